Context: an optimization exercise on an open-source flow, tuned for small area. The choices shown serve that exercise and are no tape-out recipe. At most, simulation tests tie the RTL to the original design; equivalence was not proved. The runs stand in the order in which they began. Some may have run side by side, so a run need not build on the results above it, and the first need not be the original design. Not every run is shown, and edits may drop behaviour that the tests do not exercise. For runs 3 and 4, only the layout was checked, not whether the RTL still works. Power figures rest on the tool's default switching activity, not on a simulated workload.

--- flow/config.mk ---
export PLATFORM = sky130hd
export DESIGN_NAME = my_chip
export DESIGN_NICKNAME = my_chip
export VERILOG_FILES = /design/flow/design.v
export SDC_FILE = /design/flow/constraint.sdc
export NUM_CORES = 4
export LEC_CHECK = 0
export CAP_MARGIN = 20
export CORE_MARGIN = 2
export CORE_UTILIZATION = 40
export SLEW_MARGIN = 20
--- flow/constraint.sdc ---
create_clock -name core_clock -period 20.0 [get_ports {clock}]
set_input_delay 4.0000 -clock core_clock [delete_from_list [all_inputs] [get_ports {clock}]]
set_output_delay 4.0000 -clock core_clock [all_outputs]
set_load 0.01 [all_outputs]
--- flow/design.v ---
`default_nettype none
module Board (
	row,
	col,
	is_board
);
	input wire [8:0] row;
	input wire [9:0] col;
	output wire is_board;
	wire level_0_H_Between;
	wire level_1_H_Between;
	wire level_2_H_Between;
	wire level_3_H_Between;
	wire level_4_H_Between;
	wire level_5_H_Between;
	wire level_6_H_Between;
	wire is_board_H;
	assign is_board_H = (((((level_0_H_Between | level_1_H_Between) | level_2_H_Between) | level_3_H_Between) | level_4_H_Between) | level_5_H_Between) | level_6_H_Between;
	RangeCheck #(.w(9)) level_0_H(
		.val(row),
		.high(9'd29),
		.low(9'd0),
		.is_between(level_0_H_Between)
	);
	RangeCheck #(.w(9)) level_1_H(
		.val(row),
		.high(9'd104),
		.low(9'd75),
		.is_between(level_1_H_Between)
	);
	RangeCheck #(.w(9)) level_2_H(
		.val(row),
		.high(9'd179),
		.low(9'd150),
		.is_between(level_2_H_Between)
	);
	RangeCheck #(.w(9)) level_3_H(
		.val(row),
		.high(9'd254),
		.low(9'd225),
		.is_between(level_3_H_Between)
	);
	RangeCheck #(.w(9)) level_4_H(
		.val(row),
		.high(9'd329),
		.low(9'd300),
		.is_between(level_4_H_Between)
	);
	RangeCheck #(.w(9)) level_5_H(
		.val(row),
		.high(9'd404),
		.low(9'd375),
		.is_between(level_5_H_Between)
	);
	RangeCheck #(.w(9)) level_6_H(
		.val(row),
		.high(9'd479),
		.low(9'd450),
		.is_between(level_6_H_Between)
	);
	wire level_0_V_Between;
	wire level_1_V_Between;
	wire level_2_V_Between;
	wire level_3_V_Between;
	wire level_4_V_Between;
	wire level_5_V_Between;
	wire level_6_V_Between;
	wire level_7_V_Between;
	wire is_board_V;
	assign is_board_V = ((((((level_0_V_Between | level_1_V_Between) | level_2_V_Between) | level_3_V_Between) | level_4_V_Between) | level_5_V_Between) | level_6_V_Between) | level_7_V_Between;
	RangeCheck #(.w(10)) level_0_V(
		.val(col),
		.high(10'd44),
		.low(10'd0),
		.is_between(level_0_V_Between)
	);
	RangeCheck #(.w(10)) level_1_V(
		.val(col),
		.high(10'd129),
		.low(10'd85),
		.is_between(level_1_V_Between)
	);
	RangeCheck #(.w(10)) level_2_V(
		.val(col),
		.high(10'd214),
		.low(10'd170),
		.is_between(level_2_V_Between)
	);
	RangeCheck #(.w(10)) level_3_V(
		.val(col),
		.high(10'd299),
		.low(10'd255),
		.is_between(level_3_V_Between)
	);
	RangeCheck #(.w(10)) level_4_V(
		.val(col),
		.high(10'd384),
		.low(10'd340),
		.is_between(level_4_V_Between)
	);
	RangeCheck #(.w(10)) level_5_V(
		.val(col),
		.high(10'd469),
		.low(10'd425),
		.is_between(level_5_V_Between)
	);
	RangeCheck #(.w(10)) level_6_V(
		.val(col),
		.high(10'd554),
		.low(10'd510),
		.is_between(level_6_V_Between)
	);
	RangeCheck #(.w(10)) level_7_V(
		.val(col),
		.high(10'd639),
		.low(10'd595),
		.is_between(level_7_V_Between)
	);
	assign is_board = is_board_H | is_board_V;
endmodule
`default_nettype none
module Ownership (
	player_1_input,
	player_2_input,
	player_1_confirm,
	player_2_confirm,
	switchTurn,
	clock,
	reset,
	tokens,
	newGame
);
	input wire [6:0] player_1_input;
	input wire [6:0] player_2_input;
	input wire player_1_confirm;
	input wire player_2_confirm;
	input wire switchTurn;
	input wire clock;
	input wire reset;
	output reg [83:0] tokens;
	input wire newGame;
	reg [6:0] move;
	reg confirm;
	wire [1:0] set;
	wire currentPlayer;
	wire [1:0] tokensIn [0:5][0:6];
	currentPlayerFSM fsm(
		.switchTurn(switchTurn),
		.currentPlayer(currentPlayer),
		.clock(clock),
		.reset(reset)
	);
	assign set = (~currentPlayer & confirm ? 2'b01 : (currentPlayer & confirm ? 2'b10 : 2'b00));
	always @(posedge clock)
		if (reset)
			tokens <= 84'd0;
		else if (newGame)
			tokens <= 84'd0;
		else if (~confirm || (move > 7'd6))
			tokens <= tokens;
		else if (tokens[(0 + (6 - move)) * 2+:2] == 2'b00)
			tokens[(0 + (6 - move)) * 2+:2] <= set;
		else if (tokens[(7 + (6 - move)) * 2+:2] == 2'b00)
			tokens[(7 + (6 - move)) * 2+:2] <= set;
		else if (tokens[(14 + (6 - move)) * 2+:2] == 2'b00)
			tokens[(14 + (6 - move)) * 2+:2] <= set;
		else if (tokens[(21 + (6 - move)) * 2+:2] == 2'b00)
			tokens[(21 + (6 - move)) * 2+:2] <= set;
		else if (tokens[(28 + (6 - move)) * 2+:2] == 2'b00)
			tokens[(28 + (6 - move)) * 2+:2] <= set;
		else if (tokens[(35 + (6 - move)) * 2+:2] == 2'b00)
			tokens[(35 + (6 - move)) * 2+:2] <= set;
	always @(*)
		if (~currentPlayer) begin
			case (player_1_input)
				7'd1: move = 7'd0;
				7'd2: move = 7'd1;
				7'd4: move = 7'd2;
				7'd8: move = 7'd3;
				7'd16: move = 7'd4;
				7'd32: move = 7'd5;
				7'd64: move = 7'd6;
				default: move = 7'd9;
			endcase
			confirm = player_1_confirm;
		end
		else begin
			case (player_2_input)
				7'd1: move = 7'd0;
				7'd2: move = 7'd1;
				7'd4: move = 7'd2;
				7'd8: move = 7'd3;
				7'd16: move = 7'd4;
				7'd32: move = 7'd5;
				7'd64: move = 7'd6;
				default: move = 7'd9;
			endcase
			confirm = player_2_confirm;
		end
endmodule
module currentPlayerFSM (
	switchTurn,
	currentPlayer,
	clock,
	reset
);
	input wire switchTurn;
	output reg currentPlayer;
	input wire clock;
	input wire reset;
	reg currState;
	reg nextState;
	always @(posedge clock)
		if (reset)
			currState <= 1'd0;
		else
			currState <= nextState;
	always @(*)
		case (currState)
			1'd0:
				if (switchTurn)
					nextState = 1'd1;
				else
					nextState = 1'd0;
			1'd1:
				if (~switchTurn)
					nextState = 1'd0;
				else
					nextState = 1'd1;
		endcase
	always @(*)
		case (currState)
			1'd0: currentPlayer = 0;
			1'd1: currentPlayer = 1;
		endcase
endmodule
`default_nettype none
module PvE (
	clock,
	reset,
	tokens,
	bot_turn,
	bot_move,
	bot_confirm
);
	input wire clock;
	input wire reset;
	input wire [83:0] tokens;
	input wire bot_turn;
	output wire [6:0] bot_move;
	output wire bot_confirm;
	wire [6:0] random;
	reg col0Full;
	reg col1Full;
	reg col2Full;
	reg col3Full;
	reg col4Full;
	reg col5Full;
	reg col6Full;
	reg [6:0] wantToMove;
	wire bot_confirm_FSM;
	LSFR0 rand0(
		.reset(reset),
		.clock(clock),
		.randomOut(random[0])
	);
	LSFR1 rand1(
		.reset(reset),
		.clock(clock),
		.randomOut(random[1])
	);
	LSFR2 rand2(
		.reset(reset),
		.clock(clock),
		.randomOut(random[2])
	);
	LSFR3 rand3(
		.reset(reset),
		.clock(clock),
		.randomOut(random[3])
	);
	LSFR4 rand4(
		.reset(reset),
		.clock(clock),
		.randomOut(random[4])
	);
	LSFR5 rand5(
		.reset(reset),
		.clock(clock),
		.randomOut(random[5])
	);
	LSFR6 rand6(
		.reset(reset),
		.clock(clock),
		.randomOut(random[6])
	);
	always @(*) begin
		col6Full = (tokens[70+:2] == 2'b00 ? 0 : 1);
		col5Full = (tokens[72+:2] == 2'b00 ? 0 : 1);
		col4Full = (tokens[74+:2] == 2'b00 ? 0 : 1);
		col3Full = (tokens[76+:2] == 2'b00 ? 0 : 1);
		col2Full = (tokens[78+:2] == 2'b00 ? 0 : 1);
		col1Full = (tokens[80+:2] == 2'b00 ? 0 : 1);
		col0Full = (tokens[82+:2] == 2'b00 ? 0 : 1);
	end
	always @(*) begin
		wantToMove[0] = (random[0] & ~col0Full) & bot_turn;
		wantToMove[1] = (random[1] & ~col1Full) & bot_turn;
		wantToMove[2] = (random[2] & ~col2Full) & bot_turn;
		wantToMove[3] = (random[3] & ~col3Full) & bot_turn;
		wantToMove[4] = (random[4] & ~col4Full) & bot_turn;
		wantToMove[5] = (random[5] & ~col5Full) & bot_turn;
		wantToMove[6] = (random[6] & ~col6Full) & bot_turn;
	end
	PvEFSM fsm(
		.clock(clock),
		.reset(reset),
		.wantToMove(wantToMove),
		.bot_move(bot_move),
		.bot_confirm(bot_confirm),
		.bot_turn(bot_turn)
	);
endmodule
module PvEFSM (
	clock,
	reset,
	wantToMove,
	bot_turn,
	bot_move,
	bot_confirm
);
	input wire clock;
	input wire reset;
	input wire [6:0] wantToMove;
	input wire bot_turn;
	output reg [6:0] bot_move;
	output reg bot_confirm;
	reg [6:0] selectedMove;
	reg [12:0] timeOut;
	reg timeOutEn;
	reg timeOutClear;
	wire [12:0] timeOutDelay = 13'd6250;
	reg [4:0] currState;
	reg [4:0] nextState;
	always @(posedge clock)
		if (reset) begin
			currState <= 5'd0;
			timeOut <= 13'd0;
		end
		else begin
			currState <= nextState;
			if (timeOutClear)
				timeOut <= 13'd0;
			else if (timeOutEn)
				timeOut <= timeOut + 13'd1;
		end
	always @(*)
		if (wantToMove[3])
			selectedMove = 7'd3;
		else if (wantToMove[4])
			selectedMove = 7'd4;
		else if (wantToMove[2])
			selectedMove = 7'd2;
		else if (wantToMove[5])
			selectedMove = 7'd5;
		else if (wantToMove[1])
			selectedMove = 7'd1;
		else if (wantToMove[6])
			selectedMove = 7'd6;
		else if (wantToMove[0])
			selectedMove = 7'd0;
		else
			selectedMove = 7'd10;
	always @(*) begin
		bot_move = 7'd0;
		bot_confirm = 0;
		timeOutClear = 1;
		timeOutEn = 0;
		case (currState)
			5'd0: begin
				bot_confirm = 0;
				bot_move = 7'd9;
				timeOutClear = 1;
				timeOutEn = 0;
				if (~bot_turn)
					nextState = 5'd0;
				else if (selectedMove < 7'd7)
					nextState = 5'd1;
				else
					nextState = 5'd0;
			end
			5'd1: begin
				if (selectedMove < 7'd7)
					bot_move[selectedMove] = 1;
				bot_confirm = 1;
				timeOutClear = 1;
				timeOutEn = 0;
				nextState = 5'd2;
			end
			5'd2: begin
				bot_move = 7'd9;
				bot_confirm = 0;
				timeOutEn = 1;
				timeOutClear = 0;
				if (~bot_turn && (timeOut >= timeOutDelay))
					nextState = 5'd0;
				else
					nextState = 5'd2;
			end
			default: begin
				bot_move = 7'd9;
				bot_confirm = 0;
				nextState = 5'd0;
			end
		endcase
	end
endmodule
module LSFR0 (
	reset,
	clock,
	randomOut
);
	input wire reset;
	input wire clock;
	output wire randomOut;
	reg [3:0] inputFF;
	reg [3:0] outputFF;
	assign randomOut = outputFF[3];
	always @(posedge clock)
		if (reset)
			outputFF <= 4'b1111;
		else
			outputFF <= inputFF;
	always @(*) begin
		inputFF[0] = outputFF[3] ^ outputFF[2];
		inputFF[1] = outputFF[0];
		inputFF[2] = outputFF[1];
		inputFF[3] = outputFF[2];
	end
endmodule
module LSFR1 (
	reset,
	clock,
	randomOut
);
	input wire reset;
	input wire clock;
	output wire randomOut;
	reg [3:0] inputFF;
	reg [3:0] outputFF;
	assign randomOut = outputFF[3];
	always @(posedge clock)
		if (reset)
			outputFF <= 4'b0011;
		else
			outputFF <= inputFF;
	always @(*) begin
		inputFF[0] = outputFF[3] ^ outputFF[2];
		inputFF[1] = outputFF[0];
		inputFF[2] = outputFF[1];
		inputFF[3] = outputFF[2];
	end
endmodule
module LSFR2 (
	reset,
	clock,
	randomOut
);
	input wire reset;
	input wire clock;
	output wire randomOut;
	reg [3:0] inputFF;
	reg [3:0] outputFF;
	assign randomOut = outputFF[3];
	always @(posedge clock)
		if (reset)
			outputFF <= 4'b1101;
		else
			outputFF <= inputFF;
	always @(*) begin
		inputFF[0] = outputFF[3] ^ outputFF[2];
		inputFF[1] = outputFF[0];
		inputFF[2] = outputFF[1];
		inputFF[3] = outputFF[2];
	end
endmodule
module LSFR3 (
	reset,
	clock,
	randomOut
);
	input wire reset;
	input wire clock;
	output wire randomOut;
	reg [3:0] inputFF;
	reg [3:0] outputFF;
	assign randomOut = outputFF[3];
	always @(posedge clock)
		if (reset)
			outputFF <= 4'b1100;
		else
			outputFF <= inputFF;
	always @(*) begin
		inputFF[0] = outputFF[3] ^ outputFF[2];
		inputFF[1] = outputFF[0];
		inputFF[2] = outputFF[1];
		inputFF[3] = outputFF[2];
	end
endmodule
module LSFR4 (
	reset,
	clock,
	randomOut
);
	input wire reset;
	input wire clock;
	output wire randomOut;
	reg [3:0] inputFF;
	reg [3:0] outputFF;
	assign randomOut = outputFF[3];
	always @(posedge clock)
		if (reset)
			outputFF <= 4'b1001;
		else
			outputFF <= inputFF;
	always @(*) begin
		inputFF[0] = outputFF[3] ^ outputFF[2];
		inputFF[1] = outputFF[0];
		inputFF[2] = outputFF[1];
		inputFF[3] = outputFF[2];
	end
endmodule
module LSFR5 (
	reset,
	clock,
	randomOut
);
	input wire reset;
	input wire clock;
	output wire randomOut;
	reg [3:0] inputFF;
	reg [3:0] outputFF;
	assign randomOut = outputFF[3];
	always @(posedge clock)
		if (reset)
			outputFF <= 4'b0011;
		else
			outputFF <= inputFF;
	always @(*) begin
		inputFF[0] = outputFF[3] ^ outputFF[2];
		inputFF[1] = outputFF[0];
		inputFF[2] = outputFF[1];
		inputFF[3] = outputFF[2];
	end
endmodule
module LSFR6 (
	reset,
	clock,
	randomOut
);
	input wire reset;
	input wire clock;
	output wire randomOut;
	reg [3:0] inputFF;
	reg [3:0] outputFF;
	assign randomOut = outputFF[3];
	always @(posedge clock)
		if (reset)
			outputFF <= 4'b0101;
		else
			outputFF <= inputFF;
	always @(*) begin
		inputFF[0] = outputFF[3] ^ outputFF[2];
		inputFF[1] = outputFF[0];
		inputFF[2] = outputFF[1];
		inputFF[3] = outputFF[2];
	end
endmodule
`default_nettype none
module Token (
	row,
	col,
	is_token,
	tokenRow,
	tokenCol
);
	input wire [8:0] row;
	input wire [9:0] col;
	output wire is_token;
	output wire [5:0] tokenRow;
	output wire [6:0] tokenCol;
	wire is_token_0;
	wire is_token_1;
	wire is_token_2;
	wire is_token_3;
	wire is_token_4;
	wire is_token_5;
	wire is_token_6;
	wire is_token_0_row;
	wire is_token_1_row;
	wire is_token_2_row;
	wire is_token_3_row;
	wire is_token_4_row;
	wire is_token_5_row;
	wire is_token_6_row;
	wire is_token_0_col;
	wire is_token_1_col;
	wire is_token_2_col;
	wire is_token_3_col;
	wire is_token_4_col;
	wire is_token_5_col;
	wire is_token_6_col;
	wire is_token_row_0;
	assign is_token_row_0 = (((((is_token_0 | is_token_1) | is_token_2) | is_token_3) | is_token_4) | is_token_5) | is_token_6;
	wire is_token_7;
	wire is_token_8;
	wire is_token_9;
	wire is_token_10;
	wire is_token_11;
	wire is_token_12;
	wire is_token_13;
	wire is_token_7_row;
	wire is_token_8_row;
	wire is_token_9_row;
	wire is_token_10_row;
	wire is_token_11_row;
	wire is_token_12_row;
	wire is_token_13_row;
	wire is_token_7_col;
	wire is_token_8_col;
	wire is_token_9_col;
	wire is_token_10_col;
	wire is_token_11_col;
	wire is_token_12_col;
	wire is_token_13_col;
	wire is_token_row_1;
	assign is_token_row_1 = (((((is_token_7 | is_token_8) | is_token_9) | is_token_10) | is_token_11) | is_token_12) | is_token_13;
	wire is_token_14;
	wire is_token_15;
	wire is_token_16;
	wire is_token_17;
	wire is_token_18;
	wire is_token_19;
	wire is_token_20;
	wire is_token_14_row;
	wire is_token_15_row;
	wire is_token_16_row;
	wire is_token_17_row;
	wire is_token_18_row;
	wire is_token_19_row;
	wire is_token_20_row;
	wire is_token_14_col;
	wire is_token_15_col;
	wire is_token_16_col;
	wire is_token_17_col;
	wire is_token_18_col;
	wire is_token_19_col;
	wire is_token_20_col;
	wire is_token_row_2;
	assign is_token_row_2 = (((((is_token_14 | is_token_15) | is_token_16) | is_token_17) | is_token_18) | is_token_19) | is_token_20;
	wire is_token_21;
	wire is_token_22;
	wire is_token_23;
	wire is_token_24;
	wire is_token_25;
	wire is_token_26;
	wire is_token_27;
	wire is_token_21_row;
	wire is_token_22_row;
	wire is_token_23_row;
	wire is_token_24_row;
	wire is_token_25_row;
	wire is_token_26_row;
	wire is_token_27_row;
	wire is_token_21_col;
	wire is_token_22_col;
	wire is_token_23_col;
	wire is_token_24_col;
	wire is_token_25_col;
	wire is_token_26_col;
	wire is_token_27_col;
	wire is_token_row_3;
	assign is_token_row_3 = (((((is_token_21 | is_token_22) | is_token_23) | is_token_24) | is_token_25) | is_token_26) | is_token_27;
	wire is_token_28;
	wire is_token_29;
	wire is_token_30;
	wire is_token_31;
	wire is_token_32;
	wire is_token_33;
	wire is_token_34;
	wire is_token_28_row;
	wire is_token_29_row;
	wire is_token_30_row;
	wire is_token_31_row;
	wire is_token_32_row;
	wire is_token_33_row;
	wire is_token_34_row;
	wire is_token_28_col;
	wire is_token_29_col;
	wire is_token_30_col;
	wire is_token_31_col;
	wire is_token_32_col;
	wire is_token_33_col;
	wire is_token_34_col;
	wire is_token_row_4;
	assign is_token_row_4 = (((((is_token_28 | is_token_29) | is_token_30) | is_token_31) | is_token_32) | is_token_33) | is_token_34;
	wire is_token_35;
	wire is_token_36;
	wire is_token_37;
	wire is_token_38;
	wire is_token_39;
	wire is_token_40;
	wire is_token_41;
	wire is_token_35_row;
	wire is_token_36_row;
	wire is_token_37_row;
	wire is_token_38_row;
	wire is_token_39_row;
	wire is_token_40_row;
	wire is_token_41_row;
	wire is_token_35_col;
	wire is_token_36_col;
	wire is_token_37_col;
	wire is_token_38_col;
	wire is_token_39_col;
	wire is_token_40_col;
	wire is_token_41_col;
	wire is_token_row_5;
	assign is_token_row_5 = (((((is_token_35 | is_token_36) | is_token_37) | is_token_38) | is_token_39) | is_token_40) | is_token_41;
	assign is_token = ((((is_token_row_0 | is_token_row_1) | is_token_row_2) | is_token_row_3) | is_token_row_4) | is_token_row_5;
	assign tokenRow = {is_token_row_0, is_token_row_1, is_token_row_2, is_token_row_3, is_token_row_4, is_token_row_5};
	wire is_token_col_0;
	wire is_token_col_1;
	wire is_token_col_2;
	wire is_token_col_3;
	wire is_token_col_4;
	wire is_token_col_5;
	wire is_token_col_6;
	assign is_token_col_0 = ((((is_token_0 | is_token_7) | is_token_14) | is_token_21) | is_token_28) | is_token_35;
	assign is_token_col_1 = ((((is_token_1 | is_token_8) | is_token_15) | is_token_22) | is_token_29) | is_token_36;
	assign is_token_col_2 = ((((is_token_2 | is_token_9) | is_token_16) | is_token_23) | is_token_30) | is_token_37;
	assign is_token_col_3 = ((((is_token_3 | is_token_10) | is_token_17) | is_token_24) | is_token_31) | is_token_38;
	assign is_token_col_4 = ((((is_token_4 | is_token_11) | is_token_18) | is_token_25) | is_token_32) | is_token_39;
	assign is_token_col_5 = ((((is_token_5 | is_token_12) | is_token_19) | is_token_26) | is_token_33) | is_token_40;
	assign is_token_col_6 = ((((is_token_6 | is_token_13) | is_token_20) | is_token_27) | is_token_34) | is_token_41;
	assign tokenCol = {is_token_col_0, is_token_col_1, is_token_col_2, is_token_col_3, is_token_col_4, is_token_col_5, is_token_col_6};
	RangeCheck #(.w(9)) level_0_V_0(
		.val(row),
		.high(9'd74),
		.low(9'd30),
		.is_between(is_token_0_row)
	);
	RangeCheck #(.w(10)) level_0_H_0(
		.val(col),
		.high(10'd84),
		.low(10'd45),
		.is_between(is_token_0_col)
	);
	assign is_token_0 = is_token_0_col & is_token_0_row;
	RangeCheck #(.w(9)) level_0_V_1(
		.val(row),
		.high(9'd74),
		.low(9'd30),
		.is_between(is_token_1_row)
	);
	RangeCheck #(.w(10)) level_1_H_1(
		.val(col),
		.high(10'd169),
		.low(10'd130),
		.is_between(is_token_1_col)
	);
	assign is_token_1 = is_token_1_col & is_token_1_row;
	RangeCheck #(.w(9)) level_0_V_2(
		.val(row),
		.high(9'd74),
		.low(9'd30),
		.is_between(is_token_2_row)
	);
	RangeCheck #(.w(10)) level_2_H_2(
		.val(col),
		.high(10'd254),
		.low(10'd215),
		.is_between(is_token_2_col)
	);
	assign is_token_2 = is_token_2_col & is_token_2_row;
	RangeCheck #(.w(9)) level_0_V_3(
		.val(row),
		.high(9'd74),
		.low(9'd30),
		.is_between(is_token_3_row)
	);
	RangeCheck #(.w(10)) level_3_H_3(
		.val(col),
		.high(10'd339),
		.low(10'd300),
		.is_between(is_token_3_col)
	);
	assign is_token_3 = is_token_3_col & is_token_3_row;
	RangeCheck #(.w(9)) level_0_V_4(
		.val(row),
		.high(9'd74),
		.low(9'd30),
		.is_between(is_token_4_row)
	);
	RangeCheck #(.w(10)) level_4_H_4(
		.val(col),
		.high(10'd424),
		.low(10'd385),
		.is_between(is_token_4_col)
	);
	assign is_token_4 = is_token_4_col & is_token_4_row;
	RangeCheck #(.w(9)) level_0_V_5(
		.val(row),
		.high(9'd74),
		.low(9'd30),
		.is_between(is_token_5_row)
	);
	RangeCheck #(.w(10)) level_5_H_5(
		.val(col),
		.high(10'd509),
		.low(10'd470),
		.is_between(is_token_5_col)
	);
	assign is_token_5 = is_token_5_col & is_token_5_row;
	RangeCheck #(.w(9)) level_0_V_6(
		.val(row),
		.high(9'd74),
		.low(9'd30),
		.is_between(is_token_6_row)
	);
	RangeCheck #(.w(10)) level_6_H_6(
		.val(col),
		.high(10'd594),
		.low(10'd555),
		.is_between(is_token_6_col)
	);
	assign is_token_6 = is_token_6_col & is_token_6_row;
	RangeCheck #(.w(9)) level_1_V_7(
		.val(row),
		.high(9'd149),
		.low(9'd105),
		.is_between(is_token_7_row)
	);
	RangeCheck #(.w(10)) level_0_H_7(
		.val(col),
		.high(10'd84),
		.low(10'd45),
		.is_between(is_token_7_col)
	);
	assign is_token_7 = is_token_7_col & is_token_7_row;
	RangeCheck #(.w(9)) level_1_V_8(
		.val(row),
		.high(9'd149),
		.low(9'd105),
		.is_between(is_token_8_row)
	);
	RangeCheck #(.w(10)) level_1_H_8(
		.val(col),
		.high(10'd169),
		.low(10'd130),
		.is_between(is_token_8_col)
	);
	assign is_token_8 = is_token_8_col & is_token_8_row;
	RangeCheck #(.w(9)) level_1_V_9(
		.val(row),
		.high(9'd149),
		.low(9'd105),
		.is_between(is_token_9_row)
	);
	RangeCheck #(.w(10)) level_2_H_9(
		.val(col),
		.high(10'd254),
		.low(10'd215),
		.is_between(is_token_9_col)
	);
	assign is_token_9 = is_token_9_col & is_token_9_row;
	RangeCheck #(.w(9)) level_1_V_10(
		.val(row),
		.high(9'd149),
		.low(9'd105),
		.is_between(is_token_10_row)
	);
	RangeCheck #(.w(10)) level_3_H_10(
		.val(col),
		.high(10'd339),
		.low(10'd300),
		.is_between(is_token_10_col)
	);
	assign is_token_10 = is_token_10_col & is_token_10_row;
	RangeCheck #(.w(9)) level_1_V_11(
		.val(row),
		.high(9'd149),
		.low(9'd105),
		.is_between(is_token_11_row)
	);
	RangeCheck #(.w(10)) level_4_H_11(
		.val(col),
		.high(10'd424),
		.low(10'd385),
		.is_between(is_token_11_col)
	);
	assign is_token_11 = is_token_11_col & is_token_11_row;
	RangeCheck #(.w(9)) level_1_V_12(
		.val(row),
		.high(9'd149),
		.low(9'd105),
		.is_between(is_token_12_row)
	);
	RangeCheck #(.w(10)) level_5_H_12(
		.val(col),
		.high(10'd509),
		.low(10'd470),
		.is_between(is_token_12_col)
	);
	assign is_token_12 = is_token_12_col & is_token_12_row;
	RangeCheck #(.w(9)) level_1_V_13(
		.val(row),
		.high(9'd149),
		.low(9'd105),
		.is_between(is_token_13_row)
	);
	RangeCheck #(.w(10)) level_6_H_13(
		.val(col),
		.high(10'd594),
		.low(10'd555),
		.is_between(is_token_13_col)
	);
	assign is_token_13 = is_token_13_col & is_token_13_row;
	RangeCheck #(.w(9)) level_2_V_14(
		.val(row),
		.high(9'd224),
		.low(9'd180),
		.is_between(is_token_14_row)
	);
	RangeCheck #(.w(10)) level_0_H_14(
		.val(col),
		.high(10'd84),
		.low(10'd45),
		.is_between(is_token_14_col)
	);
	assign is_token_14 = is_token_14_col & is_token_14_row;
	RangeCheck #(.w(9)) level_2_V_15(
		.val(row),
		.high(9'd224),
		.low(9'd180),
		.is_between(is_token_15_row)
	);
	RangeCheck #(.w(10)) level_1_H_15(
		.val(col),
		.high(10'd169),
		.low(10'd130),
		.is_between(is_token_15_col)
	);
	assign is_token_15 = is_token_15_col & is_token_15_row;
	RangeCheck #(.w(9)) level_2_V_16(
		.val(row),
		.high(9'd224),
		.low(9'd180),
		.is_between(is_token_16_row)
	);
	RangeCheck #(.w(10)) level_2_H_16(
		.val(col),
		.high(10'd254),
		.low(10'd215),
		.is_between(is_token_16_col)
	);
	assign is_token_16 = is_token_16_col & is_token_16_row;
	RangeCheck #(.w(9)) level_2_V_17(
		.val(row),
		.high(9'd224),
		.low(9'd180),
		.is_between(is_token_17_row)
	);
	RangeCheck #(.w(10)) level_3_H_17(
		.val(col),
		.high(10'd339),
		.low(10'd300),
		.is_between(is_token_17_col)
	);
	assign is_token_17 = is_token_17_col & is_token_17_row;
	RangeCheck #(.w(9)) level_2_V_18(
		.val(row),
		.high(9'd224),
		.low(9'd180),
		.is_between(is_token_18_row)
	);
	RangeCheck #(.w(10)) level_4_H_18(
		.val(col),
		.high(10'd424),
		.low(10'd385),
		.is_between(is_token_18_col)
	);
	assign is_token_18 = is_token_18_col & is_token_18_row;
	RangeCheck #(.w(9)) level_2_V_19(
		.val(row),
		.high(9'd224),
		.low(9'd180),
		.is_between(is_token_19_row)
	);
	RangeCheck #(.w(10)) level_5_H_19(
		.val(col),
		.high(10'd509),
		.low(10'd470),
		.is_between(is_token_19_col)
	);
	assign is_token_19 = is_token_19_col & is_token_19_row;
	RangeCheck #(.w(9)) level_2_V_20(
		.val(row),
		.high(9'd224),
		.low(9'd180),
		.is_between(is_token_20_row)
	);
	RangeCheck #(.w(10)) level_6_H_20(
		.val(col),
		.high(10'd594),
		.low(10'd555),
		.is_between(is_token_20_col)
	);
	assign is_token_20 = is_token_20_col & is_token_20_row;
	RangeCheck #(.w(9)) level_3_V_21(
		.val(row),
		.high(9'd299),
		.low(9'd255),
		.is_between(is_token_21_row)
	);
	RangeCheck #(.w(10)) level_0_H_21(
		.val(col),
		.high(10'd84),
		.low(10'd45),
		.is_between(is_token_21_col)
	);
	assign is_token_21 = is_token_21_col & is_token_21_row;
	RangeCheck #(.w(9)) level_3_V_22(
		.val(row),
		.high(9'd299),
		.low(9'd255),
		.is_between(is_token_22_row)
	);
	RangeCheck #(.w(10)) level_1_H_22(
		.val(col),
		.high(10'd169),
		.low(10'd130),
		.is_between(is_token_22_col)
	);
	assign is_token_22 = is_token_22_col & is_token_22_row;
	RangeCheck #(.w(9)) level_3_V_23(
		.val(row),
		.high(9'd299),
		.low(9'd255),
		.is_between(is_token_23_row)
	);
	RangeCheck #(.w(10)) level_2_H_23(
		.val(col),
		.high(10'd254),
		.low(10'd215),
		.is_between(is_token_23_col)
	);
	assign is_token_23 = is_token_23_col & is_token_23_row;
	RangeCheck #(.w(9)) level_3_V_24(
		.val(row),
		.high(9'd299),
		.low(9'd255),
		.is_between(is_token_24_row)
	);
	RangeCheck #(.w(10)) level_3_H_24(
		.val(col),
		.high(10'd339),
		.low(10'd300),
		.is_between(is_token_24_col)
	);
	assign is_token_24 = is_token_24_col & is_token_24_row;
	RangeCheck #(.w(9)) level_3_V_25(
		.val(row),
		.high(9'd299),
		.low(9'd255),
		.is_between(is_token_25_row)
	);
	RangeCheck #(.w(10)) level_4_H_25(
		.val(col),
		.high(10'd424),
		.low(10'd385),
		.is_between(is_token_25_col)
	);
	assign is_token_25 = is_token_25_col & is_token_25_row;
	RangeCheck #(.w(9)) level_3_V_26(
		.val(row),
		.high(9'd299),
		.low(9'd255),
		.is_between(is_token_26_row)
	);
	RangeCheck #(.w(10)) level_5_H_26(
		.val(col),
		.high(10'd509),
		.low(10'd470),
		.is_between(is_token_26_col)
	);
	assign is_token_26 = is_token_26_col & is_token_26_row;
	RangeCheck #(.w(9)) level_3_V_27(
		.val(row),
		.high(9'd299),
		.low(9'd255),
		.is_between(is_token_27_row)
	);
	RangeCheck #(.w(10)) level_6_H_27(
		.val(col),
		.high(10'd594),
		.low(10'd555),
		.is_between(is_token_27_col)
	);
	assign is_token_27 = is_token_27_col & is_token_27_row;
	RangeCheck #(.w(9)) level_4_V_28(
		.val(row),
		.high(9'd374),
		.low(9'd330),
		.is_between(is_token_28_row)
	);
	RangeCheck #(.w(10)) level_0_H_28(
		.val(col),
		.high(10'd84),
		.low(10'd45),
		.is_between(is_token_28_col)
	);
	assign is_token_28 = is_token_28_col & is_token_28_row;
	RangeCheck #(.w(9)) level_4_V_29(
		.val(row),
		.high(9'd374),
		.low(9'd330),
		.is_between(is_token_29_row)
	);
	RangeCheck #(.w(10)) level_1_H_29(
		.val(col),
		.high(10'd169),
		.low(10'd130),
		.is_between(is_token_29_col)
	);
	assign is_token_29 = is_token_29_col & is_token_29_row;
	RangeCheck #(.w(9)) level_4_V_30(
		.val(row),
		.high(9'd374),
		.low(9'd330),
		.is_between(is_token_30_row)
	);
	RangeCheck #(.w(10)) level_2_H_30(
		.val(col),
		.high(10'd254),
		.low(10'd215),
		.is_between(is_token_30_col)
	);
	assign is_token_30 = is_token_30_col & is_token_30_row;
	RangeCheck #(.w(9)) level_4_V_31(
		.val(row),
		.high(9'd374),
		.low(9'd330),
		.is_between(is_token_31_row)
	);
	RangeCheck #(.w(10)) level_3_H_31(
		.val(col),
		.high(10'd339),
		.low(10'd300),
		.is_between(is_token_31_col)
	);
	assign is_token_31 = is_token_31_col & is_token_31_row;
	RangeCheck #(.w(9)) level_4_V_32(
		.val(row),
		.high(9'd374),
		.low(9'd330),
		.is_between(is_token_32_row)
	);
	RangeCheck #(.w(10)) level_4_H_32(
		.val(col),
		.high(10'd424),
		.low(10'd385),
		.is_between(is_token_32_col)
	);
	assign is_token_32 = is_token_32_col & is_token_32_row;
	RangeCheck #(.w(9)) level_4_V_33(
		.val(row),
		.high(9'd374),
		.low(9'd330),
		.is_between(is_token_33_row)
	);
	RangeCheck #(.w(10)) level_5_H_33(
		.val(col),
		.high(10'd509),
		.low(10'd470),
		.is_between(is_token_33_col)
	);
	assign is_token_33 = is_token_33_col & is_token_33_row;
	RangeCheck #(.w(9)) level_4_V_34(
		.val(row),
		.high(9'd374),
		.low(9'd330),
		.is_between(is_token_34_row)
	);
	RangeCheck #(.w(10)) level_6_H_34(
		.val(col),
		.high(10'd594),
		.low(10'd555),
		.is_between(is_token_34_col)
	);
	assign is_token_34 = is_token_34_col & is_token_34_row;
	RangeCheck #(.w(9)) level_5_V_35(
		.val(row),
		.high(9'd449),
		.low(9'd405),
		.is_between(is_token_35_row)
	);
	RangeCheck #(.w(10)) level_0_H_35(
		.val(col),
		.high(10'd84),
		.low(10'd45),
		.is_between(is_token_35_col)
	);
	assign is_token_35 = is_token_35_col & is_token_35_row;
	RangeCheck #(.w(9)) level_5_V_36(
		.val(row),
		.high(9'd449),
		.low(9'd405),
		.is_between(is_token_36_row)
	);
	RangeCheck #(.w(10)) level_1_H_36(
		.val(col),
		.high(10'd169),
		.low(10'd130),
		.is_between(is_token_36_col)
	);
	assign is_token_36 = is_token_36_col & is_token_36_row;
	RangeCheck #(.w(9)) level_5_V_37(
		.val(row),
		.high(9'd449),
		.low(9'd405),
		.is_between(is_token_37_row)
	);
	RangeCheck #(.w(10)) level_2_H_37(
		.val(col),
		.high(10'd254),
		.low(10'd215),
		.is_between(is_token_37_col)
	);
	assign is_token_37 = is_token_37_col & is_token_37_row;
	RangeCheck #(.w(9)) level_5_V_38(
		.val(row),
		.high(9'd449),
		.low(9'd405),
		.is_between(is_token_38_row)
	);
	RangeCheck #(.w(10)) level_3_H_38(
		.val(col),
		.high(10'd339),
		.low(10'd300),
		.is_between(is_token_38_col)
	);
	assign is_token_38 = is_token_38_col & is_token_38_row;
	RangeCheck #(.w(9)) level_5_V_39(
		.val(row),
		.high(9'd449),
		.low(9'd405),
		.is_between(is_token_39_row)
	);
	RangeCheck #(.w(10)) level_4_H_39(
		.val(col),
		.high(10'd424),
		.low(10'd385),
		.is_between(is_token_39_col)
	);
	assign is_token_39 = is_token_39_col & is_token_39_row;
	RangeCheck #(.w(9)) level_5_V_40(
		.val(row),
		.high(9'd449),
		.low(9'd405),
		.is_between(is_token_40_row)
	);
	RangeCheck #(.w(10)) level_5_H_40(
		.val(col),
		.high(10'd509),
		.low(10'd470),
		.is_between(is_token_40_col)
	);
	assign is_token_40 = is_token_40_col & is_token_40_row;
	RangeCheck #(.w(9)) level_5_V_41(
		.val(row),
		.high(9'd449),
		.low(9'd405),
		.is_between(is_token_41_row)
	);
	RangeCheck #(.w(10)) level_6_H_41(
		.val(col),
		.high(10'd594),
		.low(10'd555),
		.is_between(is_token_41_col)
	);
	assign is_token_41 = is_token_41_col & is_token_41_row;
endmodule
`default_nettype none
module RangeCheck (
	val,
	high,
	low,
	is_between
);
	parameter w = 8;
	input wire [w - 1:0] val;
	input wire [w - 1:0] high;
	input wire [w - 1:0] low;
	output reg is_between;
	always @(*) is_between = ((low <= val) && (high >= val) ? 1 : 0);
endmodule
`default_nettype none
module TopChip (
	inputMoves,
	inputConfirm,
	inputSwitchPlayer,
	inputSwitchPVP,
	inputNewGame,
	inputChangeDebug,
	outputs,
	clock,
	reset
);
	input wire [6:0] inputMoves;
	input wire inputConfirm;
	input wire inputSwitchPlayer;
	input wire inputSwitchPVP;
	input wire inputNewGame;
	input wire inputChangeDebug;
	output wire [11:0] outputs;
	input wire clock;
	input wire reset;
	reg [6:0] inputMovesHalf;
	reg [6:0] inputMovesSync;
	reg inputConfirmHalf;
	reg inputConfirmSync;
	reg inputSwitchPlayerHalf;
	reg inputSwitchPlayerSync;
	reg inputSwitchPVPHalf;
	reg inputSwitchPVPSync;
	reg inputNewGameHalf;
	reg inputNewGameSync;
	reg [1:0] inputChangeDebugHalf;
	reg [1:0] inputChangeDebugSync;
	wire HS;
	wire VS;
	wire blank;
	wire [8:0] rowFromVGA;
	wire [9:0] colFromVGA;
	wire [8:0] rowToModule;
	wire [9:0] colToModule;
	wire is_board;
	wire is_token;
	wire [1:0] VGA_Red;
	wire [1:0] VGA_Green;
	wire [1:0] VGA_Blue;
	wire [83:0] tokens;
	wire [6:0] bot_input;
	wire bot_confirm;
	wire [6:0] player_2_input;
	wire player_2_confirm;
	wire [5:0] tokenRow;
	wire [6:0] tokenCol;
	reg debounceCountEn;
	reg debounceClear;
	reg [12:0] debounceCount;
	wire [12:0] debounceLimit = 13'd6250;
	assign rowToModule = rowFromVGA;
	assign colToModule = colFromVGA;
	always @(posedge clock) begin
		inputMovesSync <= inputMovesHalf;
		inputMovesHalf <= inputMoves;
		inputConfirmSync <= inputConfirmHalf;
		inputConfirmHalf <= inputConfirm;
		inputSwitchPlayerSync <= inputSwitchPlayerHalf;
		inputSwitchPlayerHalf <= inputSwitchPlayer;
		inputSwitchPVPSync <= inputSwitchPVPHalf;
		inputSwitchPVPHalf <= inputSwitchPVP;
		inputNewGameSync <= inputNewGameHalf;
		inputNewGameHalf <= inputNewGame;
		inputChangeDebugSync <= inputChangeDebugHalf;
		inputChangeDebugHalf <= inputChangeDebug;
	end
	reg inputConfirmLimited;
	reg [1:0] currStateConfirm;
	reg [1:0] nextStateConfirm;
	always @(posedge clock)
		if (reset) begin
			currStateConfirm <= 2'd2;
			debounceCount <= 0;
		end
		else begin
			currStateConfirm <= nextStateConfirm;
			if (debounceCountEn)
				debounceCount <= debounceCount + 13'd1;
			else if (debounceClear)
				debounceCount <= 13'd0;
		end
	always @(*) begin
		inputConfirmLimited = 0;
		debounceCountEn = 0;
		case (currStateConfirm)
			2'd0: begin
				inputConfirmLimited = 1;
				nextStateConfirm = 2'd1;
				debounceCountEn = 0;
				debounceClear = 1;
			end
			2'd2: begin
				inputConfirmLimited = 0;
				debounceCountEn = 0;
				debounceClear = 1;
				if (inputConfirmSync)
					nextStateConfirm = 2'd0;
				else
					nextStateConfirm = 2'd2;
			end
			2'd1: begin
				inputConfirmLimited = 0;
				debounceCountEn = 1;
				debounceClear = 0;
				if (~inputConfirmSync && (debounceCount >= debounceLimit))
					nextStateConfirm = 2'd2;
				else
					nextStateConfirm = 2'd1;
			end
			default: begin
				inputConfirmLimited = 0;
				debounceCountEn = 0;
				debounceClear = 1;
				nextStateConfirm = 2'd2;
			end
		endcase
	end
	assign player_2_input = (inputSwitchPVPSync ? inputMovesSync : bot_input);
	assign player_2_confirm = (inputSwitchPVPSync ? inputConfirmLimited : bot_confirm);
	assign outputs[0] = VS;
	assign outputs[1] = HS;
	assign outputs[2] = blank;
	assign outputs[4] = VGA_Red[1];
	assign outputs[5] = VGA_Red[0];
	assign outputs[6] = VGA_Green[1];
	assign outputs[7] = VGA_Green[0];
	assign outputs[8] = VGA_Blue[1];
	assign outputs[9] = VGA_Blue[0];
	assign outputs[3] = 1'b0;
	assign outputs[11:10] = 2'b00;
	vga vga(
		.clk(clock),
		.rst(reset),
		.hsync(HS),
		.vsync(VS),
		.valid(blank),
		.v_idx(rowFromVGA),
		.h_idx(colFromVGA)
	);
	Board board(
		.row(rowToModule),
		.col(colToModule),
		.is_board(is_board)
	);
	Token token(
		.row(rowToModule),
		.col(colToModule),
		.is_token(is_token),
		.tokenRow(tokenRow),
		.tokenCol(tokenCol)
	);
	Colors colors(
		.is_board(is_board),
		.is_token(is_token),
		.tokens(tokens),
		.red(VGA_Red),
		.blue(VGA_Blue),
		.green(VGA_Green),
		.clock(clock),
		.reset(reset),
		.tokenRow(tokenRow),
		.tokenCol(tokenCol)
	);
	Ownership owner(
		.player_1_input(inputMovesSync),
		.player_1_confirm(inputConfirmLimited),
		.player_2_input(player_2_input),
		.player_2_confirm(player_2_confirm),
		.switchTurn(inputSwitchPlayerSync),
		.clock(clock),
		.reset(reset),
		.tokens(tokens),
		.newGame(inputNewGameSync)
	);
	PvE pve(
		.clock(clock),
		.reset(reset),
		.tokens(tokens),
		.bot_turn(inputSwitchPlayerSync),
		.bot_move(bot_input),
		.bot_confirm(bot_confirm)
	);
endmodule
module Colors (
	is_board,
	is_token,
	clock,
	reset,
	tokens,
	red,
	blue,
	green,
	tokenRow,
	tokenCol
);
	input wire is_board;
	input wire is_token;
	input wire clock;
	input wire reset;
	input wire [83:0] tokens;
	output reg [1:0] red;
	output reg [1:0] blue;
	output reg [1:0] green;
	input wire [5:0] tokenRow;
	input wire [6:0] tokenCol;
	wire is_player_1;
	wire is_player_2;
	reg [5:0] currentTokenRow;
	reg [6:0] currentTokenCol;
	always @(*)
		case (tokenRow)
			6'b100000: currentTokenRow = 6'd0;
			6'b010000: currentTokenRow = 6'd1;
			6'b001000: currentTokenRow = 6'd2;
			6'b000100: currentTokenRow = 6'd3;
			6'b000010: currentTokenRow = 6'd4;
			6'b000001: currentTokenRow = 6'd5;
			default: currentTokenRow = 6'd0;
		endcase
	always @(*)
		case (tokenCol)
			7'b1000000: currentTokenCol = 7'd0;
			7'b0100000: currentTokenCol = 7'd1;
			7'b0010000: currentTokenCol = 7'd2;
			7'b0001000: currentTokenCol = 7'd3;
			7'b0000100: currentTokenCol = 7'd4;
			7'b0000010: currentTokenCol = 7'd5;
			7'b0000001: currentTokenCol = 7'd6;
			default: currentTokenCol = 7'd0;
		endcase
	assign is_player_1 = (tokens[(((5 - currentTokenRow) * 7) + (6 - currentTokenCol)) * 2+:2] == 2'b01 ? 1 : 0);
	assign is_player_2 = (tokens[(((5 - currentTokenRow) * 7) + (6 - currentTokenCol)) * 2+:2] == 2'b10 ? 1 : 0);
	always @(*) begin
		red = 2'b00;
		green = 2'b00;
		blue = 2'b00;
		if (is_board) begin
			red = 2'b00;
			green = 2'b00;
			blue = 2'b11;
		end
		else if (is_token && is_player_1) begin
			red = 2'b11;
			green = 2'b00;
			blue = 2'b00;
		end
		else if (is_token && is_player_2) begin
			red = 2'b11;
			green = 2'b11;
			blue = 2'b00;
		end
		else if (is_token) begin
			red = 2'b00;
			green = 2'b00;
			blue = 2'b00;
		end
	end
endmodule
module vga (
	v_idx,
	h_idx,
	valid,
	vsync,
	hsync,
	rst,
	clk
);
	output reg [9:0] v_idx;
	output reg [9:0] h_idx;
	output wire valid;
	output reg vsync;
	output reg hsync;
	input wire rst;
	input wire clk;
	assign valid = (v_idx < 480) && (h_idx < 640);
	always @(posedge clk)
		if (rst) begin
			v_idx <= 0;
			h_idx <= 0;
			vsync <= 1;
			hsync <= 1;
		end
		else begin
			hsync <= 1;
			h_idx <= h_idx + 1;
			if ((h_idx >= 656) && (h_idx < 752))
				hsync <= 1'b0;
			if (h_idx >= 800) begin
				h_idx <= 0;
				v_idx <= v_idx + 1;
				if ((v_idx >= 490) && (v_idx < 492))
					vsync <= 0;
				else
					vsync <= 1;
				if (v_idx >= 525)
					v_idx <= 0;
			end
		end
endmodule
`default_nettype none
module my_chip (
    input logic [11:0] io_in,  
    output logic [11:0] io_out,  
    input logic clock,
    input logic reset  
);
    TopChip top_i (.clock(clock), .reset(reset), .inputMoves(io_in[6:0]), .inputConfirm(io_in[7]),
                .inputSwitchPlayer(io_in[8]), .inputSwitchPVP(io_in[9]), .inputNewGame(io_in[10]),
                .inputChangeDebug(io_in[11]),
                .outputs(io_out));
endmodule
--- flow/run.sh ---
#!/bin/bash
# synth_recipe.tcl (not shown) runs the flow's synth.tcl, then flattens the netlist and writes it again
# the make line also repeats each setting of config.mk as NAME=value (left out here)
make -C /OpenROAD-flow-scripts/flow DESIGN_CONFIG=/design/flow/config.mk WORK_HOME=/design/flow/orfs CLKGATE_MAP_FILE= SYNTH_SCRIPT=/design/flow/synth_recipe.tcl finish
==> results of run 1 <==
## area by class of cell
type	instances	area, um2	share of cell area
multi-input combinational	2917	19800	0.745
sequential	187	3740	0.141
tap	837	1050	0.0394
timing repair buffer	131	1040	0.0390
clock buffer	17	425	0.0160
inverter	73	277	0.0104
clock inverter	15	233	0.00876
antenna	6	15.0	0.000565
## report_power, final
group / total [mW] / internal (mW) / switching, mW
Sequential: 0.389 / 0.380 / 0.00883
Clock: 0.397 / 0.185 / 0.212
Combinational: 0.730 / 0.185 / 0.545
## logic make-up after synthesis
| logic type | count (synthesis) |
|---|---|
| flops | 187 |
| other cells | 2 |
| mux | 157 |
| compound gates | 1239 |
| fa+ha+maj | 77 |
| xor+xnor | 80 |
| buf+inv | 443 |
| simple gates | 1357 |
## state kept, by name, indices dropped and copies added, names as in the netlist, 2 cells and up
name                      cells
top_i.owner.tokens           84
top_i.debounceCount          13
top_i.pve.fsm.timeOut        13
top_i.vga.h_idx              10
top_i.vga.v_idx              10
top_i.inputMovesHalf          7
top_i.inputMovesSync          7
top_i.pve.rand0.outputFF      4
top_i.pve.rand1.outputFF      4
top_i.pve.rand2.outputFF      4
top_i.pve.rand3.outputFF      4
top_i.pve.rand4.outputFF      4
top_i.pve.rand5.outputFF      4
top_i.pve.rand6.outputFF      4
top_i.currStateConfirm        2
top_i.pve.fsm.currState       2
## metal layers
metal | track usage | vias to the layer above | part of all wire
met4 | 0.307 | 10 | 0.099
met1 | 0.486 | 14300 | 0.36
met5 | 0.00376 | - | 0.00061
met3 | 0.187 | 823 | 0.16
li1 | - | 13100 | -
met2 | 0.557 | 2798 | 0.38
## metrics by stage
stage          instance area (um2)  cells
3_3_place_gp                 25900   4145
2_1_floorplan                25200   3547
5_1_grt                      26500   4177
3_5_place_dp                 25900   4145
4_1_cts                      26500   4177
6_report                     26600   4183
## cell usage after synthesis, types with 16 or more instances
library cell               count
sky130_fd_sc_hd__mux4_2       37
sky130_fd_sc_hd__or3_1        28
sky130_fd_sc_hd__o21ai_0     207
sky130_fd_sc_hd__a21oi_1     227
sky130_fd_sc_hd__o22ai_1      16
sky130_fd_sc_hd__a31oi_1      59
sky130_fd_sc_hd__a31o_2       16
sky130_fd_sc_hd__nand2_1     381
sky130_fd_sc_hd__o31ai_1      27
sky130_fd_sc_hd__a22o_1       27
sky130_fd_sc_hd__mux2i_1      84
sky130_fd_sc_hd__o221ai_1     28
sky130_fd_sc_hd__o21a_1       18
sky130_fd_sc_hd__a32o_1       23
sky130_fd_sc_hd__nor2b_1      36
sky130_fd_sc_hd__buf_1        44
sky130_fd_sc_hd__nand2b_1     30
sky130_fd_sc_hd__a211oi_1     75
sky130_fd_sc_hd__nand3_1     148
sky130_fd_sc_hd__mux2_2       33
sky130_fd_sc_hd__a22oi_1      98
sky130_fd_sc_hd__and2_1       45
sky130_fd_sc_hd__o211ai_1     50
sky130_fd_sc_hd__a21o_1       28
sky130_fd_sc_hd__nor2_1      311
sky130_fd_sc_hd__clkbuf_1    254
sky130_fd_sc_hd__nand4_1      49
sky130_fd_sc_hd__a221oi_1     88
sky130_fd_sc_hd__xor2_1       35
sky130_fd_sc_hd__a221o_1      20
sky130_fd_sc_hd__and3_1       39
sky130_fd_sc_hd__nor4_1       45
sky130_fd_sc_hd__dfxtp_1     187
sky130_fd_sc_hd__nor3_1      107
sky130_fd_sc_hd__xnor2_1      41
sky130_fd_sc_hd__ha_1         72
sky130_fd_sc_hd__a32oi_1      24
sky130_fd_sc_hd__buf_2        51
sky130_fd_sc_hd__inv_1        67
sky130_fd_sc_hd__or2_2        26
## worst max-delay path by stage
stage               cells past startpoint                                  end
floorplan                              24                            io_out[7]
global placement                       40  top_i.owner.tokens[60]$_SDFFE_PP0P_
detailed placement                     39  top_i.owner.tokens[11]$_SDFFE_PP0P_
CTS                                    39  top_i.owner.tokens[11]$_SDFFE_PP0P_
global route                           40  top_i.owner.tokens[60]$_SDFFE_PP0P_
finish                                 38  top_i.owner.tokens[75]$_SDFFE_PP0P_
## worst max-delay path: cells and delay by family (launching register included)
kind | cells | cell delay [ps]
flops | 1 | 610
simple gates | 12 | 3860
buf+inv | 9 | 2390
fa+ha+maj | 4 | 2000
compound gates | 13 | 3460
==> run summary, run 1 <==
Worst setup path
The critical path class is reg2reg. The maximum fanout encountered on the critical timing path is 43. In this run the critical register-to-register path is launched from top_i.inputSwitchPlayerSync$_DFF_P_. The critical path's most frequent cell is sky130_fd_sc_hd__buf_4. The end of the worst register-to-register path is top_i.owner.tokens[75]$_SDFFE_PP0P_. The first element of the critical path is top_i.inputSwitchPlayerSync$_DFF_P_. The critical path data arrival time is 13,010 ps. The critical path startpoint category is a flop. For this design, the slowest cell found on the critical path is sky130_fd_sc_hd__nor2_1. The reg-to-reg setup timing slack is 7480 ps.

On the worst path, the slowest cell contributes a delay of 840 ps. The critical path capture point type is a flop. The required arrival time at the worst endpoint is 20,490 ps. The count of cells along the worst register-to-register path is 38.

Power and ir drop
Power spread over the standard cell area amounts to 57.1 nW/um2. VDD sags by at most 0.0737 mV. The total chip power is 1.52 mW. The reported leakage power is 8.64 nW.

Yosys
The average instance in the mapped netlist occupies 7.10 um2. The mux cell area share after synthesis is 0.0829. The basic-gate share of the synthesized area counting and, or, nand and nor cells is 0.275.

The post-synthesis cell type count is ~140. The number of synthesized register bits is 187. After technology mapping, the gate count stands at 3,542. Of the total synthesized cell area, the portion taken by full adders, half adders and majority gates is 0.0398. The share of the Yosys chip area taken by registers is 0.149. Yosys printed 17 warnings. Yosys attributes the largest share of cell area to sky130_fd_sc_hd__dfxtp_1, sky130_fd_sc_hd__nand2_1, sky130_fd_sc_hd__nor2_1.

The complex-gate fraction of the synthesized area is 0.351. The netlist area before placement is ~25,000 um2. The dominant synthesized flop cell is sky130_fd_sc_hd__dfxtp_1. Of the post-synthesis cell area, the dominant cell type holds 0.149. The cell type contributing the most total cell area after synthesis is sky130_fd_sc_hd__dfxtp_1. The share of the synthesized netlist area taken by xor and xnor gates is 0.0296.

Yosys mapped a number of flops with a built-in enable equal to 0. After synthesis, the largest family of logic cells by area is compound AO/OA/AOI/OAI gates. Of all flip-flops after synthesis, the portion carrying an async set or reset was 0.

CTS
The CTS tree is done. The later pin in the worst-skew pair is clocked with a latency of 550 ps. The H-tree generated during clock tree synthesis spans 4 levels. Clock tree synthesis inserted a total of 17 buffers. Once the clock tree was built, the setup fixing pass inserted 0 buffers. The number of hold buffers added after cts is 0. The TritonCTS sink count is 187. Post-CTS repair changed the size of 0 cells.

The buffer type at the clock tree root is sky130_fd_sc_hd__clkbuf_16. Clock-pin slew was measured on the worst setup and hold paths at about 100 ps. The longest clock path from root to sink contains 2 buffers.

Floorplanning
The area of the core region is 61,900 um2. The die covers roughly 65,000 um2. The initialized floorplan defines 91 standard-cell rows. The total I/O pin count is 26. In this run the vertical extent of the chip is 255 um. For this configuration, the core starts out at a cell density of 0.406. The width of the die is roughly 250 um.

STA
The final count of negative-setup-slack endpoints is 0. The final hold violation count is 0. The final sum of negative setup slack is 0 ps. The tightest hold path in the finished design has a slack of 329 ps. The final period utilization is 0.626. The headroom to the max-slew limit is 0.103. For this run, the top clock speed supported by timing is 0.0799 GHz. The worst-case setup margin in the final layout is 7480 ps. Setup repair after global routing left no endpoint under its margin. The max-slew violation total from the final report is 0. The worst path needs about 13,000 ps of the cycle, external delays included.

Across the routed clock network, the largest skew measured is 29.2 ps. The transition time at the pin with the least slew margin is 1330 ps.

Route
The total iterations of the first detailed-routing run is 12. Dividing the detail-routed wire length by the instance count gives 32.1 um. The first routing iteration left 5,535 violations. The residual DRC count is 0. The via total after detailed routing is about 31,000.

The via density per instance is 7.43. Once detail routing completed, the nets flagged for antenna violations numbered 0. The wire length reported by the detailed router is between 100,000 and 150,000 um.

Hold path
The path class of the tightest hold or removal check is reg2reg. The cell depth of the worst min-delay path is 0. The worst hold endpoint is top_i.inputMovesSync[0]$_DFF_P_. In this run the most critical hold path is launched from top_i.inputMovesHalf[0]$_DFF_P_.

Placed design
The number of port buffers is 21. Detailed placement finished with a half-perimeter wire length of roughly 93,000 um. The worst slack at placement is between 7000 and 8000 ps. The weighted congestion at the end of routability-driven global placement is 1.10.

GRT
Global routing finished with a remaining overflow of 0. The total routing usage reported by global routing is 0.405. The pin count of the biggest net entering global routing is 77. The first-pass GRT wire length is 193,000 um. The via count of the first global-routing pass was 28,100. The number of antenna violations at the first check in global routing is 9.

Cells and area
For this run, the share of the core covered by cells in the final layout is 0.429. The count of nets after finishing is 3,418. The layout filler cell count is ~6,500. From synthesis to final layout, the design area changed by 5.62%.

The commonest non-fill, non-tap cell in the layout is sky130_fd_sc_hd__nand2_1. The layout cell share with drive strength beyond 1 is 0.110. In the layout the commonest cells are sky130_fd_sc_hd__nand2_1, sky130_fd_sc_hd__nor2_1, sky130_fd_sc_hd__a21oi_1.

Status
The flow ran to the end and the layout has no timing, DRC or antenna violations.

Run
Max-cap violations in this run came to 0.
==> run 2: changes to the inputs <==
==> flow/design.v (replaced) <==
`default_nettype none
module TopChip (
	input wire clock,
	input wire reset,
	input wire [11:0] io_in,
	output wire [11:0] io_out
);
	reg [6:0] mv_h, mv_s;
	reg cf_h, cf_s, sp_h, sp_s, pvp_h, pvp_s, ng_h, ng_s;
	always @(posedge clock) begin
		mv_h <= io_in[6:0];
		mv_s <= mv_h;
		cf_h <= io_in[7];
		cf_s <= cf_h;
		sp_h <= io_in[8];
		sp_s <= sp_h;
		pvp_h <= io_in[9];
		pvp_s <= pvp_h;
		ng_h <= io_in[10];
		ng_s <= ng_h;
	end
	reg cp;
	always @(posedge clock)
		if (reset)
			cp <= 1'b0;
		else
			cp <= sp_s;
	reg c_pulse, c_lock;
	reg [12:0] dcnt;
	wire d_done = ~cf_s & (dcnt >= 13'd6250);
	always @(posedge clock) begin
		if (reset) begin
			c_pulse <= 1'b0;
			c_lock <= 1'b0;
		end
		else begin
			c_pulse <= ~c_pulse & ~c_lock & cf_s;
			c_lock <= c_pulse | (c_lock & ~d_done);
		end
		dcnt <= c_lock ? dcnt + 13'd1 : 13'd0;
	end
	reg [48:0] bd;
	wire [6:0] full;
	genvar gc;
	generate
		for (gc = 0; gc < 7; gc = gc + 1) begin : g_full
			assign full[gc] = bd[7 * gc + 6];
		end
	endgenerate
	reg [3:0] lf;
	always @(posedge clock)
		if (reset)
			lf <= 4'b1001;
		else
			lf <= {lf[2:0], lf[3] ^ lf[2]};
	wire x21 = lf[2] ^ lf[1];
	wire [6:0] rnd = {x21, lf[2], lf[3], lf[3] ^ x21, lf[0], lf[2], lf[3] ^ lf[1]};
	wire [6:0] want = rnd & ~full & {7{sp_s}};
	wire [6:0] bsel;
	assign bsel[3] = want[3];
	assign bsel[4] = want[4] & ~want[3];
	assign bsel[2] = want[2] & ~(want[3] | want[4]);
	assign bsel[5] = want[5] & ~(want[3] | want[4] | want[2]);
	assign bsel[1] = want[1] & ~(want[3] | want[4] | want[2] | want[5]);
	assign bsel[6] = want[6] & ~(want[3] | want[4] | want[2] | want[5] | want[1]);
	assign bsel[0] = want[0] & ~(want[3] | want[4] | want[2] | want[5] | want[1] | want[6]);
	reg b1, b2;
	reg [12:0] tcnt;
	wire t_done = ~sp_s & (tcnt >= 13'd6250);
	always @(posedge clock) begin
		if (reset) begin
			b1 <= 1'b0;
			b2 <= 1'b0;
		end
		else begin
			b1 <= ~b1 & ~b2 & (|want);
			b2 <= b1 | (b2 & ~t_done);
		end
		tcnt <= b2 ? tcnt + 13'd1 : 13'd0;
	end
	wire human = ~cp | pvp_s;
	wire [6:0] mvec = human ? mv_s : bsel;
	wire conf = human ? c_pulse : b1;
	reg m_any, m_multi;
	integer i;
	always @(*) begin
		m_any = 1'b0;
		m_multi = 1'b0;
		for (i = 0; i < 7; i = i + 1) begin
			m_multi = m_multi | (m_any & mvec[i]);
			m_any = m_any | mvec[i];
		end
	end
	wire do_move = conf & m_any & ~m_multi;
	reg [48:0] bd_push;
	integer c, b;
	reg above;
	always @(*) begin
		bd_push = bd;
		for (c = 0; c < 7; c = c + 1) begin
			above = 1'b0;
			for (b = 6; b >= 0; b = b - 1) begin
				if (mvec[c] & ~bd[7 * c + 6] & ~above) begin
					if (bd[7 * c + b])
						bd_push[7 * c + b] = cp;
					else if (b > 0)
						bd_push[7 * c + b] = bd[7 * c + ((b > 0) ? b - 1 : 0)];
				end
				above = above | bd[7 * c + b];
			end
		end
	end
	always @(posedge clock)
		if (reset | ng_s)
			bd <= {7{7'b0000001}};
		else if (do_move)
			bd <= bd_push;
	reg [6:0] hm;
	reg [3:0] hk;
	reg [6:0] vn;
	reg [2:0] vj;
	wire eol = (hk == 4'd9) & (hm == 7'd35);
	always @(posedge clock)
		if (reset) begin
			hm <= 7'd0;
			hk <= 4'd0;
			vn <= 7'd0;
			vj <= 3'd0;
		end
		else begin
			if (eol) begin
				hm <= 7'd0;
				hk <= 4'd0;
			end
			else if (hm == 7'd84) begin
				hm <= 7'd0;
				hk <= hk + 4'd1;
			end
			else
				hm <= hm + 7'd1;
			if (eol) begin
				if (vj == 3'd7) begin
					vn <= 7'd0;
					vj <= 3'd0;
				end
				else if (vn == 7'd74) begin
					vn <= 7'd0;
					vj <= vj + 3'd1;
				end
				else
					vn <= vn + 7'd1;
			end
		end
	wire hsync = ~(((hk == 4'd7) & (hm >= 7'd62)) | ((hk == 4'd8) & (hm <= 7'd72)));
	wire vsync = ~((vj == 3'd6) & ((vn == 7'd41) | (vn == 7'd42)));
	wire valid = ((hk < 4'd7) | ((hk == 4'd7) & (hm < 7'd45))) &
	             ((vj < 3'd6) | ((vj == 3'd6) & (vn < 7'd30)));
	wire is_board = (hm < 7'd45) | (vn < 7'd30);
	reg [6:0] w;
	always @(*)
		case (hk[2:0])
			3'd0: w = bd[6:0];
			3'd1: w = bd[13:7];
			3'd2: w = bd[20:14];
			3'd3: w = bd[27:21];
			3'd4: w = bd[34:28];
			3'd5: w = bd[41:35];
			default: w = bd[48:42];
		endcase
	reg occ, p2;
	always @(*)
		case (vj)
			3'd0: begin occ = w[6]; p2 = w[5]; end
			3'd1: begin occ = |w[6:5]; p2 = w[4]; end
			3'd2: begin occ = |w[6:4]; p2 = w[3]; end
			3'd3: begin occ = |w[6:3]; p2 = w[2]; end
			3'd4: begin occ = |w[6:2]; p2 = w[1]; end
			default: begin occ = |w[6:1]; p2 = w[0]; end
		endcase
	wire red = ~is_board & occ;
	wire green = red & p2;
	assign io_out[0] = vsync;
	assign io_out[1] = hsync;
	assign io_out[2] = valid;
	assign io_out[3] = 1'b0;
	assign io_out[5:4] = {2{red}};
	assign io_out[7:6] = {2{green}};
	assign io_out[9:8] = {2{is_board}};
	assign io_out[11:10] = 2'b00;
endmodule
`default_nettype none
module my_chip (
    input logic [11:0] io_in,  
    output logic [11:0] io_out,  
    input logic clock,
    input logic reset  
);
    TopChip top_i (.clock(clock), .reset(reset), .io_in(io_in), .io_out(io_out));
endmodule
==> run summary, run 2 <==
GRT
The via count of the first global-routing pass was 4,821. Entering global routing, the biggest net connects 34 pins. For this run the aggregate overflow at the end of global routing stands at 0. The number of antenna violations at the first check in global routing is 0.

The first-pass GRT wire length is roughly 24,000 um. The total routing usage reported by global routing is 0.180.

Floorplanning
The floorplan die area is 16,800 um2. The initial standard-cell utilization of the core is 0.413. In this run the count of I/O pins placed on the die edge is 26. The width of the die is 130 um. The number of placement rows is 45.

The area of the core region is about 15,000 um2. The floorplan step set the die height to 130 um.

Worst setup path
For flop-to-flop paths, the worst setup slack is roughly 16,000 ps. The maximum fanout encountered on the critical timing path is 21. At the worst endpoint, the required time is 16,000 ps. The critical path capture point type is an output pin. The worst setup path is launched from a flop. Traced cell by cell, the critical path runs through inv_1 -> ha_1 -> a32o_1 -> a221oi_1 -> a31oi_1 -> a222oi_1 -> nor2_1 -> a2111oi_0 -> a211oi_1 -> clkdlybuf4s50_1. The critical path data arrival time is 4280 ps. The launching point of the worst reg2reg path is top_i.cp$_SDFF_PP0_. The worst register-to-register path has a depth of 7. On the worst path, the slowest cell contributes a delay of 850 ps. On the critical path, the stage with the largest delay is an instance of sky130_fd_sc_hd__dfxtp_1. The endpoint identified for the worst register-to-register timing path is top_i.bd[8]$_SDFFE_PP0P_. The critical path class is reg2out.

Route
The routed wire length per instance is 15.5 um. The first detailed-routing pass took 5 iterations. The via total after detailed routing is 5,223. The detail route stage leaves a number of antenna-violating nets equal to 0. Dividing the detail-routed via count by the number of cells gives roughly 5.6. The wire length reported by the detailed router is 14,600 um.

The initial DRC count is 474. After detailed routing, the number of remaining DRC violations is 0.

CTS
TritonCTS built the clock tree. For this design, the CTS-stage hold fixing added 0 buffers. The number of gates given a new drive strength after cts is 0. The buffer type at the clock tree root is sky130_fd_sc_hd__clkbuf_16. The maximum root-to-sink buffer count is 2. The H-tree depth reported by CTS is 4. The clock net in this run drives a total of about 130 sinks. After clock tree synthesis, the clock-pin slew on the worst setup and hold paths is 60 ps. The clock buffer count from CTS is 17. The clock reaches the later pin of the worst-skew pair after 410 ps. The number of buffers inserted to repair setup after CTS is 0.

STA
Setup repair after global routing left no endpoint under its margin. The final period utilization is 0.414. For the final routed database, the setup TNS stands at 0 ps.

The post-route clock skew is 9.27 ps. At the pin with the least slew margin, the transition time is 1140 ps. Counting I/O delays and the setup requirement, the final critical path takes 8280 ps. The max-slew violation total from the final report was 0. Headroom to the max-slew limit came out at 0.234.

The final count of negative-setup-slack endpoints is 0. The final hold violation count is 0. The fmax is 0.121 GHz.

Placed design
After legalization and detailed placement, the total HPWL measured 9940 um. The number of port buffers is 21. The number of cells in the design after placement is 906.

Routability-driven placement finished with a final weighted congestion of 0.865.

Yosys
The yosys synthesis warning count is 1. The number of synthesized register bits is 127. The cell type contributing the most total cell area after synthesis is sky130_fd_sc_hd__dfxtp_1. The share of synthesized area in the top cell type comes to 0.402. The cell area that synthesis handed to floorplanning was roughly 6300 um2. By area the synthesized netlist is led by sky130_fd_sc_hd__dfxtp_1, sky130_fd_sc_hd__ha_1, sky130_fd_sc_hd__nor2_1.

Synthesis handed over a netlist of 714 instances. After synthesis, the most frequently instantiated cells are sky130_fd_sc_hd__dfxtp_1, sky130_fd_sc_hd__nor2_1, sky130_fd_sc_hd__inv_1, sky130_fd_sc_hd__nand2_1, sky130_fd_sc_hd__a21oi_1. The cell with the most instances after synthesis is sky130_fd_sc_hd__dfxtp_1. The average cell area after synthesis is 8.86 um2. Counting distinct cell types in the post-synthesis netlist gives 78.

The fraction of synthesis flops using an asynchronous set or reset pin is 0. Of the synthesized area, sequential elements account for 0.402. In this run, synthesis inferred 0 flip-flops with an integrated enable. The dominant synthesized flop cell is sky130_fd_sc_hd__dfxtp_1.

Cells and area
The signed area change from the synthesized netlist to the final layout is 14.2%. The register with the most flip-flops in the layout has 49 of them. Leaving out fill and tap cells, the most frequent cell in the layout is sky130_fd_sc_hd__dfxtp_1. The largest registers in the layout are top_i.bd (49), top_i.dcnt (13), top_i.tcnt (13). 0 antenna diodes ended up in the layout. The library cells used most frequently in the layout, excluding fill and tap cells, are sky130_fd_sc_hd__dfxtp_1, sky130_fd_sc_hd__nor2_1, sky130_fd_sc_hd__inv_1, sky130_fd_sc_hd__nand2_1, sky130_fd_sc_hd__a21oi_1. The register with the most flip-flops is top_i.bd. The count of nets after finishing is around 750. In the final layout, the share of cells above drive strength 1 is 0.0799. The finished layout holds 937 standard cells, fillers aside.

Power and ir drop
In this run the power spent charging and discharging nets is 140 uW. The share of total power dissipated in the clock network is 0.530. The switching fraction of total power is 0.225. The share of total power dissipated in combinational logic is 0.045. The power density over the cells is 86.0 nW/um2. Cell internal power was estimated by the tool at 481 uW. The share of power burned in registers is 0.425.

The largest voltage drop on the vdd net is 0.0572 mV. The reported leakage power is approximately 2.6 nW.

Hold path
The path category of the worst min-delay check is reg2reg. The worst hold endpoint is top_i.pvp_s$_DFF_P_. The cell depth of the worst min-delay path is 0.

The startpoint identified for the worst hold timing path is top_i.pvp_h$_DFF_P_.

Status
The flow ran to the end and the layout has no timing, DRC or antenna violations.

Run
The count of maximum capacitance violations is 0.
==> run 2: cell types whose count changed after synthesis, sizes merged, moves of 52 or more <==
cell    before  now
a211oi      77    7
ha          72   20
nor3       111   11
dfxtp      187  127
a22oi       98    5
buf        115   21
mux2i       85    6
nor2       314   52
nand3      150   26
clkbuf     255   24
a221oi      88    4
nand2      383   40
o21ai      220   20
a21oi      230   30
==> run 2: routing by layer <==
metal  GRT usage  vias up  routed length (um)  share of wire
met2       0.278      129                6600           0.45
met4      0.0607        0                 190          0.013
met5           0        -                   0              0
li1            -     2603                   -              -
met3      0.0414       12                 707          0.049
met1       0.250     2479                7070           0.49
==> run 2: cell type report <==
class | count | area (um2)
tap | 211 | 264
multi-input combinational | 503 | 3400
fill | 1443 | 8090
inverter | 41 | 154
sequential | 127 | 2540
clock inverter | 13 | 189
clock buffer | 18 | 439
timing repair buffer | 24 | 233
==> run 2: cell families (layout without fill, tap and decap cells) <==
kind of cell	Yosys count	in the layout	share of synthesized area
compound gates	171	171	0.198
mux	10	10	0.0166
other cells	1	3	0.000593
buf+inv	86	96	0.0615
xor+xnor	36	36	0.0522
flops	127	127	0.402
simple gates	263	263	0.230
fa+ha+maj	20	20	0.0396
==> run 2: worst max path at each step <==
| stage | start | end | slack [ps] | depth (start not counted) |
|---|---|---|---|---|
| final | top_i.hk[2]$_SDFFE_PP0P_ | io_out[7] | 11720 | 10 |
| after global routing | top_i.hk[2]$_SDFFE_PP0P_ | io_out[6] | 11470 | 10 |
| after CTS | top_i.hk[2]$_SDFFE_PP0P_ | io_out[7] | 11720 | 10 |
| after detailed placement | top_i.hk[2]$_SDFFE_PP0P_ | io_out[7] | 12190 | 10 |
| after global placement | top_i.hk[2]$_SDFFE_PP0P_ | io_out[6] | 12180 | 10 |
| after floorplan | top_i.hk[2]$_SDFFE_PP0P_ | io_out[6] | 13080 | 13 |
==> run 2: per-stage QoR <==
step | util | hold WS (ps) | cell area, um2 | worst slack (ps) | total power, mW
2_1_floorplan | - | 310 | 6330 | 13080 | 0.289
3_3_place_gp | 0.431 | 311 | 6590 | 12180 | 0.296
3_5_place_dp | 0.431 | 312 | 6590 | 12190 | 0.297
4_1_cts | 0.472 | 326 | 7220 | 11720 | 0.627
5_1_grt | 0.472 | 333 | 7220 | 11470 | 0.644
6_report | 0.472 | 326 | 7220 | 11720 | 0.621
==> run 2: power groups by stage <==
| stage | Clock [mW] | Sequential, mW | Combinational [mW] |
|---|---|---|---|
| final | 0.329 | 0.264 | 0.0280 |
| after CTS | 0.336 | 0.264 | 0.0277 |
| after floorplan | 0 | 0.266 | 0.0230 |
| after global placement | 0 | 0.269 | 0.0270 |
| after detailed placement | 0 | 0.269 | 0.0275 |
| after global routing | 0.349 | 0.264 | 0.0310 |
==> run 2: worst max-delay path, delay by kind of cell, from the launching register on <==
family                   cells  cell delay [ps]
adder cells (fa/ha/maj)      1              450
buffers and inverters        2              860
flip-flops                   1              850
AO/OA/AOI/OAI                6             1630
AND/OR/NAND/NOR              1               60
==> run 3: changes to the inputs <==
==> flow/design.v (replaced) <==
`default_nettype none
module ConfirmCtl (
	input wire clock,
	input wire reset,
	input wire cf_s,
	output reg c_pulse
);
	reg c_lock;
	reg [12:0] dcnt;
	wire d_done = ~cf_s & (dcnt >= 13'd6250);
	always @(posedge clock) begin
		if (reset) begin
			c_pulse <= 1'b0;
			c_lock <= 1'b0;
		end
		else begin
			c_pulse <= ~c_pulse & ~c_lock & cf_s;
			c_lock <= c_pulse | (c_lock & ~d_done);
		end
		dcnt <= c_lock ? dcnt + 13'd1 : 13'd0;
	end
endmodule
module Bot (
	input wire clock,
	input wire reset,
	input wire sp_s,
	input wire [6:0] full,
	output reg [2:0] bcode,
	output reg b1
);
	reg [3:0] lf;
	always @(posedge clock)
		if (reset)
			lf <= 4'b1001;
		else
			lf <= {lf[2:0], lf[3] ^ lf[2]};
	wire x21 = lf[2] ^ lf[1];
	wire [6:0] rnd = {x21, lf[2], lf[3], lf[3] ^ x21, lf[0], lf[2], lf[3] ^ lf[1]};
	wire [6:0] want = rnd & ~full & {7{sp_s}};
	always @(*)
		if (want[3])
			bcode = 3'd3;
		else if (want[4])
			bcode = 3'd4;
		else if (want[2])
			bcode = 3'd2;
		else if (want[5])
			bcode = 3'd5;
		else if (want[1])
			bcode = 3'd1;
		else if (want[6])
			bcode = 3'd6;
		else if (want[0])
			bcode = 3'd0;
		else
			bcode = 3'd7;
	reg b2;
	reg [12:0] tcnt;
	wire t_done = ~sp_s & (tcnt >= 13'd6250);
	always @(posedge clock) begin
		if (reset) begin
			b1 <= 1'b0;
			b2 <= 1'b0;
		end
		else begin
			b1 <= ~b1 & ~b2 & (|want);
			b2 <= b1 | (b2 & ~t_done);
		end
		tcnt <= b2 ? tcnt + 13'd1 : 13'd0;
	end
endmodule
module BoardStore (
	input wire clock,
	input wire clear,
	input wire do_move,
	input wire [2:0] code,
	input wire cp,
	output reg [48:0] bd
);
	integer c;
	always @(posedge clock)
		if (clear)
			bd <= {7{7'b0000001}};
		else if (do_move)
			for (c = 0; c < 7; c = c + 1)
				if ((code == c) & ~bd[7 * c + 6])
					bd[7 * c +: 7] <= {bd[7 * c +: 6], cp};
endmodule
module Vga (
	input wire clock,
	input wire reset,
	output reg [3:0] hk,
	output reg hp,
	output reg [2:0] vj,
	output reg vq,
	output wire hsync,
	output wire vsync,
	output wire valid
);
	reg [5:0] hc;
	reg [5:0] vr;
	wire eol = (hk == 4'd9) & ~hp & (hc == 6'd35);
	always @(posedge clock)
		if (reset) begin
			hk <= 4'd0;
			hp <= 1'b0;
			hc <= 6'd0;
			vj <= 3'd0;
			vq <= 1'b0;
			vr <= 6'd0;
		end
		else begin
			if (eol) begin
				hk <= 4'd0;
				hc <= 6'd0;
			end
			else if (~hp & (hc == 6'd44)) begin
				hp <= 1'b1;
				hc <= 6'd0;
			end
			else if (hp & (hc == 6'd39)) begin
				hp <= 1'b0;
				hc <= 6'd0;
				hk <= hk + 4'd1;
			end
			else
				hc <= hc + 6'd1;
			if (eol) begin
				if (vj == 3'd7) begin
					vj <= 3'd0;
					vr <= 6'd0;
				end
				else if (~vq & (vr == 6'd29)) begin
					vq <= 1'b1;
					vr <= 6'd0;
				end
				else if (vq & (vr == 6'd44)) begin
					vq <= 1'b0;
					vr <= 6'd0;
					vj <= vj + 3'd1;
				end
				else
					vr <= vr + 6'd1;
			end
		end
	assign hsync = ~(((hk == 4'd7) & hp & (hc >= 6'd17)) | ((hk == 4'd8) & (~hp | (hc <= 6'd27))));
	assign vsync = ~((vj == 3'd6) & vq & ((vr == 6'd11) | (vr == 6'd12)));
	assign valid = ((hk < 4'd7) | ((hk == 4'd7) & ~hp)) & ((vj < 3'd6) | ((vj == 3'd6) & ~vq));
endmodule
module Pixel (
	input wire [48:0] bd,
	input wire hp,
	input wire [3:0] hk,
	input wire vq,
	input wire [2:0] vj,
	output wire red,
	output wire green,
	output wire blue
);
	wire is_board = ~hp | ~vq;
	reg [6:0] w;
	always @(*)
		case (hk[2:0])
			3'd0: w = bd[6:0];
			3'd1: w = bd[13:7];
			3'd2: w = bd[20:14];
			3'd3: w = bd[27:21];
			3'd4: w = bd[34:28];
			3'd5: w = bd[41:35];
			default: w = bd[48:42];
		endcase
	wire [6:0] mk;
	assign mk[6] = w[6];
	assign mk[5] = w[5] & ~w[6];
	assign mk[4] = w[4] & ~(|w[6:5]);
	assign mk[3] = w[3] & ~(|w[6:4]);
	assign mk[2] = w[2] & ~(|w[6:3]);
	assign mk[1] = w[1] & ~(|w[6:2]);
	assign mk[0] = w[0] & ~(|w[6:1]);
	reg occ, p2;
	always @(*)
		case (vj)
			3'd0: begin
				occ = w[6];
				p2 = (mk[6] & w[0]);
			end
			3'd1: begin
				occ = |w[6:5];
				p2 = (mk[6] & w[1]) | (mk[5] & w[0]);
			end
			3'd2: begin
				occ = |w[6:4];
				p2 = (mk[6] & w[2]) | (mk[5] & w[1]) | (mk[4] & w[0]);
			end
			3'd3: begin
				occ = |w[6:3];
				p2 = (mk[6] & w[3]) | (mk[5] & w[2]) | (mk[4] & w[1]) | (mk[3] & w[0]);
			end
			3'd4: begin
				occ = |w[6:2];
				p2 = (mk[6] & w[4]) | (mk[5] & w[3]) | (mk[4] & w[2]) | (mk[3] & w[1]) | (mk[2] & w[0]);
			end
			default: begin
				occ = |w[6:1];
				p2 = (mk[6] & w[5]) | (mk[5] & w[4]) | (mk[4] & w[3]) | (mk[3] & w[2]) | (mk[2] & w[1]) | (mk[1] & w[0]);
			end
		endcase
	assign blue = is_board;
	assign red = ~is_board & occ;
	assign green = red & p2;
endmodule
module TopChip (
	input wire clock,
	input wire reset,
	input wire [11:0] io_in,
	output wire [11:0] io_out
);
	reg [2:0] mv_code;
	always @(*)
		case (mv_h)
			7'b0000001: mv_code = 3'd0;
			7'b0000010: mv_code = 3'd1;
			7'b0000100: mv_code = 3'd2;
			7'b0001000: mv_code = 3'd3;
			7'b0010000: mv_code = 3'd4;
			7'b0100000: mv_code = 3'd5;
			7'b1000000: mv_code = 3'd6;
			default: mv_code = 3'd7;
		endcase
	reg [6:0] mv_h;
	reg [2:0] mv_s;
	reg cf_h, cf_s, sp_h, sp_s, pvp_h, pvp_s, ng_h, ng_s;
	always @(posedge clock) begin
		mv_h <= io_in[6:0];
		mv_s <= mv_code;
		cf_h <= io_in[7];
		cf_s <= cf_h;
		sp_h <= io_in[8];
		sp_s <= sp_h;
		pvp_h <= io_in[9];
		pvp_s <= pvp_h;
		ng_h <= io_in[10];
		ng_s <= ng_h;
	end
	reg cp;
	always @(posedge clock)
		if (reset)
			cp <= 1'b0;
		else
			cp <= sp_s;
	wire c_pulse;
	ConfirmCtl confirm (.clock(clock), .reset(reset), .cf_s(cf_s), .c_pulse(c_pulse));
	wire [48:0] bd;
	wire [6:0] full;
	genvar gc;
	generate
		for (gc = 0; gc < 7; gc = gc + 1) begin : g_full
			assign full[gc] = bd[7 * gc + 6];
		end
	endgenerate
	wire [2:0] bcode;
	wire b1;
	Bot bot (.clock(clock), .reset(reset), .sp_s(sp_s), .full(full), .bcode(bcode), .b1(b1));
	wire human = ~cp | pvp_s;
	wire [2:0] code = human ? mv_s : bcode;
	wire do_move = human ? c_pulse : b1;
	BoardStore board (.clock(clock), .clear(reset | ng_s), .do_move(do_move), .code(code),
	                  .cp(cp), .bd(bd));
	wire hp, vq;
	wire [3:0] hk;
	wire [2:0] vj;
	wire hsync, vsync, valid;
	Vga vga (.clock(clock), .reset(reset), .hp(hp), .hk(hk), .vq(vq), .vj(vj),
	         .hsync(hsync), .vsync(vsync), .valid(valid));
	wire red, green, blue;
	Pixel pixel (.bd(bd), .hp(hp), .hk(hk), .vq(vq), .vj(vj), .red(red), .green(green), .blue(blue));
	assign io_out[0] = vsync;
	assign io_out[1] = hsync;
	assign io_out[2] = valid;
	assign io_out[3] = 1'b0;
	assign io_out[5:4] = {2{red}};
	assign io_out[7:6] = {2{green}};
	assign io_out[9:8] = {2{blue}};
	assign io_out[11:10] = 2'b00;
endmodule
`default_nettype none
module my_chip (
    input logic [11:0] io_in,  
    output logic [11:0] io_out,  
    input logic clock,
    input logic reset  
);
    TopChip top_i (.clock(clock), .reset(reset), .io_in(io_in), .io_out(io_out));
endmodule
--- a/flow/config.mk
+++ b/flow/config.mk
@@ -10,2 +10,3 @@
 export CORE_UTILIZATION = 40
+export CTS_BUF_LIST = sky130_fd_sc_hd__clkbuf_4
 export SLEW_MARGIN = 20
==> run summary, run 3 <==
CTS
Clock-pin slew was measured on the worst setup and hold paths at 100 ps. The clock insertion delay at the later pin of the skew report is ~520 ps. Gates resized during post-CTS repair numbered 0. The H-tree depth reported by CTS is 4. The number of hold buffers added after cts is 0. CTS saw 123 sinks. The clock buffer count from CTS is 17.

TritonCTS built the clock tree. CTS placed an instance of sky130_fd_sc_hd__clkbuf_4 at the clock tree root. The longest clock path from root to sink contains 2 buffers.

The number of setup buffers added after CTS is 0.

STA
The transition time at the pin with the least slew margin is around 890 ps. The tightest hold margin is 337 ps. In the finished design, the share of the clock period the worst path needs comes to 0.431. The worst-case setup margin in the final layout is 11,380 ps. Setup repair after global routing left no endpoint under its margin. Setup violations remaining at the end of the flow were counted as 0.

The max-slew violation total from the final report is 0. The final hold violation count is 0. Headroom to the max-slew limit came out at 0.406.

For the final database, setup skew stands at 17.0 ps. The fmax is 0.116 GHz. The smallest clock period supported by the final layout is computed as around 8600 ps. The final sum of negative setup slack is 0 ps.

Placed design
The worst slack at placement is ~12,000 ps. The half-perimeter wire length after placement is 9380 um. Input and output buffers added on the ports amount to 21. Routability-driven placement finished with a final weighted congestion of ~0.79.

Yosys
Counting flops and latches in the post-synthesis netlist gives 123. The share of the Yosys chip area taken by registers is 0.406. The share of the synthesized area in the top cell type is 0.406. The synthesized design contains 0 enable-type register cells. The average cell area after synthesis is between 8 and 9 um2. In the post-synthesis netlist, the biggest area contributors are sky130_fd_sc_hd__dfxtp_1, sky130_fd_sc_hd__nand2_1, sky130_fd_sc_hd__ha_1.

The dominant synthesized flop cell is sky130_fd_sc_hd__dfxtp_1. The cell type contributing the most total cell area after synthesis is sky130_fd_sc_hd__dfxtp_1. The netlist area before placement is 6060 um2. The fraction of synthesis flops using an asynchronous set or reset pin is 0. Synthesis instantiated 73 different standard cells from the library.

Synthesis produced 703 cells. The yosys synthesis warning count is 6. The cell with the most instances after synthesis is sky130_fd_sc_hd__dfxtp_1.

After synthesis, the most frequently instantiated cells are sky130_fd_sc_hd__dfxtp_1, sky130_fd_sc_hd__nand2_1, sky130_fd_sc_hd__nand3_1, sky130_fd_sc_hd__o21ai_0, sky130_fd_sc_hd__nor2_1.

Worst setup path
The family of cells with the greatest summed delay on the critical path is compound AO/OA/AOI/OAI gates. Of all nets on the critical path, the largest fanout is 21. The startpoint identified for the worst register-to-register timing path is top_i.cp$_SDFF_PP0_. The first element of the critical path is top_i.vga.hk[2]$_SDFFE_PP0P_. For this design, the slowest cell found on the critical path is sky130_fd_sc_hd__dfxtp_1. The delay of the slowest cell on the worst path is 920 ps. The worst setup path is captured at an output pin. At the worst endpoint, the required time is 16,000 ps.

The worst setup path is launched from a flop. The combined buffer and inverter count along the critical path is 2. The critical path goes through inv_1 -> ha_1 -> a221o_1 -> o32a_4 -> or4_4 -> o221a_1 -> nor2_1 -> o31a_1 -> clkdlybuf4s50_1. The worst setup path is of the reg2out kind. The critical path data arrival time is 4620 ps.

Cells and area
Of the cells placed in the final design, the portion with a size suffix greater than 1 is 0.0756. The repair_antennas step left the layout with diodes totalling 0. The largest registers in the layout are top_i.board.bd (49), top_i.bot.tcnt (13), top_i.confirm.dcnt (13). Once layout is complete, the utilization of the core stands at 0.446. The register with the most flip-flops is top_i.board.bd. The library cell used most frequently in the layout, excluding fill and tap cells, is sky130_fd_sc_hd__dfxtp_1. The number of flip-flops under the largest register name is 49. Fill cells in the final layout number 1,401. The net count of the finished layout is 737.

Relative to the synthesized area, the layout overhead comes to 7.87%. In the layout the commonest cells are sky130_fd_sc_hd__dfxtp_1, sky130_fd_sc_hd__nand2_1, sky130_fd_sc_hd__o21ai_0, sky130_fd_sc_hd__nand3_1, sky130_fd_sc_hd__nor2_1.

Run
Max-cap violations in this run came to 0.

Floorplanning
The area of the core region is 14,600 um2. The floorplan die area is 16,200 um2. After floorplanning, the core was divided into 44 placement rows. The total I/O pin count is 26. The floorplan step set the die height to 127 um. The initial utilization of the core area, before any placement, comes to 0.414. The floorplan step set the die width to 127 um.

Power and ir drop
In this run the static leakage power is between 2 and 2.5 nW. The power density over the cells is approximately 66 nW/um2. IR analysis of the VDD net gives a maximum drop of 0.0388 mV.

The total chip power is 433 uW.

Route
The topmost layer with routed signal wires is met4. The length of routed wiring on met1 is ~6400 um. The wire length reported by the detailed router is 13,200 um. For this block, the via count after detailed routing is 4,902.

The residual DRC count is 0. Detailed routing placed a total of 6120 um of wire on met2. The sum of met3 wire segment lengths after detailed routing is about 500 um. The final antenna-violating net count is 0. After detailed routing, the number of vias per cell comes to 5.46. The total iterations of the first detailed-routing run is 5.

In the final routed layout, each cell accounts on average for between 10 and 15 um. In this run, the number of DRC markers left after iteration 0 of detailed routing was 347.

GRT
The number of antenna violations at the first check in global routing is 0. The first-pass GRT wire length is 21,800 um. The total routing usage reported by global routing is 0.167. For this run the aggregate overflow at the end of global routing stands at 0. The via count of the first global-routing pass is 4,483. The pin count of the biggest net entering global routing is 70.

Hold path
The path class of the tightest hold or removal check is reg2reg. The worst hold path begins at top_i.ng_h$_DFF_P_.

Status
The run finished with no timing, DRC or antenna violations.
## run 3: changes by cell type after synthesis, moves of 8 or more
cell	previous run	this run
sky130_fd_sc_hd__nand2b_1	14	6
sky130_fd_sc_hd__mux2i_1	6	19
sky130_fd_sc_hd__o21ai_0	15	49
sky130_fd_sc_hd__a31oi_1	20	3
sky130_fd_sc_hd__inv_1	40	22
sky130_fd_sc_hd__nor2_1	52	42
sky130_fd_sc_hd__nor4_1	14	4
sky130_fd_sc_hd__nand2_1	40	82
sky130_fd_sc_hd__nand3_1	26	49
## run 3: path summary, 6_finish.rpt
check	endpoint	slack (ps)	cells after the start
setup / recovery	io_out[6]	11380	9
hold reg to reg	top_i.ng_s$_DFF_P_	340	0
setup reg to reg	top_i.board.bd[5]$_SDFFE_PP0P_	17340	6
hold / removal	top_i.ng_s$_DFF_P_	340	0
## run 3: final cells by class
cell class / instances / area [um2] / area share
Clock buffer: 18 / 135 / 0.0207
Clock inverter: 13 / 104 / 0.0159
Inverter: 22 / 82.6 / 0.0126
Multi-Input combinational cell: 515 / 3300 / 0.504
Sequential cell: 123 / 2460 / 0.377
Tap cell: 184 / 230 / 0.0352
Timing Repair Buffer: 23 / 225 / 0.0344
## run 3: through the flow
| stage | instances | cell area [um2] |
|---|---|---|
| floorplan | 705 | 6070 |
| global route | 898 | 6540 |
| detailed placement | 867 | 6300 |
| CTS | 898 | 6540 |
| global placement | 867 | 6300 |
| finish | 898 | 6540 |
## run 3: report_power, final
group | internal (mW) | switching [mW]
Clock | 0.0607 | 0.0929
Sequential | 0.250 | 0.00646
Combinational | 0.0107 | 0.0125
Total | 0.321 | 0.112
## run 3: logic make-up after synthesis
family	Yosys count	share of synthesized area
flip-flops	123	0.406
multiplexers	23	0.0388
AND/OR/NAND/NOR	281	0.236
buffers and inverters	67	0.0520
AO/OA/AOI/OAI	154	0.173
XOR/XNOR	33	0.0500
adder cells (fa/ha/maj)	21	0.0434
other	1	0.000619
## run 3: layer usage
| metal | GRT usage | up-vias |
|---|---|---|
| met2 | 0.269 | 100 |
| met3 | 0.0415 | 11 |
| li1 | - | 2483 |
| met4 | 0.0504 | 0 |
| met1 | 0.222 | 2308 |
| met5 | 0 | - |
==> run 4: changes to the inputs <==
--- a/flow/design.v
+++ b/flow/design.v
@@ -101,3 +101,7 @@
 	reg [5:0] vr;
-	wire eol = (hk == 4'd9) & ~hp & (hc == 6'd35);
+	wire h_last = hk[3] ? (hc == 6'd47) :
+	              hp ? ((hk[2:0] == 3'd7) ? (hc == 6'd16) : (hc == 6'd39)) : (hc == 6'd44);
+	wire eol = h_last & (hk == 4'd9);
+	wire v_last = (vj == 3'd7) ? (vq ? (vr == 6'd32) : (vr == 6'd1)) :
+	              vq ? ((vj == 3'd6) ? (vr == 6'd10) : (vr == 6'd44)) : (vr == 6'd29);
 	always @(posedge clock)
@@ -112,14 +116,9 @@
 		else begin
-			if (eol) begin
-				hk <= 4'd0;
+			if (h_last) begin
 				hc <= 6'd0;
-			end
-			else if (~hp & (hc == 6'd44)) begin
-				hp <= 1'b1;
-				hc <= 6'd0;
-			end
-			else if (hp & (hc == 6'd39)) begin
-				hp <= 1'b0;
-				hc <= 6'd0;
-				hk <= hk + 4'd1;
+				hp <= ~hp & ~eol;
+				if (eol)
+					hk <= 4'd0;
+				else if (hp)
+					hk <= hk + 4'd1;
 			end
@@ -128,14 +127,7 @@
 			if (eol) begin
-				if (vj == 3'd7) begin
-					vj <= 3'd0;
+				if (v_last) begin
 					vr <= 6'd0;
-				end
-				else if (~vq & (vr == 6'd29)) begin
-					vq <= 1'b1;
-					vr <= 6'd0;
-				end
-				else if (vq & (vr == 6'd44)) begin
-					vq <= 1'b0;
-					vr <= 6'd0;
-					vj <= vj + 3'd1;
+					vq <= ~vq;
+					if (vq)
+						vj <= vj + 3'd1;
 				end
@@ -145,4 +137,4 @@
 		end
-	assign hsync = ~(((hk == 4'd7) & hp & (hc >= 6'd17)) | ((hk == 4'd8) & (~hp | (hc <= 6'd27))));
-	assign vsync = ~((vj == 3'd6) & vq & ((vr == 6'd11) | (vr == 6'd12)));
+	assign hsync = ~(hk == 4'd8);
+	assign vsync = ~((vj == 3'd7) & ~vq);
 	assign valid = ((hk < 4'd7) | ((hk == 4'd7) & ~hp)) & ((vj < 3'd6) | ((vj == 3'd6) & ~vq));
==> flow/flow/run.sh (new file) <==
#!/bin/bash
# Own flow: the standard layout (standard.sh: unchanged synthesis, floorplan,
# placement and routing) with two changes:
#  - port buffers use the smallest buffer cell (buf_1) instead of clkdlybuf4s50_1;
#  - the clock tree uses clkbuf_4 buffers and no dummy balancing loads.
# Every tool's output goes to the ORFS logs under orfs/logs and to flow.log here.
set -euo pipefail
export BUFFER_PORTS_ARGS="-buffer_cell sky130_fd_sc_hd__buf_1"
export CTS_ARGS="-sink_clustering_enable -repair_clock_nets -dont_use_dummy_load -buf_list sky130_fd_sc_hd__clkbuf_4"
bash standard.sh finish > flow.log 2>&1
==> flow/standard.sh (new file) <==
#!/bin/bash
# synth_recipe.tcl (not shown) runs the flow's synth.tcl, then flattens the netlist and writes it again
# the make line also repeats each setting of config.mk as NAME=value (left out here)
make -C /OpenROAD-flow-scripts/flow DESIGN_CONFIG=/design/flow/config.mk WORK_HOME=/design/flow/orfs CLKGATE_MAP_FILE= SYNTH_SCRIPT=/design/flow/synth_recipe.tcl "${@:-finish}"
--- a/flow/config.mk
+++ b/flow/config.mk
@@ -9,4 +9,3 @@
 export CORE_MARGIN = 2
-export CORE_UTILIZATION = 40
-export CTS_BUF_LIST = sky130_fd_sc_hd__clkbuf_4
+export CORE_UTILIZATION = 60
 export SLEW_MARGIN = 20
removed: flow/run.sh
==> run summary, run 4 <==
GRT
The via count of the first global-routing pass is 4,457. The first global-routing pass estimated 20,400 um of wire. The total routing usage reported by global routing is 0.233.

The final global-route overflow total is 0. For met1 alone, demand over resource in global routing was 0.296. The global routing usage on met3 is 0.0592. The number of antenna violations at the first check in global routing is 0. The met2 usage is 0.373. The pin count of the biggest net entering global routing is 79.

The most used routing layer in global routing is met2.

Yosys
The proportion of synthesized chip area in sequential cells is 0.413. The basic-gate share of the synthesized area counting and, or, nand and nor cells is 0.238. The complex-gate fraction of the synthesized area was 0.172. The adder and majority gate portion of the synthesized area is 0.0377.

The netlist area before placement is a little under 6000 um2. Sorting the synthesized cells by area gives the leading types as sky130_fd_sc_hd__dfxtp_1, sky130_fd_sc_hd__nand2_1, sky130_fd_sc_hd__xnor2_1. The share of the synthesized area in the top cell type is 0.413. The cell type contributing the most total cell area after synthesis is sky130_fd_sc_hd__dfxtp_1. In this run, synthesis inferred 0 flip-flops with an integrated enable.

The yosys synthesis warning count is 6. The fraction of synthesis flops using an asynchronous set or reset pin is 0. Measured against the total synthesized area, the mux share comes to 0.0214. The cell count after synthesis is ~700. Counting instances in the post-synthesis netlist gives the leading cell types as sky130_fd_sc_hd__dfxtp_1, sky130_fd_sc_hd__nand2_1, sky130_fd_sc_hd__nand3_1. The dominant synthesized flop cell is sky130_fd_sc_hd__dfxtp_1. The netlist uses 76 different library cells. The cell with the most instances after synthesis is sky130_fd_sc_hd__dfxtp_1. Of the total synthesized cell area, the portion taken by XOR and XNOR cells is 0.0625. By area, the combinational part of the netlist is dominated by simple AND/OR/NAND/NOR gates.

After synthesis the netlist holds a flip-flop and latch count of 123. The average instance in the mapped netlist occupies between 8 and 9 um2.

Worst setup path
The critical path capture point type is an output pin. The critical path class is reg2out. STA puts the critical path data required time at 16,000 ps. STA classifies the critical path startpoint as a flop. Traced cell by cell, the critical path runs through inv_1 -> ha_1 -> a32o_1 -> a211oi_2 -> a31oi_1 -> a311o_1 -> a221oi_2 -> a211oi_1 -> nor4_2 -> buf_1.

The reg-to-reg setup timing slack is between 15,000 and 20,000 ps. The combined buffer and inverter count along the critical path is 2. The slowest stage of the critical path is the sky130_fd_sc_hd__dfxtp_1 cell.

The delay of the slowest cell on the worst path is 740 ps. Of all nets on the critical path, the largest fanout is 16. In this design, the largest share of critical-path delay is due to compound AO/OA/AOI/OAI gates. STA puts the critical path data arrival time at 4250 ps.

Cells and area
The multi-input combinational cells in the finished layout cover a total of 3200 um2. In the final layout, the share of cells above drive strength 1 is 0.0728. The register with the most flip-flops is top_i.board.bd.

The layout filler cell count is just over 900. Leaving out fill and tap cells, the most frequent cells in the layout are sky130_fd_sc_hd__dfxtp_1, sky130_fd_sc_hd__nand2_1, sky130_fd_sc_hd__nand3_1. The count of nets after finishing is 721. The register with the most flip-flops in the layout has 49 of them. From synthesis to final layout, the design area changed by 2.81%. The antenna cell count is 0. The finished layout holds approximately 800 standard cells, fillers aside. The library cell used most frequently in the layout, excluding fill and tap cells, is sky130_fd_sc_hd__dfxtp_1. The combined flip-flop and latch cell area is 2460 um2. The largest registers in the layout are top_i.board.bd (49), top_i.bot.tcnt (13), top_i.confirm.dcnt (13).

CTS
The number of buffers inserted to repair setup after CTS is 0. The TritonCTS sink count is 123. The cell sitting at the root of the clock tree is a sky130_fd_sc_hd__clkbuf_4. After clock tree synthesis, the flow added hold-fix buffers numbering 0. The clock insertion delay at the later pin of the skew report is 540 ps. The maximum root-to-sink buffer count is 2. TritonCTS built the clock tree. The clock tree synthesis step divided the H-tree into 4 levels.

The register clock-pin slew on the reported worst setup and hold paths is 80 ps. The clock buffer count from CTS is 17. The number of gates given a new drive strength after cts is 0.

Power and ir drop
The total chip power is 386 uW. IR analysis of the VDD net gives a maximum drop of roughly 0.048 mV. In this run the static leakage power is 2.14 nW. The power density over the cells is 62.8 nW/um2.

Route
For this block, the routed nets add up to approximately 12,000 um of wire. The residual DRC count is 0. The final antenna-violating net count is 0. The routed wire length per instance is 14.1 um. The total iterations of the first detailed-routing run is 5. After detailed routing, the number of vias per cell comes to 5.81. Detailed routing inserted a total of 4,768 vias. The initial DRC count is 219.

STA
The headroom to the max-slew limit is 0.458. The final hold violation count is 0. The max-slew violation total from the final report is 0. The fmax is roughly 0.12 GHz.

The final period utilization is 0.412. Setup violations remaining at the end of the flow were counted as 0. Across the routed clock network, the largest skew measured is ~32 ps.

After layout, the minimum clock period comes to a little over 8000 ps. The transition time at the pin with the least slew margin is 812 ps. Setup repair after global routing left no endpoint under its margin. After routing, the total negative slack on setup checks comes to 0 ps.

Placed design
The weighted congestion at the end of routability-driven global placement is 0.875. The half-perimeter wire length after placement is 8170 um. The number of cells in the design after placement is approximately 800. Buffers placed on the I/O ports in this run total 21.

Run
The count of maximum capacitance violations is 0.

Floorplanning
In this run the core area contains 36 standard-cell rows. For this design the top-level I/O count stands at 26. The die covers 10,800 um2. The die is between 100 and 150 um wide. Measured along the y axis, the die boundary spans 104 um. The initial standard-cell utilization of the core is 0.613. The core region is 9730 um2.

Hold path
The path category of the worst min-delay check is reg2reg.

Status
The flow ran to the end and the layout has no timing, DRC or antenna violations.
## run 4: routing by layer
metal | vias to the layer above | share of wire | wire [um]
met4 | 0 | 0.024 | 272
li1 | 2414 | - | -
met5 | - | 0 | 0
met3 | 26 | 0.040 | 460
met2 | 87 | 0.47 | 5380
met1 | 2241 | 0.47 | 5440
## run 4: area by class of cell
type                       count  share of cell area
clock buffer                  17              0.0208
inverter                      20              0.0122
multi-input combinational    503               0.522
sequential                   123               0.401
tap                          133              0.0271
timing repair buffer          24              0.0165
## run 4: worst paths after layout
kind                                                   start                           end  depth (start not counted)
worst min-delay path                      top_i.sp_h$_DFF_P_            top_i.sp_s$_DFF_P_                          0
worst max register to register  top_i.vga.hk[2]$_SDFFE_PP0P_  top_i.vga.vj[2]$_SDFFE_PP0P_                          9
worst min register to register            top_i.sp_h$_DFF_P_            top_i.sp_s$_DFF_P_                          0
worst max-delay path            top_i.vga.hk[2]$_SDFFE_PP0P_                     io_out[7]                         10
## run 4: kinds of logic (layout without fill, tap and decap cells)
group | count (synthesis) | in the layout
and+or+nand+nor | 277 | 277
AOI/OAI and AO/OA | 152 | 152
DFF | 123 | 123
buffers and inverters | 69 | 61
xor gates and xnor gates | 41 | 41
adders and majority gates | 18 | 18
muxes | 12 | 12
other | 1 | 3
## run 4: power by group
group	total, mW	internal, mW	switching (mW)	leakage (nW)
Clock	0.111	0.0386	0.0727	0.0782
Sequential	0.255	0.249	0.00586	1.00
Combinational	0.0191	0.00843	0.0107	1.06
Total	0.386	0.296	0.0893	2.14
## run 4: stage by stage
stage               setup WS [ps]  area [um2]  hold WS [ps]   util
CTS                         11780        6130           333  0.630
finish                      11750        6140           330  0.631
detailed placement          12370        6000           316  0.617
global placement            12430        6000           311  0.617
floorplan                   13160        5980           310      -
global route                11380        6140           335  0.631
==> run 5: changes to the inputs <==
--- a/flow/design.v
+++ b/flow/design.v
@@ -1,2 +1,15 @@
 `default_nettype none
+module Count6250 (
+	input wire clock,
+	input wire run,
+	output reg done
+);
+	reg [12:0] s;
+	wire low_zero = (s[11:0] == 12'd0);
+	wire fb = s[12] ^ s[3] ^ s[2] ^ s[0] ^ low_zero;
+	always @(posedge clock) begin
+		s <= run ? {s[11:0], fb} : 13'd0;
+		done <= run & ((s == 13'b1011011110111) | (done & ~(s[12] & low_zero)));
+	end
+endmodule
 module ConfirmCtl (
@@ -8,4 +21,5 @@
 	reg c_lock;
-	reg [12:0] dcnt;
-	wire d_done = ~cf_s & (dcnt >= 13'd6250);
+	wire d_cnt_done;
+	Count6250 dcnt (.clock(clock), .run(c_lock), .done(d_cnt_done));
+	wire d_done = ~cf_s & d_cnt_done;
 	always @(posedge clock) begin
@@ -19,3 +33,2 @@
 		end
-		dcnt <= c_lock ? dcnt + 13'd1 : 13'd0;
 	end
@@ -57,4 +70,5 @@
 	reg b2;
-	reg [12:0] tcnt;
-	wire t_done = ~sp_s & (tcnt >= 13'd6250);
+	wire t_cnt_done;
+	Count6250 tcnt (.clock(clock), .run(b2), .done(t_cnt_done));
+	wire t_done = ~sp_s & t_cnt_done;
 	always @(posedge clock) begin
@@ -68,3 +82,2 @@
 		end
-		tcnt <= b2 ? tcnt + 13'd1 : 13'd0;
 	end
@@ -101,7 +114,12 @@
 	reg [5:0] vr;
-	wire h_last = hk[3] ? (hc == 6'd47) :
-	              hp ? ((hk[2:0] == 3'd7) ? (hc == 6'd16) : (hc == 6'd39)) : (hc == 6'd44);
+	wire h_last = hk[3] ? (hc == 6'b100110) :                 
+	              hp ? ((hk[2:0] == 3'd7) ? (hc == 6'b010011) :  
+	                                        (hc == 6'b110111)) :  
+	                   (hc == 6'b101100);                       
 	wire eol = h_last & (hk == 4'd9);
-	wire v_last = (vj == 3'd7) ? (vq ? (vr == 6'd32) : (vr == 6'd1)) :
-	              vq ? ((vj == 3'd6) ? (vr == 6'd10) : (vr == 6'd44)) : (vr == 6'd29);
+	wire v_last = (vj == 3'd7) ? (vq ? (vr == 6'b001001) :       
+	                                   (vr == 6'b000010)) :       
+	              vq ? ((vj == 3'd6) ? (vr == 6'b110001) :       
+	                                   (vr == 6'b101100)) :       
+	                   (vr == 6'b111001);                       
 	always @(posedge clock)
@@ -110,6 +128,6 @@
 			hp <= 1'b0;
-			hc <= 6'd0;
+			hc <= 6'b000001;
 			vj <= 3'd0;
 			vq <= 1'b0;
-			vr <= 6'd0;
+			vr <= 6'b000001;
 		end
@@ -117,3 +135,3 @@
 			if (h_last) begin
-				hc <= 6'd0;
+				hc <= 6'b000001;
 				hp <= ~hp & ~eol;
@@ -125,6 +143,6 @@
 			else
-				hc <= hc + 6'd1;
+				hc <= {hc[4:0], hc[5] ^ hc[4]};
 			if (eol) begin
 				if (v_last) begin
-					vr <= 6'd0;
+					vr <= 6'b000001;
 					vq <= ~vq;
@@ -134,3 +152,3 @@
 				else
-					vr <= vr + 6'd1;
+					vr <= {vr[4:0], vr[5] ^ vr[4]};
 			end
==> flow/flow/run.sh (replaced) <==
#!/bin/bash
# Own flow: the standard layout (standard.sh) with these changes:
#  - synthesis is the standard flow's script (synth_recipe.tcl, so -nofsm -noshare, flatten and
#    the same renaming; registers are mapped before ABC and keep their names and
#    cells) with ABC's cell mapping run by an area-oriented script (abc_area.script)
#    instead of ORFS's speed script;
#  - port buffers use the smallest buffer cell (buf_1);
#  - the clock tree uses clkbuf_4 buffers and no dummy balancing loads.
# Every tool's output goes to the ORFS logs under orfs/logs and to flow.log here.
set -euo pipefail
here=$(pwd)
# The standard flow's synthesis script with ABC's -script argument pointed at ours
{
  head -n 1 synth_recipe.tcl
  cat flow/abc_override.tcl
  tail -n +2 synth_recipe.tcl
} > synth_area.tcl
sed "s#SYNTH_SCRIPT=[^ ]*#SYNTH_SCRIPT=$here/synth_area.tcl#" standard.sh > standard_area.sh
export AREA_ABC_SCRIPT="$here/flow/abc_area.script"
export BUFFER_PORTS_ARGS="-buffer_cell sky130_fd_sc_hd__buf_1"
export CTS_ARGS="-sink_clustering_enable -repair_clock_nets -dont_use_dummy_load -buf_list sky130_fd_sc_hd__clkbuf_4"
bash standard_area.sh finish > flow.log 2>&1
==> flow/flow/abc_area.script (new file) <==
strash
dc2
dch -f
amap
topo
stime -c
==> flow/flow/abc_override.tcl (new file) <==
# run ABC's cell mapping with the script named by AREA_ABC_SCRIPT
proc abc {args} {
  set i [lsearch -exact $args -script]
  if {$i >= 0 && [info exists ::env(AREA_ABC_SCRIPT)]} {
    lset args [expr {$i + 1}] $::env(AREA_ABC_SCRIPT)
  }
  yosys abc {*}$args
}
==> run summary, run 5 <==
Status
The flow ran to the end and the layout has no timing, DRC or antenna violations.

Worst setup path
On the critical path the largest part of the delay comes from simple AND/OR/NAND/NOR gates. The critical path data arrival time is ~4500 ps. The maximum fanout encountered on the critical timing path is 8. The signal on the critical path passes through clkinv_1 -> ha_1 -> clkinv_1 -> nor2_1 -> clkinv_1 -> nand3_1 -> clkinv_1 -> o22ai_1 -> nand2_1 -> nor2_1 -> clkinv_1 -> nor2_1 -> clkinv_1 -> a2111oi_0 -> nor2_1 -> o41ai_1 -> a31oi_1 -> buf_1. The critical path capture point type is an output pin. The worst setup path is of the reg2out kind.

The critical path's most frequent cell is sky130_fd_sc_hd__clkinv_1. Counting both buffers and inverters, the worst setup path holds a total of 7. The worst setup path is launched from a flop. The delay of the slowest cell on the worst path is 490 ps. The required arrival time at the worst endpoint is between 15,000 and 20,000 ps.

The cell with the largest stage delay on the worst path is sky130_fd_sc_hd__nor2_1.

Power and ir drop
Power comes to 387 uW. The reported leakage power is 1.83 nW. Dividing total power by cell area gives a power density of 71.6 nW/um2.

The largest voltage drop on the vdd net is 0.0538 mV.

Floorplanning
The width of the die is between 90 and 100 um. The area of the core region is 8260 um2. From bottom edge to top edge, the die measures 96.4 um. The total I/O pin count is 26. The initial standard-cell utilization of the core is 0.621. The number of placement rows is 33. The floorplan step defined a die boundary enclosing 9300 um2.

Cells and area
The combined flip-flop and latch cell area is 2500 um2. The number of flip-flops under the largest register name is 49. The largest registers in the layout are top_i.board.bd (49), top_i.bot.tcnt.s (13), top_i.confirm.dcnt.s (13). The multi-input gate area in the final layout is 2170 um2.

The area growth from synthesis to layout is 5.57%. The layout filler cell count is 727. Of the cells placed in the final design, the portion with a size suffix greater than 1 is 0.0327.

Leaving out fill and tap cells, the most frequent cells in the layout are sky130_fd_sc_hd__dfxtp_1, sky130_fd_sc_hd__nor2_1, sky130_fd_sc_hd__clkinv_1. top_i.board.bd holds more flip-flops than any other register. At the end of the flow, the number of nets in the layout was 670. The finished cells cover 5410 um2. The count of cells in the finished layout, fillers not included, comes to between 700 and 800. 0 antenna diodes ended up in the layout. The library cell used most frequently in the layout, excluding fill and tap cells, is sky130_fd_sc_hd__dfxtp_1.

The final design utilization is 0.655.

CTS
After clock tree synthesis, the clock-pin slew on the worst setup and hold paths is approximately 100 ps. The maximum root-to-sink buffer count is 2. The clock insertion delay at the later pin of the skew report is slightly above 500 ps. The CTS tree is done. The number of hold buffers added after cts is 0.

The H-tree depth reported by CTS is 4. The buffer type at the clock tree root is sky130_fd_sc_hd__clkbuf_4. The number of buffers inserted to repair setup after CTS is 0. CTS saw roughly 130 sinks.

The number of gates given a new drive strength after cts is 0. The number of clock buffers added by TritonCTS is 17.

Yosys
The number of flops mapped to enable cells by yosys is 0. The dominant synthesized flop cell is sky130_fd_sc_hd__dfxtp_1. Of the synthesized area, sequential elements account for 0.488. The average cell area after synthesis is roughly 8.4 um2. The fraction of synthesis flops using an asynchronous set or reset pin is 0.

Yosys attributes the largest share of cell area to sky130_fd_sc_hd__dfxtp_1, sky130_fd_sc_hd__nor2_1, sky130_fd_sc_hd__clkinv_1. The mapped netlist covers 5120 um2. Yosys printed 7 warnings. The number of synthesized register bits is approximately 130.

The largest total area in the synthesized netlist belongs to sky130_fd_sc_hd__dfxtp_1. Yosys mapped the design onto 36 distinct sky130hd cell types. The cell count after synthesis is slightly above 600. By count the netlist is led by sky130_fd_sc_hd__dfxtp_1, sky130_fd_sc_hd__nor2_1, sky130_fd_sc_hd__clkinv_1. The cell with the most instances after synthesis is sky130_fd_sc_hd__dfxtp_1. The share of synthesized area in the top cell type comes to 0.488.

STA
The final count of negative-setup-slack endpoints is 0. Counting I/O delays and the setup requirement, the final critical path takes 8540 ps. The tightest hold margin is 338 ps. The worst-case setup margin in the final layout is roughly 11,000 ps. The final hold violation count is 0. The max-slew violation total from the final report is 0. Setup repair after global routing left no endpoint under its margin. Based on the critical path, the design can be clocked at up to 0.117 GHz. The headroom to the max-slew limit is 0.258.

Across the routed clock network, the largest skew measured is ~51 ps. At the pin with the least slew margin, the transition time is between 1000 and 1500 ps. The final sum of negative setup slack is 0 ps. The final period utilization is 0.427.

Placed design
Timing analysis after detailed placement gives a worst setup slack of 12,080 ps. Once placement finished, the instance area stood at roughly 5300 um2. The half-perimeter wire length after placement is 7980 um. The weighted congestion at the end of routability-driven global placement is 0.884. In this run the tool buffered the top-level ports with 21 buffer cells. Once placement completed, the tool counted placed cells totaling 730.

GRT
The first global-routing pass estimated 17,000 um of wire. The via count of the first global-routing pass was around 3,700. The number of antenna violations at the first check in global routing is 0. The total routing usage reported by global routing is 0.237. The pin count of the biggest net entering global routing is 42. The final global-route overflow total is 0.

Run
The count of maximum capacitance violations is 0.

Route
In the final routed layout, each cell accounts on average for 14.3 um. Summed over all layers, the routed wires come to 10,700 um. The detailed router finished its first iteration with roughly 270 violations. The routed layout has 4,380 vias.

The final antenna-violating net count is 0. The total iterations of the first detailed-routing run is 8. The via density per instance is around 6.

The residual DRC count is 0.

Hold path
The worst hold path belongs to the class reg2reg.
==> run 5: changes by cell type after synthesis, sizes merged, moves of 9 or more <==
cell / before / now
and2: 18 / 0
clkbuf: 21 / 0
nand3: 47 / 12
clkinv: 0 / 98
a222oi: 5 / 14
nor2: 44 / 107
xor2: 13 / 0
xnor2: 27 / 0
inv: 20 / 0
o21ai: 57 / 21
nand2: 80 / 32
or3: 12 / 3
buf: 28 / 12
a22oi: 8 / 35
==> run 5: layout make-up <==
type                       count  share of cell area
clock buffer                  17              0.0236
inverter                      98              0.0680
multi-input combinational    377               0.401
sequential                   125               0.463
tap                          105              0.0243
timing repair buffer          25              0.0201
==> run 5: cells by family (layout without fill, tap and decap cells) <==
kind of cell	count (synthesis)	count (layout)	share of synthesized area
AO/OA/AOI/OAI	154	154	0.214
adder cells (fa/ha/maj)	12	12	0.0293
buffers and inverters	110	140	0.0894
flip-flops	125	125	0.488
other	1	3	0.000732
AND/OR/NAND/NOR	208	208	0.178
==> run 5: worst register-to-register path: cells and delay by family, from the launching register on <==
kind	cells	cell delay [ps]
AO/OA/AOI/OAI	6	1470
AND/OR/NAND/NOR	3	1170
buffers and inverters	3	760
flip-flops	1	330
==> run 5: final timing paths <==
check                                                   from                              to  slack, ps  cells after the start
worst max-delay path            top_i.vga.hk[0]$_SDFFE_PP0P_                       io_out[7]      11460                     18
worst min register to register            top_i.sp_h$_DFF_P_              top_i.sp_s$_DFF_P_        340                      0
worst max register to register            top_i.sp_s$_DFF_P_  top_i.board.bd[9]$_SDFFE_PP0P_      16120                     12
worst min-delay path                      top_i.sp_h$_DFF_P_              top_i.sp_s$_DFF_P_        340                      0
==> run 5: layer usage <==
| metal | global-route usage | up-vias | wire length, um |
|---|---|---|---|
| met2 | 0.360 | 121 | 4760 |
| li1 | - | 2219 | - |
| met3 | 0.0784 | 18 | 637 |
| met1 | 0.320 | 2022 | 5130 |
| met5 | 0 | - | 0 |
| met4 | 0.0810 | 0 | 178 |
==> run 5: where the power goes <==
group          leakage (nW)  internal (mW)  total (mW)  switching (mW)
clock                0.0782         0.0389       0.113          0.0738
sequential             1.02          0.253       0.256         0.00246
combinational         0.732        0.00591      0.0189          0.0130
==> run 6: changes to the inputs <==
--- a/flow/flow/run.sh
+++ b/flow/flow/run.sh
@@ -20,3 +20,3 @@
 export BUFFER_PORTS_ARGS="-buffer_cell sky130_fd_sc_hd__buf_1"
-export CTS_ARGS="-sink_clustering_enable -repair_clock_nets -dont_use_dummy_load -buf_list sky130_fd_sc_hd__clkbuf_4"
+export CTS_ARGS="-sink_clustering_enable -repair_clock_nets -dont_use_dummy_load -buf_list sky130_fd_sc_hd__clkbuf_4 -root_buf sky130_fd_sc_hd__clkbuf_8"
 bash standard_area.sh finish > flow.log 2>&1
==> flow/flow/abc_area.script (replaced) <==
strash
dc2
&get -n
&deepsyn -I 10 -J 3
&put
dch -f
amap
topo
stime -c
==> run summary, run 6 <==
Cells and area
In the layout the commonest cells are sky130_fd_sc_hd__dfxtp_1, sky130_fd_sc_hd__clkinv_1, sky130_fd_sc_hd__nor2_1. The register with the most flip-flops is top_i.board.bd. In the final layout, the share of cells above drive strength 1 is 0.0260. The commonest non-fill, non-tap cell in the layout is sky130_fd_sc_hd__dfxtp_1.

The area growth from synthesis to layout is 5.15%. The antenna cell count is 0. The number of flip-flops under the largest register name is 49.

The largest registers in the layout are top_i.board.bd (49), top_i.bot.tcnt.s (13), top_i.confirm.dcnt.s (13). At the end of the flow, the number of nets in the layout was about 680.

Worst setup path
The critical path class is reg2out. The delay of the slowest cell on the worst path is 820 ps. The family of cells with the greatest summed delay on the critical path is compound AO/OA/AOI/OAI gates. The critical path startpoint category is a flop. The maximum fanout encountered on the critical timing path is 9. The critical path contains buffers and inverters numbering 3 combined. The worst setup path is captured at an output pin.

For this design, the slowest cell found on the critical path is sky130_fd_sc_hd__o21ai_0. The critical path data arrival time is approximately 3800 ps. The required arrival time at the worst endpoint is 16,000 ps. Walking the worst path, the cells encountered are clkinv_1 -> ha_1 -> nor3_1 -> nand2_1 -> o21ai_0 -> clkinv_1 -> and3_1 -> o21ai_0 -> nand2_1 -> o32ai_1 -> o21a_1 -> nor2_1 -> buf_1.

CTS
The tree built by TritonCTS fans out to 125 sinks. In this run the deepest clock path goes through 2 buffers. The buffer type at the clock tree root is sky130_fd_sc_hd__clkbuf_8.

The number of buffers inserted to repair setup after CTS is 0. The number of hold buffers added after cts is 0. The clock buffer count from CTS is 17. The CTS tree is done. The H-tree depth reported by CTS is 4. The later pin in the worst-skew pair is clocked with a latency of 400 ps. After clock tree synthesis, the clock-pin slew on the worst setup and hold paths is 100 ps. The number of gates given a new drive strength after cts is 0.

Placed design
Detailed placement finished with a half-perimeter wire length of 7390 um. Port buffering added 21 buffers. The weighted congestion at the end of routability-driven global placement is 0.788.

GRT
Summed over all layers, the global routing overflow is 0. The total routing usage reported by global routing is 0.238. The pin count of the biggest net entering global routing is 22.

The number of antenna violations at the first check in global routing is 0. The first-pass GRT wire length is 17,100 um. The via count of the first global-routing pass is 3,901.

Route
The sum of met3 wire segment lengths after detailed routing is 467 um. The final antenna-violating net count is 0. The length of routed wiring on met1 is 4670 um.

The via density per instance is 5.58. The total iterations of the first detailed-routing run is 4. The wire length reported by the detailed router is approximately 9900 um. The initial DRC count is 147. For this run, design rule violations remaining after detail routing come to 0. In the final routed layout, each cell accounts on average for 13.1 um. The routed design uses 4690 um of met2 wire. The final route contains around 4,200 vias.

The topmost layer with routed signal wires is met4.

Yosys
sky130_fd_sc_hd__dfxtp_1 is the most common cell in the netlist. Synthesis produced a netlist whose cell count is ~630. After synthesis, the most frequently instantiated cells are sky130_fd_sc_hd__dfxtp_1, sky130_fd_sc_hd__clkinv_1, sky130_fd_sc_hd__nor2_1. Of the post-synthesis cell area, the dominant cell type holds 0.493. The fraction of synthesis flops using an asynchronous set or reset pin is 0. The average cell area after synthesis is about 8.1 um2. Synthesis instantiated 36 different standard cells from the library.

The yosys synthesis warning count is 7. Counting flops with a built-in enable in the synthesized netlist gives 0. The netlist area before placement is 5080 um2. The proportion of synthesized chip area in sequential cells is 0.493.

The dominant synthesized flop cell is sky130_fd_sc_hd__dfxtp_1. Counting flops and latches in the post-synthesis netlist gives 125. By area the synthesized netlist is led by sky130_fd_sc_hd__dfxtp_1, sky130_fd_sc_hd__o22ai_1, sky130_fd_sc_hd__clkinv_1. The cell type contributing the most total cell area after synthesis is sky130_fd_sc_hd__dfxtp_1.

STA
In the final timing run, aggregate negative setup slack is 0 ps. The worst path in the final design needs a cycle of 7830 ps, including I/O delays and setup. The fmax is 0.128 GHz. The final hold violation count is 0. Across the routed clock network, the largest skew measured is 30.2 ps.

The transition time at the pin with the least slew margin is 993 ps. Headroom to the max-slew limit came out at 0.331. The max-slew violation total from the final report is 0. Setup violations remaining at the end of the flow were counted as 0.

In the finished design, the share of the clock period the worst path needs comes to 0.392. The tightest hold margin is roughly 340 ps. Setup repair after global routing left no endpoint under its margin.

Floorplanning
In this run the core area contains 33 standard-cell rows. The floorplan die area is 9220 um2. The initial utilization of the core area, before any placement, comes to 0.618. The width of the die is 96 um. Pin placement for this block handled 26 I/O pins.

In this run the vertical extent of the chip is 96 um. The area of the core region is 8220 um2.

Power and ir drop
The largest voltage drop on the vdd net is between 0.07 and 0.08 mV. Dividing total power by cell area gives a power density of 72.7 nW/um2. The reported leakage power is 1.82 nW. Total power for the finished layout comes to 388 uW.

Status
The flow ran to the end and the layout has no timing, DRC or antenna violations.

Hold path
In this run the worst hold path is classified as reg2reg.

Run
The count of maximum capacitance violations is 0.
==> run 6: changes by cell type in the layout (fill, tap and decap cells not counted), moves of 8 or more <==
| cell | change |
|---|---|
| sky130_fd_sc_hd__a222oi_1 | -14 |
| sky130_fd_sc_hd__nor2_1 | -13 |
| sky130_fd_sc_hd__o22ai_1 | +65 |
| sky130_fd_sc_hd__a22oi_1 | -34 |
| sky130_fd_sc_hd__clkinv_1 | +24 |
| sky130_fd_sc_hd__nor2b_1 | -8 |
| sky130_fd_sc_hd__o21ai_0 | -8 |
==> run 6: through the flow <==
stage / area (um2) / worst slack (ps) / util / cells
2_1_floorplan: 5090 / 13240 / - / 627
3_3_place_gp: 5210 / 12790 / 0.634 / 741
3_5_place_dp: 5210 / 12670 / 0.634 / 741
4_1_cts: 5340 / 12250 / 0.650 / 758
5_1_grt: 5340 / 11760 / 0.650 / 758
6_report: 5340 / 12170 / 0.650 / 758
==> run 6: cell type report <==
| class | count | area, um2 |
|---|---|---|
| sequential | 125 | 2500 |
| multi-input combinational | 368 | 2040 |
| tap | 105 | 131 |
| inverter | 122 | 458 |
| fill | 745 | 2880 |
| timing repair buffer | 21 | 78.8 |
| clock buffer | 17 | 134 |
==> run 6: cells by family after synthesis <==
| group | count (synthesis) | synth area share |
|---|---|---|
| AO/OA/AOI/OAI | 146 | 0.185 |
| adder cells (fa/ha/maj) | 12 | 0.0296 |
| buffers and inverters | 134 | 0.108 |
| flip-flops | 125 | 0.493 |
| other | 1 | 0.000738 |
| AND/OR/NAND/NOR | 207 | 0.184 |
==> run 6: final timing paths <==
path	startpoint	endpoint	slack (ps)	cells past startpoint
worst max-delay path	top_i.vga.hk[2]$_SDFFE_PP0P_	io_out[7]	12170	13
worst min-delay path	top_i.pvp_h$_DFF_P_	top_i.pvp_s$_DFF_P_	340	0
worst max register to register	top_i.bot.lf[2]$_SDFF_PP0_	top_i.board.bd[39]$_SDFFE_PP0P_	17020	11
worst min register to register	top_i.pvp_h$_DFF_P_	top_i.pvp_s$_DFF_P_	340	0
==> run 6: power breakdown <==
group	total, mW	internal (mW)	switching (mW)
registers	0.256	0.253	0.00283
logic	0.0176	0.00591	0.0117
clock network	0.115	0.0417	0.0731
total	0.388	0.301	0.0876
==> run 6: layer usage <==
metal | vias up | track usage
met1 | 1937 | 0.307
met3 | 10 | 0.0540
met5 | - | 0
li1 | 2192 | -
met4 | 0 | 0.0786
met2 | 89 | 0.394
==> run 7: changes to the inputs <==
--- a/flow/flow/run.sh
+++ b/flow/flow/run.sh
@@ -20,3 +20,3 @@
 export BUFFER_PORTS_ARGS="-buffer_cell sky130_fd_sc_hd__buf_1"
-export CTS_ARGS="-sink_clustering_enable -repair_clock_nets -dont_use_dummy_load -buf_list sky130_fd_sc_hd__clkbuf_4 -root_buf sky130_fd_sc_hd__clkbuf_8"
+export CTS_ARGS="-sink_clustering_enable -repair_clock_nets -dont_use_dummy_load -buf_list sky130_fd_sc_hd__clkbuf_4"
 bash standard_area.sh finish > flow.log 2>&1
--- a/flow/config.mk
+++ b/flow/config.mk
@@ -9,3 +9,3 @@
 export CORE_MARGIN = 2
-export CORE_UTILIZATION = 60
+export CORE_UTILIZATION = 55
 export SLEW_MARGIN = 20
==> run summary, run 7 <==
GRT
Entering global routing, the biggest net connects 22 pins. The via count of the first global-routing pass is 3,939. The final global-route overflow total is 0.

The total routing usage reported by global routing is 0.214. The first-pass GRT wire length is approximately 17,000 um. The number of antenna violations at the first check in global routing is 0.

STA
Setup violations remaining at the end of the flow were counted as 0. The final period utilization is 0.392. Headroom to the max-slew limit came out at 0.340. The post-route clock skew is 49.5 ps.

The max-slew violation total from the final report was 0. The final hold violation count was 0. The tightest hold margin is 333 ps. After routing, the total negative slack on setup checks comes to 0 ps.

In the post-route analysis, the smallest setup slack over all paths is 12,160 ps. At the pin with the least slew margin, the transition time is 980 ps. Counting I/O delays and the setup requirement, the final critical path takes 7840 ps.

The fmax is around 0.13 GHz. Setup repair after global routing left no endpoint under its margin.

Power and ir drop
The largest voltage drop on the vdd net is 0.0512 mV. The reported leakage power is ~1.8 nW. Power comes to between 300 and 400 uW. For this design the ratio of total power to cell area is 72.4 nW/um2.

Floorplanning
The initial standard-cell utilization of the core is 0.558. The vertical extent of the die is between 100 and 150 um. The number of placement rows is 35.

The total I/O pin count is 26. The area of the core region is 9110 um2. Measured along the x axis, the die boundary spans ~100 um. The floorplan die area is 10,000 um2.

Hold path
The path category of the worst min-delay check is reg2reg. The startpoint identified for the worst hold timing path is top_i.sp_h$_DFF_P_. For hold timing, the worst endpoint is top_i.sp_s$_DFF_P_.

The cell depth of the worst min-delay path is 0.

Worst setup path
The required arrival time at the worst endpoint is 16,000 ps. STA puts the critical path data arrival time at 3840 ps. The end of the worst register-to-register path is top_i.board.bd[18]$_SDFFE_PP0P_.

The critical path capture point type is an output pin. The critical path class is reg2out. The largest individual stage delay along the critical path comes from the cell sky130_fd_sc_hd__o21ai_0. In this run the critical register-to-register path is launched from top_i.bot.lf[2]$_SDFF_PP0_. Grouping stages by cell kind, the critical path spends the most delay in compound AO/OA/AOI/OAI gates. The critical path goes through clkinv_1 -> ha_1 -> nor3_1 -> nand2_1 -> o21ai_0 -> clkinv_1 -> and3_1 -> o21ai_0 -> nand2_1 -> o32ai_1 -> o21a_1 -> nor2_1 -> buf_1. The delay of the slowest cell on the worst path is 810 ps. The total stage count of the critical path is 13. The combined buffer and inverter count along the critical path is 3.

The maximum fanout encountered on the critical timing path is 9. The worst setup path is launched from a flop. The count of cells along the worst register-to-register path is 13. The reg-to-reg setup timing slack is 16,940 ps.

The most critical setup path has its startpoint at top_i.vga.hk[2]$_SDFFE_PP0P_.

Cells and area
In the layout the commonest cells are sky130_fd_sc_hd__dfxtp_1, sky130_fd_sc_hd__clkinv_1, sky130_fd_sc_hd__nor2_1. The library cell used most frequently in the layout, excluding fill and tap cells, is sky130_fd_sc_hd__dfxtp_1. The register with the most flip-flops in the layout has 49 of them. Fill cells in the final layout number between 800 and 900.

The count of nets after finishing is 681. At the end of the flow the core is filled with cells to 0.586. The signed area change from the synthesized netlist to the final layout is 5.17%.

In the final layout, the share of cells above drive strength 1 is 0.0260. The antenna cell count is 0. The largest registers in the layout are top_i.board.bd (49), top_i.bot.tcnt.s (13), top_i.confirm.dcnt.s (13). The register with the most flip-flops is top_i.board.bd.

The final non-filler cell total is 764. Once layout is done, the placed cells without fillers occupy 5340 um2.

CTS
The CTS tree is done. The H-tree depth reported by CTS is 4. The number of gates given a new drive strength after cts is 0. The later pin in the worst-skew pair is clocked with a latency of around 520 ps. In this run the deepest clock path goes through 2 buffers. The number of buffers inserted to repair setup after CTS is 0. The clock buffer count from CTS is 17. The register clock-pin slew on the reported worst setup and hold paths is ~90 ps. The TritonCTS sink count is 125. The number of hold buffers added after cts is 0.

CTS placed an instance of sky130_fd_sc_hd__clkbuf_4 at the clock tree root.

Yosys
After synthesis the netlist holds a flip-flop and latch count of 125. The post-synthesis cell type count is 36. In the post-synthesis netlist, the biggest area contributors are sky130_fd_sc_hd__dfxtp_1, sky130_fd_sc_hd__o22ai_1, sky130_fd_sc_hd__clkinv_1.

The dominant synthesized flop cell is sky130_fd_sc_hd__dfxtp_1. Yosys instantiated no cell more often than sky130_fd_sc_hd__dfxtp_1. The share of the synthesized area in the top cell type is 0.493. The average cell area after synthesis is 8.13 um2. The proportion of synthesized chip area in sequential cells is 0.493. The yosys synthesis warning count is 7. Synthesis produced a netlist whose cell count is 625.

In the synthesized netlist the async set-or-reset flop fraction comes to 0. sky130_fd_sc_hd__dfxtp_1 takes more of the synthesized area than any other cell. The number of flops mapped to enable cells by yosys is 0. The netlist area before placement is 5080 um2. Ranked by instance count, the synthesized netlist is headed by sky130_fd_sc_hd__dfxtp_1, sky130_fd_sc_hd__clkinv_1, sky130_fd_sc_hd__nor2_1.

Route
After detailed routing, the average wire length per cell comes to 13.0 um. After detailed routing, the met2 layer carries 4580 um of wire. In the routed layout, each cell is associated on average with a via count of 5.52. After detailed routing, the number of remaining DRC violations is 0. The wire length reported by the detailed router is 9970 um. The length of routed wiring on met1 is a little under 5000 um. The sum of met3 wire segment lengths after detailed routing is 347 um. The routed layout has 4,218 vias. After the first detailed-routing iteration, the DRC count stood at 165. The first detailed-routing pass took 4 iterations. The detail route stage leaves a number of antenna-violating nets equal to 0. The detailed router used layers up to and including met4.

Placed design
The congestion estimate from routability-driven global placement came to 0.864. The instance area at placement is 5210 um2. The half-perimeter wire length after placement is 7470 um.

Input and output buffers added on the ports amount to 21. The number of cells in the design after placement is 747. Timing analysis after detailed placement gives a worst setup slack of 12,730 ps.

Run
Max-cap violations in this run came to 0.

Status
The run finished with no timing, DRC or antenna violations.
[run 7: cell types whose count changed in the layout (fill, tap and decap cells not counted)]
cell                       before  now
sky130_fd_sc_hd__clkbuf_4      16   17
sky130_fd_sc_hd__clkbuf_8       1    0
[run 7: per-layer routing]
metal  vias to the layer above  track usage
li1                       2191            -
met1                      1939        0.282
met2                        77        0.352
met3                        11       0.0460
met4                         0       0.0695
met5                         -            0
[run 7: area by class of cell]
| class | count | area (um2) | share of cell area |
|---|---|---|---|
| multi-input combinational | 368 | 2040 | 0.381 |
| sequential | 125 | 2500 | 0.468 |
| inverter | 122 | 458 | 0.0857 |
| timing repair buffer | 21 | 78.8 | 0.0148 |
| clock buffer | 17 | 128 | 0.0239 |
| tap | 111 | 139 | 0.0260 |
[run 7: kinds of logic after synthesis]
group,count (synthesis),synth area share
simple gates,207,0.184
compound gates,146,0.185
buf+inv,134,0.108
flops,125,0.493
fa+ha+maj,12,0.0296
other cells,1,0.000738
[run 7: how the worst max path moves through the flow]
stage	to	slack, ps
after floorplan	io_out[6]	13240
after global placement	io_out[6]	12750
after detailed placement	io_out[7]	12730
after CTS	io_out[7]	12180
after global routing	io_out[6]	11660
final	io_out[7]	12160
[run 7: where the power goes]
part / switching, mW / leakage, nW / internal, mW
logic: 0.0115 / 0.722 / 0.00591
registers: 0.00280 / 1.02 / 0.253
clock network: 0.0743 / 0.0782 / 0.0389
[run 7: worst reg2reg max path: stages, from the launching register on]
cell,delay (ps)
sky130_fd_sc_hd__dfxtp_1,390
sky130_fd_sc_hd__clkinv_1,200
sky130_fd_sc_hd__a211oi_1,440
sky130_fd_sc_hd__a21oi_1,110
sky130_fd_sc_hd__a21oi_1,140
sky130_fd_sc_hd__nor2_1,60
sky130_fd_sc_hd__a21oi_1,140
sky130_fd_sc_hd__nor2_1,60
sky130_fd_sc_hd__a21oi_1,320
sky130_fd_sc_hd__clkinv_1,150
sky130_fd_sc_hd__or3_1,350
sky130_fd_sc_hd__nor2_1,180
sky130_fd_sc_hd__or2_0,310
sky130_fd_sc_hd__o22ai_1,120
==> run 8: changes to the inputs <==
--- a/flow/flow/run.sh
+++ b/flow/flow/run.sh
@@ -20,3 +20,3 @@
 export BUFFER_PORTS_ARGS="-buffer_cell sky130_fd_sc_hd__buf_1"
-export CTS_ARGS="-sink_clustering_enable -repair_clock_nets -dont_use_dummy_load -buf_list sky130_fd_sc_hd__clkbuf_4"
+export CTS_ARGS="-sink_clustering_enable -repair_clock_nets -dont_use_dummy_load -buf_list sky130_fd_sc_hd__clkbuf_4 -root_buf sky130_fd_sc_hd__clkbuf_8"
 bash standard_area.sh finish > flow.log 2>&1
==> flow/flow/abc_area.script (replaced) <==
strash
dc2
&get -n
&deepsyn -I 10 -J 3
&dch -f
&nf -R 1000 -p -F 8 -A 4
&put
topo
stime -c
--- a/flow/config.mk
+++ b/flow/config.mk
@@ -9,3 +9,3 @@
 export CORE_MARGIN = 2
-export CORE_UTILIZATION = 55
+export CORE_UTILIZATION = 60
 export SLEW_MARGIN = 20
==> run summary, run 8 <==
STA
Adding up every negative setup slack in the final design gives 0 ps. The final hold violation count is 0. Of the available clock period, the critical path in the final layout requires 0.386. Across the routed clock network, the largest skew measured is about 36 ps. The max-slew violation total from the final report is 0. For the finished layout, the period the worst path requires is 7710 ps. For this run, the top clock speed supported by timing is 0.130 GHz. In this run the tightest slew margin relative to its limit is 0.378. The final count of negative-setup-slack endpoints is 0. Setup repair after global routing left no endpoint under its margin. The transition time at the pin with the least slew margin is 933 ps.

Worst setup path
The worst register-to-register path ends at top_i.board.bd[0]$_SDFFE_PP1P_. The largest single stage delay on the critical path is 740 ps. Data arrives at the worst endpoint at 3710 ps. Walking the worst path, the cells encountered are clkinv_1 -> ha_1 -> nor4_2 -> nand2_1 -> nand3_1 -> nor2b_1 -> nand2_1 -> a21oi_1 -> a2111o_1 -> a21oi_1 -> a31oi_1 -> o21ai_0 -> a31oi_1 -> buf_1. The worst register-to-register path begins at top_i.bot.lf[3]$_SDFF_PP1_.

The maximum fanout encountered on the critical timing path is 10. The worst setup path is launched from a flop. The critical path capture point type is an output pin. Data on the critical path is required at its endpoint by 16,000 ps. For flop-to-flop paths, the worst setup slack is 16,990 ps. Counting cells, the worst reg-to-reg path comes to 10. The cell with the largest stage delay on the worst path is sky130_fd_sc_hd__nor4_2. The worst setup path is of the reg2out kind.

Cells and area
Excluding fillers, the count of instances in the completed layout stands at 643. In the final layout, the registers with the most flip-flops are top_i.board.bd (49), top_i.bot.tcnt.s (13), top_i.confirm.dcnt.s (13). The register with the most flip-flops is top_i.board.bd. Of the cells placed in the final design, the portion with a size suffix greater than 1 is 0.0335. The library cells used most frequently in the layout, excluding fill and tap cells, are sky130_fd_sc_hd__dfxtp_1, sky130_fd_sc_hd__a22o_1, sky130_fd_sc_hd__nor2_1. The layout filler cell count is 700.

The antenna cell count is 0. The multi-input combinational cells in the finished layout cover a total of 2300 um2. The signed area change from the synthesized netlist to the final layout is 5.39%. The combined flip-flop and latch cell area is 2500 um2.

The library cell used most frequently in the layout, excluding fill and tap cells, is sky130_fd_sc_hd__dfxtp_1. The register with the most flip-flops in the layout has 49 of them. The finished cells cover 5230 um2.

The count of nets after finishing is around 570.

GRT
In the global route stage, met1 resource usage came out at 0.332. The pin count of the biggest net entering global routing is 19. For this run, global-route usage on met2 was measured as 0.349. The global routing usage on met3 is 0.0630. The final global-route overflow total is 0. The number of antenna violations at the first check in global routing is 0. The first-pass GRT wire length is 16,300 um.

In this run the most used layer during global routing was met2. The total routing usage reported by global routing is 0.236. The via count of the first global-routing pass is 3,455.

Yosys
The number of flops mapped to enable cells by yosys is 0. Sorting the synthesized cells by how often they occur yields sky130_fd_sc_hd__dfxtp_1, sky130_fd_sc_hd__a22o_1, sky130_fd_sc_hd__nor2_1. The number of synthesized register bits is ~130.

A synthesized cell averages between 9 and 10 um2. The fraction of synthesis flops using an asynchronous set or reset pin is 0. Yosys mapped the design onto just over 50 distinct sky130hd cell types. Among all cell types in the netlist, the one instantiated most often is sky130_fd_sc_hd__dfxtp_1. Yosys attributes the largest share of cell area to sky130_fd_sc_hd__dfxtp_1, sky130_fd_sc_hd__a22o_1, sky130_fd_sc_hd__and2_0. The mapped netlist covers 4960 um2.

Of the synthesized area, sequential elements account for 0.504. The share of synthesized area in the top cell type comes to 0.504. Counting every instance in the synthesized netlist gives between 500 and 600.

Yosys printed 7 warnings. Among all flip-flop cells after synthesis, the most frequent one is sky130_fd_sc_hd__dfxtp_1. The biggest area contributor in the post-synthesis netlist is sky130_fd_sc_hd__dfxtp_1.

Route
The routed wire length per instance is 15.2 um. The first detailed-routing pass ran for 6 iterations. The via density per instance is 5.93. For this block, the initial DRC count from the detailed router was 303. The residual DRC count is 0. The wire length reported by the detailed router is 9800 um. The final antenna-violating net count is 0. The detailed router placed 3,812 vias in this run.

CTS
Clock-pin slew was measured on the worst setup and hold paths at 100 ps. Once the clock tree was built, the resizer swapped 0 gates to a different size. The clock buffer count from CTS is 17. After clock tree synthesis, the flow added hold-fix buffers numbering 0. CTS placed an instance of sky130_fd_sc_hd__clkbuf_8 at the clock tree root. The CTS tree is done. The clock tree synthesis step divided the H-tree into 4 levels. The number of buffers inserted to repair setup after CTS is 0. The clock reaches the later pin of the worst-skew pair after 390 ps. Counting along the longest clock path gives a buffer depth of 2. For this design, the sink count on the clock tree is 125.

Floorplanning
For this configuration, the core starts out at a cell density of 0.610. During I/O placement, the number of pins put on the boundary was 26. The floorplan step defined a die boundary enclosing 9020 um2. The area of the core region is 8130 um2.

From bottom edge to top edge, the die measures 95.0 um. The number of placement rows is 33. From left edge to right edge, the die measures 95.0 um.

Placed design
Once placement finished, the instance area stood at 5090 um2. The weighted congestion at the end of routability-driven global placement is 0.822. Counting tap cells, the placed design contains a total of 626 instances. The half-perimeter wire length after placement is approximately 7100 um. The number of port buffers is 21.

Run
Max-cap violations in this run came to 0.

Power and ir drop
The largest voltage drop on the vdd net is 0.0592 mV. The reported leakage power is between 1.5 and 2 nW. The power density over the cells is between 70 and 80 nW/um2.

Hold path
For hold timing, the worst endpoint is top_i.cf_s$_DFF_P_. The cell depth of the worst min-delay path is 0. The tightest min-delay check is of the reg2reg type. The start point of the worst min-delay path is top_i.cf_h$_DFF_P_.

Status
The flow ran to the end and the layout has no timing, DRC or antenna violations.
run 8: cell types whose count changed in the layout (fill, tap and decap cells not counted), moves of 7 or more:
| cell | delta |
|---|---|
| sky130_fd_sc_hd__a222oi_1 | +14 |
| sky130_fd_sc_hd__a22o_1 | +44 |
| sky130_fd_sc_hd__and2_0 | +35 |
| sky130_fd_sc_hd__clkinv_1 | -100 |
| sky130_fd_sc_hd__nor2_1 | -55 |
| sky130_fd_sc_hd__nor2b_1 | +9 |
| sky130_fd_sc_hd__nor3_1 | -12 |
| sky130_fd_sc_hd__o21ai_0 | +7 |
| sky130_fd_sc_hd__o22a_1 | -7 |
| sky130_fd_sc_hd__o22ai_1 | -73 |
| sky130_fd_sc_hd__or2_0 | -7 |
run 8: where the power goes:
group / internal (mW) / switching (mW)
logic: 0.00619 / 0.00898
registers: 0.253 / 0.00489
clock network: 0.0417 / 0.0713
total: 0.301 / 0.0851
run 8: area by class of cell:
class / instances / share of cell area
flip-flops and latches: 125 / 0.478
well taps: 105 / 0.0251
clock buffers: 17 / 0.0256
multi-input cells: 353 / 0.440
inverters: 22 / 0.0158
repair buffers: 21 / 0.0151
run 8: cells by family after synthesis:
group,synth area share
AOI/OAI and AO/OA,0.213
xor gates and xnor gates,0.0141
adders and majority gates,0.0302
buffers and inverters,0.0348
DFF,0.504
muxes,0.00403
other,0.000755
and+or+nand+nor,0.199
run 8: how the worst max path moves through the flow:
stage	startpoint	to	slack, ps	depth (start not counted)
final	top_i.vga.hk[2]$_SDFFE_PP0P_	io_out[7]	12290	14
after global placement	top_i.vga.hk[0]$_SDFFE_PP0P_	io_out[6]	12500	14
after floorplan	top_i.vga.hk[0]$_SDFFE_PP0P_	io_out[6]	13170	14
after detailed placement	top_i.vga.hk[2]$_SDFFE_PP0P_	io_out[7]	12430	14
after global routing	top_i.vga.hk[2]$_SDFFE_PP0P_	io_out[6]	11790	14
after CTS	top_i.vga.hk[2]$_SDFFE_PP0P_	io_out[7]	12010	14
run 8: per-stage QoR:
stage | hold slack [ps] | utilization | total power [mW] | setup slack, ps
after floorplan | 310 | - | 0.275 | 13170
after global placement | 310 | 0.626 | 0.278 | 12500
after detailed placement | 318 | 0.626 | 0.279 | 12430
after CTS | 346 | 0.643 | 0.391 | 12010
after global routing | 349 | 0.643 | 0.406 | 11790
final | 340 | 0.643 | 0.386 | 12290
run 8: metal layers:
layer / vias to the layer above / part of all wire
li1: 1946 / -
met5: - / 0
met3: 9 / 0.055
met4: 0 / 0.012
met2: 96 / 0.44
met1: 1761 / 0.49
run 8: worst max-delay path, delay by kind of cell (launching register included):
family	cells	cell delay [ps]
buf+inv	2	310
simple gates	5	1430
compound gates	6	770
fa+ha+maj	1	350
flops	1	480
==> run 9: changes to the inputs <==
--- a/flow/design.v
+++ b/flow/design.v
@@ -114,2 +114,5 @@
 	reg [5:0] vr;
+	wire [3:0] hk_inc = {hk[3] | (hk[2] & hk[1] & hk[0]), hk[2] ^ (hk[1] & hk[0]),
+	                     hk[1] ^ hk[0], ~hk[0]};
+	wire [2:0] vj_inc = {vj[2] ^ (vj[1] & vj[0]), vj[1] ^ vj[0], ~vj[0]};
 	wire h_last = hk[3] ? (hc == 6'b100110) :                 
@@ -140,3 +143,3 @@
 				else if (hp)
-					hk <= hk + 4'd1;
+					hk <= hk_inc;
 			end
@@ -149,3 +152,3 @@
 					if (vq)
-						vj <= vj + 3'd1;
+						vj <= vj_inc;
 				end
==> flow/flow/run.sh (replaced) <==
#!/bin/bash
# Own flow: the standard layout (standard.sh) with these changes:
#  - synthesis is the standard flow's script (synth_recipe.tcl: -nofsm -noshare, flatten and the
#    same renaming; registers are mapped before ABC and keep their names and cells)
#    with the changes in synth_override.tcl: ABC maps cells with an area-oriented
#    script (abc_area.script) instead of ORFS's speed script, and adders are not
#    extracted into half/full adder cells;
#  - port buffers use the smallest buffer cell (buf_1);
#  - the clock tree uses clkbuf_4 buffers under a clkbuf_8 root and no dummy
#    balancing loads.
# Every tool's output goes to the ORFS logs under orfs/logs and to flow.log here.
set -euo pipefail
here=$(pwd)
{
  head -n 1 synth_recipe.tcl
  cat flow/synth_override.tcl
  tail -n +2 synth_recipe.tcl
} > synth_area.tcl
sed "s#SYNTH_SCRIPT=[^ ]*#SYNTH_SCRIPT=$here/synth_area.tcl#" standard.sh > standard_area.sh
export AREA_ABC_SCRIPT="$here/flow/abc_area.script"
export BUFFER_PORTS_ARGS="-buffer_cell sky130_fd_sc_hd__buf_1"
export CTS_ARGS="-sink_clustering_enable -repair_clock_nets -dont_use_dummy_load -buf_list sky130_fd_sc_hd__clkbuf_4 -root_buf sky130_fd_sc_hd__clkbuf_8"
bash standard_area.sh finish > flow.log 2>&1
==> flow/flow/synth_override.tcl (new file) <==
# Changes to the standard flow's synthesis script (synth_recipe.tcl), sourced after its first line.
# Registers are mapped by dfflibmap as before, so they keep their names and cells.
# 1. Run ABC's cell mapping with the script named by AREA_ABC_SCRIPT.
proc abc {args} {
  set i [lsearch -exact $args -script]
  if {$i >= 0 && [info exists ::env(AREA_ABC_SCRIPT)]} {
    lset args [expr {$i + 1}] $::env(AREA_ABC_SCRIPT)
  }
  yosys abc {*}$args
}
# 2. Leave small adders to ABC instead of fixing them as half/full adder cells.
proc extract_fa {args} {}
removed: flow/flow/abc_override.tcl
==> run summary, run 9 <==
Floorplanning
The core region is 7770 um2. The floorplan step defined a die boundary enclosing 8780 um2. The width of the die is ~94 um.

The initial utilization of the core area, before any placement, comes to 0.622. The vertical extent of the die is 93.7 um. The total I/O pin count is 26. The floorplan has 32 rows.

Yosys
The cell count after synthesis is 504. By count the netlist is led by sky130_fd_sc_hd__dfxtp_1, sky130_fd_sc_hd__nor2_1, sky130_fd_sc_hd__a22o_1. The share of synthesized area in the top cell type comes to 0.518.

In this run, distinct cell masters in the synthesized netlist total 46. During synthesis, Yosys emitted a total of 7 warnings. Counting flops with an async set or reset pin after synthesis yields a share of 0.

Yosys attributes the largest share of cell area to sky130_fd_sc_hd__dfxtp_1, sky130_fd_sc_hd__a22o_1, sky130_fd_sc_hd__and2_0. Of the synthesized area, sequential elements account for 0.518. sky130_fd_sc_hd__dfxtp_1 takes more of the synthesized area than any other cell. The netlist area before placement is 4830 um2. The number of flops mapped to enable cells by yosys is 0. The average cell area after synthesis is 9.58 um2. The dominant synthesized flop cell is sky130_fd_sc_hd__dfxtp_1. The cell with the most instances after synthesis is sky130_fd_sc_hd__dfxtp_1. The synthesized design contains 125 register bits.

Cells and area
The layout filler cell count is 643. The count of nets after finishing is roughly 550. Summing all multi-input logic gate instances after layout gives 2180 um2. For this run, the share of the core covered by cells in the final layout is 0.656. The register with the most flip-flops in the layout has a little under 50 of them. The commonest non-fill, non-tap cell in the layout is sky130_fd_sc_hd__dfxtp_1. The final non-filler cell total is 635. In the final layout, the share of cells above drive strength 1 is 0.0338. In the final layout, the registers with the most flip-flops are top_i.board.bd (49), top_i.bot.tcnt.s (13), top_i.confirm.dcnt.s (13).

After routing the design area is approximately 5100 um2. 0 antenna diodes ended up in the layout. In the layout the commonest cells are sky130_fd_sc_hd__dfxtp_1, sky130_fd_sc_hd__nor2_1, sky130_fd_sc_hd__a22o_1. The register with the most flip-flops is top_i.board.bd.

The combined flip-flop and latch cell area is 2500 um2. The area growth from synthesis to layout is 5.49%.

Status
The flow ran to the end and the layout has no timing, DRC or antenna violations.

STA
Setup repair after global routing left no endpoint under its margin. Hold timing on the final database bottoms out at a slack of around 330 ps. At the pin with the least slew margin, the transition time is 920 ps.

The max-slew violation total from the final report came to 0. The post-route clock skew is approximately 50 ps. The final count of negative-setup-slack endpoints is 0. The fmax is 0.134 GHz. The final hold violation count is 0. The final period utilization is 0.372. The worst pin sits at a relative slew slack of 0.382. The worst-case setup margin in the final layout is 12,560 ps. The clock period could shrink to ~7400 ps. After routing, the total negative slack on setup checks comes to 0 ps.

GRT
The number of antenna violations at the first check in global routing is 0. The pin count of the biggest net entering global routing is 22. The total overflow left after global routing is 0. The via count of the first global-routing pass is 3,658. For this run, the total global-route usage over all layers was measured as 0.243.

The first global-routing pass estimated 16,800 um of wire.

Worst setup path
The critical path startpoint category is a flop. The cell with the largest stage delay on the worst path is sky130_fd_sc_hd__nor3_1. STA puts the critical path data arrival time at 3440 ps.

In this run the worst path has a maximum fanout of 14. Data on the critical path is required at its endpoint by 16,000 ps. In this design, the stage delay of the slowest critical-path cell is between 800 and 900 ps. The worst setup path is of the reg2out kind. STA classifies the critical path endpoint as an output pin.

The critical path goes through nor3_1 -> a22oi_1 -> and3_1 -> mux2_1 -> o211ai_1 -> nand3_1 -> o311ai_0 -> a21oi_1 -> nor4_1 -> buf_1. In this run the register-to-register setup slack is 17,030 ps.

Placed design
The number of cells in the design after placement is 618. At the end of routability-driven placement, the weighted congestion stood at slightly above 0.9. The number of port buffers is 21. The half-perimeter wire length after placement is roughly 7000 um.

Once placement finished, the instance area stood at 4960 um2. Prior to clock tree synthesis, the placed netlist has a worst setup slack of around 13,000 ps.

Route
The via density per instance is 6.04. The routed wire length per instance is about 15 um. The initial DRC count is 176.

The final route contains ~3,800 vias. The final antenna-violating net count is 0. The pre-antenna-repair detailed-routing pass consisted of 6 iterations. The final layout contains routed wiring with a total length of 9730 um. In the routed design, unresolved DRC markers number 0.

CTS
The register clock-pin slew on the reported worst setup and hold paths is approximately 80 ps. In this run the number of H-tree levels came out at 4. The TritonCTS sink count is 125. The clock passes through at most 2 buffers. Counting the buffers created by CTS gives 17. Post-CTS timing repair inserted 0 buffers for setup.

The buffer type at the clock tree root is sky130_fd_sc_hd__clkbuf_8. For this design, the CTS-stage hold fixing added 0 buffers. The CTS tree is done. In this run, post-CTS repair resized a total of 0 instances.

The clock insertion delay at the later pin of the skew report is 410 ps.

Power and ir drop
The combinational fraction of design power is 0.040. The net switching component of the power is roughly 87 uW. The switching fraction of total power is 0.224. The power density over the cells is 76.2 nW/um2. The design draws 388 uW. The share of power burned in the clock network is 0.296. The worst-case IR drop observed on VDD is 0.0609 mV. The cell-internal power is roughly 300 uW. The share of power burned in registers is 0.665.

The reported leakage power is 1.83 nW.

Hold path
The min-delay analysis places its worst path in the category reg2reg.

Run
Across the run, the number of max-cap violations was 0.
-- run 9: cell count changes after synthesis, moves of 8 or more --
cell,delta
sky130_fd_sc_hd__a21oi_1,+8
sky130_fd_sc_hd__a22oi_1,+11
sky130_fd_sc_hd__o21ai_0,-9
sky130_fd_sc_hd__nand2_1,-10
sky130_fd_sc_hd__ha_1,-12
sky130_fd_sc_hd__nor3_1,+9
sky130_fd_sc_hd__nor2_1,+10
sky130_fd_sc_hd__a222oi_1,-8
sky130_fd_sc_hd__and3_1,+8
-- run 9: area by class of cell --
class                           instances  share of cell area
Clock buffer                           17              0.0263
Inverter                               17              0.0125
Multi-Input combinational cell        352               0.428
Sequential cell                       125               0.491
Tap cell                              102              0.0250
Timing Repair Buffer                   22              0.0169
-- run 9: power groups by stage --
stage	registers, mW	clock network, mW	logic (mW)
after floorplan	0.262	0	0.0118
after detailed placement	0.264	0	0.0153
after global routing	0.259	0.131	0.0177
final	0.258	0.115	0.0154
after CTS	0.258	0.117	0.0154
after global placement	0.264	0	0.0147
-- run 9: worst paths after layout --
check | startpoint | to | cells after the start
worst max-delay path | top_i.vga.hk[0]$_SDFFE_PP0P_ | io_out[7] | 10
worst min-delay path | top_i.cf_h$_DFF_P_ | top_i.cf_s$_DFF_P_ | 0
worst max register to register | top_i.vga.hk[1]$_SDFFE_PP0P_ | top_i.vga.vr[1]$_SDFFE_PP0P_ | 6
worst min register to register | top_i.cf_h$_DFF_P_ | top_i.cf_s$_DFF_P_ | 0
-- run 9: per-layer routing --
metal  up-vias  track usage  part of all wire
li1       1907            -                 -
met1      1786        0.322              0.48
met2       115        0.376              0.45
met3        25       0.0714             0.050
met4         0       0.0918             0.020
met5         -            0                 0
-- run 9: critical path, delay by kind of cell (launching register included) --
family	cells	cell delay (ps)
AND/OR/NAND/NOR	4	1540
flip-flops	1	460
AO/OA/AOI/OAI	4	530
buffers and inverters	1	190
multiplexers	1	350
-- run 9: kinds of logic (layout without fill, tap and decap cells) --
| logic type | Yosys count | after routing | share of synthesized area |
|---|---|---|---|
| buffers and inverters | 29 | 56 | 0.0319 |
| XOR/XNOR | 12 | 12 | 0.0218 |
| flip-flops | 125 | 125 | 0.518 |
| multiplexers | 2 | 2 | 0.00440 |
| AND/OR/NAND/NOR | 198 | 198 | 0.216 |
| other | 1 | 3 | 0.000776 |
| AO/OA/AOI/OAI | 137 | 137 | 0.208 |
==> run 10: changes to the inputs <==
--- a/flow/flow/run.sh
+++ b/flow/flow/run.sh
@@ -8,3 +8,3 @@
 #  - port buffers use the smallest buffer cell (buf_1);
-#  - the clock tree uses clkbuf_4 buffers under a clkbuf_8 root and no dummy
+#  - the clock tree uses clkbuf_4 buffers under a clkbuf_16 root and no dummy
 #    balancing loads.
@@ -21,3 +21,3 @@
 export BUFFER_PORTS_ARGS="-buffer_cell sky130_fd_sc_hd__buf_1"
-export CTS_ARGS="-sink_clustering_enable -repair_clock_nets -dont_use_dummy_load -buf_list sky130_fd_sc_hd__clkbuf_4 -root_buf sky130_fd_sc_hd__clkbuf_8"
+export CTS_ARGS="-sink_clustering_enable -repair_clock_nets -dont_use_dummy_load -buf_list sky130_fd_sc_hd__clkbuf_4 -root_buf sky130_fd_sc_hd__clkbuf_16"
 bash standard_area.sh finish > flow.log 2>&1
==> run summary, run 10 <==
GRT
The most used routing layer in global routing is met2. The number of antenna violations at the first check in global routing came to 0. The pin count of the biggest net entering global routing is 22.

The total routing usage reported by global routing is 0.243. The global routing usage on met3 is 0.0714. The met1 routing resource usage after global routing is 0.322. Summed over all layers, the global routing overflow is 0. The via count of the first global-routing pass is 3,658. For met2 alone, demand over resource in global routing was 0.376. The first-pass GRT wire length is ~17,000 um.

Yosys
The cell type contributing the most total cell area after synthesis is sky130_fd_sc_hd__dfxtp_1. By area the synthesized netlist is led by sky130_fd_sc_hd__dfxtp_1, sky130_fd_sc_hd__a22o_1, sky130_fd_sc_hd__and2_0. The share of the synthesized area in the top cell type is 0.518.

The post-synthesis cell type count is 46. Ranked by instance count, the synthesized netlist is headed by sky130_fd_sc_hd__dfxtp_1, sky130_fd_sc_hd__nor2_1, sky130_fd_sc_hd__a22o_1. Among all cell types in the netlist, the one instantiated most often is sky130_fd_sc_hd__dfxtp_1. The dominant synthesized flop cell is sky130_fd_sc_hd__dfxtp_1. The yosys synthesis warning count is 7. Counting flops with a built-in enable in the synthesized netlist gives 0. For this run, the register share of the synthesized area comes to 0.518. The average cell area after synthesis is ~9.6 um2. After synthesis the cells add up to 4830 um2. After synthesis the netlist holds a flip-flop and latch count of 125. Synthesis produced a netlist whose cell count is 504. The fraction of synthesis flops using an asynchronous set or reset pin is 0.

STA
The fmax is approximately 0.13 GHz. For the pin with the worst max-slew slack, the measured transition is 976 ps. The routed design could run at a clock period as short as 7430 ps.

The max-slew violation total from the final report came to 0. The final count of negative-setup-slack endpoints is 0. In this run the tightest slew margin relative to its limit is 0.344. In the finished design, the share of the clock period the worst path needs comes to 0.372.

In the final timing run, aggregate negative setup slack is 0 ps. Across all hold checks on the routed design, the worst slack comes to 331 ps. Setup repair after global routing left no endpoint under its margin.

The final hold violation count is 0. The post-route clock skew is 51.1 ps.

Worst setup path
STA classifies the critical path endpoint as an output pin. The reg-to-reg setup timing slack is 17,020 ps. Measured in cells, the most critical reg-to-reg path has a length of 6.

The critical path ends at io_out[7]. Tracing the worst setup path back leads to its startpoint at top_i.vga.hk[0]$_SDFFE_PP0P_. The cell with the largest stage delay on the worst path is sky130_fd_sc_hd__nor3_1. The required arrival time at the worst endpoint is 16,000 ps. The startpoint identified for the worst register-to-register timing path is top_i.vga.hk[1]$_SDFFE_PP0P_.

Along the worst path, the maximum fanout reaches 14. In this run the critical register-to-register path is captured at top_i.vga.vr[1]$_SDFFE_PP0P_. In this design, the stage delay of the slowest critical-path cell is 860 ps. The critical path is of the reg2out type. Data arrives at the worst endpoint at 3430 ps.

STA classifies the critical path startpoint as a flop. Walking the worst path, the cells encountered are nor3_1 -> a22oi_1 -> and3_1 -> mux2_1 -> o211ai_1 -> nand3_1 -> o311ai_0 -> a21oi_1 -> nor4_1 -> buf_1.

CTS
After clock tree synthesis, the clock-pin slew on the worst setup and hold paths is roughly 80 ps. The number of hold buffers added after cts is 0. The longest clock path from root to sink contains 2 buffers.

The H-tree depth reported by CTS is 4. The clock buffer count from CTS is 17. The TritonCTS sink count is about 130. The number of gates given a new drive strength after cts is 0. TritonCTS built the clock tree. Buffers added to address setup during post-CTS repair amount to 0. The buffer type at the clock tree root is sky130_fd_sc_hd__clkbuf_16. The clock insertion delay at the later pin of the skew report is 360 ps.

Power and ir drop
The reported leakage power is 1.83 nW. VDD sags by at most 0.0612 mV. Dividing total power by cell area gives a power density of ~77 nW/um2.

Cells and area
The largest registers in the layout are top_i.board.bd (49), top_i.bot.tcnt.s (13), top_i.confirm.dcnt.s (13). From synthesis to final layout, the design area changed by 5.73%. The register with the most flip-flops in the layout has 49 of them. Of the cells placed in the final design, the portion with a size suffix greater than 1 is 0.0338.

The final layout contains roughly 550 nets. The register with the most flip-flops is top_i.board.bd. Fill cells in the final layout number 641. The commonest non-fill, non-tap cell in the layout is sky130_fd_sc_hd__dfxtp_1. The antenna cell count is 0.

Leaving out fill and tap cells, the most frequent cells in the layout are sky130_fd_sc_hd__dfxtp_1, sky130_fd_sc_hd__nor2_1, sky130_fd_sc_hd__a22o_1.

Route
Before antenna repair, the detailed router went through 5 iterations. For this block, the via count after detailed routing is roughly 3,800. For this block, the routed nets add up to a little under 10,000 um of wire.

The first routing iteration left 161 violations. In the final routed layout, each cell accounts on average for 15.3 um. The via density per instance is between 6 and 7. The residual DRC count is 0. The final antenna-violating net count is 0.

Floorplanning
The width of the die is ~94 um. The initial standard-cell utilization of the core is 0.622. The number of placement rows is 32. From bottom edge to top edge, the die measures ~94 um. The floorplan step defined a core boundary enclosing 7770 um2.

The floorplan die area is 8780 um2. The total I/O pin count is 26.

Status
The flow ran to the end and the layout has no timing, DRC or antenna violations.

Placed design
Detailed placement ended at an HPWL of 7020 um. The number of port buffers is 21. The weighted congestion at the end of routability-driven global placement is 0.909.

Run
The count of maximum capacitance violations is 0.

Hold path
In this run the worst hold path is classified as reg2reg.
[run 10: final cells by class]
class	instances	area, um2	area share
well taps	102	128	0.0250
repair buffers	22	86.3	0.0169
flip-flops and latches	125	2500	0.490
inverters	17	63.8	0.0125
multi-input cells	352	2180	0.427
clock buffers	17	145	0.0284
[run 10: worst min-delay path by stage]
stage / slack, ps / from / cells after the start / end
2_1_floorplan: 310 / top_i.cf_h$_DFF_P_ / 0 / top_i.cf_s$_DFF_P_
6_report: 330 / top_i.cf_h$_DFF_P_ / 0 / top_i.cf_s$_DFF_P_
3_3_place_gp: 310 / top_i.ng_h$_DFF_P_ / 0 / top_i.ng_s$_DFF_P_
5_1_grt: 330 / top_i.cf_h$_DFF_P_ / 0 / top_i.cf_s$_DFF_P_
4_1_cts: 330 / top_i.cf_h$_DFF_P_ / 0 / top_i.cf_s$_DFF_P_
3_5_place_dp: 310 / top_i.cf_h$_DFF_P_ / 0 / top_i.cf_s$_DFF_P_
[run 10: kinds of logic after synthesis]
kind of cell | Yosys count | share of synthesized area
muxes | 2 | 0.00440
other | 1 | 0.000776
xor gates and xnor gates | 12 | 0.0218
DFF | 125 | 0.518
buffers and inverters | 29 | 0.0319
AOI/OAI and AO/OA | 137 | 0.208
and+or+nand+nor | 198 | 0.216
[run 10: stage by stage]
stage | total power [mW] | util | worst slack, ps | cells | area [um2]
after floorplan | 0.274 | - | 13420 | 506 | 4840
after global placement | 0.278 | 0.639 | 13020 | 618 | 4960
after detailed placement | 0.279 | 0.639 | 12990 | 618 | 4960
after CTS | 0.396 | 0.657 | 12630 | 635 | 5110
after global routing | 0.412 | 0.657 | 12260 | 635 | 5110
final | 0.393 | 0.657 | 12570 | 635 | 5110
[run 10: where the power goes]
| part | leakage (nW) | switching, mW | internal, mW |
|---|---|---|---|
| Clock | 0.0859 | 0.0726 | 0.0463 |
| Combinational | 0.731 | 0.00925 | 0.00623 |
| Sequential | 1.02 | 0.00479 | 0.253 |
[run 10: routing by layer]
| layer | up-vias | routed length [um] |
|---|---|---|
| met1 | 1796 | 4670 |
| met3 | 26 | 482 |
| met2 | 110 | 4360 |
| met5 | - | 0 |
| li1 | 1905 | - |
| met4 | 0 | 195 |
[run 10: worst max-delay path, delay by kind of cell (launching register included)]
| family | cells | cell delay [ps] |
|---|---|---|
| mux | 1 | 350 |
| compound gates | 4 | 530 |
| flops | 1 | 470 |
| buf+inv | 1 | 190 |
| simple gates | 4 | 1580 |
==> run 11: changes to the inputs <==
--- a/flow/config.mk
+++ b/flow/config.mk
@@ -9,3 +9,3 @@
 export CORE_MARGIN = 2
-export CORE_UTILIZATION = 60
+export CORE_UTILIZATION = 50
 export SLEW_MARGIN = 20
==> run summary, run 11 <==
Route
The via total after detailed routing is around 3,700. After detailed routing, the number of remaining DRC violations is 0. The topmost layer with routed signal wires is met4. The first detailed-routing pass took 5 iterations. The sum of met3 wire segment lengths after detailed routing is 376 um. After detailed routing, the average wire length per cell comes to 15.0 um. For this block, wires on met1 add up to 4970 um. Wire segments on met2 add up to 4370 um in the final route. The final antenna-violating net count is 0. After the first detailed-routing iteration, the DRC count stood at 180. The via density per instance is 5.64. The routed design has slightly below 10,000 um of wire.

Cells and area
The count of nets after finishing is 549. The top cell types in the final layout, fill and taps aside, are sky130_fd_sc_hd__dfxtp_1, sky130_fd_sc_hd__nor2_1, sky130_fd_sc_hd__a22o_1. The register with the most flip-flops in the layout has between 40 and 50 of them.

The layout cell share with drive strength beyond 1 is 0.0338. The commonest non-fill, non-tap cell in the layout is sky130_fd_sc_hd__dfxtp_1. Once layout is complete, the utilization of the core stands at 0.551. The antenna cell count is 0. The largest registers in the layout are top_i.board.bd (49), top_i.bot.tcnt.s (13), top_i.confirm.dcnt.s (13).

top_i.board.bd holds more flip-flops than any other register. From synthesis to final layout, the design area changed by 6.42%.

Yosys
Sorting the synthesized cells by how often they occur yields sky130_fd_sc_hd__dfxtp_1, sky130_fd_sc_hd__nor2_1, sky130_fd_sc_hd__a22o_1. The share of the synthesized area in the top cell type is 0.518. The cell count after synthesis is 504.

In the synthesized netlist the async set-or-reset flop fraction comes to 0. The number of synthesized register bits is 125. By area the synthesized netlist is led by sky130_fd_sc_hd__dfxtp_1, sky130_fd_sc_hd__a22o_1, sky130_fd_sc_hd__and2_0. The number of different library cells used by synthesis comes to 46. The yosys synthesis warning count is 7. The most used flip-flop cell after synthesis is sky130_fd_sc_hd__dfxtp_1.

After synthesis the cells add up to 4830 um2. The cell with the most instances after synthesis is sky130_fd_sc_hd__dfxtp_1. The proportion of synthesized chip area in sequential cells is 0.518. The synthesized design spends more area on one cell type than any other, namely sky130_fd_sc_hd__dfxtp_1. The number of flops mapped to enable cells by yosys is 0. The average instance in the mapped netlist occupies 9.58 um2.

Power and ir drop
Of the total power, registers draw 0.655. The largest voltage drop on the vdd net is 0.0582 mV. The share of total power dissipated in combinational logic is 0.039. For this design the ratio of total power to cell area is 76.7 nW/um2. The switching fraction of total power is 0.224. The cell-internal power is between 300 and 400 uW. Summed over all cells, the static leakage comes to 1.83 nW. The share of power burned in the clock network is 0.307. For this design the total switching power over the nets is 88.5 uW.

Worst setup path
The critical path is of the reg2out type. The maximum fanout encountered on the critical timing path is 11. The critical path startpoint category is a flop. At the worst endpoint, the required time is about 16,000 ps. For the worst setup path, the data arrival time is 3420 ps. STA classifies the critical path endpoint as an output pin.

STA
For the pin with the worst max-slew slack, the measured transition is 929 ps. The max-slew violation total from the final report came to 0. The headroom to the max-slew limit is 0.376. The routed design could run at a clock period as short as 7420 ps.

The fmax is 0.135 GHz. The final count of negative-setup-slack endpoints is 0. The final hold violation count is 0.

In the final timing run, aggregate negative setup slack is 0 ps. The post-route clock skew is 34.4 ps. Setup repair after global routing left no endpoint under its margin. The final period utilization is 0.371.

CTS
The H-tree depth reported by CTS is 4. The register clock-pin slew on the reported worst setup and hold paths is 80 ps. The TritonCTS sink count is ~130. The number of buffers inserted to repair setup after CTS is 0. The clock insertion delay at the later pin of the skew report is 360 ps.

In this run, CTS created clock tree buffers numbering 17. Counting along the longest clock path gives a buffer depth of 2. The root buffer cell chosen for the clock tree is sky130_fd_sc_hd__clkbuf_16. The number of hold buffers added after cts is 0.

The number of gates given a new drive strength after cts is 0. The CTS tree is done.

Floorplanning
The area of the core region is roughly 9300 um2. The width of the die is 102 um. The number of placement rows is 35. The floorplan die area is 10,500 um2. The initial utilization of the core area, before any placement, comes to 0.518. The die is just over 100 um tall.

26 I/O pins were placed.

GRT
The via count of the first global-routing pass is 3,540. The final global-route overflow total is 0. The number of antenna violations at the first check in global routing is 0. Entering global routing, the biggest net connects 22 pins. The total routing usage reported by global routing is 0.209. The first global-routing pass estimated 16,900 um of wire.

Run
Across the run, the number of max-cap violations was 0.

Placed design
At the end of routability-driven placement, the weighted congestion stood at 0.820. During placement, the flow inserted port buffers numbering 21. The wire-length estimate of the detail-placed layout is 7060 um.

Status
The flow ran to the end and the layout has no timing, DRC or antenna violations.

Hold path
The tightest min-delay check is of the reg2reg type.
run 11: through the flow:
step	area [um2]	std cells	power, mW	worst slack [ps]	hold slack, ps
after floorplan	4840	506	0.274	13420	310
after global placement	4990	645	0.279	12960	312
after detailed placement	4990	645	0.279	12960	312
after CTS	5140	662	0.399	12580	337
after global routing	5140	662	0.413	12170	341
final	5140	662	0.394	12580	329
run 11: worst paths after layout:
kind,from,end,slack (ps),depth (start not counted)
setup / recovery,top_i.vga.hk[1]$_SDFFE_PP0P_,io_out[7],12580,10
hold / removal,top_i.ng_h$_DFF_P_,top_i.ng_s$_DFF_P_,330,0
setup reg to reg,top_i.vga.hk[1]$_SDFFE_PP0P_,top_i.vga.vr[0]$_SDFFE_PP1P_,17050,6
hold reg to reg,top_i.ng_h$_DFF_P_,top_i.ng_s$_DFF_P_,330,0
run 11: power groups by stage:
| stage | Sequential (mW) | Combinational, mW | Clock, mW |
|---|---|---|---|
| 2_1_floorplan | 0.262 | 0.0118 | 0 |
| 4_1_cts | 0.258 | 0.0154 | 0.125 |
| 3_3_place_gp | 0.264 | 0.0149 | 0 |
| 5_1_grt | 0.259 | 0.0175 | 0.137 |
| 3_5_place_dp | 0.264 | 0.0153 | 0 |
| 6_report | 0.258 | 0.0154 | 0.121 |
run 11: layer usage:
metal  track usage  vias up
li1              -     1906
met1         0.285     1745
met2         0.313       71
met3        0.0540       14
met4        0.0964        0
met5             0        -
run 11: worst max-delay path, cell delays in order (launching register included):
cell and delay, ps:
sky130_fd_sc_hd__dfxtp_1 510, sky130_fd_sc_hd__nor3b_1 790, sky130_fd_sc_hd__a222oi_1 180, sky130_fd_sc_hd__and3_1 330, sky130_fd_sc_hd__mux2_1 340, sky130_fd_sc_hd__o211ai_1 160, sky130_fd_sc_hd__nand3_1 90, sky130_fd_sc_hd__o311ai_0 120
sky130_fd_sc_hd__a21oi_1 70, sky130_fd_sc_hd__nor4_1 290, sky130_fd_sc_hd__buf_1 190
run 11: layout make-up:
type,instances,area (um2)
Timing Repair Buffer,22,86.3
Inverter,17,63.8
Sequential cell,125,2500
Tap cell,129,161
Fill cell,885,4190
Clock buffer,17,145
Multi-Input combinational cell,352,2180
run 11: cell families after synthesis:
family                    count (synthesis)  synth area share
buffers and inverters                    29            0.0319
and+or+nand+nor                         198             0.216
other                                     1          0.000776
DFF                                     125             0.518
muxes                                     2           0.00440
xor gates and xnor gates                 12            0.0218
AOI/OAI and AO/OA                       137             0.208
==> run 12: changes to the inputs <==
--- a/flow/flow/run.sh
+++ b/flow/flow/run.sh
@@ -8,3 +8,3 @@
 #  - port buffers use the smallest buffer cell (buf_1);
-#  - the clock tree uses clkbuf_4 buffers under a clkbuf_16 root and no dummy
+#  - the clock tree uses clkbuf_4 buffers under a clkbuf_8 root and no dummy
 #    balancing loads.
@@ -21,3 +21,3 @@
 export BUFFER_PORTS_ARGS="-buffer_cell sky130_fd_sc_hd__buf_1"
-export CTS_ARGS="-sink_clustering_enable -repair_clock_nets -dont_use_dummy_load -buf_list sky130_fd_sc_hd__clkbuf_4 -root_buf sky130_fd_sc_hd__clkbuf_16"
+export CTS_ARGS="-sink_clustering_enable -repair_clock_nets -dont_use_dummy_load -buf_list sky130_fd_sc_hd__clkbuf_4 -root_buf sky130_fd_sc_hd__clkbuf_8"
 bash standard_area.sh finish > flow.log 2>&1
==> flow/flow/abc_area.script (replaced) <==
strash
dc2
&get -n
&deepsyn -I 20 -J 5
&dch -f
&nf -R 1000 -p -F 16 -A 8 -C 32
&put
topo
stime -c
==> run summary, run 12 <==
Status
The run finished with no timing, DRC or antenna violations.

STA
The final hold violation count is 0. After routing, the total negative slack on setup checks comes to 0 ps. Setup repair after global routing left no endpoint under its margin. The final period utilization is 0.367.

The max-slew violation total from the final report is 0. In this run the tightest slew margin relative to its limit is 0.332. For the finished layout, the period the worst path requires is 7350 ps. For the pin with the worst max-slew slack, the measured transition is 1000 ps. The worst-case setup margin in the final layout is 12,650 ps. The fmax is 0.136 GHz.

The post-route clock skew is 26.9 ps. The tightest hold margin is 331 ps. The final count of negative-setup-slack endpoints is 0.

Worst setup path
The critical path class is reg2out. In this run the register-to-register setup slack is between 15,000 and 20,000 ps. STA classifies the critical path endpoint as an output pin. At the worst endpoint, the required time is 16,000 ps. The critical path startpoint category is a flop. The worst setup path endpoint is io_out[6]. Data arrives at the worst endpoint at 3350 ps. In this run the worst setup path begins at top_i.vga.hk[0]$_SDFFE_PP0P_. The worst register-to-register path begins at top_i.bot.lf[2]$_SDFF_PP0_. In this run the worst path has a maximum fanout of 16. For the worst flop-to-flop path, the logic depth is 11. The worst register-to-register path ends at top_i.board.bd[19]$_SDFFE_PP0P_.

Placed design
At the end of routability-driven placement, the weighted congestion stood at 0.821. Input and output buffers added on the ports amount to 21. The half-perimeter wire length after placement is about 7000 um. The instance area at placement is 4960 um2. Counting tap cells, the placed design contains a total of 644 instances. The worst slack at placement is 13,020 ps.

Route
The initial DRC count is between 150 and 200. In the routed design, unresolved DRC markers number 0. The final antenna-violating net count is 0. The via density per instance is approximately 5.7. The wire length reported by the detailed router is 9820 um. The final route contains 3,752 vias. After detailed routing, the average wire length per cell comes to 14.9 um. The total iterations of the first detailed-routing run is 6.

Power and ir drop
IR analysis of the VDD net gives a maximum drop of 0.0446 mV. The reported leakage power is 1.79 nW. The total chip power is between 300 and 400 uW. The power density over the cells is about 76 nW/um2.

Yosys
After synthesis, the share of flip-flops with an asynchronous set or reset is 0. Ranked by total cell area, the synthesized netlist is headed by sky130_fd_sc_hd__dfxtp_1, sky130_fd_sc_hd__a22o_1, sky130_fd_sc_hd__and2_0. The post-synthesis cell type count is 45. The share of the synthesized area in the top cell type is 0.522. The yosys synthesis warning count is 7. The dominant synthesized flop cell is sky130_fd_sc_hd__dfxtp_1. The cell count after synthesis is 503. Ranked by instance count, the synthesized netlist is headed by sky130_fd_sc_hd__dfxtp_1, sky130_fd_sc_hd__nor2_1, sky130_fd_sc_hd__a22o_1.

In this run, synthesis inferred 0 flip-flops with an integrated enable. The cell type contributing the most total cell area after synthesis is sky130_fd_sc_hd__dfxtp_1. Counting flops and latches in the post-synthesis netlist gives roughly 130. Of the synthesized area, sequential elements account for 0.522. The cell with the most instances after synthesis is sky130_fd_sc_hd__dfxtp_1.

After synthesis, the mean cell area works out to 9.53 um2. The cell area that synthesis handed to floorplanning was 4790 um2.

GRT
In the global route stage, met3 resource usage came out at 0.0513. The via count of the first global-routing pass is ~3,500. The pin count of the biggest net entering global routing is 22.

In the global route stage, overall resource usage came out at 0.203. Summed over all layers, the global routing overflow is 0. In the global route stage, met1 resource usage came out at 0.267.

The first global-routing pass estimated 16,400 um of wire. The number of antenna violations at the first check in global routing is 0. After global routing, the most crowded layer is met2. For met2 alone, demand over resource in global routing was 0.322.

CTS
After clock tree synthesis, the flow added hold-fix buffers numbering 0. TritonCTS built the clock tree. The number of buffers inserted to repair setup after CTS is 0. In this run the number of H-tree levels came out at 4. The maximum root-to-sink buffer count is 2.

The TritonCTS sink count is about 130. The clock buffer count from CTS is 17. Clock latency on the worst-skew pair, taken at its later pin, is 390 ps. The number of gates given a new drive strength after cts is 0.

The buffer type at the clock tree root is sky130_fd_sc_hd__clkbuf_8. The register clock-pin slew on the reported worst setup and hold paths is 80 ps.

Cells and area
The register with the most flip-flops is top_i.board.bd. The largest registers in the layout are top_i.board.bd (49), top_i.bot.tcnt.s (13), top_i.confirm.dcnt.s (13). The net count of the finished layout is 548.

The antenna cell count is 0. Leaving out fill and tap cells, the most frequent cells in the layout are sky130_fd_sc_hd__dfxtp_1, sky130_fd_sc_hd__nor2_1, sky130_fd_sc_hd__a22o_1. The final non-filler cell total is approximately 660. The layout cell share with drive strength beyond 1 is 0.0338. The combined flip-flop and latch cell area is 2500 um2. The finished cells cover 5090 um2.

The multi-input gate area in the final layout is 2140 um2. The number of flip-flops under the largest register name is 49. Compared with the post-synthesis result, the final layout area differs by 6.24%. The library cell used most frequently in the layout, excluding fill and tap cells, is sky130_fd_sc_hd__dfxtp_1.

The layout has 885 filler cells. For this run, the share of the core covered by cells in the final layout is 0.549.

Floorplanning
The total I/O pin count is 26. The die is 102 um tall. The area of the core region is between 9000 and 10,000 um2. The die covers 10,400 um2. For this configuration, the core starts out at a cell density of 0.516. The number of placement rows is 35. The width of the die is between 100 and 150 um.

Hold path
In this run the worst hold path is classified as reg2reg. In this run the most critical hold path is launched from top_i.sp_h$_DFF_P_.

Run
The count of maximum capacitance violations is 0.
run 12: cell types whose count changed in the layout (fill, tap and decap cells not counted), sizes merged, moves of 4 or more:
| cell | previous run | this run |
|---|---|---|
| nor3 | 20 | 14 |
| a31oi | 10 | 6 |
| o211ai | 6 | 0 |
| o21ai | 11 | 17 |
| o22ai | 0 | 4 |
| nand2b | 8 | 4 |
run 12: per-layer routing:
layer  part of all wire  wire, um
met1               0.49      4810
met2               0.45      4450
met3              0.043       422
met4              0.014       139
met5                  0         0
run 12: how the worst min path moves through the flow:
| stage | slack [ps] | depth (start not counted) | endpoint |
|---|---|---|---|
| after floorplan | 310 | 0 | top_i.cf_s$_DFF_P_ |
| after global placement | 310 | 0 | top_i.pvp_s$_DFF_P_ |
| after detailed placement | 310 | 0 | top_i.sp_s$_DFF_P_ |
| after CTS | 330 | 0 | top_i.pvp_s$_DFF_P_ |
| after global routing | 340 | 0 | top_i.pvp_s$_DFF_P_ |
| final | 330 | 0 | top_i.sp_s$_DFF_P_ |
run 12: cell families after synthesis:
| logic type | synth area share |
|---|---|
| AO/OA/AOI/OAI | 0.211 |
| other | 0.000782 |
| XOR/XNOR | 0.0164 |
| buffers and inverters | 0.0329 |
| multiplexers | 0.00209 |
| AND/OR/NAND/NOR | 0.215 |
| flip-flops | 0.522 |
run 12: area by class of cell:
class | count | share of cell area
repair buffers | 22 | 0.0170
clock buffers | 17 | 0.0263
well taps | 129 | 0.0317
flip-flops and latches | 125 | 0.491
multi-input cells | 350 | 0.420
inverters | 18 | 0.0133
run 12: worst max-delay path, cell delays in order (launching register included):
cell	delay (ps)
sky130_fd_sc_hd__dfxtp_1	490
sky130_fd_sc_hd__nor3_1	810
sky130_fd_sc_hd__a22oi_1	220
sky130_fd_sc_hd__and3_1	280
sky130_fd_sc_hd__o21bai_1	160
sky130_fd_sc_hd__a31oi_1	180
sky130_fd_sc_hd__nor3_1	70
sky130_fd_sc_hd__a21oi_1	120
sky130_fd_sc_hd__nor2_1	50
sky130_fd_sc_hd__nor2_1	190
sky130_fd_sc_hd__o21ai_0	100
sky130_fd_sc_hd__nor2_1	120
sky130_fd_sc_hd__buf_1	170
run 12: where the power goes:
part / leakage (nW) / internal, mW / switching (mW) / total [mW]
Sequential: 1.02 / 0.253 / 0.00463 / 0.258
Clock: 0.0808 / 0.0417 / 0.0724 / 0.114
Combinational: 0.696 / 0.00614 / 0.00891 / 0.0151

[afterwards: timing with drivers on the ports]
No port has a modelled driver above. Below, the same layouts with a new extraction and two added sets of constraints. Step 1, drivers: a clkbuf_16 drives clock and a buf_2 each remaining input, both assumed. Step 2 also shifts input and output timing later by t, the mid clock arrival at the registers, as if the neighbouring blocks saw the same clock. Slacks: ideal / step 1 / step 2; pairs: ideal / step 1.
run	shift t [ns]	setup slack, ns	pins driven straight from the clock port
run 1	0.603	7.478 / 7.478 / 7.478	1
run 2	0.450	11.722 / 11.682 / 12.132	1
run 3	0.546	11.385 / 11.347 / 11.892	1
run 4	0.561	11.752 / 11.718 / 12.279	1
run 5	0.516	11.464 / 11.431 / 11.947	1
run 6	0.415	12.169 / 12.140 / 12.555	1
run 7	0.519	12.156 / 12.126 / 12.645	1
run 8	0.411	12.286 / 12.249 / 12.661	1
run 9	0.409	12.561 / 12.530 / 12.939	1
run 10	0.369	12.568 / 12.533 / 12.901	1
run 11	0.381	12.583 / 12.544 / 12.925	1
run 12	0.411	12.652 / 12.618 / 13.030	1
After both steps every run listed still meets setup and hold.
